This is an optimization exercise on Yosys and OpenROAD, whose aim is small area and a short achievable clock period, not a production implementation. At most, simulation tests tie the RTL to the original design; equivalence was not proved. Order is by start time. A run may have started before the one above it ended, and the first run may already hold edits. Not every run is shown, and edits may drop behaviour that the tests do not exercise. Function not checked in runs 2 to 7, 10 to 17 and 20: the RTL went through the layout flow alone. The clock port is modelled as an ideal driver, which makes a skipped or thinned clock tree look cheaper than it is; a real chip needs a root buffer or a tree.

==> flow/design.v <==
module led_driver(input mclk, ready, input [15:0] data, output reg [15:0] LED);         
      always @(posedge(mclk))
          begin            
            if(ready == 1'b1)
                begin
                  case (data[15:12])
                    1:  LED <= 16'b11;
                    2:  LED <= 16'b111;
                    3:  LED <= 16'b1111;
                    4:  LED <= 16'b11111;
                    5:  LED <= 16'b111111;
                    6:  LED <= 16'b1111111; 
                    7:  LED <= 16'b11111111;
                    8:  LED <= 16'b111111111;
                    9:  LED <= 16'b1111111111;
                    10: LED <= 16'b11111111111;
                    11: LED <= 16'b111111111111;
                    12: LED <= 16'b1111111111111;
                    13: LED <= 16'b11111111111111;
                    14: LED <= 16'b111111111111111;
                    15: LED <= 16'b1111111111111111;                        
                    default: LED <= 16'b1; 
                   endcase
                end   
          end
endmodule
module decimal_to_digits(input mclk, input [15:0] data, output reg [3:0] dig0, dig1, dig2, dig3, dig4, dig5, dig6);
    reg [32:0] decimal; 
    always @ (posedge(mclk))
        begin
            decimal = data[15:4];
            if(decimal >= 4093)
                begin
                    dig0 = 0;
                    dig1 = 0;
                    dig2 = 0;
                    dig3 = 0;
                    dig4 = 0;
                    dig5 = 0;
                    dig6 = 1;
                end
            else 
                begin
                    decimal = decimal * 250000;
                    decimal = decimal >> 10;
                    dig0 = decimal % 10;
                    decimal = decimal / 10;
                    dig1 = decimal % 10;
                    decimal = decimal / 10;
                    dig2 = decimal % 10;
                    decimal = decimal / 10;
                    dig3 = decimal % 10;
                    decimal = decimal / 10;
                    dig4 = decimal % 10;
                    decimal = decimal / 10;
                    dig5 = decimal % 10;
                    decimal = decimal / 10; 
                    dig6 = decimal % 10;
                    decimal = decimal / 10; 
                end
        end  
endmodule
module adc_display(
    input         clk,
    input         ready,
    input  [15:0] data,
    output [15:0] LED,
    output [3:0]  dig0,
    output [3:0]  dig1,
    output [3:0]  dig2,
    output [3:0]  dig3,
    output [3:0]  dig4,
    output [3:0]  dig5,
    output [3:0]  dig6
);
    led_driver led_driver_module(.mclk(clk), .ready(ready), .data(data), .LED(LED));
    decimal_to_digits dec_to_dig_module(.mclk(clk), .data(data), .dig0(dig0), .dig1(dig1),
        .dig2(dig2), .dig3(dig3), .dig4(dig4), .dig5(dig5), .dig6(dig6));
endmodule
==> flow/run.sh <==
#!/bin/bash
# synth_recipe.tcl (not shown) runs the flow's synth.tcl, then flattens the netlist and writes it again
# the make line also repeats each setting of config.mk as NAME=value (left out here)
make -C /OpenROAD-flow-scripts/flow DESIGN_CONFIG=/design/flow/config.mk WORK_HOME=/design/flow/orfs CLKGATE_MAP_FILE= SYNTH_SCRIPT=/design/flow/synth_recipe.tcl finish
==> flow/config.mk <==
export PLATFORM = sky130hd
export DESIGN_NAME = adc_display
export DESIGN_NICKNAME = adc_display
export VERILOG_FILES = /design/flow/design.v
export SDC_FILE = /design/flow/constraint.sdc
export NUM_CORES = 4
export LEC_CHECK = 0
export CAP_MARGIN = 20
export CORE_MARGIN = 2
export CORE_UTILIZATION = 40
export SLEW_MARGIN = 20
==> flow/constraint.sdc <==
create_clock -name core_clock -period 25.0 [get_ports {clk}]
set_input_delay 5.0000 -clock core_clock [delete_from_list [all_inputs] [get_ports {clk}]]
set_output_delay 5.0000 -clock core_clock [all_outputs]
set_load 0.01 [all_outputs]
==> summary.md, run 1 <==
| Metric | Value |
|---|---|
| Register area share after synthesis | 6.89% |
| Final period util | 96.6% |
| Starting Density | 40.7% |
| CTS root buf | clkbuf_16 |
| Startpoint types | input port |
| Crit-path max cell delay | 0.57 ns |
| Critical path required time | 25.17 ns |
| Area Growth Syn to Fin | 21.6% |
| Initial antenna violation count | 0 |
| Netlist cell types | 130 |
| Post-synth ARST share | 0% |
| Worst hold-check path type | in -> reg |
| CTS HTree Levels | 2 |
| Post-synthesis compound-gate area fraction | 37.3% |
| TritonCTS buffer count | 5 |
| DRT Wirelength | 44500 um |
| Post-Synthesis Cell Area | 14100 um^2 |
| Wirelength per Cell | 16.9 um |
| Worst slew pin tran | 1.18 ns |
| Xor-xnor portion of the synthesized cell area | 4.65% |
| Detail Route Antenna Nets | 0 |
| Multiplexer area fraction after synthesis | 2.05% |
| Average size of a mapped cell | 6.99 um^2 |
| All-Layer GR Usage | 23.4% |
| Num ports | 62 |
| Fin nets | 2332 |
| Clock transition at path regs | 0.06 ns |
| Crit path arrival time | 24.32 ns |
| CP Class | in -> reg |
| Max Fclk | 41.4 MHz |
| CP endpoint kind | register |
| Highest-count cells in the layout ignoring fill and taps | 216 x nand2_1, 203 x buf_4, 201 x nor2_1 |
| Slew Viols, Final | 0 |
| Hold buffer count at CTS | 0 |
| Most frequent CP cell | buf_4 |
| Post-synthesis register bit count | 41 |
| DIE AREA | 36700 um^2 |
| CP Max Fanout | 12 |
| GRT Residual Overflow | 0 |
| Share of cells above drive strength 1 | 19.2% |
| HPWL after detailed placement | 35200 um |
| Setup-failing EPs final | 0 |
| Placement-stage cell area | 16000 um^2 |
| Global-route wire length before repair | 73000 um |
| # DRC | 0 |
| Adder-Cell Fraction of Synth Area | 15.2% |
| Largest net degree at the start of global routing | 25 |
| Via-per-instance ratio | 6.14 |
| Final hold violations | 0 |
| Commonest non-fill, non-tap cell in the layout | nand2_1 |
| Routed via count | 16159 |
| Slew margin rel. | 21.4% |
| Synth Area in Simple Gates | 27.1% |
| Max cap viols | 0 |
| Number of synthesized flops with an enable pin | 15 |
| FP Rows | 68 |
| Setup TNS | 0 ns |
| Largest family of logic cells by synthesized area | compound AO/OA/AOI/OAI gates |
| Die height | 192 um |
| Number of global-route vias before repair | 14639 |
| Final instance area | 17100 um^2 |
| Die W | 192 um |
| Syn Inst Count | 2014 |
| Number of port buffers | 54 |
| Hold_sp | data[12] |
| CTS sink count | 41 |
| Slowest stage cell, crit path | fa_1 |
| Most used DFF post-synth | dfxtp_1 |
| Synthesis warning total | 2 |
| Status | complete, no violations |
| Core Footprint | 34600 um^2 |
| Worst setup startpoint | data[7] |
| Pre-antenna DRT Iters | 5 |
| Tmin final | 24.15 ns |
| CTS Buffer Depth | 2 |
| CTS tree | built |
| N_diodes | 0 |
| Iteration-0 DRC Markers | 1589 |
| Gpl congestion | 0.933 |
-- routing by layer --
metal	GRT usage, %	part of all wire, %	vias to the layer above
met4	4.14	1.1	0
li1	-	-	7985
met1	35.0	49	7608
met2	37.1	44	529
met5	0	0	-
met3	1.59	5.7	37
-- registers in the layout, indices dropped and copies added, names as in the netlist --
signal                  flops
dec_to_dig_module.dig4      4
dec_to_dig_module.dig1      4
dec_to_dig_module.dig3      4
dec_to_dig_module.dig0      4
led_driver_module.LED      15
dec_to_dig_module.dig5      4
dec_to_dig_module.dig6      2
dec_to_dig_module.dig2      4
-- worst max-delay path, delay by kind of cell --
| kind | cells | cell delay, ns |
|---|---|---|
| AND/OR/NAND/NOR | 21 | 4.38 |
| adder cells (fa/ha/maj) | 11 | 4.05 |
| XOR/XNOR | 3 | 0.45 |
| buffers and inverters | 16 | 2.45 |
| multiplexers | 5 | 1.26 |
| AO/OA/AOI/OAI | 32 | 6.69 |
-- cell families (layout without fill, tap and decap cells) --
group	Yosys count	in the layout
multiplexers	26	26
AO/OA/AOI/OAI	710	710
other	2	3
AND/OR/NAND/NOR	793	793
adder cells (fa/ha/maj)	153	153
XOR/XNOR	73	73
buffers and inverters	216	378
flip-flops	41	41
-- through the flow --
step	setup slack, ns	utilization, %	std cells	hold WS (ns)
final	0.850	49.4	2632	5.64
after global routing	-0.133	49.4	2632	5.70
after CTS	0.106	46.7	2602	5.63
after detailed placement	-0.109	46.2	2594	5.73
after global placement	-0.0774	46.2	2594	5.74
after floorplan	1.10	-	2015	5.10
-- final timing paths --
path | endpoint | slack, ns | cells past startpoint
setup / recovery | dec_to_dig_module.dig5[1] | 0.85 | 88
hold / removal | led_driver_module.LED[1] | 5.64 | 4
-- final cells by class --
type	instances	area, um^2
clock buffer	5	125
multi-input combinational	1758	12900
inverter	110	418
timing repair buffer	260	2090
clock inverter	3	43.8
tap	455	569
sequential	41	971
fill	3456	17500
-- timing repair --
action	CTS	global route
setup buffers	0	30
resized for setup	0	141
setup endpoints to repair	0	8
-- cells in the mapped netlist, types with 13 or more instances --
| library cell | count | area (um^2) |
|---|---|---|
| nor3_1 | 79 | 395 |
| a211oi_1 | 28 | 210 |
| o21ai_1 | 27 | 135 |
| and2_1 | 30 | 188 |
| mux2i_1 | 14 | 140 |
| and3_1 | 22 | 138 |
| dfxtp_1 | 26 | 521 |
| a21oi_1 | 135 | 676 |
| o22ai_1 | 26 | 163 |
| buf_2 | 30 | 150 |
| nand3_1 | 90 | 450 |
| ha_1 | 103 | 1290 |
| inv_1 | 107 | 402 |
| clkbuf_1 | 55 | 206 |
| nand2b_1 | 14 | 87.6 |
| o31ai_1 | 24 | 180 |
| o211ai_1 | 33 | 248 |
| nor2_1 | 208 | 781 |
| nand2_1 | 221 | 830 |
| xnor2_1 | 56 | 490 |
| maj3_1 | 14 | 140 |
| o21ai_0 | 92 | 460 |
| a31oi_1 | 37 | 231 |
| xor2_1 | 15 | 131 |
| nand4_1 | 22 | 138 |
| fa_1 | 35 | 701 |
| a22oi_1 | 13 | 97.6 |
| o21a_1 | 19 | 143 |
| nor4_1 | 24 | 150 |
| or3_1 | 20 | 125 |
| edfxtp_1 | 15 | 450 |
| a21o_1 | 22 | 165 |
Power of run 1 is not shown: default switching activity piles up to over one toggle a cycle in this logic, so the estimate is an artifact.
==> run 2, diff against run 1 <==
==> flow/design.v (replaced) <==
module frac_digits(input [11:0] c, output [3:0] d5, d4, d3, d2, d1, d0);
    wire [14:0] t1 = c * 3'd5;           
    wire [10:0] x1 = t1[10:0];
    wire [13:0] t2 = x1 * 3'd5;
    wire [9:0]  x2 = t2[9:0];
    wire [12:0] t3 = x2 * 3'd5;
    wire [8:0]  x3 = t3[8:0];
    wire [11:0] t4 = x3 * 3'd5;
    wire [7:0]  x4 = t4[7:0];
    wire [10:0] t5 = x4 * 3'd5;
    wire [6:0]  x5 = t5[6:0];
    wire [9:0]  t6 = x5 * 3'd5;
    assign d5 = t1[14:11];
    assign d4 = t2[13:10];
    assign d3 = t3[12:9];
    assign d2 = t4[11:8];
    assign d1 = t5[10:7];
    assign d0 = t6[9:6];
endmodule
module adc_display(
    input         clk,
    input         ready,
    input  [15:0] data,
    output [15:0] LED,
    output [3:0]  dig0,
    output [3:0]  dig1,
    output [3:0]  dig2,
    output [3:0]  dig3,
    output [3:0]  dig4,
    output [3:0]  dig5,
    output [3:0]  dig6
);
    reg [11:0] code;
    reg [3:0]  level;
    always @(posedge clk) begin
        code <= data[15:4];
        if (ready) level <= data[15:12];
    end
    genvar i;
    generate
        for (i = 0; i < 16; i = i + 1) begin : bar
            assign LED[i] = (level >= i);
        end
    endgenerate
    wire full = (code >= 12'd4093);
    wire [3:0] d5, d4, d3, d2, d1, d0;
    frac_digits conv(.c(code), .d5(d5), .d4(d4), .d3(d3), .d2(d2), .d1(d1), .d0(d0));
    assign dig0 = full ? 4'd0 : d0;
    assign dig1 = full ? 4'd0 : d1;
    assign dig2 = full ? 4'd0 : d2;
    assign dig3 = full ? 4'd0 : d3;
    assign dig4 = full ? 4'd0 : d4;
    assign dig5 = full ? 4'd0 : d5;
    assign dig6 = {3'b000, full};
endmodule
==> run 2 against run 1 <==
Net effect: via count shrank 84%; highest routed layer unchanged; non-clock buffer count shrank 207; synthesized area shrank 79%.
==> summary.md, run 2 <==
| Metric | Value |
|---|---|
| Worst setup startpoint | code[1] |
| Area Growth Syn to Fin | 21.3% |
| Commonest non-fill, non-tap cell in the layout | ha_1 |
| Die height | 90.2 um (-53%) |
| Most frequent CP cell | ha_1 |
| CP Max Fanout | 5 (-7) |
| Initial antenna violation count | 0 (unchanged) |
| Final period util | 49.8% (-47 points) |
| Synthesis warning total | 1 (-1) |
| Share of cells above drive strength 1 | 3.32% (-16 points) |
| Multiplexer area fraction after synthesis | 1.35% (-0.71 points) |
| CP Class | reg -> out |
| Critical path required time | 20.00 ns (-5.17 ns) |
| Wirelength per Cell | 12.3 um (-27%) |
| Starting Density | 41.2% (+0.57 points) |
| Worst hold-check path type | in -> reg |
| Average size of a mapped cell | 8.60 um^2 (+23%) |
| Number of flip-flops under the largest register name | 12 (-3) |
| Synth cell count leaders | 81 x ha_1, 23 x a21oi_1, 23 x nor2_1 |
| HPWL after detailed placement | 5170 um (-85%) |
| Post-Synthesis Cell Area | 2980 um^2 (-79%) |
| CTS HTree Levels | 1 (-1) |
| Via-per-instance ratio | 5.30 (-14%) |
| Synth top area share | 34.1% (+25 points) |
| All-Layer GR Usage | 15.1% (-8.4 points) |
| Core Footprint | 7210 um^2 (-79%) |
| Worst slew pin tran | 0.521 ns (-0.654 ns) |
| CTS tree | built |
| Register area share after synthesis | 12.1% (+5.2 points) |
| Largest family of logic cells by synthesized area | adder cells |
| Number of synthesized flops with an enable pin | 4 (-11) |
| Slew margin rel. | 65.2% (+44 points) |
| Global-route wire length before repair | 10800 um (-85%) |
| Post-synthesis register bit count | 16 (-61%) |
| Status | complete, no violations |
| Die W | 90.2 um (-53%) |
| Placed Instances | 487 (-81%) |
| Final Core Density | 50.0% (+0.59 points) |
| Crit-path max cell delay | 0.55 ns (-0.02 ns) |
| Setup TNS | 0 ns (unchanged) |
| CTS Buffer Depth | 2 (unchanged) |
| Adder-Cell Fraction of Synth Area | 36.8% (+22 points) |
| Largest registers | code: 12 flops, level: 4 flops |
| Tmin final | 12.45 ns (-11.70 ns) |
| Num ports | 62 (unchanged) |
| GRT Residual Overflow | 0 (unchanged) |
| Pre-antenna DRT Iters | 4 (-1) |
| Gpl congestion | 0.785 (-16%) |
| Most used DFF post-synth | dfxtp_1 |
| CP endpoint kind | output port |
| Iteration-0 DRC Markers | 65 (-96%) |
| Max cap viols | 0 (unchanged) |
| Detail Route Antenna Nets | 0 (unchanged) |
| Final hold violations | 0 (unchanged) |
| Netlist cell types | 53 (-59%) |
| Highest-count cells in the layout ignoring fill and taps | 81 x ha_1, 53 x clkdlybuf4s50_1, 23 x nor2_1, 23 x a21oi_1, 18 x inv_1 |
| Number of port buffers | 53 (-1.9%) |
| CTS sink count | 16 (-61%) |
| Top reg by flops | code |
| Hold buffer count at CTS | 0 (unchanged) |
| Slowest stage cell, crit path | clkdlybuf4s50_1 |
| Synth Area in Simple Gates | 13.7% (-13 points) |
| Post CTS Setup Buffer Count | 0 (unchanged) |
| Xor-xnor portion of the synthesized cell area | 8.54% (+3.9 points) |
| Top area cells in the synthesized netlist | ha_1 34%, dfxtp_1 8.1%, xnor2_1 5.0% |
| DRT Wirelength | 6040 um (-86%) |
| Most common cell in the synthesized netlist | ha_1 |
| CTS root buf | clkbuf_8 |
| Resized Gates After CTS | 0 (unchanged) |
| FP Rows | 31 (-54%) |
| DIE AREA | 8140 um^2 (-78%) |
| Crit path arrival time | 7.45 ns (-16.87 ns) |
| TritonCTS buffer count | 3 (-2) |
| Syn Inst Count | 346 (-83%) |
| Post-synthesis compound-gate area fraction | 22.6% (-15 points) |
| Routed via count | 2595 (-84%) |
| RSZ-0062 raised after global routing | false |
| Number of global-route vias before repair | 2585 (-82%) |
| Hold_sp | data[4] |
| N_diodes | 0 (unchanged) |
| Fin nets | 496 (-79%) |
| # DRC | 0 (unchanged) |
| Max Fclk | 80.3 MHz (+94%) |
| Synth area leader | ha_1 |
| Slew Viols, Final | 0 (unchanged) |
| Clock transition at path regs | 0.06 ns (about the same) |
| Fin cells | 490 (-81%) |
| Startpoint types | register |
| Post-synth ARST share | 0% (unchanged) |
| Setup-failing EPs final | 0 (unchanged) |
| Largest net degree at the start of global routing | 18 (-28%) |
-- run 2: cell types whose count changed after synthesis, sizes merged, moves of 31 or more --
| cell | previous run | this run |
|---|---|---|
| a21oi | 141 | 23 |
| a31oi | 39 | 2 |
| buf | 51 | 6 |
| clkbuf | 55 | 7 |
| fa | 35 | 4 |
| inv | 108 | 19 |
| nand2 | 222 | 16 |
| nand3 | 90 | 4 |
| nor2 | 211 | 23 |
| nor3 | 85 | 7 |
| o211ai | 37 | 4 |
| o21ai | 125 | 14 |
| xnor2 | 58 | 17 |
-- run 2: cell type report --
class,count,area (um^2)
fill,742,3600
multi-input combinational,300,2480
timing repair buffer,53,531
sequential,16,360
tap,99,124
inverter,19,71.3
clock buffer,3,41.3
-- run 2: metal layers --
layer | up-vias | routed length [um] | GRT usage (%)
met5 | - | 0 | 0
met4 | 0 | 27 | 1.67
met3 | 2 | 85 | 0.838
met2 | 29 | 2890 | 27.8
met1 | 1192 | 3030 | 19.9
li1 | 1372 | - | -
-- run 2: stage by stage --
step / setup slack [ns] / hold slack (ns) / cell area (um^2)
global route: 11.98 / 5.19 / 3610
finish: 12.55 / 5.20 / 3610
detailed placement: 12.80 / 5.45 / 3570
CTS: 12.49 / 5.19 / 3610
floorplan: 13.79 / 5.03 / 2980
global placement: 12.84 / 5.45 / 3570
-- run 2: path summary, 6_finish.rpt --
| kind | to | depth (start not counted) | slack, ns |
|---|---|---|---|
| setup / recovery | dig0[2] | 25 | 12.55 |
| hold / removal | code[0] | 1 | 5.20 |
-- run 2: cell families after synthesis --
family	after synthesis
multiplexers	4
adder cells (fa/ha/maj)	85
buffers and inverters	32
flip-flops	16
AO/OA/AOI/OAI	98
other	2
XOR/XNOR	29
AND/OR/NAND/NOR	80
-- run 2: critical path: cells and delay by family, from the launching register on --
kind / cells / cell delay (ns)
AOI/OAI and AO/OA: 3 / 0.68
xor gates and xnor gates: 5 / 1.11
adders and majority gates: 13 / 4.13
buffers and inverters: 2 / 0.63
DFF: 1 / 0.44
and+or+nand+nor: 2 / 0.24
Power of run 2 is left out for the same reason.
==> run 3, diff against run 2 <==
--- a/flow/design.v
+++ b/flow/design.v
@@ -1,13 +1,13 @@
 module frac_digits(input [11:0] c, output [3:0] d5, d4, d3, d2, d1, d0);
-    wire [14:0] t1 = c * 3'd5;           
+    wire [14:0] t1 = {c, 2'b00} + c;
     wire [10:0] x1 = t1[10:0];
-    wire [13:0] t2 = x1 * 3'd5;
+    wire [13:0] t2 = {x1, 2'b00} + x1;
     wire [9:0]  x2 = t2[9:0];
-    wire [12:0] t3 = x2 * 3'd5;
+    wire [12:0] t3 = {x2, 2'b00} + x2;
     wire [8:0]  x3 = t3[8:0];
-    wire [11:0] t4 = x3 * 3'd5;
+    wire [11:0] t4 = {x3, 2'b00} + x3;
     wire [7:0]  x4 = t4[7:0];
-    wire [10:0] t5 = x4 * 3'd5;
+    wire [10:0] t5 = {x4, 2'b00} + x4;
     wire [6:0]  x5 = t5[6:0];
-    wire [9:0]  t6 = x5 * 3'd5;
+    wire [9:0]  t6 = {x5, 2'b00} + x5;
     assign d5 = t1[14:11];
==> run 3 against run 2 <==
Net effect: utilization grew 2.1 points; hold slack lost 0.00079 ns; largest cell class unchanged; first-iteration DRC count grew 6.2%; count of clock-buffer cells in the layout is the same; via count shrank 12%; setup slack gained 1.4 ns; design area shrank 13%; final cell count shrank 10%.
==> summary.md, run 3 <==
| Metric | Value |
|---|---|
| Max cap viols | 0 (unchanged) |
| CTS HTree Levels | 1 (unchanged) |
| Worst hold-check path type | in -> reg |
| CTS root buf | clkbuf_8 |
| # DRC | 0 (unchanged) |
| Xor-xnor portion of the synthesized cell area | 10.8% (+2.2 points) |
| All-Layer GR Usage | 15.3% (+0.24 points) |
| Synth area leader | ha_1 |
| Commonest non-fill, non-tap cell in the layout | clkdlybuf4s50_1 |
| Number of flip-flops under the largest register name | 12 (unchanged) |
| Clock transition at path regs | 0.06 ns (about the same) |
| Routed via count | 2296 (-12%) |
| Number of global-route vias before repair | 2132 (-18%) |
| Final hold violations | 0 (unchanged) |
| Synthesis warning total | 1 (unchanged) |
| Slew margin rel. | 58.2% (-7.0 points) |
| Hold Crit Depth | 1 (unchanged) |
| Highest-count cells in the layout ignoring fill and taps | 53 x clkdlybuf4s50_1, 41 x ha_1, 33 x nor2_1 |
| Die W | 83.5 um (-7.5%) |
| Max Fclk | 90.1 MHz (+12%) |
| Share of cells above drive strength 1 | 4.37% (+1.0 points) |
| Largest family of logic cells by synthesized area | adder cells |
| CP endpoint kind | output port |
| Worst slew pin tran | 0.621 ns (+0.0992 ns) |
| CTS sink count | 16 (unchanged) |
| Pre-antenna DRT Iters | 4 (unchanged) |
| Synth top area share | 20.3% (-14 points) |
| Post-Synthesis Cell Area | 2520 um^2 (-15%) |
| N_diodes | 0 (unchanged) |
| DIE AREA | 6960 um^2 (-14%) |
| Hold buffer count at CTS | 0 (unchanged) |
| Number of synthesized flops with an enable pin | 4 (unchanged) |
| Critical path required time | 20.00 ns (about the same) |
| Crit path arrival time | 6.09 ns (-1.36 ns) |
| Slew Viols, Final | 0 (unchanged) |
| Post-synthesis register bit count | 16 (unchanged) |
| Slowest stage cell, crit path | clkdlybuf4s50_1 |
| Setup TNS | 0 ns (unchanged) |
| Hold EP | code[3] |
| FP Rows | 28 (-9.7%) |
| Status | complete, no violations |
| Die height | 83.5 um (-7.5%) |
| Detail Route Antenna Nets | 0 (unchanged) |
| Wirelength per Cell | 12.2 um (-1.2%) |
| Adder-Cell Fraction of Synth Area | 24.3% (-12 points) |
| Core Footprint | 6030 um^2 (-16%) |
| Netlist cell types | 52 (-1.9%) |
| Post-synthesis compound-gate area fraction | 23.7% (+1.1 points) |
| Average size of a mapped cell | 7.97 um^2 (-7.4%) |
| Post CTS Setup Buffer Count | 0 (unchanged) |
| Largest net degree at the start of global routing | 20 (+2) |
| Post-synth ARST share | 0% (unchanged) |
| Via-per-instance ratio | 5.21 (-1.7%) |
| Multiplexer area fraction after synthesis | 1.39% (+0.042 points) |
| CTS tree | built |
| CTS Buffer Depth | 2 (unchanged) |
| Hold_sp | data[7] |
| Filler instances | 627 (-15%) |
| CP Class | reg -> out |
| Tmin final | 11.09 ns (-1.36 ns) |
| Register area share after synthesis | 14.3% (+2.2 points) |
| Fin nets | 431 (-13%) |
| Initial antenna violation count | 0 (unchanged) |
| Most common cell in the synthesized netlist | ha_1 |
| Most used DFF post-synth | dfxtp_1 |
| Syn Inst Count | 317 (-8.4%) |
| Top area cells in the synthesized netlist | ha_1 20%, dfxtp_1 9.5%, xnor2_1 7.3% |
| RSZ-0062 raised after global routing | false |
| DRT Wirelength | 5370 um (-11%) |
| Final period util | 44.4% (-5.4 points) |
| Gpl congestion | 0.809 (+3.0%) |
| Synth cell count leaders | 41 x ha_1, 33 x nor2_1, 27 x a21oi_1 |
| Startpoint types | register |
| Resized Gates After CTS | 0 (unchanged) |
| Starting Density | 41.9% (+0.66 points) |
| Area Growth Syn to Fin | 24.5% |
| Final Core Density | 52.2% (+2.1 points) |
| Worst-path cell chain | ha_1 > fa_1 > a21oi_1 > nor2b_1 > or3_1 > nor2b_1 > ha_1 > o21a_1 > o31a_1 > a21oi_1 > ha_1 > xor2_1 > ha_1 > xnor2_1 > ha_1 > xor2_1 > ha_1 > a21oi_1 > nor2b_1 > xnor2_1 > nor2_1 > clkdlybuf4s50_1 |
| Setup-failing EPs final | 0 (unchanged) |
| Iteration-0 DRC Markers | 69 (+6.2%) |
| Largest registers | code: 12 flops, level: 4 flops |
| Crit-path max cell delay | 0.54 ns (about the same) |
| Synth Area in Simple Gates | 19.9% (+6.2 points) |
| Global-route wire length before repair | 9260 um (-15%) |
| Num ports | 62 (unchanged) |
| HPWL after detailed placement | 4440 um (-14%) |
| Number of port buffers | 53 (unchanged) |
| Most frequent CP cell | ha_1 |
| CP Max Fanout | 7 (+2) |
| Top reg by flops | code |
| GRT Residual Overflow | 0 (unchanged) |
| TritonCTS buffer count | 3 (unchanged) |
==> run 3: how the worst max path moves through the flow <==
stage	to	from	slack, ns
after floorplan	dig0[1]	code[0]	15.14
after global placement	dig0[2]	code[0]	14.22
after detailed placement	dig0[2]	code[0]	14.17
after CTS	dig0[2]	code[0]	13.86
after global routing	dig0[1]	code[0]	13.42
final	dig0[2]	code[0]	13.91
==> run 3: cell type report <==
| class | count | area (um^2) | area share [%] |
|---|---|---|---|
| Timing Repair Buffer | 53 | 531 | 16.9 |
| Clock buffer | 3 | 41.3 | 1.31 |
| Multi-Input combinational cell | 272 | 2040 | 64.7 |
| Clock inverter | 1 | 3.75 | 0.119 |
| Sequential cell | 16 | 360 | 11.5 |
| Tap cell | 75 | 93.8 | 2.98 |
| Inverter | 21 | 78.8 | 2.51 |
==> run 3: cell families (layout without fill, tap and decap cells) <==
group / count (synthesis) / after routing
multiplexers: 3 / 3
adder cells (fa/ha/maj): 46 / 46
flip-flops: 16 / 16
other: 2 / 4
AND/OR/NAND/NOR: 95 / 95
XOR/XNOR: 31 / 31
AO/OA/AOI/OAI: 93 / 93
buffers and inverters: 31 / 78
==> run 3: metrics by stage <==
step	instances	hold slack, ns	area, um^2	worst slack (ns)
after floorplan	319	5.03	2530	15.14
after global placement	437	5.45	3100	14.22
after detailed placement	437	5.45	3100	14.17
after CTS	441	5.19	3140	13.86
after global routing	441	5.18	3140	13.42
final	441	5.20	3140	13.91
==> run 3: layer usage <==
layer | routed length [um] | part of all wire, % | up-vias | track usage, %
met4 | 65 | 1.2 | 0 | 3.08
met2 | 2420 | 45 | 51 | 25.7
li1 | - | - | 1224 | -
met3 | 169 | 3.1 | 10 | 1.48
met1 | 2720 | 51 | 1011 | 21.4
met5 | 0 | 0 | - | 0
==> run 3: worst max-delay path, delay by kind of cell, from the launching register on <==
kind / cells / cell delay (ns)
xor+xnor: 4 / 1.02
fa+ha+maj: 7 / 2.46
compound gates: 5 / 0.76
flops: 1 / 0.35
buf+inv: 1 / 0.54
simple gates: 5 / 0.70
Power of run 3 is left out for the same reason.
==> run 4, diff against run 3 <==
==> flow/design.v (replaced) <==
module frac_digits_hi(input [11:0] c, output [3:0] d5, d4, d3, output [8:0] x3);
    wire [14:0] t1 = {c, 2'b00} + c;
    wire [10:0] x1 = t1[10:0];
    wire [13:0] t2 = {x1, 2'b00} + x1;
    wire [9:0]  x2 = t2[9:0];
    wire [12:0] t3 = {x2, 2'b00} + x2;
    assign x3 = t3[8:0];
    assign d5 = t1[14:11];
    assign d4 = t2[13:10];
    assign d3 = t3[12:9];
endmodule
module frac_digits_lo(input [8:0] x3, output [3:0] d2, d1, d0);
    wire [11:0] t4 = {x3, 2'b00} + x3;
    wire [7:0]  x4 = t4[7:0];
    wire [10:0] t5 = {x4, 2'b00} + x4;
    wire [6:0]  x5 = t5[6:0];
    wire [9:0]  t6 = {x5, 2'b00} + x5;
    assign d2 = t4[11:8];
    assign d1 = t5[10:7];
    assign d0 = t6[9:6];
endmodule
module adc_display(
    input         clk,
    input         ready,
    input  [15:0] data,
    output [15:0] LED,
    output [3:0]  dig0,
    output [3:0]  dig1,
    output [3:0]  dig2,
    output [3:0]  dig3,
    output [3:0]  dig4,
    output [3:0]  dig5,
    output [3:0]  dig6
);
    wire [11:0] c = data[15:4];
    wire full = (c >= 12'd4093);
    wire [3:0] d5, d4, d3;
    wire [8:0] x3;
    frac_digits_hi conv_hi(.c(c), .d5(d5), .d4(d4), .d3(d3), .x3(x3));
    reg        full_q;
    reg [3:0]  d5_q, d4_q, d3_q;
    reg [8:0]  x3_q;
    reg [3:0]  level;
    always @(posedge clk) begin
        full_q <= full;
        d5_q   <= full ? 4'd0 : d5;
        d4_q   <= full ? 4'd0 : d4;
        d3_q   <= full ? 4'd0 : d3;
        x3_q   <= full ? 9'd0 : x3;
        if (ready) level <= data[15:12];
    end
    genvar i;
    generate
        for (i = 0; i < 16; i = i + 1) begin : bar
            assign LED[i] = (level >= i);
        end
    endgenerate
    wire [3:0] d2, d1, d0;
    frac_digits_lo conv_lo(.x3(x3_q), .d2(d2), .d1(d1), .d0(d0));
    assign dig0 = d0;
    assign dig1 = d1;
    assign dig2 = d2;
    assign dig3 = d3_q;
    assign dig4 = d4_q;
    assign dig5 = d5_q;
    assign dig6 = {3'b000, full_q};
endmodule
==> run 4 against run 3 <==
Net effect: still clean; synthesized area rose by 9.6%; utilization decreased by 1.8 points; setup slack improved by 2.0 ns; maximum frequency is 23% higher; routed wire length shrank 1.5%; flip-flop and latch count up 10; via count is 2.1% lower; hold slack improved by 0.23 ns; critical path type is now in -> reg; highest routed layer unchanged.
==> summary.md, run 4 <==
| Metric | Value |
|---|---|
| Resized Gates After CTS | 0 (unchanged) |
| Hold buffer count at CTS | 0 (unchanged) |
| Synth top area share | 19.0% (-1.3 points) |
| Wirelength per Cell | 11.7 um (-3.9%) |
| Placement-stage cell area | 3340 um^2 (+7.6%) |
| Top reg by flops | x3_q |
| Top area cells in the synthesized netlist | ha_1 19%, dfxtp_1 16%, xnor2_1 8.2% |
| Netlist cell types | 48 (-7.7%) |
| DIE AREA | 7600 um^2 (+9.1%) |
| HPWL after detailed placement | 4540 um (+2.2%) |
| Setup TNS | 0 ns (unchanged) |
| Critical path required time | 25.19 ns (+5.19 ns) |
| Number of global-route vias before repair | 2063 (-3.2%) |
| Placed Instances | 448 (+2.5%) |
| CTS tree | built |
| Fin cells | 452 (+2.5%) |
| Via-per-instance ratio | 4.97 (-4.5%) |
| Crit path arrival time | 9.25 ns (+3.16 ns) |
| Most frequent CP cell | ha_1 |
| Routed via count | 2248 (-2.1%) |
| Setup-failing EPs final | 0 (unchanged) |
| Worst-path cell chain | clkdlybuf4s50_1 > ha_1 > inv_1 > fa_1 > nor2b_1 > o21a_1 > o21ai_1 > nand2b_1 > a21oi_1 > xnor2_1 > ha_1 > nor2b_1 > o2111ai_1 > o211a_1 > xor2_1 > ha_1 > or4_1 > a31o_1 > mux2i_1 |
| Slew Viols, Final | 0 (unchanged) |
| RSZ-0062 raised after global routing | false |
| CP Max Fanout | 5 (-2) |
| Worst hold-check path type | in -> reg |
| Filler instances | 693 (+11%) |
| PnR worst setup slack | 15.95 ns (+2.04 ns) |
| CTS sink count | 26 (+10) |
| GRT Residual Overflow | 0 (unchanged) |
| Synthesis warning total | 1 (unchanged) |
| Area Growth Syn to Fin | 23.2% |
| # DRC | 0 (unchanged) |
| Average size of a mapped cell | 8.51 um^2 (+6.9%) |
| Final instance area | 3410 um^2 (+8.4%) |
| Die W | 87.2 um (+4.4%) |
| Detail Route Antenna Nets | 0 (unchanged) |
| Share of cells above drive strength 1 | 4.57% (+0.20 points) |
| Crit-path max cell delay | 0.58 ns (+0.04 ns) |
| Number of synthesized flops with an enable pin | 4 (unchanged) |
| Post-Synthesis Cell Area | 2770 um^2 (+9.6%) |
| Iteration-0 DRC Markers | 80 (+16%) |
| FP Rows | 30 (+7.1%) |
| Pre-antenna DRT Iters | 4 (unchanged) |
| Num ports | 62 (unchanged) |
| CP endpoint kind | register |
| All-Layer GR Usage | 14.4% (-0.91 points) |
| Final period util | 36.2% (-8.2 points) |
| Number of port buffers | 53 (unchanged) |
| Worst path buffer plus inverter count | 2 (+1) |
| Gpl congestion | 0.836 (+3.4%) |
| Post-synthesis register bit count | 26 (+10) |
| Number of flip-flops under the largest register name | 9 (-3) |
| Synth area leader | ha_1 |
| TritonCTS buffer count | 3 (unchanged) |
| Most used DFF post-synth | dfxtp_1 |
| CP Class | in -> reg |
| Synth cell count leaders | 42 x ha_1, 29 x nor2_1, 26 x xnor2_1 |
| Setup WS pre-CTS | 15.67 ns (+1.50 ns) |
| Global-route wire length before repair | 9190 um (-0.75%) |
| Post CTS Setup Buffer Count | 0 (unchanged) |
| Core Footprint | 6760 um^2 (+12%) |
| Commonest non-fill, non-tap cell in the layout | clkdlybuf4s50_1 |
| CTS Buffer Depth | 2 (unchanged) |
| Slowest stage cell, crit path | clkdlybuf4s50_1 |
| Status | complete, no violations |
| Syn Inst Count | 325 (+2.5%) |
| Tmin final | 9.05 ns (-2.04 ns) |
| Register area share after synthesis | 20.3% (+6.0 points) |
| Starting Density | 40.9% (-0.96 points) |
| Crit path max-delay family | adder cells |
| Startpoint types | input port |
| N_diodes | 0 (unchanged) |
| Clock transition at path regs | 0.09 ns (+0.03 ns) |
| Max cap viols | 0 (unchanged) |
| Highest-count cells in the layout ignoring fill and taps | 53 x clkdlybuf4s50_1, 42 x ha_1, 29 x nor2_1 |
| DRT Wirelength | 5290 um (-1.5%) |
| CTS root buf | clkbuf_8 |
| CTS HTree Levels | 1 (unchanged) |
| Final hold violations | 0 (unchanged) |
| Post-synth ARST share | 0% (unchanged) |
| Initial antenna violation count | 0 (unchanged) |
| Fin nets | 438 (+1.6%) |
| Die height | 87.2 um (+4.4%) |
| Most common cell in the synthesized netlist | ha_1 |
| Max Fclk | 110 MHz (+23%) |
| Largest net degree at the start of global routing | 24 (+20%) |
## run 4: worst paths after layout
kind | start | to | slack, ns | cells past startpoint
setup / recovery | data[4] | d3_q[2] | 15.95 | 19
hold / removal | ready | level[0] | 5.42 | 1
## run 4: logic make-up (layout without fill, tap and decap cells)
group	after synthesis	count (layout)	synth area share, %
AND/OR/NAND/NOR	82	82	15.0
buffers and inverters	37	82	6.24
other	2	4	0.271
XOR/XNOR	37	37	12.0
AO/OA/AOI/OAI	91	91	22.5
flip-flops	26	26	20.3
adder cells (fa/ha/maj)	47	47	22.6
multiplexers	3	3	1.09
## run 4: metrics by stage
step | hold WS [ns] | util (%)
after floorplan | 5.09 | -
after global placement | 5.69 | 49.4
after detailed placement | 5.70 | 49.4
after CTS | 5.41 | 50.4
after global routing | 5.41 | 50.4
final | 5.42 | 50.4
## run 4: area by class of cell
type / instances / area (um^2) / share of cell area [%]
Tap cell: 80 / 100 / 2.94
Inverter: 24 / 90.1 / 2.64
Sequential cell: 26 / 561 / 16.5
Multi-Input combinational cell: 264 / 2050 / 60.1
Timing Repair Buffer: 54 / 538 / 15.8
Clock buffer: 3 / 41.3 / 1.21
Clock inverter: 1 / 30.0 / 0.881
## run 4: metal layers
layer / share of wire (%) / vias up / track usage (%)
met5: 0 / - / 0
met2: 44 / 34 / 22.5
met1: 53 / 989 / 21.7
met4: 1.2 / 0 / 3.78
li1: - / 1220 / -
met3: 1.8 / 5 / 0.569
Power of run 4 is not shown: the default activity estimate is doubtful for this run.
==> run 5, diff against run 4 <==
==> flow/flow/run.sh (new file) <==
#!/bin/bash
# The standard layout, with the port buffers made of the smallest plain buffer
# (buf_1) instead of the delay buffer that buffer_ports picks on its own.
set -euo pipefail
export BUFFER_PORTS_ARGS="-buffer_cell sky130_fd_sc_hd__buf_1"
bash standard.sh finish > standard.log 2>&1
==> flow/standard.sh (new file) <==
#!/bin/bash
# synth_recipe.tcl (not shown) runs the flow's synth.tcl, then flattens the netlist and writes it again
# the make line also repeats each setting of config.mk as NAME=value (left out here)
make -C /OpenROAD-flow-scripts/flow DESIGN_CONFIG=/design/flow/config.mk WORK_HOME=/design/flow/orfs CLKGATE_MAP_FILE= SYNTH_SCRIPT=/design/flow/synth_recipe.tcl "${@:-finish}"
removed: flow/run.sh
==> run 5 against run 4 <==
Net effect: still clean; count of clock-buffer cells in the layout stayed put; hold slack got worse by 0.38 ns; utilization fell by 4.9 points; synthesized cell count did not move; critical path depth unchanged; design area is 9.7% lower; global-route usage decreased by 0.35 points; largest cell class unchanged.
==> summary.md, run 5 <==
| Metric | Value |
|---|---|
| Crit path arrival time | 8.97 ns (-0.28 ns) |
| Top area cells in the synthesized netlist | ha_1 19%, dfxtp_1 16%, xnor2_1 8.2% |
| Post-synthesis compound-gate area fraction | 22.5% (unchanged) |
| Most common cell in the synthesized netlist | ha_1 |
| Largest net degree at the start of global routing | 24 (unchanged) |
| Synth cell count leaders | 42 x ha_1, 29 x nor2_1, 26 x xnor2_1 |
| RSZ-0062 raised after global routing | false |
| Iteration-0 DRC Markers | 70 (-13%) |
| Synthesis warning total | 1 (unchanged) |
| Multiplexer area fraction after synthesis | 1.09% (unchanged) |
| Average size of a mapped cell | 8.51 um^2 (unchanged) |
| Hold Crit Depth | 1 (unchanged) |
| N_diodes | 0 (unchanged) |
| Detail Route Antenna Nets | 0 (unchanged) |
| Share of cells above drive strength 1 | 4.57% (unchanged) |
| Slew Viols, Final | 0 (unchanged) |
| DRT Wirelength | 5320 um (+0.55%) |
| Syn Inst Count | 325 (unchanged) |
| Critical path required time | 25.20 ns (about the same) |
| Top reg by flops | x3_q |
| Setup WS pre-CTS | 15.93 ns (+0.263 ns) |
| Max Fclk | 114 MHz (+3.2%) |
| Startpoint types | input port |
| Num ports | 62 (unchanged) |
| Wirelength per Cell | 11.8 um (+0.55%) |
| Worst hold-check path type | in -> reg |
| Register area share after synthesis | 20.3% (unchanged) |
| Die height | 87.2 um (unchanged) |
| TritonCTS buffer count | 3 (unchanged) |
| Multi-input logic area | 2050 um^2 (unchanged) |
| CTS sink count | 26 (unchanged) |
| HPWL after detailed placement | 4430 um (-2.4%) |
| Xor-xnor portion of the synthesized cell area | 12.0% (unchanged) |
| CP endpoint kind | register |
| Final hold violations | 0 (unchanged) |
| Synth area leader | ha_1 |
| Number of port buffers | 53 (unchanged) |
| Synth Area in Simple Gates | 15.0% (unchanged) |
| CTS HTree Levels | 1 (unchanged) |
| Hold_sp | ready |
| Setup-failing EPs final | 0 (unchanged) |
| Max cap viols | 0 (unchanged) |
| Register Area | 561 um^2 (unchanged) |
| Number of global-route vias before repair | 2024 (-1.9%) |
| Area Growth Syn to Fin | 11.2% |
| # DRC | 0 (unchanged) |
| Final period util | 35.1% (-1.1 points) |
| CTS root buf | clkbuf_8 |
| Most used DFF post-synth | dfxtp_1 |
| Filler instances | 702 (+1.3%) |
| CP Class | in -> reg |
| Number of synthesized flops with an enable pin | 4 (unchanged) |
| GRT Residual Overflow | 0 (unchanged) |
| Via-per-instance ratio | 5.08 (+2.0%) |
| PnR worst setup slack | 16.23 ns (+0.281 ns) |
| Tmin final | 8.77 ns (-0.281 ns) |
| Netlist cell types | 48 (unchanged) |
| Largest family of logic cells by synthesized area | adder cells |
| Routed via count | 2294 (+2.0%) |
| Pre-antenna DRT Iters | 4 (unchanged) |
| FP Rows | 30 (unchanged) |
| CTS tree | built |
| Post-Synthesis Cell Area | 2770 um^2 (unchanged) |
| Post CTS Setup Buffer Count | 0 (unchanged) |
| Starting Density | 40.9% (unchanged) |
| Gpl congestion | 0.782 (-6.5%) |
| Core Footprint | 6760 um^2 (unchanged) |
| Adder-Cell Fraction of Synth Area | 22.6% (unchanged) |
| Post-synthesis register bit count | 26 (unchanged) |
| Fin nets | 438 (unchanged) |
| Global-route wire length before repair | 8920 um (-2.9%) |
| Min Hold Slack | 5.04 ns (-0.380 ns) |
| Die W | 87.2 um (unchanged) |
| DIE AREA | 7600 um^2 (unchanged) |
| Synth top area share | 19.0% (unchanged) |
| Hold EP | level[3] |
| CP Max Fanout | 5 (unchanged) |
| Clock transition at path regs | 0.09 ns (about the same) |
| CTS Buffer Depth | 2 (unchanged) |
| Commonest non-fill, non-tap cell in the layout | buf_1 |
| Highest-count cells in the layout ignoring fill and taps | 53 x buf_1, 42 x ha_1, 29 x nor2_1 |
| Hold buffer count at CTS | 0 (unchanged) |
| Resized Gates After CTS | 0 (unchanged) |
| All-Layer GR Usage | 14.0% (-0.35 points) |
| Status | complete, no violations |
| Setup TNS | 0 ns (unchanged) |
| Post-synth ARST share | 0% (unchanged) |
| Number of flip-flops under the largest register name | 9 (unchanged) |
| Initial antenna violation count | 0 (unchanged) |
## run 5: cell counts after synthesis
Identical to the previous run, type by type.
## run 5: worst max-delay path by stage
| stage | from | to | slack [ns] | cells past startpoint |
|---|---|---|---|---|
| final | data[4] | d3_q[2] | 16.23 | 19 |
| after global routing | data[4] | d3_q[2] | 15.84 | 19 |
| after CTS | data[4] | d3_q[2] | 16.18 | 19 |
| after detailed placement | data[4] | d3_q[2] | 15.93 | 19 |
| after global placement | data[4] | d3_q[2] | 16.03 | 19 |
| after floorplan | data[4] | d3_q[2] | 16.68 | 18 |
## run 5: worst max-delay path, cell delays in order
cell,delay [ns]
buf_1,0.22
ha_1,0.33
inv_1,0.08
fa_1,0.40
nor2b_1,0.14
o21a_1,0.15
o21ai_1,0.08
nand2b_1,0.09
a21oi_1,0.08
xnor2_1,0.17
ha_1,0.37
nor2b_1,0.16
o2111ai_1,0.13
o211a_1,0.21
xor2_1,0.22
ha_1,0.26
or4_1,0.51
a31o_1,0.23
mux2i_1,0.14
## run 5: metrics by stage
| step | std cells | instance area (um^2) | utilization [%] |
|---|---|---|---|
| after floorplan | 327 | 2770 | - |
| after detailed placement | 448 | 3000 | 44.5 |
| after global routing | 452 | 3080 | 45.5 |
| final | 452 | 3080 | 45.5 |
| after global placement | 448 | 3000 | 44.5 |
| after CTS | 452 | 3080 | 45.5 |
## run 5: final cells by class
cell class,instances,share of cell area [%]
Multi-Input combinational cell,264,66.6
Tap cell,80,3.25
Clock buffer,3,1.34
Clock inverter,1,0.976
Sequential cell,26,18.2
Inverter,24,2.93
Timing Repair Buffer,54,6.71
## run 5: cells by family (layout without fill, tap and decap cells)
group / Yosys count / in the layout
flops: 26 / 26
simple gates: 82 / 82
other cells: 2 / 4
xor+xnor: 37 / 37
compound gates: 91 / 91
buf+inv: 37 / 82
fa+ha+maj: 47 / 47
mux: 3 / 3
## run 5: metal layers
layer  GRT usage, %  up-vias  wire length, um
li1               -     1225                -
met1           20.4     1030             2790
met2           23.0       35             2350
met3          0.379        4              127
met4           3.78        0               46
met5              0        -                0
Power of run 5 is not shown: the default activity estimate is doubtful for this run.
==> run 6, diff against run 5 <==
--- a/flow/design.v
+++ b/flow/design.v
@@ -1,21 +1,35 @@
+module times_five #(parameter M = 12) (input [M-1:0] x, output [3:0] d, output [M-2:0] xn);
+    wire [M+2:0] t;
+    wire [M:2]   cy;             
+    assign t[1:0] = x[1:0];
+    assign cy[2] = 1'b0;
+    genvar j;
+    generate
+        for (j = 2; j < M; j = j + 1) begin : add
+            assign t[j]    = x[j] ^ x[j-2] ^ cy[j];
+            assign cy[j+1] = (x[j] & x[j-2]) | (x[j] & cy[j]) | (x[j-2] & cy[j]);
+        end
+    endgenerate
+    wire cm1;
+    assign t[M]   = x[M-2] ^ cy[M];
+    assign cm1    = x[M-2] & cy[M];
+    assign t[M+1] = x[M-1] ^ cm1;
+    assign t[M+2] = x[M-1] & cm1;
+    assign d  = t[M+2:M-1];
+    assign xn = t[M-2:0];
+endmodule
 module frac_digits_hi(input [11:0] c, output [3:0] d5, d4, d3, output [8:0] x3);
-    wire [14:0] t1 = {c, 2'b00} + c;
-    wire [10:0] x1 = t1[10:0];
-    wire [13:0] t2 = {x1, 2'b00} + x1;
-    wire [9:0]  x2 = t2[9:0];
-    wire [12:0] t3 = {x2, 2'b00} + x2;
-    assign x3 = t3[8:0];
-    assign d5 = t1[14:11];
-    assign d4 = t2[13:10];
-    assign d3 = t3[12:9];
+    wire [10:0] x1;
+    wire [9:0]  x2;
+    times_five #(12) s1(.x(c),  .d(d5), .xn(x1));
+    times_five #(11) s2(.x(x1), .d(d4), .xn(x2));
+    times_five #(10) s3(.x(x2), .d(d3), .xn(x3));
 endmodule
 module frac_digits_lo(input [8:0] x3, output [3:0] d2, d1, d0);
-    wire [11:0] t4 = {x3, 2'b00} + x3;
-    wire [7:0]  x4 = t4[7:0];
-    wire [10:0] t5 = {x4, 2'b00} + x4;
-    wire [6:0]  x5 = t5[6:0];
-    wire [9:0]  t6 = {x5, 2'b00} + x5;
-    assign d2 = t4[11:8];
-    assign d1 = t5[10:7];
-    assign d0 = t6[9:6];
+    wire [7:0] x4;
+    wire [6:0] x5;
+    wire [5:0] x6;
+    times_five #(9) s4(.x(x3), .d(d2), .xn(x4));
+    times_five #(8) s5(.x(x4), .d(d1), .xn(x5));
+    times_five #(7) s6(.x(x5), .d(d0), .xn(x6));
 endmodule
==> run 6 against run 5 <==
Net effect: still clean; die area shrank 24%; maximum frequency decreased by 15%; first-iteration DRC count decreased by 79%; critical endpoint unchanged; highest routed layer unchanged.
==> summary.md, run 6 <==
| Metric | Value |
|---|---|
| Status | complete, no violations |
| Hold EP | level[2] |
| Final period util | 41.1% (+6.1 points) |
| Number of flip-flops under the largest register name | 9 (unchanged) |
| RSZ-0062 raised after global routing | false |
| M3 GR Usage | 1.98% (+1.6 points) |
| CTS root buf | clkbuf_8 |
| HPWL after detailed placement | 2530 um (-43%) |
| Slowest stage cell, crit path | fa_1 |
| Post-synth ARST share | 0% (unchanged) |
| Slew Viols, Final | 0 (unchanged) |
| Worst hold-check path type | in -> reg |
| Min Hold Slack | 5.04 ns (-0.000730 ns) |
| GRT Residual Overflow | 0 (unchanged) |
| Clock transition at path regs | 0.09 ns (about the same) |
| Num ports | 62 (unchanged) |
| CTS Buffer Depth | 2 (unchanged) |
| Via-per-instance ratio | 4.08 (-20%) |
| Hold Crit Depth | 1 (unchanged) |
| Met2 Use GR | 17.5% (-5.4 points) |
| TritonCTS buffer count | 3 (unchanged) |
| DRT Wirelength | 2850 um (-46%) |
| Number of port buffers | 53 (unchanged) |
| Critical path required time | 25.13 ns (-0.07 ns) |
| Hold buffer count at CTS | 0 (unchanged) |
| Resized Gates After CTS | 0 (unchanged) |
| Post CTS Setup Buffer Count | 0 (unchanged) |
| Final instance area | 2360 um^2 (-23%) |
| Register Area | 561 um^2 (unchanged) |
| Most frequent CP cell | fa_1 |
| Starting Density | 41.0% (+0.048 points) |
| Commonest non-fill, non-tap cell in the layout | buf_1 |
| Area Growth Syn to Fin | 14.4% |
| # DRC | 0 (unchanged) |
| PnR worst setup slack | 14.71 ns (-1.52 ns) |
| Iteration-0 DRC Markers | 15 (-79%) |
| Max cap viols | 0 (unchanged) |
| Crit path arrival time | 10.42 ns (+1.45 ns) |
| Post-Synthesis Cell Area | 2070 um^2 (-25%) |
| DIE AREA | 5760 um^2 (-24%) |
| Setup-failing EPs final | 0 (unchanged) |
| Netlist cell types | 29 (-40%) |
| FP Rows | 26 (-13%) |
| Crit-path max cell delay | 0.58 ns (+0.07 ns) |
| Initial antenna violation count | 0 (unchanged) |
| Top area cells in the synthesized netlist | fa_1 35%, dfxtp_1 21%, ha_1 10% |
| CTS tree | built |
| Most common cell in the synthesized netlist | inv_1 |
| Synthesis warning total | 1 (unchanged) |
| Setup WS pre-CTS | 14.36 ns (-1.58 ns) |
| Routed via count | 1265 (-45%) |
| Highest-count cells in the layout ignoring fill and taps | 53 x buf_1, 49 x inv_1, 36 x fa_1 |
| Max Fclk | 97.2 MHz (-15%) |
| Startpoint types | input port |
| Top reg by flops | x3_q |
| Worst-path cell chain | buf_1 > ha_1 > inv_1 > fa_1 > fa_1 > fa_1 > fa_1 > fa_1 > fa_1 > fa_1 > inv_1 > fa_1 > inv_1 > fa_1 > inv_1 > ha_1 > ha_1 > nor2b_1 |
| Synth top area share | 34.9% (+16 points) |
| CP endpoint kind | register |
| Synth cell count leaders | 49 x inv_1, 36 x fa_1, 22 x dfxtp_1 |
| Hold_sp | data[14] |
| Global-route wire length before repair | 4680 um (-48%) |
| GR peak layer | met2 |
| Register area share after synthesis | 27.1% (+6.9 points) |
| Detail Route Antenna Nets | 0 (unchanged) |
| Met1 usage | 13.8% (-6.5 points) |
| Fin nets | 312 (-29%) |
| Placement-stage cell area | 2290 um^2 (-24%) |
| Average size of a mapped cell | 10.8 um^2 (+26%) |
| Share of cells above drive strength 1 | 2.92% (-1.7 points) |
| Gpl congestion | 0.692 (-12%) |
| Most used DFF post-synth | dfxtp_1 |
| CTS HTree Levels | 1 (unchanged) |
| All-Layer GR Usage | 10.6% (-3.4 points) |
| Multi-input logic area | 1260 um^2 (-38%) |
| Slew margin rel. | 49.4% |
| CP Class | in -> reg |
| Die height | 75.9 um (-13%) |
| Setup TNS | 0 ns (unchanged) |
| Final hold violations | 0 (unchanged) |
| Pre-antenna DRT Iters | 2 (-2) |
| Core Footprint | 5040 um^2 (-25%) |
| Synth area leader | fa_1 |
| Number of global-route vias before repair | 1132 (-44%) |
| Post-synthesis register bit count | 26 (unchanged) |
| CP Max Fanout | 5 (unchanged) |
| Largest net degree at the start of global routing | 23 (-4.2%) |
| Worst slew pin tran | 0.757 ns |
| Die W | 75.9 um (-13%) |
| Number of synthesized flops with an enable pin | 4 (unchanged) |
| CTS sink count | 26 (unchanged) |
| Syn Inst Count | 192 (-41%) |
| N_diodes | 0 (unchanged) |
| Filler instances | 504 (-28%) |
| Wirelength per Cell | 9.18 um (-22%) |
| Tmin final | 10.29 ns (+1.52 ns) |
## run 6: cell count changes in the layout (fill, tap and decap cells not counted), moves of 14 or more
cell	previous run	this run
a21oi_1	24	1
ha_1	42	17
fa_1	5	36
nor2_1	29	9
inv_1	24	49
a21o_1	15	1
xnor2_1	26	1
## run 6: final cells by class
class	instances	share of cell area, %
clock buffers	3	1.75
inverters	49	7.78
well taps	70	3.70
repair buffers	53	8.41
flip-flops and latches	26	23.7
multi-input cells	108	53.4
clock inverters	1	1.27
## run 6: worst max path at each step
stage,startpoint,to,slack (ns),cells after the start
2_1_floorplan,data[4],d3_q[2],14.87,17
3_3_place_gp,data[4],d3_q[2],14.38,18
3_5_place_dp,data[4],d3_q[2],14.36,18
4_1_cts,data[4],d3_q[2],14.66,18
5_1_grt,data[4],d3_q[2],14.45,18
6_report,data[4],d3_q[2],14.71,18
## run 6: cells by family (layout without fill, tap and decap cells)
family	count (synthesis)	in the layout	share of synthesized area [%]
flops	26	26	27.1
fa+ha+maj	53	53	45.2
xor+xnor	2	2	0.848
buf+inv	60	106	12.2
other cells	2	4	0.363
simple gates	39	39	10.7
compound gates	10	10	3.69
## run 6: through the flow
stage               util, %  instances
floorplan                 -        194
global placement       45.5        306
detailed placement     45.5        306
CTS                    46.9        310
global route           46.9        310
finish                 46.9        310
## run 6: metal layers
| metal | vias up | wire length [um] |
|---|---|---|
| met2 | 33 | 1350 |
| met3 | 4 | 138 |
| met5 | - | 0 |
| met1 | 577 | 1320 |
| met4 | 0 | 40 |
| li1 | 651 | - |
## run 6: worst max-delay path: cells and delay by family
| family | cells | cell delay (ns) |
|---|---|---|
| adder cells (fa/ha/maj) | 12 | 4.79 |
| buffers and inverters | 5 | 0.50 |
| AND/OR/NAND/NOR | 1 | 0.12 |
Power of run 6 is not shown: the default activity estimate is doubtful for this run.
==> run 7, diff against run 6 <==
--- a/flow/design.v
+++ b/flow/design.v
@@ -20,8 +20,16 @@
 endmodule
-module frac_digits_hi(input [11:0] c, output [3:0] d5, d4, d3, output [8:0] x3);
+module frac_digits_hi(input [11:0] c, output full, output [3:0] d5, d4, d3, output [8:0] x3);
     wire [10:0] x1;
     wire [9:0]  x2;
-    times_five #(12) s1(.x(c),  .d(d5), .xn(x1));
-    times_five #(11) s2(.x(x1), .d(d4), .xn(x2));
-    times_five #(10) s3(.x(x2), .d(d3), .xn(x3));
+    wire [3:0]  e5, e4, e3;
+    wire [8:0]  y3;
+    times_five #(12) s1(.x(c),  .d(e5), .xn(x1));
+    times_five #(11) s2(.x(x1), .d(e4), .xn(x2));
+    times_five #(10) s3(.x(x2), .d(e3), .xn(y3));
+    assign full = &c[11:2] & (c[1] | c[0]);
+    wire keep = ~full;
+    assign d5 = {e5[3] & keep, e5[2:1], e5[0] & keep};
+    assign d4 = {e4[3] & keep, e4[2:1], e4[0] & keep};
+    assign d3 = {e3[3] & keep, e3[2:1], e3[0] & keep};
+    assign x3 = {y3[8:7] & {2{keep}}, y3[6:4], y3[3:0] & {4{keep}}};
 endmodule
@@ -48,7 +56,6 @@
 );
-    wire [11:0] c = data[15:4];
-    wire full = (c >= 12'd4093);
+    wire       full;
     wire [3:0] d5, d4, d3;
     wire [8:0] x3;
-    frac_digits_hi conv_hi(.c(c), .d5(d5), .d4(d4), .d3(d3), .x3(x3));
+    frac_digits_hi conv_hi(.c(data[15:4]), .full(full), .d5(d5), .d4(d4), .d3(d3), .x3(x3));
     reg        full_q;
@@ -59,6 +66,6 @@
         full_q <= full;
-        d5_q   <= full ? 4'd0 : d5;
-        d4_q   <= full ? 4'd0 : d4;
-        d3_q   <= full ? 4'd0 : d3;
-        x3_q   <= full ? 9'd0 : x3;
+        d5_q   <= d5;
+        d4_q   <= d4;
+        d3_q   <= d3;
+        x3_q   <= x3;
         if (ready) level <= data[15:12];
@@ -71,7 +78,3 @@
     endgenerate
-    wire [3:0] d2, d1, d0;
-    frac_digits_lo conv_lo(.x3(x3_q), .d2(d2), .d1(d1), .d0(d0));
-    assign dig0 = d0;
-    assign dig1 = d1;
-    assign dig2 = d2;
+    frac_digits_lo conv_lo(.x3(x3_q), .d2(dig2), .d1(dig1), .d0(dig0));
     assign dig3 = d3_q;
--- a/flow/config.mk
+++ b/flow/config.mk
@@ -7,2 +7,3 @@
 export LEC_CHECK = 0
+export ABC_AREA = 1
 export CAP_MARGIN = 20
@@ -11 +12,2 @@
 export SLEW_MARGIN = 20
+export SYNTH_HIERARCHICAL = 1
==> run 7 against run 6 <==
Net effect: still clean on timing, DRC and antenna; hold slack improved by 0.0028 ns; global-route usage about the same; first-iteration DRC count is 6.7% higher; critical path type unchanged.
==> summary.md, run 7 <==
| Metric | Value |
|---|---|
| CP Max Fanout | 5 (unchanged) |
| Detail Route Antenna Nets | 0 (unchanged) |
| DIE AREA | 5460 um^2 (-5.1%) |
| Max cap viols | 0 (unchanged) |
| Final hold violations | 0 (unchanged) |
| Gpl congestion | 0.810 (+17%) |
| Max Fclk | 105 MHz (+7.8%) |
| Num ports | 62 (unchanged) |
| Number of flip-flops under the largest register name | 9 (unchanged) |
| Post-Synthesis Cell Area | 1960 um^2 (-5.4%) |
| Starting Density | 41.4% (+0.41 points) |
| Setup-failing EPs final | 0 (unchanged) |
| Commonest non-fill, non-tap cell in the layout | buf_1 |
| N_diodes | 0 (unchanged) |
| Syn Inst Count | 161 (-16%) |
| Core Footprint | 4720 um^2 (-6.3%) |
| Placed Instances | 266 (-13%) |
| FP Rows | 25 (-3.8%) |
| CTS HTree Levels | 1 (unchanged) |
| Resized Gates After CTS | 0 (unchanged) |
| Fin nets | 279 (-11%) |
| CP endpoint kind | register |
| HPWL after detailed placement | 2440 um (-3.6%) |
| CTS root buf | clkbuf_8 |
| Status | complete, no violations |
| Post CTS Setup Buffer Count | 0 (unchanged) |
| Share of cells above drive strength 1 | 5.91% (+3.0 points) |
| Slew Viols, Final | 0 (unchanged) |
| Highest-count cells in the layout ignoring fill and taps | 53 x buf_1, 39 x fa_1, 23 x nand2_1 |
| Average size of a mapped cell | 12.1 um^2 (+13%) |
| Critical path required time | 25.16 ns (+0.03 ns) |
| Number of global-route vias before repair | 1083 (-4.3%) |
| # DRC | 0 (unchanged) |
| TritonCTS buffer count | 3 (unchanged) |
| Initial antenna violation count | 0 (unchanged) |
| Clock transition at path regs | 0.09 ns (about the same) |
| Worst hold-check path type | in -> reg |
| Wirelength per Cell | 9.86 um (+7.4%) |
| Top reg by flops | x3_q |
| Final period util | 38.2% (-3.0 points) |
| CP Class | in -> reg |
| Crit path arrival time | 9.70 ns (-0.72 ns) |
| Tmin final | 9.54 ns (-0.746 ns) |
| Iteration-0 DRC Markers | 16 (+1) |
| Largest net degree at the start of global routing | 16 (-30%) |
| Hold Crit Depth | 1 (unchanged) |
| Synthesis warning total | 7 (+6) |
| Hold buffer count at CTS | 0 (unchanged) |
| GRT Residual Overflow | 0 (unchanged) |
| Via-per-instance ratio | 4.06 (-0.61%) |
| CTS tree | built |
| Startpoint types | input port |
| CTS sink count | 26 (unchanged) |
| Die height | 73.9 um (-2.6%) |
| Routed via count | 1095 (-13%) |
| DRT Wirelength | 2660 um (-6.5%) |
| RSZ-0062 raised after global routing | false |
| Number of port buffers | 53 (unchanged) |
| Global-route wire length before repair | 4460 um (-4.6%) |
| Setup TNS | 0 ns (unchanged) |
| Die W | 73.9 um (-2.6%) |
| Pre-antenna DRT Iters | 2 (unchanged) |
| CTS Buffer Depth | 2 (unchanged) |
| Filler instances | 458 (-9.1%) |
| Area Growth Syn to Fin | 12.0% |
| Fin cells | 270 (-13%) |
| All-Layer GR Usage | 10.6% (-0.017 points) |
==> run 7: stage by stage <==
stage | setup WS (ns) | hold slack (ns) | area (um^2) | utilization [%]
5_1_grt | 15.28 | 5.04 | 2190 | 46.4
4_1_cts | 15.46 | 5.04 | 2190 | 46.4
2_1_floorplan | 15.53 | 5.10 | 1960 | -
3_3_place_gp | 15.19 | 5.32 | 2120 | 44.8
6_report | 15.46 | 5.04 | 2190 | 46.4
3_5_place_dp | 15.17 | 5.33 | 2120 | 44.8
==> run 7: critical path, cell delays in order <==
cell and delay, ns:
buf_1 0.23, ha_1 0.21, fa_1 0.47, fa_1 0.43
fa_1 0.39, fa_1 0.39, fa_1 0.52, fa_1 0.44
fa_1 0.40, fa_1 0.40, fa_1 0.37, ha_1 0.19
ha_1 0.17, nand2_1 0.06, inv_1 0.04
==> run 7: cell type report <==
type / instances / area (um^2) / share of cell area (%)
multi-input cells: 102 / 1210 / 55.1
inverters: 18 / 67.6 / 3.09
clock buffers: 3 / 41.3 / 1.89
well taps: 67 / 83.8 / 3.83
repair buffers: 53 / 199 / 9.09
flip-flops and latches: 26 / 561 / 25.6
clock inverters: 1 / 30.0 / 1.37
==> run 7: worst paths after layout <==
path | from | to
min | ready | level[3]
max | data[4] | d3_q[3]
==> run 7: metal layers <==
metal,part of all wire [%],global-route usage [%]
met5,0,0
met4,2.2,5.45
met3,4.1,1.65
met2,50,17.4
met1,44,13.5
Power of run 7 is not shown: the default activity estimate is doubtful for this run.
==> run 8, diff against run 7 <==
--- a/flow/design.v
+++ b/flow/design.v
@@ -20,10 +20,8 @@
 endmodule
-module frac_digits_hi(input [11:0] c, output full, output [3:0] d5, d4, d3, output [8:0] x3);
+module frac_digits_hi(input [11:0] c, output full, output [3:0] d5, d4, output [9:0] x2);
     wire [10:0] x1;
-    wire [9:0]  x2;
-    wire [3:0]  e5, e4, e3;
-    wire [8:0]  y3;
+    wire [9:0]  y2;
+    wire [3:0]  e5, e4;
     times_five #(12) s1(.x(c),  .d(e5), .xn(x1));
-    times_five #(11) s2(.x(x1), .d(e4), .xn(x2));
-    times_five #(10) s3(.x(x2), .d(e3), .xn(y3));
+    times_five #(11) s2(.x(x1), .d(e4), .xn(y2));
     assign full = &c[11:2] & (c[1] | c[0]);
@@ -32,6 +30,6 @@
     assign d4 = {e4[3] & keep, e4[2:1], e4[0] & keep};
-    assign d3 = {e3[3] & keep, e3[2:1], e3[0] & keep};
-    assign x3 = {y3[8:7] & {2{keep}}, y3[6:4], y3[3:0] & {4{keep}}};
+    assign x2 = y2 & {10{keep}};
 endmodule
-module frac_digits_lo(input [8:0] x3, output [3:0] d2, d1, d0);
+module frac_digits_lo(input [9:0] x2, output [3:0] d3, d2, d1, d0);
+    wire [8:0] x3;
     wire [7:0] x4;
@@ -39,5 +37,6 @@
     wire [5:0] x6;
-    times_five #(9) s4(.x(x3), .d(d2), .xn(x4));
-    times_five #(8) s5(.x(x4), .d(d1), .xn(x5));
-    times_five #(7) s6(.x(x5), .d(d0), .xn(x6));
+    times_five #(10) s3(.x(x2), .d(d3), .xn(x3));
+    times_five #(9)  s4(.x(x3), .d(d2), .xn(x4));
+    times_five #(8)  s5(.x(x4), .d(d1), .xn(x5));
+    times_five #(7)  s6(.x(x5), .d(d0), .xn(x6));
 endmodule
@@ -57,8 +56,8 @@
     wire       full;
-    wire [3:0] d5, d4, d3;
-    wire [8:0] x3;
-    frac_digits_hi conv_hi(.c(data[15:4]), .full(full), .d5(d5), .d4(d4), .d3(d3), .x3(x3));
+    wire [3:0] d5, d4;
+    wire [9:0] x2;
+    frac_digits_hi conv_hi(.c(data[15:4]), .full(full), .d5(d5), .d4(d4), .x2(x2));
     reg        full_q;
-    reg [3:0]  d5_q, d4_q, d3_q;
-    reg [8:0]  x3_q;
+    reg [3:0]  d5_q, d4_q;
+    reg [9:0]  x2_q;
     reg [3:0]  level;
@@ -68,4 +67,3 @@
         d4_q   <= d4;
-        d3_q   <= d3;
-        x3_q   <= x3;
+        x2_q   <= x2;
         if (ready) level <= data[15:12];
@@ -78,4 +76,3 @@
     endgenerate
-    frac_digits_lo conv_lo(.x3(x3_q), .d2(dig2), .d1(dig1), .d0(dig0));
-    assign dig3 = d3_q;
+    frac_digits_lo conv_lo(.x2(x2_q), .d3(dig3), .d2(dig2), .d1(dig1), .d0(dig0));
     assign dig4 = d4_q;
==> run 8 against run 7 <==
Net effect: die area is 2.2% lower; synthesized cell count increased by 0.62%; still clean; design area down 3.9%; flip-flop and latch count shrank 3; via count up 2.5%; count of clock-buffer cells in the layout is the same; non-clock buffer count unchanged; synthesized area down 2.3%; setup slack worse by 0.080 ns; maximum frequency is 0.83% lower; first-iteration DRC count increased by 88%.
==> summary.md, run 8 <==
| Metric | Value |
|---|---|
| Setup TNS | 0 ns (unchanged) |
| CTS tree | built |
| HPWL after detailed placement | 2410 um (-1.3%) |
| Top reg by flops | x2_q |
| Largest net degree at the start of global routing | 16 (unchanged) |
| Hold buffer count at CTS | 0 (unchanged) |
| RSZ-0062 raised after global routing | false |
| CP Class | reg -> out |
| Register Area | 500 um^2 (-11%) |
| Commonest non-fill, non-tap cell in the layout | buf_1 |
| GRT Residual Overflow | 0 (unchanged) |
| Detail Route Antenna Nets | 0 (unchanged) |
| Die W | 73.1 um (-1.1%) |
| DRT Wirelength | 2600 um (-2.2%) |
| Startpoint types | register |
| Worst hold-check path type | in -> reg |
| Filler instances | 467 (+2.0%) |
| Most frequent CP cell | fa_1 |
| Average size of a mapped cell | 11.8 um^2 (-2.9%) |
| Area Growth Syn to Fin | 10.1% |
| Core Footprint | 4660 um^2 (-1.3%) |
| CP endpoint kind | output port |
| Starting Density | 41.0% (-0.41 points) |
| Global-route wire length before repair | 4510 um (+0.92%) |
| Initial antenna violation count | 0 (unchanged) |
| Setup-failing EPs final | 0 (unchanged) |
| All-Layer GR Usage | 10.7% (+0.15 points) |
| Slowest stage cell, crit path | fa_1 |
| Fin nets | 280 (+0.36%) |
| Number of port buffers | 53 (unchanged) |
| Hold_sp | data[4] |
| Iteration-0 DRC Markers | 30 (+14) |
| Tmin final | 9.62 ns (+0.0802 ns) |
| Max Fclk | 104 MHz (-0.83%) |
| Slew Viols, Final | 0 (unchanged) |
| Post-Synthesis Cell Area | 1910 um^2 (-2.3%) |
| CTS root buf | clkbuf_8 |
| Routed via count | 1122 (+2.5%) |
| Crit path max-delay family | adder cells |
| Final hold violations | 0 (unchanged) |
| Hold EP | x2_q[0] |
| Crit-path max cell delay | 0.56 ns (+0.04 ns) |
| Critical path required time | 20.00 ns (-5.16 ns) |
| Multi-input logic area | 1210 um^2 (+0.62%) |
| Wirelength per Cell | 10.1 um (+2.3%) |
| DIE AREA | 5350 um^2 (-2.2%) |
| Die height | 73.1 um (-1.1%) |
| Clock transition at path regs | 0.07 ns (-0.02 ns) |
| CTS Buffer Depth | 2 (unchanged) |
| Status | complete, no violations |
| Crit path arrival time | 4.62 ns (-5.08 ns) |
| Synthesis warning total | 7 (unchanged) |
| Final period util | 38.5% (+0.32 points) |
| Hold Crit Depth | 3 (+2) |
| Highest-count cells in the layout ignoring fill and taps | 53 x buf_1, 39 x fa_1, 25 x nand2_1 |
| Resized Gates After CTS | 0 (unchanged) |
| Via-per-instance ratio | 4.35 (+7.2%) |
| CTS sink count | 23 (-12%) |
| Worst-path cell chain | ha_1 > fa_1 > fa_1 > fa_1 > fa_1 > fa_1 > fa_1 > fa_1 > ha_1 > ha_1 > buf_1 |
| Syn Inst Count | 162 (+0.62%) |
| Number of flip-flops under the largest register name | 10 (+1) |
| TritonCTS buffer count | 3 (unchanged) |
| FP Rows | 25 (unchanged) |
| Share of cells above drive strength 1 | 5.88% (-0.029 points) |
| Gpl congestion | 0.690 (-15%) |
| Num ports | 62 (unchanged) |
| CP Max Fanout | 4 (-1) |
| Max cap viols | 0 (unchanged) |
| CTS HTree Levels | 1 (unchanged) |
| Worst path buffer plus inverter count | 1 (-1) |
| N_diodes | 0 (unchanged) |
| Number of global-route vias before repair | 1087 (+0.37%) |
| Post CTS Setup Buffer Count | 0 (unchanged) |
| # DRC | 0 (unchanged) |
| Pre-antenna DRT Iters | 4 (+2) |
[run 8: worst max-delay path by stage]
| stage | start | end | slack, ns | cells past startpoint |
|---|---|---|---|---|
| 2_1_floorplan | data[4] | d4_q[2] | 15.70 | 12 |
| 3_3_place_gp | data[4] | d4_q[3] | 15.43 | 15 |
| 3_5_place_dp | data[4] | d4_q[2] | 15.39 | 13 |
| 4_1_cts | x2_q[0] | dig0[2] | 15.33 | 11 |
| 5_1_grt | x2_q[0] | dig0[2] | 15.14 | 11 |
| 6_report | x2_q[0] | dig0[2] | 15.38 | 11 |
[run 8: tightest hold or removal path: cells and delay by family]
family	cells	cell delay [ns]
buf+inv	2	0.16
simple gates	1	0.09
[run 8: final cells by class]
class,instances,share of cell area [%]
multi-input cells,104,57.8
clock buffers,3,1.96
flip-flops and latches,23,23.8
well taps,54,3.21
clock inverters,1,0.238
inverters,20,3.57
repair buffers,53,9.46
[run 8: metrics by stage]
stage               std cells  cell area (um^2)  setup WS, ns  util [%]  hold WS (ns)
floorplan                 164              1920         15.70         -          5.10
global placement          254              2060         15.43      44.1          5.31
detailed placement        254              2060         15.39      44.1          5.31
CTS                       258              2100         15.33      45.1          5.03
global route              258              2100         15.14      45.1          5.06
finish                    258              2100         15.38      45.1          5.04
[run 8: per-layer routing]
| metal | wire length (um) | track usage (%) | share of wire (%) |
|---|---|---|---|
| met5 | 0 | 0 | 0 |
| met4 | 25 | 3.70 | 0.96 |
| met3 | 104 | 1.80 | 4.0 |
| met2 | 1240 | 17.0 | 48 |
| met1 | 1230 | 14.9 | 47 |
Power of run 8 is left out: the tool's default activity adds up to more than one toggle a clock period on the data nets, which glitch-free logic cannot reach.
==> run 9, diff against run 8 <==
==> flow/flow/run.sh (replaced) <==
#!/bin/bash
# The standard layout, with two changes to how it is built:
# - the port buffers are the smallest plain buffer (buf_1) instead of the delay
#   buffer that buffer_ports picks on its own;
# - clock tree synthesis inserts no dummy load cells.
set -euo pipefail
export BUFFER_PORTS_ARGS="-buffer_cell sky130_fd_sc_hd__buf_1"
export CTS_ARGS="-sink_clustering_enable -repair_clock_nets -dont_use_dummy_load"
bash standard.sh finish > standard.log 2>&1
==> run 9 against run 8 <==
Net effect: die area is the same; first-iteration DRC count grew 3.3%; highest routed layer unchanged; hold slack gained 0.0097 ns; synthesized cell count is the same; via count shrank 0.27%.
==> summary.md, run 9 <==
| Metric | Value |
|---|---|
| Worst setup startpoint | x2_q[0] |
| CTS root buf | clkbuf_8 |
| Hold buffer count at CTS | 0 (unchanged) |
| RSZ-0062 raised after global routing | false |
| Startpoint types | register |
| Fin nets | 280 (unchanged) |
| CP Max Fanout | 4 (unchanged) |
| Final instance area | 2100 um^2 (-0.24%) |
| Post CTS Setup Buffer Count | 0 (unchanged) |
| Setup TNS | 0 ns (unchanged) |
| FP Rows | 25 (unchanged) |
| Area Growth Syn to Fin | 9.82% |
| Most frequent CP cell | fa_1 |
| Largest net degree at the start of global routing | 16 (unchanged) |
| Global-route wire length before repair | 4500 um (-0.16%) |
| Crit path max-delay family | adder cells |
| Crit path arrival time | 4.61 ns (about the same) |
| Die W | 73.1 um (unchanged) |
| Gpl congestion | 0.690 (unchanged) |
| CP Class | reg -> out |
| CTS Buffer Depth | 2 (unchanged) |
| Post-Synthesis Cell Area | 1910 um^2 (unchanged) |
| Num ports | 62 (unchanged) |
| # DRC | 0 (unchanged) |
| Resized Gates After CTS | 0 (unchanged) |
| Number of port buffers | 53 (unchanged) |
| Highest-count cells in the layout ignoring fill and taps | 53 x buf_1, 39 x fa_1, 25 x nand2_1 |
| Critical path required time | 20.00 ns (about the same) |
| Worst path buffer plus inverter count | 1 (unchanged) |
| Final hold violations | 0 (unchanged) |
| Setup WS pre-CTS | 15.39 ns (unchanged) |
| Tmin final | 9.61 ns (-0.0122 ns) |
| Final period util | 38.4% (-0.049 points) |
| Slowest stage cell, crit path | fa_1 |
| DIE AREA | 5350 um^2 (unchanged) |
| HPWL after detailed placement | 2410 um (unchanged) |
| Initial antenna violation count | 0 (unchanged) |
| Wirelength per Cell | 10.1 um (+0.23%) |
| Crit-path max cell delay | 0.56 ns (about the same) |
| Setup-failing EPs final | 0 (unchanged) |
| Hold_sp | data[4] |
| PnR worst setup slack | 15.39 ns (+0.0122 ns) |
| Number of flip-flops under the largest register name | 10 (unchanged) |
| Placement-stage cell area | 2060 um^2 (unchanged) |
| Synthesis warning total | 7 (unchanged) |
| Iteration-0 DRC Markers | 31 (+3.3%) |
| TritonCTS buffer count | 3 (unchanged) |
| Pre-antenna DRT Iters | 4 (unchanged) |
| CTS sink count | 23 (unchanged) |
| Status | complete, no violations |
| Clock transition at path regs | 0.06 ns (about the same) |
| Routed via count | 1119 (-0.27%) |
| N_diodes | 0 (unchanged) |
| All-Layer GR Usage | 10.7% (unchanged) |
| Share of cells above drive strength 1 | 5.42% (-0.46 points) |
| Worst hold-check path type | in -> reg |
| Commonest non-fill, non-tap cell in the layout | buf_1 |
| Worst-path cell chain | ha_1 > fa_1 > fa_1 > fa_1 > fa_1 > fa_1 > fa_1 > fa_1 > ha_1 > ha_1 > buf_1 |
| Core Footprint | 4660 um^2 (unchanged) |
| DRT Wirelength | 2600 um (-0.15%) |
| Syn Inst Count | 162 (unchanged) |
| Max Fclk | 104 MHz (+0.13%) |
| Average size of a mapped cell | 11.8 um^2 (unchanged) |
| Number of global-route vias before repair | 1082 (-0.46%) |
| CTS HTree Levels | 1 (unchanged) |
| Slew Viols, Final | 0 (unchanged) |
| Detail Route Antenna Nets | 0 (unchanged) |
| CTS tree | built |
| Max cap viols | 0 (unchanged) |
| GRT Residual Overflow | 0 (unchanged) |
| Die height | 73.1 um (unchanged) |
| Top reg by flops | x2_q |
| CP endpoint kind | output port |
| Starting Density | 41.0% (unchanged) |
| Via-per-instance ratio | 4.35 (+0.12%) |
==> run 9: cell types whose count changed in the layout (fill, tap and decap cells not counted), sizes merged <==
cell    delta
clkinv     -1
==> run 9: final timing paths <==
path	cells past startpoint	slack [ns]	to
worst max-delay path	11	15.39	dig0[2]
worst min-delay path	3	5.05	x2_q[0]
==> run 9: final cells by class <==
cell class              count  area [um^2]
fillers                   466         2560
clock buffers               3         41.3
repair buffers             53          199
multi-input cells         104         1210
flip-flops and latches     23          500
well taps                  54         67.6
inverters                  20         75.1
==> run 9: metrics by stage <==
step	cells	hold slack, ns	utilization (%)
4_1_cts	257	5.04	45.0
3_5_place_dp	254	5.31	44.1
2_1_floorplan	164	5.10	-
3_3_place_gp	254	5.31	44.1
5_1_grt	257	5.06	45.0
6_report	257	5.05	45.0
==> run 9: routing by layer <==
metal	vias up	routed length (um)	GRT usage, %
li1	553	-	-
met1	534	1230	14.8
met2	28	1240	17.1
met3	4	104	1.80
met4	0	25	3.70
met5	-	0	0
Power of run 9 is left out for the same reason.
==> run 10, diff against run 9 <==
--- a/flow/design.v
+++ b/flow/design.v
@@ -1,11 +1,21 @@
-module times_five #(parameter M = 12) (input [M-1:0] x, output [3:0] d, output [M-2:0] xn);
-    wire [M+2:0] t;
-    wire [M:2]   cy;             
-    assign t[1:0] = x[1:0];
-    assign cy[2] = 1'b0;
+module full_add(input a, input b, input ci, output s, output co);
+    assign s  = a ^ b ^ ci;
+    assign co = (a & b) | (a & ci) | (b & ci);
+endmodule
+module half_add(input a, input b, output s, output co);
+    assign s  = a ^ b;
+    assign co = a & b;
+endmodule
+module carry3(input a, input b, input ci, output co);
+    assign co = (a & b) | (a & ci) | (b & ci);
+endmodule
+module times_five_hi #(parameter M = 12, parameter L = 3)
+        (input [M-1:0] x, input cin, output [M-2:L] s, output [3:0] d);
+    wire [M+2:L] t;
+    wire [M:L]   cy;             
+    assign cy[L] = cin;
     genvar j;
     generate
-        for (j = 2; j < M; j = j + 1) begin : add
-            assign t[j]    = x[j] ^ x[j-2] ^ cy[j];
-            assign cy[j+1] = (x[j] & x[j-2]) | (x[j] & cy[j]) | (x[j-2] & cy[j]);
+        for (j = L; j < M; j = j + 1) begin : add
+            full_add fa(.a(x[j]), .b(x[j-2]), .ci(cy[j]), .s(t[j]), .co(cy[j+1]));
         end
@@ -13,8 +23,6 @@
     wire cm1;
-    assign t[M]   = x[M-2] ^ cy[M];
-    assign cm1    = x[M-2] & cy[M];
-    assign t[M+1] = x[M-1] ^ cm1;
-    assign t[M+2] = x[M-1] & cm1;
-    assign d  = t[M+2:M-1];
-    assign xn = t[M-2:0];
+    half_add top0(.a(x[M-2]), .b(cy[M]), .s(t[M]),   .co(cm1));
+    half_add top1(.a(x[M-1]), .b(cm1),   .s(t[M+1]), .co(t[M+2]));
+    assign d = t[M+2:M-1];
+    assign s = t[M-2:L];
 endmodule
@@ -24,4 +32,9 @@
     wire [3:0]  e5, e4;
-    times_five #(12) s1(.x(c),  .d(e5), .xn(x1));
-    times_five #(11) s2(.x(x1), .d(e4), .xn(y2));
+    wire        c1_3, c2_3;
+    assign x1[1:0] = c[1:0];
+    half_add h1(.a(c[2]), .b(c[0]), .s(x1[2]), .co(c1_3));
+    times_five_hi #(12, 3) s1(.x(c), .cin(c1_3), .s(x1[10:3]), .d(e5));
+    assign y2[2:0] = c[2:0];
+    assign c2_3 = x1[2] & x1[0];
+    times_five_hi #(11, 3) s2(.x(x1), .cin(c2_3), .s(y2[9:3]), .d(e4));
     assign full = &c[11:2] & (c[1] | c[0]);
@@ -37,6 +50,14 @@
     wire [5:0] x6;
-    times_five #(10) s3(.x(x2), .d(d3), .xn(x3));
-    times_five #(9)  s4(.x(x3), .d(d2), .xn(x4));
-    times_five #(8)  s5(.x(x4), .d(d1), .xn(x5));
-    times_five #(7)  s6(.x(x5), .d(d0), .xn(x6));
+    wire       c3_3, c4_3, c6_4;
+    assign x3[1:0] = x2[1:0];
+    half_add h3(.a(x2[2]), .b(x2[0]), .s(x3[2]), .co(c3_3));
+    times_five_hi #(10, 3) s3(.x(x2), .cin(c3_3), .s(x3[8:3]), .d(d3));
+    assign x4[2:0] = x2[2:0];
+    assign c4_3 = x3[2] & x3[0];
+    times_five_hi #(9, 3) s4(.x(x3), .cin(c4_3), .s(x4[7:3]), .d(d2));
+    assign x5[2:0] = x3[2:0];
+    times_five_hi #(8, 3) s5(.x(x4), .cin(c3_3), .s(x5[6:3]), .d(d1));
+    assign x6[3:0] = x2[3:0];
+    carry3 k6(.a(x5[3]), .b(x5[1]), .ci(c4_3), .co(c6_4));
+    times_five_hi #(7, 4) s6(.x(x5), .cin(c6_4), .s(x6[5:4]), .d(d0));
 endmodule
==> run 10 against run 9 <==
Net effect: hold slack worse by 0.051 ns; count of clock-buffer cells in the layout stayed put; non-clock buffer count did not move; synthesized cell count shrank 4.3%; global-route usage up 0.57 points; routed wire length rose by 0.35%; setup slack got worse by 0.16 ns; design area is 2.1% lower; final cell count increased by 0.39%; flip-flop and latch count unchanged; sequential share of layout area is 0.51 points higher; highest routed layer unchanged.
==> summary.md, run 10 <==
| Metric | Value |
|---|---|
| Status | complete, no violations |
| TritonCTS buffer count | 3 (unchanged) |
| Setup-failing EPs final | 0 (unchanged) |
| N_diodes | 0 (unchanged) |
| Via-per-instance ratio | 4.35 (about the same) |
| Hold buffer count at CTS | 0 (unchanged) |
| Clock transition at path regs | 0.07 ns (about the same) |
| Syn Inst Count | 155 (-4.3%) |
| Most common cell in the synthesized netlist | fa_1 |
| Slew Viols, Final | 0 (unchanged) |
| Number of flip-flops under the largest register name | 10 (unchanged) |
| Top area cells in the synthesized netlist | fa_1 42%, dfxtp_1 21%, ha_1 9.8% |
| Post-Synthesis Cell Area | 1790 um^2 (-6.1%) |
| Max Fclk | 102 MHz (-1.6%) |
| Number of port buffers | 53 (unchanged) |
| Starting Density | 41.5% (+0.50 points) |
| Post-synthesis register bit count | 23 |
| Largest net degree at the start of global routing | 16 (unchanged) |
| Most frequent CP cell | fa_1 |
| Register area share after synthesis | 27.9% |
| Post-synth ARST share | 0% |
| Worst-path cell chain | ha_1 > fa_1 > fa_1 > fa_1 > fa_1 > fa_1 > fa_1 > fa_1 > ha_1 > ha_1 > buf_1 |
| HPWL after detailed placement | 2360 um (-1.9%) |
| Global-route wire length before repair | 4610 um (+2.5%) |
| Synth area leader | fa_1 |
| Routed via count | 1123 (+0.36%) |
| CTS HTree Levels | 1 (unchanged) |
| CP Class | reg -> out |
| Core Footprint | 4320 um^2 (-7.2%) |
| Num ports | 62 (unchanged) |
| RSZ-0062 raised after global routing | false |
| Netlist cell types | 17 |
| Max cap viols | 0 (unchanged) |
| CP Max Fanout | 3 (-1) |
| Tmin final | 9.76 ns (+0.155 ns) |
| Share of cells above drive strength 1 | 4.37% (-1.0 points) |
| Worst path buffer plus inverter count | 1 (unchanged) |
| Gpl congestion | 0.713 (+3.3%) |
| Slowest stage cell, crit path | fa_1 |
| Critical path required time | 20.00 ns (about the same) |
| # DRC | 0 (unchanged) |
| Die W | 71.0 um (-2.9%) |
| Final hold violations | 0 (unchanged) |
| CTS sink count | 23 (unchanged) |
| Highest-count cells in the layout ignoring fill and taps | 53 x buf_1, 38 x fa_1, 31 x nand2_1 |
| DRT Wirelength | 2610 um (+0.35%) |
| DIE AREA | 5040 um^2 (-5.8%) |
| Crit-path max cell delay | 0.52 ns (-0.04 ns) |
| Worst hold-check path type | in -> reg |
| Commonest non-fill, non-tap cell in the layout | buf_1 |
| Detail Route Antenna Nets | 0 (unchanged) |
| CP endpoint kind | output port |
| Resized Gates After CTS | 0 (unchanged) |
| Synth top area share | 42.4% |
| Wirelength per Cell | 10.1 um (about the same) |
| Number of synthesized flops with an enable pin | 4 |
| Iteration-0 DRC Markers | 12 (-61%) |
| Top reg by flops | x2_q |
| Die height | 71.0 um (-2.9%) |
| Post CTS Setup Buffer Count | 0 (unchanged) |
| Initial antenna violation count | 0 (unchanged) |
| Final period util | 39.1% (+0.62 points) |
| Area Growth Syn to Fin | 14.5% |
| Synthesis warning total | 7 (unchanged) |
| Number of global-route vias before repair | 1083 (+0.092%) |
| CTS Buffer Depth | 2 (unchanged) |
| Most used DFF post-synth | dfxtp_1 |
| CTS root buf | clkbuf_8 |
| GRT Residual Overflow | 0 (unchanged) |
| Average size of a mapped cell | 11.6 um^2 (-1.8%) |
| Hold Crit Depth | 3 (unchanged) |
| Startpoint types | register |
| Hold EP | x2_q[0] |
| FP Rows | 24 (-4.0%) |
| Synth cell count leaders | 38 x fa_1, 31 x nand2_1, 22 x inv_1 |
| Hold_sp | data[4] |
| CTS tree | built |
| Crit path arrival time | 4.76 ns (+0.15 ns) |
| All-Layer GR Usage | 11.3% (+0.57 points) |
| Pre-antenna DRT Iters | 4 (unchanged) |
| Fin nets | 278 (-0.71%) |
| Crit path max-delay family | adder cells |
| Setup TNS | 0 ns (unchanged) |
==> run 10: cell count changes in the layout (fill, tap and decap cells not counted), moves of 2 or more <==
cell | previous run | this run
inv_1 | 20 | 22
nand2_1 | 25 | 31
nor2_2 | 2 | 0
nor2_1 | 7 | 9
ha_1 | 18 | 14
==> run 10: worst max-delay path by stage <==
| stage | cells after the start | from | end | slack (ns) |
|---|---|---|---|---|
| finish | 11 | x2_q[2] | dig0[2] | 15.24 |
| CTS | 11 | x2_q[2] | dig0[2] | 15.18 |
| global route | 11 | x2_q[2] | dig0[2] | 15.00 |
| floorplan | 12 | data[6] | d4_q[2] | 15.67 |
| global placement | 13 | data[6] | d4_q[2] | 15.41 |
| detailed placement | 15 | data[6] | d4_q[3] | 15.39 |
==> run 10: metal layers <==
| metal | wire (um) | global-route usage, % | share of wire, % | up-vias |
|---|---|---|---|---|
| li1 | - | - | - | 560 |
| met1 | 1110 | 14.9 | 43 | 529 |
| met2 | 1330 | 19.1 | 51 | 30 |
| met3 | 126 | 1.85 | 4.8 | 4 |
| met4 | 37 | 3.77 | 1.4 | 0 |
| met5 | 0 | 0 | 0 | - |
==> run 10: cell type report <==
class	count	area [um^2]
Clock buffer	3	41.3
Tap cell	52	65.1
Inverter	22	82.6
Multi-Input combinational cell	105	1170
Timing Repair Buffer	53	199
Sequential cell	23	500
Fill cell	430	2270
==> run 10: cells by family (layout without fill, tap and decap cells) <==
kind of cell	after synthesis	count (layout)	synth area share (%)
flip-flops	23	23	27.9
AO/OA/AOI/OAI	4	4	1.53
other	2	4	0.419
buffers and inverters	29	78	7.53
AND/OR/NAND/NOR	45	45	10.5
adder cells (fa/ha/maj)	52	52	52.2
==> run 10: per-module statistics from Yosys, one instance, submodules excluded, excerpt <==
module          area, um^2  cells inside  flip-flops and latches
full_add              20.0             1                       0
half_add              12.5             1                       0
frac_digits_hi         174            42                       0
frac_digits_lo        7.51             2                       0
carry3                21.3             4                       0
adc_display            656            55                      23
==> run 10: worst min-delay path, stage by stage <==
cell,delay [ns]
buf_1,0.11
nand2_1,0.08
inv_1,0.03
==> run 10: per-stage QoR <==
| stage | std cells | hold WS (ns) | utilization [%] | setup WS [ns] | area, um^2 |
|---|---|---|---|---|---|
| 2_1_floorplan | 157 | 5.10 | - | 15.67 | 1800 |
| 3_3_place_gp | 255 | 5.27 | 46.6 | 15.41 | 2010 |
| 3_5_place_dp | 255 | 5.27 | 46.6 | 15.39 | 2010 |
| 4_1_cts | 258 | 4.99 | 47.5 | 15.18 | 2050 |
| 5_1_grt | 258 | 5.04 | 47.5 | 15.00 | 2050 |
| 6_report | 258 | 5.00 | 47.5 | 15.24 | 2050 |
Power of run 10 is left out for the same reason.
==> run 11, diff against run 10 <==
--- a/flow/design.v
+++ b/flow/design.v
@@ -7,2 +7,5 @@
     assign co = a & b;
+endmodule
+module and_bit(input a, input b, output y);
+    assign y = a & b;
 endmodule
@@ -41,5 +44,15 @@
     wire keep = ~full;
-    assign d5 = {e5[3] & keep, e5[2:1], e5[0] & keep};
-    assign d4 = {e4[3] & keep, e4[2:1], e4[0] & keep};
-    assign x2 = y2 & {10{keep}};
+    wire [1:0] m5, m4;
+    and_bit k53(.a(e5[3]), .b(keep), .y(m5[1]));
+    and_bit k50(.a(e5[0]), .b(keep), .y(m5[0]));
+    and_bit k43(.a(e4[3]), .b(keep), .y(m4[1]));
+    and_bit k40(.a(e4[0]), .b(keep), .y(m4[0]));
+    assign d5 = {m5[1], e5[2:1], m5[0]};
+    assign d4 = {m4[1], e4[2:1], m4[0]};
+    genvar i;
+    generate
+        for (i = 0; i < 10; i = i + 1) begin : mask
+            and_bit k(.a(y2[i]), .b(keep), .y(x2[i]));
+        end
+    endgenerate
 endmodule
@@ -62,2 +75,10 @@
     times_five_hi #(7, 4) s6(.x(x5), .cin(c6_4), .s(x6[5:4]), .d(d0));
+endmodule
+module led_bar(input [3:0] level, output [15:0] LED);
+    genvar i;
+    generate
+        for (i = 0; i < 16; i = i + 1) begin : bar
+            assign LED[i] = (level >= i);
+        end
+    endgenerate
 endmodule
@@ -91,8 +112,3 @@
     end
-    genvar i;
-    generate
-        for (i = 0; i < 16; i = i + 1) begin : bar
-            assign LED[i] = (level >= i);
-        end
-    endgenerate
+    led_bar bar(.level(level), .LED(LED));
     frac_digits_lo conv_lo(.x2(x2_q), .d3(dig3), .d2(dig2), .d1(dig1), .d0(dig0));
==> flow/flow/run.sh (replaced) <==
#!/bin/bash
# The standard layout, with two changes to how it is built:
# - the port buffers are the smallest plain buffer (buf_1) instead of the delay
#   buffer that buffer_ports picks on its own;
# - clock tree synthesis inserts no dummy load cells and clusters all the
#   flip-flops under one buffer.
set -euo pipefail
export BUFFER_PORTS_ARGS="-buffer_cell sky130_fd_sc_hd__buf_1"
export CTS_ARGS="-sink_clustering_enable -repair_clock_nets -dont_use_dummy_load -sink_clustering_size 30 -sink_clustering_max_diameter 200"
bash standard.sh finish > standard.log 2>&1
--- a/flow/config.mk
+++ b/flow/config.mk
@@ -7,3 +7,2 @@
 export LEC_CHECK = 0
-export ABC_AREA = 1
 export CAP_MARGIN = 20
==> run 11 against run 10 <==
Net effect: flip-flop and latch count unchanged; final cell count decreased by 11%; critical path depth unchanged; via count decreased by 5.4%; critical path type unchanged; still clean; design area decreased by 2.2%; synthesized cell count decreased by 17%; maximum frequency decreased by 0.94%; first-iteration DRC count decreased by 58%; routed wire length increased by 10%; non-clock buffer count unchanged; setup slack got worse by 0.092 ns; global-route usage increased by 0.82 points.
==> summary.md, run 11 <==
| Metric | Value |
|---|---|
| Status | complete, no violations |
| TritonCTS buffer count | 3 (unchanged) |
| DIE AREA | 4960 um^2 (-1.5%) |
| DRT Wirelength | 2870 um (+10%) |
| CTS root buf | clkbuf_8 |
| Core Footprint | 4290 um^2 (-0.69%) |
| Pre-antenna DRT Iters | 2 (-2) |
| Global-route wire length before repair | 4750 um (+3.1%) |
| Hold EP | x2_q[0] |
| Iteration-0 DRC Markers | 5 (-7) |
| Most used DFF post-synth | dfxtp_1 |
| Max Fclk | 101 MHz (-0.94%) |
| Critical path required time | 20.00 ns (about the same) |
| CTS sink count | 23 (unchanged) |
| Synth top area share | 43.1% (+0.69 points) |
| FP Rows | 24 (unchanged) |
| Synthesis warning total | 7 (unchanged) |
| CP Class | reg -> out |
| Die W | 70.4 um (-0.76%) |
| Number of flip-flops under the largest register name | 10 (unchanged) |
| Resized Gates After CTS | 0 (unchanged) |
| Placement-stage cell area | 1970 um^2 (-2.2%) |
| Detail Route Antenna Nets | 0 (unchanged) |
| Synth area leader | fa_1 |
| HPWL after detailed placement | 2530 um (+7.0%) |
| Initial antenna violation count | 0 (unchanged) |
| Starting Density | 41.1% (-0.38 points) |
| Max cap viols | 0 (unchanged) |
| GRT Residual Overflow | 0 (unchanged) |
| Final hold violations | 0 (unchanged) |
| Num ports | 62 (unchanged) |
| Average size of a mapped cell | 13.8 um^2 (+19%) |
| Hold buffer count at CTS | 0 (unchanged) |
| Netlist cell types | 28 (+11) |
| Syn Inst Count | 128 (-17%) |
| Worst hold-check path type | in -> reg |
| Hold_sp | data[4] |
| CP endpoint kind | output port |
| Crit path arrival time | 4.86 ns (+0.10 ns) |
| Synth cell count leaders | 38 x fa_1, 19 x dfxtp_1, 15 x and2_1 |
| CP Max Fanout | 3 (unchanged) |
| Setup-failing EPs final | 0 (unchanged) |
| Post-Synthesis Cell Area | 1770 um^2 (-1.6%) |
| Number of global-route vias before repair | 1108 (+2.3%) |
| Number of port buffers | 53 (unchanged) |
| Tmin final | 9.86 ns (+0.0923 ns) |
| CTS HTree Levels | 1 (unchanged) |
| Top area cells in the synthesized netlist | fa_1 43%, dfxtp_1 22%, ha_1 9.9% |
| Largest net degree at the start of global routing | 15 (-1) |
| Setup TNS | 0 ns (unchanged) |
| Post-synthesis register bit count | 23 (unchanged) |
| Startpoint types | register |
| RSZ-0062 raised after global routing | false |
| Post CTS Setup Buffer Count | 0 (unchanged) |
| Via-per-instance ratio | 4.64 (+6.5%) |
| Final period util | 39.4% (+0.37 points) |
| Post-synth ARST share | 0% (unchanged) |
| # DRC | 0 (unchanged) |
| Final instance area | 2010 um^2 (-2.2%) |
| Commonest non-fill, non-tap cell in the layout | buf_1 |
| Die height | 70.4 um (-0.76%) |
| Slew Viols, Final | 0 (unchanged) |
| Routed via count | 1062 (-5.4%) |
| N_diodes | 0 (unchanged) |
| Register area share after synthesis | 28.3% (+0.45 points) |
| Gpl congestion | 0.830 (+16%) |
| Wirelength per Cell | 12.5 um (+24%) |
| Highest-count cells in the layout ignoring fill and taps | 53 x buf_1, 38 x fa_1, 19 x dfxtp_1 |
| All-Layer GR Usage | 12.1% (+0.82 points) |
| CTS tree | built |
| Most common cell in the synthesized netlist | fa_1 |
| CTS Buffer Depth | 2 (unchanged) |
| Top reg by flops | x2_q |
| Share of cells above drive strength 1 | 5.08% (+0.72 points) |
| Fin nets | 249 (-10%) |
| Clock transition at path regs | 0.08 ns (about the same) |
| Area Growth Syn to Fin | 13.8% |
| Number of synthesized flops with an enable pin | 4 (unchanged) |
| Hold Crit Depth | 2 (-1) |
run 11: per-layer routing:
layer / wire length, um / part of all wire, % / GRT usage (%) / vias to the layer above
li1: - / - / - / 506
met1: 1100 / 38 / 13.4 / 524
met2: 1590 / 55 / 22.4 / 30
met3: 149 / 5.2 / 2.60 / 2
met4: 27 / 0.94 / 4.70 / 0
met5: 0 / 0 / 0 / -
run 11: cells by family (layout without fill, tap and decap cells):
| kind of cell | after synthesis | after routing | share of synthesized area, % |
|---|---|---|---|
| buffers and inverters | 11 | 58 | 4.32 |
| AO/OA/AOI/OAI | 7 | 7 | 2.98 |
| flip-flops | 23 | 23 | 28.3 |
| adder cells (fa/ha/maj) | 53 | 53 | 53.6 |
| other | 2 | 4 | 0.425 |
| AND/OR/NAND/NOR | 32 | 32 | 10.3 |
run 11: how the worst max path moves through the flow:
stage | start | end | slack, ns | cells past startpoint
global placement | data[6] | d4_q[3] | 15.36 | 14
global route | x2_q[2] | dig0[2] | 14.92 | 11
floorplan | data[6] | d4_q[3] | 15.63 | 13
finish | x2_q[2] | dig0[2] | 15.14 | 11
detailed placement | data[6] | d4_q[3] | 15.31 | 14
CTS | x2_q[2] | dig0[2] | 15.11 | 11
run 11: Yosys stat by module, one instance, submodules excluded, a selection:
module	copies in the design	flip-flops and latches
and_bit	14	0
led_bar	1	0
full_add	38	0
carry3	1	0
adc_display	1	23
frac_digits_lo	1	0
frac_digits_hi	1	0
half_add	14	0
run 11: metrics by stage:
step | utilization [%] | instances | hold WS, ns | setup WS (ns)
3_3_place_gp | 45.8 | 226 | 5.31 | 15.36
2_1_floorplan | - | 130 | 5.10 | 15.63
6_report | 46.8 | 229 | 5.04 | 15.14
4_1_cts | 46.8 | 229 | 5.05 | 15.11
5_1_grt | 46.8 | 229 | 5.06 | 14.92
3_5_place_dp | 45.8 | 226 | 5.32 | 15.31
run 11: final cells by class:
class                   count  area, um^2
flip-flops and latches     23         500
repair buffers             53         199
fillers                   405        2280
well taps                  52        65.1
multi-input cells          96        1200
clock buffers               3        41.3
inverters                   2        7.51
run 11: critical path, cell delays in order (launching register included):
cell,delay (ns)
dfxtp_1,0.42
ha_1,0.23
fa_1,0.49
fa_1,0.47
fa_1,0.42
fa_1,0.53
fa_1,0.47
fa_1,0.50
fa_1,0.44
ha_1,0.20
ha_1,0.28
buf_1,0.15
Power of run 11 is left out for the same reason.
==> run 12, diff against run 11 <==
--- a/flow/config.mk
+++ b/flow/config.mk
@@ -7,2 +7,3 @@
 export LEC_CHECK = 0
+export ABC_AREA = 1
 export CAP_MARGIN = 20
==> run 12 against run 11 <==
Net effect: flip-flop and latch count is the same; die area grew 0.74%; hold slack lost 0.033 ns; setup slack gained 0.087 ns; utilization grew 0.63 points; sequential share of layout area shrank 0.50 points; critical path depth is the same; design area grew 2.1%; first-iteration DRC count grew to 6.4 times the previous value.
==> summary.md, run 12 <==
| Metric | Value |
|---|---|
| Average size of a mapped cell | 11.4 um^2 (-17%) |
| Number of port buffers | 53 (unchanged) |
| CP endpoint kind | output port |
| Tmin final | 9.77 ns (-0.0874 ns) |
| Multi-input logic area | 1160 um^2 (-2.8%) |
| Synth cell count leaders | 38 x fa_1, 33 x nand2_1, 22 x inv_1 |
| All-Layer GR Usage | 11.4% (-0.70 points) |
| CP Max Fanout | 3 (unchanged) |
| Synth Area in Simple Gates | 10.5% (+0.27 points) |
| Most used DFF post-synth | dfxtp_1 |
| N_diodes | 0 (unchanged) |
| Starting Density | 41.1% (about the same) |
| Number of flip-flops under the largest register name | 10 (unchanged) |
| Initial antenna violation count | 0 (unchanged) |
| CTS sink count | 23 (unchanged) |
| Clock transition at path regs | 0.06 ns (-0.02 ns) |
| Post-synthesis compound-gate area fraction | 1.34% (-1.6 points) |
| Final hold violations | 0 (unchanged) |
| Adder-Cell Fraction of Synth Area | 52.6% (-1.0 points) |
| Critical path required time | 20.00 ns (about the same) |
| Startpoint types | register |
| Num ports | 62 (unchanged) |
| Status | complete, no violations |
| Number of synthesized flops with an enable pin | 4 (unchanged) |
| Resized Gates After CTS | 0 (unchanged) |
| Worst slew pin tran | 0.519 ns |
| Commonest non-fill, non-tap cell in the layout | buf_1 |
| Post-Synthesis Cell Area | 1780 um^2 (+0.78%) |
| Post-synth ARST share | 0% (unchanged) |
| Final period util | 39.1% (-0.35 points) |
| Synthesis warning total | 7 (unchanged) |
| Gpl congestion | 0.706 (-15%) |
| Setup WS pre-CTS | 15.33 ns (+0.0198 ns) |
| Max cap viols | 0 (unchanged) |
| Die height | 70.7 um (+0.37%) |
| RSZ-0062 raised after global routing | false |
| Hold Crit Depth | 3 (+1) |
| GRT Residual Overflow | 0 (unchanged) |
| PnR worst setup slack | 15.23 ns (+0.0874 ns) |
| Via-per-instance ratio | 4.49 (-3.2%) |
| CTS tree | built |
| CTS Buffer Depth | 2 (unchanged) |
| Routed via count | 1167 (+9.9%) |
| Iteration-0 DRC Markers | 32 (+27) |
| Hold buffer count at CTS | 0 (unchanged) |
| Number of global-route vias before repair | 1122 (+1.3%) |
| Hold EP | x2_q[0] |
| Register Area | 500 um^2 (unchanged) |
| TritonCTS buffer count | 3 (unchanged) |
| Fin nets | 280 (+12%) |
| Worst hold-check path type | in -> reg |
| # DRC | 0 (unchanged) |
| Multiplexer area fraction after synthesis | 0% (unchanged) |
| Highest-count cells in the layout ignoring fill and taps | 53 x buf_1, 38 x fa_1, 33 x nand2_1 |
| DRT Wirelength | 2770 um (-3.2%) |
| CTS HTree Levels | 1 (unchanged) |
| Max Fclk | 102 MHz (+0.90%) |
| FP Rows | 24 (unchanged) |
| Hold_sp | data[4] |
| Slew Viols, Final | 0 (unchanged) |
| Netlist cell types | 16 (-43%) |
| HPWL after detailed placement | 2510 um (-0.86%) |
| Slew margin rel. | 65.3% |
| DIE AREA | 5000 um^2 (+0.74%) |
| Area Growth Syn to Fin | 15.3% |
| Largest net degree at the start of global routing | 15 (unchanged) |
| Most common cell in the synthesized netlist | fa_1 |
| Synth area leader | fa_1 |
| Core Footprint | 4320 um^2 (+0.70%) |
| Pre-antenna DRT Iters | 4 (+2) |
| Syn Inst Count | 156 (+22%) |
| Min Hold Slack | 5.01 ns (-0.0330 ns) |
| Fin cells | 260 (+14%) |
| Detail Route Antenna Nets | 0 (unchanged) |
| Xor-xnor portion of the synthesized cell area | 0% (unchanged) |
| Global-route wire length before repair | 4600 um (-3.2%) |
| Largest family of logic cells by synthesized area | adder cells |
| Placed Instances | 257 (+14%) |
| Top reg by flops | x2_q |
| Top area cells in the synthesized netlist | fa_1 43%, dfxtp_1 21%, ha_1 9.8% |
| CP Class | reg -> out |
| Die W | 70.7 um (+0.37%) |
| Post-synthesis register bit count | 23 (unchanged) |
| Filler instances | 444 (+9.6%) |
| Crit path arrival time | 4.77 ns (-0.09 ns) |
| CTS root buf | clkbuf_8 |
| Share of cells above drive strength 1 | 2.88% (-2.2 points) |
| Register area share after synthesis | 28.1% (-0.22 points) |
| Setup TNS | 0 ns (unchanged) |
| Post CTS Setup Buffer Count | 0 (unchanged) |
| Wirelength per Cell | 10.7 um (-15%) |
| Synth top area share | 42.8% (-0.33 points) |
| Setup-failing EPs final | 0 (unchanged) |
==> run 12: worst max-delay path by stage <==
stage                  from      end  slack [ns]
detailed placement  data[6]  d4_q[3]       15.33
finish              x2_q[2]  dig0[2]       15.23
floorplan           data[6]  d4_q[2]       15.67
global route        x2_q[2]  dig0[2]       15.01
global placement    data[6]  d4_q[3]       15.41
CTS                 x2_q[2]  dig0[2]       15.16
==> run 12: logic make-up (layout without fill, tap and decap cells) <==
family                     after synthesis  after routing
DFF                                     23             23
adders and majority gates               52             52
AOI/OAI and AO/OA                        4              4
and+or+nand+nor                         47             47
buffers and inverters                   28             78
other                                    2              4
==> run 12: layout make-up <==
type                    count  share of cell area [%]
repair buffers             53                    9.70
well taps                  52                    3.17
clock buffers               3                    2.01
flip-flops and latches     23                    24.4
multi-input cells         107                    56.7
inverters                  22                    4.03
==> run 12: critical path, stage by stage (launching register included) <==
cell and delay [ns]:
dfxtp_1 0.41, ha_1 0.24, fa_1 0.49, fa_1 0.46, fa_1 0.52, fa_1 0.46, fa_1 0.39, fa_1 0.50
fa_1 0.44, ha_1 0.19, ha_1 0.27, buf_1 0.14
==> run 12: stage by stage <==
step,utilization (%),instance area [um^2]
6_report,47.4,2050
5_1_grt,47.4,2050
3_3_place_gp,46.5,2010
2_1_floorplan,-,1790
3_5_place_dp,46.5,2010
4_1_cts,47.4,2050
==> run 12: per-module statistics from Yosys, one instance, submodules excluded, a selection <==
module | cells | cell area (um^2) | flip-flops and latches | times used
frac_digits_hi | 15 | 57.6 | 0 | 1
adc_display | 28 | 534 | 23 | 1
frac_digits_lo | 2 | 7.51 | 0 | 1
led_bar | 27 | 118 | 0 | 1
full_add | 1 | 20.0 | 0 | 38
half_add | 1 | 12.5 | 0 | 14
and_bit | 2 | 7.51 | 0 | 14
carry3 | 4 | 21.3 | 0 | 1
==> run 12: routing by layer <==
layer	GRT usage [%]	vias to the layer above	share of wire [%]
li1	-	564	-
met1	14.5	565	40
met2	19.9	34	54
met3	1.85	4	4.7
met4	3.77	0	1.0
met5	0	-	0
Power of run 12 is left out for the same reason.
==> run 13, diff against run 12 <==
--- a/flow/flow/run.sh
+++ b/flow/flow/run.sh
@@ -9,2 +9,3 @@
 export CTS_ARGS="-sink_clustering_enable -repair_clock_nets -dont_use_dummy_load -sink_clustering_size 30 -sink_clustering_max_diameter 200"
+export SETUP_SLACK_MARGIN=15.6
 bash standard.sh finish > standard.log 2>&1
--- a/flow/config.mk
+++ b/flow/config.mk
@@ -7,3 +7,2 @@
 export LEC_CHECK = 0
-export ABC_AREA = 1
 export CAP_MARGIN = 20
==> run 13 against run 12 <==
Net effect: design area grew 8.3%; sequential share of layout area shrank 1.6 points; critical path depth is the same; highest routed layer unchanged; utilization grew 4.3 points; hold slack lost 0.017 ns; count of clock-buffer cells in the layout is the same; via count shrank 2.1%; synthesized cell count shrank 18%; non-clock buffer count grew 15; routed wire length grew 14%.
==> summary.md, run 13 <==
| Metric | Value |
|---|---|
| Gpl congestion | 0.830 (+18%) |
| Top reg by flops | x2_q |
| Routed via count | 1142 (-2.1%) |
| Critical path required time | 20.00 ns (about the same) |
| Global-route wire length before repair | 5150 um (+12%) |
| Detail Route Antenna Nets | 0 (unchanged) |
| Via-per-instance ratio | 4.68 (+4.3%) |
| Area Growth Syn to Fin | 25.8% |
| Hold_sp | data[4] |
| RSZ-0062 raised after global routing | true |
| Core Footprint | 4290 um^2 (-0.69%) |
| Max cap viols | 0 (unchanged) |
| Number of flip-flops under the largest register name | 10 (unchanged) |
| CTS tree | built |
| Post-Synthesis Cell Area | 1770 um^2 (-0.77%) |
| Max Fclk | 107 MHz (+4.4%) |
| Crit path arrival time | 4.36 ns (-0.41 ns) |
| Hold EP | x2_q[0] |
| Highest-count cells in the layout ignoring fill and taps | 50 x buf_1, 20 x fa_1, 18 x fa_2 |
| Top area cells in the synthesized netlist | fa_1 43%, dfxtp_1 22%, ha_1 9.9% |
| Synth top area share | 43.1% (+0.33 points) |
| Final hold violations | 0 (unchanged) |
| Share of cells above drive strength 1 | 26.6% (+24 points) |
| GRT Residual Overflow | 0 (unchanged) |
| Number of synthesized flops with an enable pin | 4 (unchanged) |
| Worst-path cell chain | ha_4 > fa_2 > fa_2 > fa_2 > fa_2 > fa_2 > fa_2 > fa_2 > ha_4 > ha_4 > buf_6 |
| CTS sink count | 23 (unchanged) |
| Post-synthesis register bit count | 23 (unchanged) |
| All-Layer GR Usage | 13.2% (+1.8 points) |
| Initial antenna violation count | 0 (unchanged) |
| Netlist cell types | 28 (+12) |
| Tmin final | 9.36 ns (-0.409 ns) |
| Most used DFF post-synth | dfxtp_1 |
| Num ports | 62 (unchanged) |
| Clock transition at path regs | 0.08 ns (+0.02 ns) |
| Post-synth ARST share | 0% (unchanged) |
| CP Max Fanout | 2 (-1) |
| Synth area leader | fa_1 |
| Pre-antenna DRT Iters | 4 (unchanged) |
| Register area share after synthesis | 28.3% (+0.22 points) |
| CTS HTree Levels | 1 (unchanged) |
| Status | complete, no violations |
| Hold Crit Depth | 2 (-1) |
| Fin nets | 264 (-5.7%) |
| Setup-failing EPs final | 0 (unchanged) |
| Worst hold-check path type | in -> reg |
| HPWL after detailed placement | 2530 um (+0.87%) |
| Syn Inst Count | 128 (-18%) |
| Final period util | 37.4% (-1.6 points) |
| DRT Wirelength | 3150 um (+14%) |
| CP Class | reg -> out |
| Die height | 70.4 um (-0.37%) |
| Slew Viols, Final | 0 (unchanged) |
| Slowest stage cell, crit path | fa_2 |
| Most frequent CP cell | fa_2 |
| CTS root buf | clkbuf_8 |
| Crit-path max cell delay | 0.57 ns (+0.05 ns) |
| Iteration-0 DRC Markers | 7 (-78%) |
| N_diodes | 0 (unchanged) |
| FP Rows | 24 (unchanged) |
| Hold buffer count at CTS | 0 (unchanged) |
| DIE AREA | 4960 um^2 (-0.73%) |
| Wirelength per Cell | 12.9 um (+21%) |
| Commonest non-fill, non-tap cell in the layout | buf_1 |
| Largest net degree at the start of global routing | 15 (unchanged) |
| CTS Buffer Depth | 2 (unchanged) |
| Average size of a mapped cell | 13.8 um^2 (+21%) |
| TritonCTS buffer count | 3 (unchanged) |
| Number of port buffers | 53 (unchanged) |
| Die W | 70.4 um (-0.37%) |
| Number of global-route vias before repair | 1184 (+5.5%) |
| # DRC | 0 (unchanged) |
| Most common cell in the synthesized netlist | fa_1 |
| Starting Density | 41.1% (about the same) |
| Synthesis warning total | 7 (unchanged) |
| Startpoint types | register |
| CP endpoint kind | output port |
| Synth cell count leaders | 38 x fa_1, 19 x dfxtp_1, 15 x and2_1 |
| Setup TNS | 0 ns (unchanged) |
[run 13: changes by cell type in the layout (fill, tap and decap cells not counted), sizes merged, moves of 2 or more]
cell,before,now
and2,0,16
buf,53,66
clkbuf,3,5
inv,22,2
nand2,34,4
nand3,3,0
nand4,0,2
nor2,10,4
o21ai,3,1
or3,0,2
[run 13: repair_timing]
| action | 4_1_cts | 5_1_grt |
|---|---|---|
| buffers inserted | 12 | 3 |
| gates resized for setup | 22 | 9 |
| pin swaps | 16 | 14 |
| setup endpoints to repair | 9 | 8 |
[run 13: routing by layer]
metal / up-vias / part of all wire [%] / global-route usage, %
met5: - / 0 / 0
li1: 533 / - / -
met1: 570 / 37 / 14.7
met3: 2 / 4.9 / 2.31
met4: 0 / 0.86 / 4.70
met2: 37 / 57 / 24.8
[run 13: cell type report]
type | count | area, um^2
repair buffers | 68 | 322
inverters | 2 | 7.51
multi-input cells | 96 | 1280
clock buffers | 3 | 41.3
flip-flops and latches | 23 | 507
fillers | 390 | 2070
well taps | 52 | 65.1
[run 13: cell families (layout without fill, tap and decap cells)]
| kind of cell | count (synthesis) | in the layout | share of synthesized area, % |
|---|---|---|---|
| compound gates | 7 | 7 | 2.98 |
| fa+ha+maj | 53 | 53 | 53.6 |
| buf+inv | 11 | 73 | 4.32 |
| flops | 23 | 23 | 28.3 |
| other cells | 2 | 4 | 0.425 |
| simple gates | 32 | 32 | 10.3 |
[run 13: metrics by stage]
| step | hold slack [ns] | instance area [um^2] | utilization (%) | setup slack, ns | std cells |
|---|---|---|---|---|---|
| after floorplan | 5.10 | 1770 | - | 15.63 | 130 |
| after global placement | 5.31 | 1970 | 45.8 | 15.36 | 226 |
| after detailed placement | 5.32 | 1970 | 45.8 | 15.31 | 226 |
| after CTS | 5.05 | 2180 | 50.8 | 15.57 | 241 |
| after global routing | 5.00 | 2220 | 51.7 | 15.54 | 244 |
| final | 4.99 | 2220 | 51.7 | 15.64 | 244 |
[run 13: critical path: cells and delay by family, from the launching register on]
family                     cells  cell delay, ns
buffers and inverters          1            0.09
adders and majority gates     10            3.66
DFF                            1            0.36
[run 13: worst max path at each step]
stage	from	end	slack, ns
2_1_floorplan	data[6]	d4_q[3]	15.63
3_3_place_gp	data[6]	d4_q[3]	15.36
3_5_place_dp	data[6]	d4_q[3]	15.31
4_1_cts	x2_q[2]	dig0[2]	15.57
5_1_grt	x2_q[2]	dig0[2]	15.54
6_report	x2_q[2]	dig0[2]	15.64
[run 13: modules after synthesis (local to each module, per instance), a selection]
module	area, um^2	copies in the design
frac_digits_hi	38.8	1
adc_display	534	1
led_bar	151	1
full_add	20.0	38
frac_digits_lo	6.26	1
half_add	12.5	14
and_bit	6.26	14
carry3	11.3	1
Power of run 13 is left out for the same reason.
==> run 14, diff against run 13 <==
==> flow/flow/run.sh (replaced) <==
#!/bin/bash
# The standard layout, with three changes to how it is built:
# - the port buffers are the smallest plain buffer (buf_1) instead of the delay
#   buffer that buffer_ports picks on its own;
# - clock tree synthesis inserts no dummy load cells;
# - after clock tree synthesis, one root buffer drives every flip-flop
#   (flow/cts_hook.tcl), in place of a root and two leaf buffers.
set -euo pipefail
export BUFFER_PORTS_ARGS="-buffer_cell sky130_fd_sc_hd__buf_1"
export CTS_ARGS="-sink_clustering_enable -repair_clock_nets -dont_use_dummy_load"
export POST_CTS_TCL="$(pwd)/flow/cts_hook.tcl"
export CLOCK_ROOT_CELL=sky130_fd_sc_hd__clkbuf_16
bash standard.sh finish > standard.log 2>&1
==> flow/flow/cts_hook.tcl (new file) <==
# After clock tree synthesis: the design has few flip-flops, so drive all of
# them from the root clock buffer (upsized so their clock slew stays low) and
# remove the leaf buffers of the tree.
set block [ord::get_db_block]
set root [$block findInst clkbuf_0_clk]
set rootnet [[$root findITerm X] getNet]
foreach it [$rootnet getITerms] {
  set inst [$it getInst]
  if {$inst eq $root} { continue }
  if {![string match "*clkbuf*" [[$inst getMaster] getName]]} { continue }
  set leafnet [[$inst findITerm X] getNet]
  foreach sink [$leafnet getITerms] {
    if {[$sink getInst] eq $inst} { continue }
    $sink disconnect
    $sink connect $rootnet
  }
  puts "clock hook: removed [$inst getName]"
  odb::dbInst_destroy $inst
  odb::dbNet_destroy $leafnet
}
$root swapMaster [[ord::get_db] findMaster $::env(CLOCK_ROOT_CELL)]
puts "clock hook: root [$root getName] is [[$root getMaster] getName], driving [llength [$rootnet getITerms]] pins"
detailed_placement
estimate_parasitics -placement
report_clock_skew
==> run 14 against run 13 <==
Net effect: still clean on timing, DRC and antenna; critical path depth is the same; first-iteration DRC count grew to 4.7 times the previous value; non-clock buffer count shrank 15; count of clock-buffer cells in the layout shrank 2; highest routed layer unchanged.
==> summary.md, run 14 <==
| Metric | Value |
|---|---|
| CP Max Fanout | 3 (+1) |
| Detail Route Antenna Nets | 0 (unchanged) |
| Highest-count cells in the layout ignoring fill and taps | 53 x buf_1, 38 x fa_1, 19 x dfxtp_1 |
| Filler instances | 407 (+4.4%) |
| Synth top area share | 43.1% (unchanged) |
| Worst hold-check path type | in -> reg |
| Share of cells above drive strength 1 | 4.00% (-23 points) |
| Area Growth Syn to Fin | 12.9% |
| Fin nets | 247 (-6.4%) |
| CP endpoint kind | output port |
| Pre-antenna DRT Iters | 5 (+1) |
| Synth area leader | fa_1 |
| Via-per-instance ratio | 4.76 (+1.7%) |
| # DRC | 0 (unchanged) |
| Post-Synthesis Cell Area | 1770 um^2 (unchanged) |
| Wirelength per Cell | 12.7 um (-1.3%) |
| Register area share after synthesis | 28.3% (unchanged) |
| Number of flip-flops under the largest register name | 10 (unchanged) |
| Starting Density | 41.1% (unchanged) |
| Critical path required time | 20.00 ns (about the same) |
| CP Capture Point | dig0[2] |
| Setup TNS | 0 ns (unchanged) |
| Final hold violations | 0 (unchanged) |
| Iteration-0 DRC Markers | 33 (+26) |
| Multi-input logic area | 1200 um^2 (-6.5%) |
| Clock transition at path regs | 0.09 ns (about the same) |
| All-Layer GR Usage | 13.0% (-0.18 points) |
| Syn Inst Count | 128 (unchanged) |
| Average size of a mapped cell | 13.8 um^2 (unchanged) |
| RSZ-0062 raised after global routing | false |
| Slew Viols, Final | 0 (unchanged) |
| Number of global-route vias before repair | 1095 (-7.5%) |
| Post-synthesis register bit count | 23 (unchanged) |
| Most common cell in the synthesized netlist | fa_1 |
| Worst setup startpoint | x2_q[2] |
| Post-synth ARST share | 0% (unchanged) |
| Die W | 70.4 um (unchanged) |
| Routed via count | 1081 (-5.3%) |
| Largest net degree at the start of global routing | 24 (+9) |
| Max cap viols | 0 (unchanged) |
| Gpl congestion | 0.830 (unchanged) |
| Synth cell count leaders | 38 x fa_1, 19 x dfxtp_1, 15 x and2_1 |
| Synthesis warning total | 7 (unchanged) |
| Top reg by flops | x2_q |
| Max Fclk | 103 MHz (-4.0%) |
| Tmin final | 9.75 ns (+0.389 ns) |
| Top area cells in the synthesized netlist | fa_1 43%, dfxtp_1 22%, ha_1 9.9% |
| FP Rows | 24 (unchanged) |
| HPWL after detailed placement | 2530 um (unchanged) |
| Register Area | 500 um^2 (-1.2%) |
| Startpoint types | register |
| DIE AREA | 4960 um^2 (unchanged) |
| Commonest non-fill, non-tap cell in the layout | buf_1 |
| Final period util | 39.0% (+1.6 points) |
| Netlist cell types | 28 (unchanged) |
| CTS sink count | 23 (unchanged) |
| DRT Wirelength | 2890 um (-8.2%) |
| N_diodes | 0 (unchanged) |
| Number of port buffers | 53 (unchanged) |
| Global-route wire length before repair | 4690 um (-9.1%) |
| Status | complete, no violations |
| Crit path arrival time | 4.75 ns (+0.39 ns) |
| Core Footprint | 4290 um^2 (unchanged) |
| Most used DFF post-synth | dfxtp_1 |
| Setup-failing EPs final | 0 (unchanged) |
| CP Class | reg -> out |
| GRT Residual Overflow | 0 (unchanged) |
| Initial antenna violation count | 0 (unchanged) |
| Die height | 70.4 um (unchanged) |
| Number of synthesized flops with an enable pin | 4 (unchanged) |
| Num ports | 62 (unchanged) |
run 14: cell types whose count changed in the layout (fill, tap and decap cells not counted), sizes merged:
cell | before | now
buf | 66 | 53
clkbuf | 5 | 1
run 14: logic make-up (layout without fill, tap and decap cells):
kind of cell,after synthesis,after routing,share of synthesized area [%]
DFF,23,23,28.3
buffers and inverters,11,56,4.32
other,2,4,0.425
adders and majority gates,53,53,53.6
AOI/OAI and AO/OA,7,7,2.98
and+or+nand+nor,32,32,10.3
run 14: layout make-up:
type                    count  share of cell area (%)
inverters                   2                   0.377
well taps                  52                    3.26
repair buffers             53                    9.98
flip-flops and latches     23                    25.1
clock buffers               1                    1.26
multi-input cells          96                    60.0
run 14: how the worst min path moves through the flow:
stage	start	endpoint	slack, ns	cells after the start
after global routing	data[4]	x2_q[0]	5.17	2
after global placement	ready	level[3]	5.31	1
after detailed placement	ready	level[2]	5.32	1
after floorplan	data[12]	level[0]	5.10	0
final	ready	level[2]	5.15	1
run 14: per-layer routing:
metal / share of wire, % / GRT usage [%]
met5: 0 / 0
met4: 1.5 / 2.78
met1: 37 / 14.6
met2: 54 / 25.4
met3: 6.6 / 2.16
run 14: stage by stage:
| step | area, um^2 | cells | util (%) | hold WS [ns] | setup slack [ns] |
|---|---|---|---|---|---|
| after global routing | 1990 | 227 | 46.4 | 5.17 | 15.04 |
| final | 1990 | 227 | 46.4 | 5.15 | 15.25 |
| after global placement | 1970 | 226 | 45.8 | 5.31 | 15.36 |
| after floorplan | 1770 | 130 | - | 5.10 | 15.63 |
| after detailed placement | 1970 | 226 | 45.8 | 5.32 | 15.31 |
run 14: worst max-delay path: stages (launching register included):
cell and delay, ns:
dfxtp_1 0.42, ha_1 0.23, fa_1 0.49, fa_1 0.47, fa_1 0.42, fa_1 0.53, fa_1 0.47, fa_1 0.50
fa_1 0.44, ha_1 0.20, ha_1 0.28, buf_1 0.15
run 14: per-module statistics from Yosys, one instance, submodules excluded, excerpt:
module / cell area, um^2 / cells / times used / flip-flops and latches
carry3: 11.3 / 1 / 1 / 0
adc_display: 534 / 28 / 1 / 23
full_add: 20.0 / 1 / 38 / 0
frac_digits_lo: 6.26 / 1 / 1 / 0
frac_digits_hi: 38.8 / 6 / 1 / 0
and_bit: 6.26 / 1 / 14 / 0
half_add: 12.5 / 1 / 14 / 0
led_bar: 151 / 26 / 1 / 0
Power of run 14 is left out for the same reason.
==> run 15, diff against run 14 <==
--- a/flow/flow/run.sh
+++ b/flow/flow/run.sh
@@ -11,3 +11,3 @@
 export POST_CTS_TCL="$(pwd)/flow/cts_hook.tcl"
-export CLOCK_ROOT_CELL=sky130_fd_sc_hd__clkbuf_16
+export CLOCK_ROOT_CELL=sky130_fd_sc_hd__clkbuf_8
 bash standard.sh finish > standard.log 2>&1
==> run 15 against run 14 <==
Net effect: first-iteration DRC count is 45% lower; count of clock-buffer cells in the layout unchanged; routed wire length fell by 1.4%; global-route usage rose by 0.092 points; synthesized cell count did not move; hold slack got worse by 0.027 ns; flip-flop and latch count unchanged; critical path type unchanged.
==> summary.md, run 15 <==
| Metric | Value |
|---|---|
| Synth top area share | 43.1% (unchanged) |
| Detail Route Antenna Nets | 0 (unchanged) |
| Number of port buffers | 53 (unchanged) |
| Highest-count cells in the layout ignoring fill and taps | 53 x buf_1, 38 x fa_1, 19 x dfxtp_1 |
| Top reg by flops | x2_q |
| DRT met1 WL | 1090 um (+0.46%) |
| Top area cells in the synthesized netlist | fa_1 43%, dfxtp_1 22%, ha_1 9.9% |
| Die W | 70.4 um (unchanged) |
| Setup TNS | 0 ns (unchanged) |
| Fin nets | 247 (unchanged) |
| Starting Density | 41.1% (unchanged) |
| Num ports | 62 (unchanged) |
| N_diodes | 0 (unchanged) |
| CP Max Fanout | 3 (unchanged) |
| Share of cells above drive strength 1 | 4.00% (unchanged) |
| Post-Synthesis Cell Area | 1770 um^2 (unchanged) |
| Via-per-instance ratio | 4.67 (-1.9%) |
| Met3 WL | 138 um (-28%) |
| Routed via count | 1060 (-1.9%) |
| Crit path arrival time | 4.79 ns (+0.04 ns) |
| Register area share after synthesis | 28.3% (unchanged) |
| Most common cell in the synthesized netlist | fa_1 |
| Wirelength per Cell | 12.6 um (-1.4%) |
| # DRC | 0 (unchanged) |
| Number of synthesized flops with an enable pin | 4 (unchanged) |
| RSZ-0062 raised after global routing | false |
| GRT Residual Overflow | 0 (unchanged) |
| Commonest non-fill, non-tap cell in the layout | buf_1 |
| Global-route wire length before repair | 4700 um (+0.28%) |
| Area Growth Syn to Fin | 12.3% |
| Setup-failing EPs final | 0 (unchanged) |
| Pre-antenna DRT Iters | 4 (-1) |
| Most used DFF post-synth | dfxtp_1 |
| Netlist cell types | 28 (unchanged) |
| CTS sink count | 23 (unchanged) |
| Final period util | 39.1% (+0.14 points) |
| Final hold violations | 0 (unchanged) |
| Synthesis warning total | 7 (unchanged) |
| All-Layer GR Usage | 13.1% (+0.092 points) |
| Synth cell count leaders | 38 x fa_1, 19 x dfxtp_1, 15 x and2_1 |
| Syn Inst Count | 128 (unchanged) |
| Largest net degree at the start of global routing | 24 (unchanged) |
| Max cap viols | 0 (unchanged) |
| Clock transition at path regs | 0.12 ns (+0.03 ns) |
| Metal2 WL | 1600 um (+1.5%) |
| Critical path required time | 20.00 ns (about the same) |
| HPWL after detailed placement | 2530 um (unchanged) |
| Iteration-0 DRC Markers | 18 (-45%) |
| Slew Viols, Final | 0 (unchanged) |
| FP Rows | 24 (unchanged) |
| CP Class | reg -> out |
| Number of global-route vias before repair | 1098 (+0.27%) |
| Highest metal used | met4 |
| Max Fclk | 102 MHz (-0.37%) |
| Core Footprint | 4290 um^2 (unchanged) |
| Number of flip-flops under the largest register name | 10 (unchanged) |
| Average size of a mapped cell | 13.8 um^2 (unchanged) |
| Startpoint types | register |
| Tmin final | 9.79 ns (+0.0357 ns) |
| CP endpoint kind | output port |
| DIE AREA | 4960 um^2 (unchanged) |
| Die height | 70.4 um (unchanged) |
| Post-synth ARST share | 0% (unchanged) |
| Initial antenna violation count | 0 (unchanged) |
| Gpl congestion | 0.830 (unchanged) |
| Status | complete, no violations |
| Worst hold-check path type | in -> reg |
| Post-synthesis register bit count | 23 (unchanged) |
| DRT Wirelength | 2850 um (-1.4%) |
| Synth area leader | fa_1 |
run 15: cell counts after synthesis:
Identical to the previous run, type by type.
run 15: final timing paths:
path / startpoint / to / slack [ns] / depth (start not counted)
max: x2_q[2] / dig0[2] / 15.21 / 11
min: ready / level[2] / 5.13 / 1
run 15: final cells by class:
type	count	area, um^2
repair buffers	53	199
fillers	409	2310
flip-flops and latches	23	500
clock buffers	1	13.8
well taps	52	65.1
multi-input cells	96	1200
inverters	2	7.51
run 15: through the flow:
step	utilization [%]	area [um^2]	instances	hold WS [ns]	setup WS (ns)
3_3_place_gp	45.8	1970	226	5.31	15.36
2_1_floorplan	-	1770	130	5.10	15.63
5_1_grt	46.2	1980	227	5.13	14.99
3_5_place_dp	45.8	1970	226	5.32	15.31
6_report	46.2	1980	227	5.13	15.21
run 15: metal layers:
metal / up-vias / track usage, %
met5: - / 0
met2: 32 / 25.4
met4: 0 / 2.78
met3: 2 / 2.16
met1: 528 / 14.9
li1: 498 / -
run 15: worst max-delay path, cell delays in order, from the launching register on:
cell and delay, ns:
dfxtp_1 0.43, ha_1 0.23, fa_1 0.49, fa_1 0.47, fa_1 0.42, fa_1 0.53
fa_1 0.47, fa_1 0.50, fa_1 0.44, ha_1 0.20, ha_1 0.28, buf_1 0.15
run 15: per-module statistics from Yosys (local to each module, per instance), excerpt:
module          area, um^2  cells
adc_display            534     28
and_bit               6.26      1
carry3                11.3      1
frac_digits_hi        38.8      6
frac_digits_lo        6.26      1
full_add              20.0      1
half_add              12.5      1
led_bar                151     26
run 15: cells by family after synthesis:
logic type | synth area share (%)
buf+inv | 4.32
simple gates | 10.3
fa+ha+maj | 53.6
flops | 28.3
compound gates | 2.98
other cells | 0.425
Power of run 15 is left out for the same reason.
==> run 16, diff against run 15 <==
--- a/flow/design.v
+++ b/flow/design.v
@@ -30,2 +30,19 @@
     assign s = t[M-2:L];
+endmodule
+module times_five_last #(parameter M = 7, parameter L = 4)
+        (input [M-1:0] x, input cin, output [3:0] d);
+    wire [M+2:M-1] t;
+    wire [M:L]     cy;           
+    assign cy[L] = cin;
+    genvar j;
+    generate
+        for (j = L; j < M-1; j = j + 1) begin : add
+            carry3 ca(.a(x[j]), .b(x[j-2]), .ci(cy[j]), .co(cy[j+1]));
+        end
+    endgenerate
+    full_add fa(.a(x[M-1]), .b(x[M-3]), .ci(cy[M-1]), .s(t[M-1]), .co(cy[M]));
+    wire cm1;
+    half_add top0(.a(x[M-2]), .b(cy[M]), .s(t[M]),   .co(cm1));
+    half_add top1(.a(x[M-1]), .b(cm1),   .s(t[M+1]), .co(t[M+2]));
+    assign d = t[M+2:M-1];
 endmodule
@@ -62,3 +79,2 @@
     wire [6:0] x5;
-    wire [5:0] x6;
     wire       c3_3, c4_3, c6_4;
@@ -72,5 +88,3 @@
     times_five_hi #(8, 3) s5(.x(x4), .cin(c3_3), .s(x5[6:3]), .d(d1));
-    assign x6[3:0] = x2[3:0];
-    carry3 k6(.a(x5[3]), .b(x5[1]), .ci(c4_3), .co(c6_4));
-    times_five_hi #(7, 4) s6(.x(x5), .cin(c6_4), .s(x6[5:4]), .d(d0));
+    times_five_last #(7, 3) s6(.x(x5), .cin(c4_3), .d(d0));
 endmodule
--- a/flow/flow/run.sh
+++ b/flow/flow/run.sh
@@ -11,3 +11,5 @@
 export POST_CTS_TCL="$(pwd)/flow/cts_hook.tcl"
-export CLOCK_ROOT_CELL=sky130_fd_sc_hd__clkbuf_8
+export CLOCK_ROOT_CELL=sky130_fd_sc_hd__clkbuf_16
+export SETUP_SLACK_MARGIN=15.45
+export SETUP_MOVE_SEQUENCE=sizeup,swap
 bash standard.sh finish > standard.log 2>&1
==> run 16 against run 15 <==
Net effect: still clean on timing, DRC and antenna; utilization grew 2.0 points; routed wire length rose by 0.18%; sequential share of layout area down 0.86 points; first-iteration DRC count up 5.6%; critical path depth unchanged; design area is 4.3% higher; final cell count stayed put; count of clock-buffer cells in the layout unchanged; die area shrank 0.93%; critical path type unchanged.
==> summary.md, run 16 <==
| Metric | Value |
|---|---|
| Status | complete, no violations |
| Final period util | 37.6% (-1.5 points) |
| Fin nets | 245 (-0.81%) |
| Highest-count cells in the layout ignoring fill and taps | 50 x buf_1, 21 x fa_1, 18 x dfxtp_1 |
| Num ports | 62 (unchanged) |
| Worst hold-check path type | in -> reg |
| Number of port buffers | 53 (unchanged) |
| DIE AREA | 4910 um^2 (-0.93%) |
| Most common cell in the synthesized netlist | fa_1 |
| Slowest stage cell, crit path | fa_2 |
| Synth cell count leaders | 36 x fa_1, 19 x dfxtp_1, 15 x and2_1 |
| Post-Synthesis Cell Area | 1750 um^2 (-0.99%) |
| Fin cells | 227 (unchanged) |
| Detail Route Antenna Nets | 0 (unchanged) |
| Area Growth Syn to Fin | 18.3% |
| GRT Residual Overflow | 0 (unchanged) |
| Register area share after synthesis | 28.6% (+0.28 points) |
| Largest net degree at the start of global routing | 24 (unchanged) |
| Syn Inst Count | 128 (unchanged) |
| Most frequent CP cell | fa_2 |
| CP Class | reg -> out |
| Synth top area share | 41.2% (-1.9 points) |
| Worst path buffer plus inverter count | 1 (unchanged) |
| Post-synthesis register bit count | 23 (unchanged) |
| HPWL after detailed placement | 2490 um (-1.7%) |
| Filler instances | 418 (+2.2%) |
| Top reg by flops | x2_q |
| Hold Crit Depth | 2 (+1) |
| All-Layer GR Usage | 13.4% (+0.27 points) |
| Startpoint types | register |
| Initial antenna violation count | 0 (unchanged) |
| Routed via count | 1088 (+2.6%) |
| Number of flip-flops under the largest register name | 10 (unchanged) |
| Most used DFF post-synth | dfxtp_1 |
| DRT Wirelength | 2860 um (+0.18%) |
| Hold_sp | data[4] |
| Final hold violations | 0 (unchanged) |
| Via-per-instance ratio | 4.79 (+2.6%) |
| Crit path max-delay family | adder cells |
| Setup TNS | 0 ns (unchanged) |
| N_diodes | 0 (unchanged) |
| Commonest non-fill, non-tap cell in the layout | buf_1 |
| Starting Density | 40.7% (-0.41 points) |
| Die W | 70.1 um (-0.47%) |
| RSZ-0062 raised after global routing | false |
| Tmin final | 9.40 ns (-0.385 ns) |
| Crit-path max cell delay | 0.61 ns (+0.08 ns) |
| Netlist cell types | 28 (unchanged) |
| Setup-failing EPs final | 0 (unchanged) |
| Die height | 70.1 um (-0.47%) |
| Post-synth ARST share | 0% (unchanged) |
| FP Rows | 24 (unchanged) |
| CP endpoint kind | output port |
| Setup WS pre-CTS | 15.30 ns (-0.0114 ns) |
| Global-route wire length before repair | 4780 um (+1.8%) |
| Crit path arrival time | 4.40 ns (-0.39 ns) |
| Placed Instances | 226 (unchanged) |
| Number of global-route vias before repair | 1129 (+2.8%) |
| Iteration-0 DRC Markers | 19 (+1) |
| Register Area | 504 um^2 (+0.75%) |
| # DRC | 0 (unchanged) |
| CTS sink count | 23 (unchanged) |
| Max cap viols | 0 (unchanged) |
| Critical path required time | 20.00 ns (about the same) |
| Wirelength per Cell | 12.6 um (+0.18%) |
| Synthesis warning total | 7 (unchanged) |
| Multi-input logic area | 1260 um^2 (+5.0%) |
| Hold EP | x2_q[0] |
| CP Max Fanout | 3 (unchanged) |
| Share of cells above drive strength 1 | 18.3% (+14 points) |
| Worst-path cell chain | ha_4 > fa_2 > fa_2 > fa_2 > fa_2 > fa_2 > fa_2 > fa_2 > ha_4 > ha_4 > buf_6 |
| Average size of a mapped cell | 13.7 um^2 (-0.99%) |
| Number of synthesized flops with an enable pin | 4 (unchanged) |
| Top area cells in the synthesized netlist | fa_1 41%, dfxtp_1 22%, ha_1 10% |
| Clock transition at path regs | 0.08 ns (-0.04 ns) |
| Slew Viols, Final | 0 (unchanged) |
| PnR worst setup slack | 15.60 ns (+0.385 ns) |
| Max Fclk | 106 MHz (+4.1%) |
| Core Footprint | 4290 um^2 (unchanged) |
| Synth area leader | fa_1 |
| Pre-antenna DRT Iters | 4 (unchanged) |
| Gpl congestion | 0.789 (-5.0%) |
-- run 16: final cells by class --
| type | count | share of cell area, % |
|---|---|---|
| well taps | 52 | 3.15 |
| repair buffers | 53 | 10.1 |
| flip-flops and latches | 23 | 24.4 |
| clock buffers | 1 | 1.21 |
| multi-input cells | 96 | 60.8 |
| inverters | 2 | 0.363 |
-- run 16: cell families (layout without fill, tap and decap cells) --
| kind of cell | count (synthesis) | count (layout) | synth area share, % |
|---|---|---|---|
| adders and majority gates | 53 | 53 | 53.2 |
| and+or+nand+nor | 32 | 32 | 10.4 |
| DFF | 23 | 23 | 28.6 |
| buffers and inverters | 11 | 56 | 4.37 |
| AOI/OAI and AO/OA | 7 | 7 | 3.01 |
| other | 2 | 4 | 0.430 |
-- run 16: worst max-delay path by stage --
stage             from      end  cells after the start
2_1_floorplan  data[6]  d4_q[3]                     13
3_3_place_gp   data[6]  d4_q[3]                     14
3_5_place_dp   data[6]  d4_q[3]                     14
5_1_grt        data[6]  d4_q[3]                     14
6_report       x2_q[2]  dig0[2]                     11
-- run 16: metal layers --
layer,track usage (%),share of wire (%),vias up
met4,1.92,0.49,0
met1,15.2,38,550
met5,0,0,-
met2,26.6,55,32
li1,-,-,504
met3,2.02,5.8,2
-- run 16: modules after synthesis, one instance, submodules excluded, a selection --
module          copies in the design  cells
half_add                          14      1
frac_digits_lo                     1      1
and_bit                           14      1
adc_display                        1     28
full_add                          36      1
carry3                             3      1
led_bar                            1     26
frac_digits_hi                     1      6
-- run 16: through the flow --
stage                     hold slack (ns)  area (um^2)  utilization, %
after floorplan                      5.10         1760               -
after global placement               5.31         1950            45.4
after detailed placement             5.32         1950            45.4
after global routing                 5.13         2070            48.1
final                                5.12         2070            48.1
Power of run 16 is left out for the same reason.
==> run 17, diff against run 16 <==
--- a/flow/flow/run.sh
+++ b/flow/flow/run.sh
@@ -12,4 +12,2 @@
 export CLOCK_ROOT_CELL=sky130_fd_sc_hd__clkbuf_16
-export SETUP_SLACK_MARGIN=15.45
-export SETUP_MOVE_SEQUENCE=sizeup,swap
 bash standard.sh finish > standard.log 2>&1
==> run 17 against run 16 <==
Net effect: count of clock-buffer cells in the layout stayed put; synthesized cell count is the same; design area is 4.4% lower; still clean; maximum frequency is 3.1% lower; first-iteration DRC count grew 47%.
==> summary.md, run 17 <==
| Metric | Value |
|---|---|
| Status | complete, no violations |
| Crit path arrival time | 4.70 ns (+0.30 ns) |
| Top reg by flops | x2_q |
| Global-route wire length before repair | 4770 um (-0.15%) |
| CP Class | reg -> out |
| Synthesis warning total | 7 (unchanged) |
| Area Growth Syn to Fin | 13.0% |
| Xor-xnor portion of the synthesized cell area | 0% (unchanged) |
| Max Fclk | 103 MHz (-3.1%) |
| Number of port buffers | 53 (unchanged) |
| Most common cell in the synthesized netlist | fa_1 |
| Gpl congestion | 0.789 (unchanged) |
| Synth area leader | fa_1 |
| Top area cells in the synthesized netlist | fa_1 41%, dfxtp_1 22%, ha_1 10% |
| All-Layer GR Usage | 13.4% (about the same) |
| Startpoint types | register |
| Worst setup startpoint | x2_q[2] |
| Most used DFF post-synth | dfxtp_1 |
| Post-synthesis register bit count | 23 (unchanged) |
| Worst hold-check path type | in -> reg |
| Pre-antenna DRT Iters | 4 (unchanged) |
| Synth Area in Simple Gates | 10.4% (unchanged) |
| Critical path required time | 20.00 ns (about the same) |
| Post-synth ARST share | 0% (unchanged) |
| Synth cell count leaders | 36 x fa_1, 19 x dfxtp_1, 15 x and2_1 |
| Clock transition at path regs | 0.08 ns (about the same) |
| Initial antenna violation count | 0 (unchanged) |
| Post-Synthesis Cell Area | 1750 um^2 (unchanged) |
| Final period util | 38.8% (+1.2 points) |
| Adder-Cell Fraction of Synth Area | 53.2% (unchanged) |
| Routed via count | 1084 (-0.37%) |
| Iteration-0 DRC Markers | 28 (+9) |
| Highest-count cells in the layout ignoring fill and taps | 53 x buf_1, 36 x fa_1, 19 x dfxtp_1 |
| Largest net degree at the start of global routing | 24 (unchanged) |
| Commonest non-fill, non-tap cell in the layout | buf_1 |
| Starting Density | 40.7% (unchanged) |
| Via-per-instance ratio | 4.78 (-0.37%) |
| Core Footprint | 4290 um^2 (unchanged) |
| Number of synthesized flops with an enable pin | 4 (unchanged) |
| Slew Viols, Final | 0 (unchanged) |
| RSZ-0062 raised after global routing | false |
| # DRC | 0 (unchanged) |
| CP Capture Point | dig0[2] |
| Syn Inst Count | 128 (unchanged) |
| Die W | 70.1 um (unchanged) |
| DRT Wirelength | 2860 um (unchanged) |
| Number of global-route vias before repair | 1129 (unchanged) |
| Largest family of logic cells by synthesized area | adder cells |
| Max cap viols | 0 (unchanged) |
| CP endpoint kind | output port |
| CP Max Fanout | 3 (unchanged) |
| N_diodes | 0 (unchanged) |
| Wirelength per Cell | 12.6 um (unchanged) |
| Post-synthesis compound-gate area fraction | 3.01% (unchanged) |
| Number of flip-flops under the largest register name | 10 (unchanged) |
| Multiplexer area fraction after synthesis | 0% (unchanged) |
| Share of cells above drive strength 1 | 5.14% (-13 points) |
| Netlist cell types | 28 (unchanged) |
| CTS sink count | 23 (unchanged) |
| Final hold violations | 0 (unchanged) |
| Register area share after synthesis | 28.6% (unchanged) |
| FP Rows | 24 (unchanged) |
| Die height | 70.1 um (unchanged) |
| HPWL after detailed placement | 2490 um (unchanged) |
| Setup TNS | 0 ns (unchanged) |
| Fin nets | 245 (unchanged) |
| GRT Residual Overflow | 0 (unchanged) |
| Tmin final | 9.70 ns (+0.297 ns) |
| DIE AREA | 4910 um^2 (unchanged) |
| Setup-failing EPs final | 0 (unchanged) |
| Average size of a mapped cell | 13.7 um^2 (unchanged) |
| Num ports | 62 (unchanged) |
| Synth top area share | 41.2% (unchanged) |
| Detail Route Antenna Nets | 0 (unchanged) |
run 17: changes by cell type in the layout (fill, tap and decap cells not counted):
cell / change
fa_1: +15
fa_2: -15
ha_1: +4
buf_1: +3
ha_4: -3
clkbuf_2: -2
buf_6: -1
dfxtp_1: +1
dfxtp_4: -1
ha_2: -1
run 17: how the worst min path moves through the flow:
stage / from / to / slack [ns] / cells after the start
finish: ready / level[2] / 5.15 / 1
floorplan: data[12] / level[0] / 5.10 / 0
global placement: ready / level[3] / 5.31 / 1
global route: ready / level[2] / 5.16 / 1
detailed placement: ready / level[2] / 5.32 / 1
run 17: final cells by class:
type / instances / area (um^2)
Timing Repair Buffer: 53 / 199
Tap cell: 52 / 65.1
Sequential cell: 23 / 500
Fill cell: 428 / 2320
Inverter: 2 / 7.51
Multi-Input combinational cell: 96 / 1180
Clock buffer: 1 / 25.0
run 17: worst max-delay path, stage by stage, from the launching register on:
cell	delay (ns)
dfxtp_1	0.43
ha_1	0.24
fa_1	0.49
fa_1	0.47
fa_1	0.40
fa_1	0.51
fa_1	0.45
fa_1	0.50
fa_1	0.44
ha_1	0.19
ha_1	0.26
buf_1	0.14
run 17: routing by layer:
metal / GRT usage (%) / share of wire, %
met1: 15.3 / 40
met2: 26.6 / 54
met3: 2.02 / 5.5
met4: 1.92 / 0.49
met5: 0 / 0
run 17: stage by stage:
stage | instances | hold WS (ns) | utilization, % | cell area [um^2] | worst slack [ns]
5_1_grt | 227 | 5.16 | 46.0 | 1980 | 15.08
6_report | 227 | 5.15 | 46.0 | 1980 | 15.30
2_1_floorplan | 130 | 5.10 | - | 1760 | 15.63
3_5_place_dp | 226 | 5.32 | 45.4 | 1950 | 15.30
3_3_place_gp | 226 | 5.31 | 45.4 | 1950 | 15.36
run 17: cells by family after synthesis:
kind of cell | after synthesis
AO/OA/AOI/OAI | 7
AND/OR/NAND/NOR | 32
buffers and inverters | 11
adder cells (fa/ha/maj) | 53
flip-flops | 23
other | 2
run 17: per-module statistics from Yosys, one instance, submodules excluded, excerpt:
module,flip-flops and latches,copies in the design,area (um^2),cells inside
full_add,0,36,20.0,1
frac_digits_hi,0,1,38.8,6
adc_display,23,1,534,28
led_bar,0,1,151,26
and_bit,0,14,6.26,1
half_add,0,14,12.5,1
frac_digits_lo,0,1,6.26,1
carry3,0,3,11.3,1
Power of run 17 is left out for the same reason.
==> run 18, diff against run 17 <==
--- a/flow/design.v
+++ b/flow/design.v
@@ -79,3 +79,3 @@
     wire [6:0] x5;
-    wire       c3_3, c4_3, c6_4;
+    wire       c3_3, c4_3;
     assign x3[1:0] = x2[1:0];
==> run 18 against run 17 <==
Net effect: setup slack unchanged; synthesized cell count unchanged; synthesized area unchanged; sequential share of layout area unchanged; non-clock buffer count unchanged; via count unchanged; highest routed layer unchanged; critical endpoint unchanged; first-iteration DRC count unchanged; maximum frequency unchanged; critical path depth unchanged; flip-flop and latch count unchanged.
==> summary.md, run 18 <==
| Metric | Value |
|---|---|
| Clock transition at path regs | 0.08 ns (about the same) |
| Routed via count | 1084 (unchanged) |
| Top reg by flops | x2_q |
| CTS sink count | 23 (unchanged) |
| CP endpoint kind | output port |
| Top area cells in the synthesized netlist | fa_1 41%, dfxtp_1 22%, ha_1 10% |
| Tmin final | 9.70 ns (unchanged) |
| Most common cell in the synthesized netlist | fa_1 |
| Hold_sp | ready |
| Share of cells above drive strength 1 | 5.14% (unchanged) |
| Number of port buffers | 53 (unchanged) |
| HPWL after detailed placement | 2490 um (unchanged) |
| GRT Residual Overflow | 0 (unchanged) |
| Starting Density | 40.7% (unchanged) |
| Post-synthesis register bit count | 23 (unchanged) |
| Largest net degree at the start of global routing | 24 (unchanged) |
| Slew Viols, Final | 0 (unchanged) |
| Iteration-0 DRC Markers | 28 (unchanged) |
| Netlist cell types | 28 (unchanged) |
| RSZ-0062 raised after global routing | false |
| All-Layer GR Usage | 13.4% (unchanged) |
| Synth top area share | 41.2% (unchanged) |
| Average size of a mapped cell | 13.7 um^2 (unchanged) |
| Critical path required time | 20.00 ns (about the same) |
| Core Footprint | 4290 um^2 (unchanged) |
| Startpoint types | register |
| Highest-count cells in the layout ignoring fill and taps | 53 x buf_1, 36 x fa_1, 19 x dfxtp_1 |
| Hold Crit Depth | 1 (unchanged) |
| Slowest stage cell, crit path | fa_1 |
| Crit path arrival time | 4.70 ns (about the same) |
| Worst-path cell chain | ha_1 > fa_1 > fa_1 > fa_1 > fa_1 > fa_1 > fa_1 > fa_1 > ha_1 > ha_1 > buf_1 |
| Most frequent CP cell | fa_1 |
| Pre-antenna DRT Iters | 4 (unchanged) |
| Max cap viols | 0 (unchanged) |
| Synth area leader | fa_1 |
| Num ports | 62 (unchanged) |
| # DRC | 0 (unchanged) |
| Final period util | 38.8% (unchanged) |
| Status | complete, no violations |
| Most used DFF post-synth | dfxtp_1 |
| Global-route wire length before repair | 4770 um (unchanged) |
| Hold EP | level[2] |
| Via-per-instance ratio | 4.78 (unchanged) |
| Area Growth Syn to Fin | 13.0% (unchanged) |
| Synthesis warning total | 7 (unchanged) |
| Number of flip-flops under the largest register name | 10 (unchanged) |
| Final hold violations | 0 (unchanged) |
| Filler instances | 428 (unchanged) |
| Gpl congestion | 0.789 (unchanged) |
| Synth cell count leaders | 36 x fa_1, 19 x dfxtp_1, 15 x and2_1 |
| Die W | 70.1 um (unchanged) |
| Crit-path max cell delay | 0.51 ns (about the same) |
| Setup TNS | 0 ns (unchanged) |
| Worst hold-check path type | in -> reg |
| Commonest non-fill, non-tap cell in the layout | buf_1 |
| Setup-failing EPs final | 0 (unchanged) |
| Number of synthesized flops with an enable pin | 4 (unchanged) |
| N_diodes | 0 (unchanged) |
| Number of global-route vias before repair | 1129 (unchanged) |
| Syn Inst Count | 128 (unchanged) |
| Initial antenna violation count | 0 (unchanged) |
| Wirelength per Cell | 12.6 um (unchanged) |
| Register Area | 500 um^2 (unchanged) |
| Register area share after synthesis | 28.6% (unchanged) |
| CP Class | reg -> out |
| Multi-input logic area | 1180 um^2 (unchanged) |
| FP Rows | 24 (unchanged) |
| Detail Route Antenna Nets | 0 (unchanged) |
| Fin nets | 245 (unchanged) |
| DIE AREA | 4910 um^2 (unchanged) |
| Max Fclk | 103 MHz (unchanged) |
| Post-Synthesis Cell Area | 1750 um^2 (unchanged) |
| DRT Wirelength | 2860 um (unchanged) |
| Die height | 70.1 um (unchanged) |
| Post-synth ARST share | 0% (unchanged) |
| CP Max Fanout | 3 (unchanged) |
[run 18: cell counts after synthesis]
Identical to the previous run, type by type.
[run 18: cells by family (layout without fill, tap and decap cells)]
logic type,after synthesis,in the layout,share of synthesized area (%)
AOI/OAI and AO/OA,7,7,3.01
DFF,23,23,28.6
adders and majority gates,53,53,53.2
and+or+nand+nor,32,32,10.4
other,2,4,0.430
buffers and inverters,11,56,4.37
[run 18: per-module statistics from Yosys, one instance, submodules excluded, a selection]
module,flip-flops and latches,cell area [um^2],cells inside,times used
frac_digits_hi,0,38.8,6,1
full_add,0,20.0,1,36
frac_digits_lo,0,6.26,1,1
half_add,0,12.5,1,14
and_bit,0,6.26,1,14
adc_display,23,534,28,1
carry3,0,11.3,1,3
led_bar,0,151,26,1
[run 18: final cells by class]
class	instances	share of cell area, %
Clock buffer	1	1.27
Tap cell	52	3.29
Sequential cell	23	25.3
Timing Repair Buffer	53	10.1
Multi-Input combinational cell	96	59.7
Inverter	2	0.380
[run 18: worst max-delay path: cells and delay by family (launching register included)]
family                     cells  cell delay, ns
adders and majority gates     10            3.95
DFF                            1            0.43
buffers and inverters          1            0.14
[run 18: worst max-delay path by stage]
stage                 start      end  slack [ns]
detailed placement  data[6]  d4_q[3]       15.30
finish              x2_q[2]  dig0[2]       15.30
global placement    data[6]  d4_q[3]       15.36
floorplan           data[6]  d4_q[3]       15.63
global route        x2_q[2]  dig0[2]       15.08
[run 18: layer usage]
metal | GRT usage, % | up-vias | wire, um
li1 | - | 506 | -
met1 | 15.3 | 546 | 1130
met2 | 26.6 | 30 | 1560
met3 | 2.02 | 2 | 156
met4 | 1.92 | 0 | 14
met5 | 0 | - | 0
[run 18: stage by stage]
| step | cell area [um^2] | worst slack, ns | utilization, % | std cells | hold slack [ns] |
|---|---|---|---|---|---|
| global route | 1980 | 15.08 | 46.0 | 227 | 5.16 |
| floorplan | 1760 | 15.63 | - | 130 | 5.10 |
| detailed placement | 1950 | 15.30 | 45.4 | 226 | 5.32 |
| global placement | 1950 | 15.36 | 45.4 | 226 | 5.31 |
| finish | 1980 | 15.30 | 46.0 | 227 | 5.15 |
Power of run 18 is left out for the same reason.
==> run 19, diff against run 18 <==
--- a/flow/flow/run.sh
+++ b/flow/flow/run.sh
@@ -12,2 +12,4 @@
 export CLOCK_ROOT_CELL=sky130_fd_sc_hd__clkbuf_16
+export SETUP_SLACK_MARGIN=15.7
+export SETUP_MOVE_SEQUENCE=swap
 bash standard.sh finish > standard.log 2>&1
==> run 19 against run 18 <==
Net effect: design area up 1.1%; critical path depth unchanged; critical endpoint unchanged; maximum frequency up 0.63%; global-route usage up 0.28 points; final cell count unchanged; utilization up 0.52 points; flip-flop and latch count unchanged; still clean.
==> summary.md, run 19 <==
| Metric | Value |
|---|---|
| Post-synth ARST share | 0% (unchanged) |
| PnR worst setup slack | 15.36 ns (+0.0602 ns) |
| Final instance area | 2000 um^2 (+1.1%) |
| Worst-path cell chain | ha_1 > fa_1 > fa_1 > fa_1 > fa_1 > fa_1 > fa_1 > fa_1 > ha_1 > ha_1 > buf_1 |
| Area Growth Syn to Fin | 14.3% |
| Register area share after synthesis | 28.6% (unchanged) |
| Num ports | 62 (unchanged) |
| Met3 WL | 198 um (+27%) |
| Detail Route Antenna Nets | 0 (unchanged) |
| Critical path required time | 20.00 ns (about the same) |
| Setup WS pre-CTS | 15.37 ns (+0.0685 ns) |
| Synth cell count leaders | 36 x fa_1, 19 x dfxtp_1, 15 x and2_1 |
| Share of cells above drive strength 1 | 10.3% (+5.1 points) |
| RSZ-0062 raised after global routing | true |
| Largest net degree at the start of global routing | 24 (unchanged) |
| CP endpoint kind | output port |
| Number of flip-flops under the largest register name | 10 (unchanged) |
| Final period util | 38.5% (-0.24 points) |
| Min Hold Slack | 5.16 ns (+0.00769 ns) |
| All-Layer GR Usage | 13.7% (+0.28 points) |
| Number of port buffers | 53 (unchanged) |
| Global-route wire length before repair | 4900 um (+2.6%) |
| Post-Synthesis Cell Area | 1750 um^2 (unchanged) |
| CP Max Fanout | 3 (unchanged) |
| Gpl congestion | 0.762 (-3.4%) |
| DRT Wirelength | 2930 um (+2.5%) |
| Commonest non-fill, non-tap cell in the layout | buf_1 |
| Most frequent CP cell | fa_1 |
| Number of synthesized flops with an enable pin | 4 (unchanged) |
| Worst hold-check path type | in -> reg |
| Iteration-0 DRC Markers | 19 (-32%) |
| Fin nets | 245 (unchanged) |
| Tmin final | 9.64 ns (-0.0602 ns) |
| Most common cell in the synthesized netlist | fa_1 |
| HPWL after detailed placement | 2550 um (+2.6%) |
| DIE AREA | 4910 um^2 (unchanged) |
| Initial antenna violation count | 0 (unchanged) |
| Netlist cell types | 28 (unchanged) |
| Setup TNS | 0 ns (unchanged) |
| Wirelength per Cell | 12.9 um (+2.5%) |
| Core Footprint | 4290 um^2 (unchanged) |
| Synth area leader | fa_1 |
| CP Class | reg -> out |
| Metal2 WL | 1550 um (-0.71%) |
| Die W | 70.1 um (unchanged) |
| Slew Viols, Final | 0 (unchanged) |
| Crit path max-delay family | adder cells |
| Routed via count | 1090 (+0.55%) |
| Pre-antenna DRT Iters | 4 (unchanged) |
| Number of global-route vias before repair | 1123 (-0.53%) |
| CTS sink count | 23 (unchanged) |
| Die height | 70.1 um (unchanged) |
| Max Fclk | 104 MHz (+0.63%) |
| Starting Density | 40.7% (unchanged) |
| Post-synthesis register bit count | 23 (unchanged) |
| Highest-count cells in the layout ignoring fill and taps | 53 x buf_1, 27 x fa_1, 19 x dfxtp_1 |
| N_diodes | 0 (unchanged) |
| Startpoint types | register |
| DRT met1 WL | 1170 um (+3.5%) |
| GRT Residual Overflow | 0 (unchanged) |
| Worst path buffer plus inverter count | 1 (unchanged) |
| Status | complete, no violations |
| Top area cells in the synthesized netlist | fa_1 41%, dfxtp_1 22%, ha_1 10% |
| Via-per-instance ratio | 4.80 (+0.55%) |
| Slowest stage cell, crit path | fa_1 |
| Filler instances | 405 (-5.4%) |
| Top reg by flops | x2_q |
| # DRC | 0 (unchanged) |
| Setup-failing EPs final | 0 (unchanged) |
| Final hold violations | 0 (unchanged) |
| Max cap viols | 0 (unchanged) |
| Placement-stage cell area | 1970 um^2 (+1.2%) |
| Crit path arrival time | 4.64 ns (-0.06 ns) |
| Syn Inst Count | 128 (unchanged) |
| Highest metal used | met4 |
| Clock transition at path regs | 0.08 ns (about the same) |
| Crit-path max cell delay | 0.51 ns (about the same) |
| Synthesis warning total | 7 (unchanged) |
| Most used DFF post-synth | dfxtp_1 |
| Average size of a mapped cell | 13.7 um^2 (unchanged) |
| FP Rows | 24 (unchanged) |
| Synth top area share | 41.2% (unchanged) |
==> run 19: final cells by class <==
class / count / area, um^2 / area share (%)
multi-input combinational: 96 / 1200 / 60.1
clock buffer: 1 / 25.0 / 1.25
tap: 52 / 65.1 / 3.26
timing repair buffer: 53 / 199 / 9.96
sequential: 23 / 500 / 25.0
inverter: 2 / 7.51 / 0.376
==> run 19: Yosys stat by module (local to each module, per instance), a selection <==
module          times used  area, um^2  flip-flops and latches  cells inside
frac_digits_lo           1        6.26                       0             1
carry3                   3        11.3                       0             1
adc_display              1         534                      23            28
half_add                14        12.5                       0             1
full_add                36        20.0                       0             1
led_bar                  1         151                       0            26
frac_digits_hi           1        38.8                       0             6
and_bit                 14        6.26                       0             1
==> run 19: routing by layer <==
layer | vias up | GRT usage (%)
met4 | 0 | 1.92
met3 | 2 | 2.31
met2 | 40 | 26.3
met5 | - | 0
li1 | 503 | -
met1 | 545 | 16.2
==> run 19: final timing paths <==
| kind | depth (start not counted) | from | endpoint |
|---|---|---|---|
| setup / recovery | 11 | x2_q[2] | dig0[2] |
| hold / removal | 1 | ready | level[2] |
==> run 19: cells by family after synthesis <==
family,count (synthesis),synth area share (%)
AOI/OAI and AO/OA,7,3.01
adders and majority gates,53,53.2
buffers and inverters,11,4.37
DFF,23,28.6
other,2,0.430
and+or+nand+nor,32,10.4
==> run 19: stage by stage <==
stage	cells	util [%]
global route	227	46.5
finish	227	46.5
global placement	226	45.9
detailed placement	226	45.9
floorplan	130	-
Power of run 19 is left out for the same reason.
==> run 20, diff against run 19 <==
--- a/flow/design.v
+++ b/flow/design.v
@@ -48,6 +48,7 @@
 endmodule
-module frac_digits_hi(input [11:0] c, output full, output [3:0] d5, d4, output [9:0] x2);
+module frac_digits_hi(input [11:0] c, output full, output [3:0] d5, d4, d3, output [8:0] x3);
     wire [10:0] x1;
-    wire [9:0]  y2;
-    wire [3:0]  e5, e4;
+    wire [9:0]  x2;
+    wire [8:0]  y3;
+    wire [3:0]  e5, e4, e3;
     wire        c1_3, c2_3;
@@ -56,34 +57,42 @@
     times_five_hi #(12, 3) s1(.x(c), .cin(c1_3), .s(x1[10:3]), .d(e5));
-    assign y2[2:0] = c[2:0];
-    assign c2_3 = x1[2] & x1[0];
-    times_five_hi #(11, 3) s2(.x(x1), .cin(c2_3), .s(y2[9:3]), .d(e4));
+    assign x2[2:0] = c[2:0];
+    and_bit a2(.a(x1[2]), .b(x1[0]), .y(c2_3));
+    times_five_hi #(11, 3) s2(.x(x1), .cin(c2_3), .s(x2[9:3]), .d(e4));
+    assign y3[2:0] = x1[2:0];
+    times_five_hi #(10, 3) s3(.x(x2), .cin(c1_3), .s(y3[8:3]), .d(e3));
     assign full = &c[11:2] & (c[1] | c[0]);
     wire keep = ~full;
-    wire [1:0] m5, m4;
-    and_bit k53(.a(e5[3]), .b(keep), .y(m5[1]));
-    and_bit k50(.a(e5[0]), .b(keep), .y(m5[0]));
-    and_bit k43(.a(e4[3]), .b(keep), .y(m4[1]));
-    and_bit k40(.a(e4[0]), .b(keep), .y(m4[0]));
-    assign d5 = {m5[1], e5[2:1], m5[0]};
-    assign d4 = {m4[1], e4[2:1], m4[0]};
+    wire [5:0] m;
+    and_bit k53(.a(e5[3]), .b(keep), .y(m[5]));
+    and_bit k50(.a(e5[0]), .b(keep), .y(m[4]));
+    and_bit k43(.a(e4[3]), .b(keep), .y(m[3]));
+    and_bit k40(.a(e4[0]), .b(keep), .y(m[2]));
+    and_bit k33(.a(e3[3]), .b(keep), .y(m[1]));
+    and_bit k30(.a(e3[0]), .b(keep), .y(m[0]));
+    assign d5 = {m[5], e5[2:1], m[4]};
+    assign d4 = {m[3], e4[2:1], m[2]};
+    assign d3 = {m[1], e3[2:1], m[0]};
+    wire [8:0] mx;
     genvar i;
     generate
-        for (i = 0; i < 10; i = i + 1) begin : mask
-            and_bit k(.a(y2[i]), .b(keep), .y(x2[i]));
+        for (i = 0; i < 9; i = i + 1) begin : mask
+            if (i >= 4 && i <= 6) begin : zero
+                assign mx[i] = y3[i];
+            end else begin : gate
+                and_bit k(.a(y3[i]), .b(keep), .y(mx[i]));
+            end
         end
     endgenerate
+    assign x3 = mx;
 endmodule
-module frac_digits_lo(input [9:0] x2, output [3:0] d3, d2, d1, d0);
-    wire [8:0] x3;
+module frac_digits_lo(input [8:0] x3, output [3:0] d2, d1, d0);
     wire [7:0] x4;
     wire [6:0] x5;
-    wire       c3_3, c4_3;
-    assign x3[1:0] = x2[1:0];
-    half_add h3(.a(x2[2]), .b(x2[0]), .s(x3[2]), .co(c3_3));
-    times_five_hi #(10, 3) s3(.x(x2), .cin(c3_3), .s(x3[8:3]), .d(d3));
-    assign x4[2:0] = x2[2:0];
-    assign c4_3 = x3[2] & x3[0];
+    wire       c4_3, c5_3;
+    assign x4[1:0] = x3[1:0];
+    half_add h4(.a(x3[2]), .b(x3[0]), .s(x4[2]), .co(c4_3));
     times_five_hi #(9, 3) s4(.x(x3), .cin(c4_3), .s(x4[7:3]), .d(d2));
     assign x5[2:0] = x3[2:0];
-    times_five_hi #(8, 3) s5(.x(x4), .cin(c3_3), .s(x5[6:3]), .d(d1));
+    and_bit a5(.a(x4[2]), .b(x4[0]), .y(c5_3));
+    times_five_hi #(8, 3) s5(.x(x4), .cin(c5_3), .s(x5[6:3]), .d(d1));
     times_five_last #(7, 3) s6(.x(x5), .cin(c4_3), .d(d0));
@@ -112,8 +121,8 @@
     wire       full;
-    wire [3:0] d5, d4;
-    wire [9:0] x2;
-    frac_digits_hi conv_hi(.c(data[15:4]), .full(full), .d5(d5), .d4(d4), .x2(x2));
+    wire [3:0] d5, d4, d3;
+    wire [8:0] x3;
+    frac_digits_hi conv_hi(.c(data[15:4]), .full(full), .d5(d5), .d4(d4), .d3(d3), .x3(x3));
     reg        full_q;
-    reg [3:0]  d5_q, d4_q;
-    reg [9:0]  x2_q;
+    reg [3:0]  d5_q, d4_q, d3_q;
+    reg [8:0]  x3_q;
     reg [3:0]  level;
@@ -123,3 +132,4 @@
         d4_q   <= d4;
-        x2_q   <= x2;
+        d3_q   <= d3;
+        x3_q   <= x3;
         if (ready) level <= data[15:12];
@@ -127,3 +137,4 @@
     led_bar bar(.level(level), .LED(LED));
-    frac_digits_lo conv_lo(.x2(x2_q), .d3(dig3), .d2(dig2), .d1(dig1), .d0(dig0));
+    frac_digits_lo conv_lo(.x3(x3_q), .d2(dig2), .d1(dig1), .d0(dig0));
+    assign dig3 = d3_q;
     assign dig4 = d4_q;
--- a/flow/flow/run.sh
+++ b/flow/flow/run.sh
@@ -12,4 +12,2 @@
 export CLOCK_ROOT_CELL=sky130_fd_sc_hd__clkbuf_16
-export SETUP_SLACK_MARGIN=15.7
-export SETUP_MOVE_SEQUENCE=swap
 bash standard.sh finish > standard.log 2>&1
==> run 20 against run 19 <==
Net effect: critical endpoint is now d3_q[3]; still clean on timing, DRC and antenna; largest cell class unchanged; maximum frequency shrank 1.2%; critical path type is now in -> reg; final cell count is 0.44% higher; setup slack got worse by 0.12 ns; first-iteration DRC count rose by 32%; routed wire length decreased by 5.3%; global-route usage shrank 0.11 points; flip-flop and latch count up 3; synthesized area is 2.6% higher; critical path depth rose by 3; utilization increased by 0.23 points; design area increased by 1.2%.
==> summary.md, run 20 <==
| Metric | Value |
|---|---|
| Slew Viols, Final | 0 (unchanged) |
| Final period util | 39.0% (+0.46 points) |
| Post-synthesis register bit count | 26 (+13%) |
| Die W | 71.0 um (+1.2%) |
| Routed via count | 1077 (-1.2%) |
| DIE AREA | 5040 um^2 (+2.5%) |
| CP Class | in -> reg |
| GRT Residual Overflow | 0 (unchanged) |
| Setup-failing EPs final | 0 (unchanged) |
| Pre-antenna DRT Iters | 4 (unchanged) |
| FP Rows | 24 (unchanged) |
| Num ports | 62 (unchanged) |
| Detail Route Antenna Nets | 0 (unchanged) |
| Highest-count cells in the layout ignoring fill and taps | 53 x buf_1, 36 x fa_1, 22 x dfxtp_1 |
| Status | complete, no violations |
| Global-route wire length before repair | 5020 um (+2.4%) |
| Worst hold-check path type | in -> reg |
| Top reg by flops | x3_q |
| CTS sink count | 26 (+13%) |
| Gpl congestion | 0.812 (+6.6%) |
| Setup TNS | 0 ns (unchanged) |
| Area Growth Syn to Fin | 12.7% |
| Initial antenna violation count | 0 (unchanged) |
| All-Layer GR Usage | 13.6% (-0.11 points) |
| Startpoint types | input port |
| Post-Synthesis Cell Area | 1790 um^2 (+2.6%) |
| Netlist cell types | 27 (-3.6%) |
| Synthesis warning total | 7 (unchanged) |
| Top area cells in the synthesized netlist | fa_1 40%, dfxtp_1 25%, ha_1 9.8% |
| Largest net degree at the start of global routing | 27 (+13%) |
| Syn Inst Count | 129 (+0.78%) |
| Register area share after synthesis | 31.2% (+2.6 points) |
| CP endpoint kind | register |
| RSZ-0062 raised after global routing | false |
| Clock transition at path regs | 0.09 ns (about the same) |
| HPWL after detailed placement | 2440 um (-4.4%) |
| # DRC | 0 (unchanged) |
| Synth cell count leaders | 36 x fa_1, 22 x dfxtp_1, 14 x and2_1, 14 x ha_1, 5 x buf_4 |
| Crit path arrival time | 9.81 ns (+5.17 ns) |
| Core Footprint | 4320 um^2 (+0.70%) |
| Worst setup startpoint | data[6] |
| Min Hold Slack | 5.15 ns (-0.0137 ns) |
| Max cap viols | 0 (unchanged) |
| Most common cell in the synthesized netlist | fa_1 |
| Synth top area share | 40.2% (-1.1 points) |
| Number of port buffers | 53 (unchanged) |
| Number of synthesized flops with an enable pin | 4 (unchanged) |
| Share of cells above drive strength 1 | 4.55% (-5.7 points) |
| Average size of a mapped cell | 13.9 um^2 (+1.9%) |
| CP Capture Point | d3_q[3] |
| Commonest non-fill, non-tap cell in the layout | buf_1 |
| Number of global-route vias before repair | 1189 (+5.9%) |
| CP Max Fanout | 4 (+1) |
| Wirelength per Cell | 12.2 um (-5.7%) |
| Tmin final | 9.75 ns (+0.115 ns) |
| N_diodes | 0 (unchanged) |
| Synth area leader | fa_1 |
| Starting Density | 41.5% (+0.79 points) |
| Max Fclk | 103 MHz (-1.2%) |
| Fin nets | 246 (+0.41%) |
| Most used DFF post-synth | dfxtp_1 |
| Via-per-instance ratio | 4.72 (-1.6%) |
| Post-synth ARST share | 0% (unchanged) |
| Final hold violations | 0 (unchanged) |
| DRT Wirelength | 2770 um (-5.3%) |
| Iteration-0 DRC Markers | 25 (+6) |
| Die height | 71.0 um (+1.2%) |
| Number of flip-flops under the largest register name | 9 (-1) |
| Critical path required time | 25.06 ns (+5.06 ns) |
## run 20: cell count changes in the layout (fill, tap and decap cells not counted)
cell / before / now
dfxtp_1: 19 / 22
and2_2: 1 / 0
and2_1: 15 / 14
fa_1: 27 / 36
fa_2: 9 / 0
## run 20: cell families (layout without fill, tap and decap cells)
family,after synthesis,in the layout,synth area share (%)
compound gates,7,7,2.93
simple gates,30,30,9.34
flops,26,26,31.2
other cells,2,4,0.419
buf+inv,11,56,4.25
fa+ha+maj,53,53,51.8
## run 20: how the worst min path moves through the flow
stage,from,to,cells past startpoint
after floorplan,data[12],level[0],0
after global placement,ready,level[0],1
after detailed placement,ready,level[2],1
after global routing,ready,level[3],1
final,ready,level[2],1
## run 20: modules after synthesis, one instance, submodules excluded, excerpt
module	area, um^2	flip-flops and latches
adc_display	594	26
and_bit	6.26	0
carry3	11.3	0
full_add	20.0	0
half_add	12.5	0
led_bar	151	0
## run 20: routing by layer
layer / part of all wire [%] / global-route usage (%)
met1: 38 / 16.1
met2: 55 / 25.9
met5: 0 / 0
met3: 6.6 / 2.14
met4: 0.94 / 2.52
## run 20: worst max-delay path: stages
cell	delay (ns)
buf_1	0.23
ha_1	0.26
fa_1	0.49
fa_1	0.57
fa_1	0.47
fa_1	0.39
fa_1	0.39
fa_1	0.39
fa_1	0.38
fa_1	0.38
fa_1	0.37
ha_1	0.19
ha_1	0.16
and2_1	0.15
## run 20: per-stage QoR
step           std cells  cell area [um^2]  worst slack [ns]  utilization, %
5_1_grt              228              2020             15.00            46.8
2_1_floorplan        131              1800             15.41               -
3_5_place_dp         227              2000             15.04            46.2
3_3_place_gp         227              2000             15.07            46.2
6_report             228              2020             15.25            46.8
## run 20: area by class of cell
cell class / count / area, um^2
clock buffer: 1 / 25.0
fill: 402 / 2300
inverter: 2 / 7.51
multi-input combinational: 94 / 1160
sequential: 26 / 561
tap: 52 / 65.1
timing repair buffer: 53 / 199
Power of run 20 is not shown: the default activity estimate is doubtful for this run.
==> run 21, diff against run 20 <==
==> flow/design.v (replaced) <==
module full_add(input a, input b, input ci, output s, output co);
    assign s  = a ^ b ^ ci;
    assign co = (a & b) | (a & ci) | (b & ci);
endmodule
module half_add(input a, input b, output s, output co);
    assign s  = a ^ b;
    assign co = a & b;
endmodule
module and_bit(input a, input b, output y);
    assign y = a & b;
endmodule
module carry3(input a, input b, input ci, output co);
    assign co = (a & b) | (a & ci) | (b & ci);
endmodule
module times_five_hi #(parameter M = 12, parameter L = 3)
        (input [M-1:0] x, input cin, output [M-2:L] s, output [3:0] d);
    wire [M+2:L] t;
    wire [M:L]   cy;             
    assign cy[L] = cin;
    genvar j;
    generate
        for (j = L; j < M; j = j + 1) begin : add
            full_add fa(.a(x[j]), .b(x[j-2]), .ci(cy[j]), .s(t[j]), .co(cy[j+1]));
        end
    endgenerate
    wire cm1;
    half_add top0(.a(x[M-2]), .b(cy[M]), .s(t[M]),   .co(cm1));
    half_add top1(.a(x[M-1]), .b(cm1),   .s(t[M+1]), .co(t[M+2]));
    assign d = t[M+2:M-1];
    assign s = t[M-2:L];
endmodule
module times_five_pre #(parameter M = 12, parameter L = 3)
        (input [M-1:0] x, input cin, output [M-2:L] s, output [1:0] top, output co, output lsb);
    wire [M-1:L] t;
    wire [M:L]   cy;             
    assign cy[L] = cin;
    genvar j;
    generate
        for (j = L; j < M; j = j + 1) begin : add
            full_add fa(.a(x[j]), .b(x[j-2]), .ci(cy[j]), .s(t[j]), .co(cy[j+1]));
        end
    endgenerate
    assign top = x[M-1:M-2];
    assign co  = cy[M];
    assign lsb = t[M-1];
    assign s   = t[M-2:L];
endmodule
module digit_post(input [1:0] top, input co, input lsb, input clr, output [3:0] d);
    wire cm1;
    wire d3;
    half_add top0(.a(top[0]), .b(co),  .s(d[1]), .co(cm1));
    half_add top1(.a(top[1]), .b(cm1), .s(d[2]), .co(d3));
    assign d[3] = d3 & ~clr;
    assign d[0] = lsb & ~clr;
endmodule
module times_five_last #(parameter M = 7, parameter L = 4)
        (input [M-1:0] x, input cin, output [3:0] d);
    wire [M+2:M-1] t;
    wire [M:L]     cy;           
    assign cy[L] = cin;
    genvar j;
    generate
        for (j = L; j < M-1; j = j + 1) begin : add
            carry3 ca(.a(x[j]), .b(x[j-2]), .ci(cy[j]), .co(cy[j+1]));
        end
    endgenerate
    full_add fa(.a(x[M-1]), .b(x[M-3]), .ci(cy[M-1]), .s(t[M-1]), .co(cy[M]));
    wire cm1;
    half_add top0(.a(x[M-2]), .b(cy[M]), .s(t[M]),   .co(cm1));
    half_add top1(.a(x[M-1]), .b(cm1),   .s(t[M+1]), .co(t[M+2]));
    assign d = t[M+2:M-1];
endmodule
module frac_digits_hi(input [11:0] c, output full,
        output [1:0] t5, output co5, output lsb5, output [1:0] t4, output co4, output lsb4,
        output [9:1] x2, output x3_2, output c3_3, output c4_3);
    wire [10:0] x1;
    wire [9:0]  y2;
    wire        c1_3, c2_3;
    assign x1[1:0] = c[1:0];
    half_add h1(.a(c[2]), .b(c[0]), .s(x1[2]), .co(c1_3));
    times_five_pre #(12, 3) s1(.x(c), .cin(c1_3), .s(x1[10:3]), .top(t5), .co(co5), .lsb(lsb5));
    assign y2[2:0] = c[2:0];
    and_bit a2(.a(x1[2]), .b(x1[0]), .y(c2_3));
    times_five_pre #(11, 3) s2(.x(x1), .cin(c2_3), .s(y2[9:3]), .top(t4), .co(co4), .lsb(lsb4));
    assign full = &c[11:2] & (c[1] | c[0]);
    wire keep = ~full;
    genvar i;
    generate
        for (i = 1; i < 10; i = i + 1) begin : mask
            and_bit k(.a(y2[i]), .b(keep), .y(x2[i]));
        end
    endgenerate
    and_bit k32(.a(x1[2]), .b(keep), .y(x3_2));
    and_bit k33(.a(c1_3),  .b(keep), .y(c3_3));
    and_bit k43(.a(c2_3),  .b(keep), .y(c4_3));
endmodule
module frac_digits_lo(input [9:1] x2, input x3_2, input c3_3, input c4_3,
        output [3:0] d3, d2, d1, d0);
    wire [8:1] x3;
    wire [7:1] x4;
    wire [6:1] x5;
    wire [9:0] x2f = {x2, 1'b0};     
    wire [8:0] x3f = {x3, 1'b0};
    wire [7:0] x4f = {x4, 1'b0};
    wire [6:0] x5f = {x5, 1'b0};
    assign x3[2:1] = {x3_2, x2[1]};
    times_five_hi #(10, 3) s3(.x(x2f), .cin(c3_3), .s(x3[8:3]), .d(d3));
    assign x4[2:1] = x2[2:1];
    times_five_hi #(9, 3) s4(.x(x3f), .cin(c4_3), .s(x4[7:3]), .d(d2));
    assign x5[2:1] = x3[2:1];
    times_five_hi #(8, 3) s5(.x(x4f), .cin(c3_3), .s(x5[6:3]), .d(d1));
    times_five_last #(7, 3) s6(.x(x5f), .cin(c4_3), .d(d0));
endmodule
module led_bar(input [3:0] level, output [15:0] LED);
    genvar i;
    generate
        for (i = 0; i < 16; i = i + 1) begin : bar
            assign LED[i] = (level >= i);
        end
    endgenerate
endmodule
module adc_display(
    input         clk,
    input         ready,
    input  [15:0] data,
    output [15:0] LED,
    output [3:0]  dig0,
    output [3:0]  dig1,
    output [3:0]  dig2,
    output [3:0]  dig3,
    output [3:0]  dig4,
    output [3:0]  dig5,
    output [3:0]  dig6
);
    wire       full;
    wire [1:0] t5, t4;
    wire       co5, lsb5, co4, lsb4;
    wire [9:1] x2;
    wire       x3_2, c3_3, c4_3;
    frac_digits_hi conv_hi(.c(data[15:4]), .full(full),
        .t5(t5), .co5(co5), .lsb5(lsb5), .t4(t4), .co4(co4), .lsb4(lsb4),
        .x2(x2), .x3_2(x3_2), .c3_3(c3_3), .c4_3(c4_3));
    reg        full_q;
    reg [1:0]  t5_q, t4_q;
    reg        co5_q, lsb5_q, co4_q, lsb4_q;
    reg [9:1]  x2_q;
    reg        x3_2_q, c3_3_q, c4_3_q;
    reg [3:0]  level;
    always @(posedge clk) begin
        full_q <= full;
        t5_q   <= t5;
        co5_q  <= co5;
        lsb5_q <= lsb5;
        t4_q   <= t4;
        co4_q  <= co4;
        lsb4_q <= lsb4;
        x2_q   <= x2;
        x3_2_q <= x3_2;
        c3_3_q <= c3_3;
        c4_3_q <= c4_3;
        if (ready) level <= data[15:12];
    end
    led_bar bar(.level(level), .LED(LED));
    frac_digits_lo conv_lo(.x2(x2_q), .x3_2(x3_2_q), .c3_3(c3_3_q), .c4_3(c4_3_q),
        .d3(dig3), .d2(dig2), .d1(dig1), .d0(dig0));
    digit_post p5(.top(t5_q), .co(co5_q), .lsb(lsb5_q), .clr(full_q), .d(dig5));
    digit_post p4(.top(t4_q), .co(co4_q), .lsb(lsb4_q), .clr(full_q), .d(dig4));
    assign dig6 = {3'b000, full_q};
endmodule
==> flow/run.sh (new file) <==
#!/bin/bash
# synth_recipe.tcl (not shown) runs the flow's synth.tcl, then flattens the netlist and writes it again
# the make line also repeats each setting of config.mk as NAME=value (left out here)
make -C /OpenROAD-flow-scripts/flow DESIGN_CONFIG=/design/flow/config.mk WORK_HOME=/design/flow/orfs CLKGATE_MAP_FILE= SYNTH_SCRIPT=/design/flow/synth_recipe.tcl finish
removed: flow/flow/run.sh
removed: flow/flow/cts_hook.tcl
removed: flow/standard.sh
==> run 21 against run 20 <==
Net effect: maximum frequency shrank 2.2%; critical endpoint is now dig0[2]; non-clock buffer count is the same; setup slack lost 0.22 ns; still clean on timing, DRC and antenna; sequential share of layout area shrank 4.8 points; utilization grew 7.5 points; critical path type is now reg -> out; global-route usage shrank 0.44 points; count of clock-buffer cells in the layout grew 2; critical path depth shrank 4.
==> summary.md, run 21 <==
| Metric | Value |
|---|---|
| GRT Residual Overflow | 0 (unchanged) |
| Setup-failing EPs final | 0 (unchanged) |
| Via-per-instance ratio | 4.68 (-0.99%) |
| DIE AREA | 5080 um^2 (+0.85%) |
| Startpoint types | register |
| Post-Synthesis Cell Area | 1810 um^2 (+0.91%) |
| Slowest stage cell, crit path | fa_1 |
| FP Rows | 24 (unchanged) |
| Crit-path max cell delay | 0.52 ns (-0.05 ns) |
| CP Class | reg -> out |
| Die W | 71.3 um (+0.42%) |
| Synthesis warning total | 7 (unchanged) |
| CTS root buf | clkbuf_8 |
| # DRC | 0 (unchanged) |
| PnR worst setup slack | 15.03 ns (-0.216 ns) |
| Clock transition at path regs | 0.08 ns (about the same) |
| Tmin final | 9.97 ns (+0.216 ns) |
| Resized Gates After CTS | 0 |
| Setup TNS | 0 ns (unchanged) |
| Setup WS pre-CTS | 15.28 ns (+0.244 ns) |
| Number of global-route vias before repair | 1251 (+5.2%) |
| Gpl congestion | 0.806 (-0.71%) |
| Worst-path cell chain | fa_1 > fa_1 > fa_1 > fa_1 > fa_1 > fa_1 > fa_1 > ha_1 > ha_1 > clkdlybuf4s50_1 |
| Placed Instances | 228 (+0.44%) |
| Share of cells above drive strength 1 | 6.11% (+1.6 points) |
| CTS sink count | 25 (-3.8%) |
| Commonest non-fill, non-tap cell in the layout | clkdlybuf4s50_1 |
| Largest net degree at the start of global routing | 15 (-44%) |
| Status | complete, no violations |
| CTS Buffer Depth | 2 |
| Number of flip-flops under the largest register name | 9 (unchanged) |
| Syn Inst Count | 134 (+3.9%) |
| Max Fclk | 100 MHz (-2.2%) |
| Initial antenna violation count | 0 (unchanged) |
| Hold buffer count at CTS | 0 |
| Top reg by flops | x2_q |
| Fin nets | 248 (+0.81%) |
| Final instance area | 2360 um^2 (+17%) |
| Average size of a mapped cell | 13.5 um^2 (-2.9%) |
| CP endpoint kind | output port |
| Core Footprint | 4350 um^2 (+0.69%) |
| N_diodes | 0 (unchanged) |
| Global-route wire length before repair | 5250 um (+4.7%) |
| CP Max Fanout | 4 (unchanged) |
| Post CTS Setup Buffer Count | 0 |
| Crit path arrival time | 4.97 ns (-4.84 ns) |
| Number of port buffers | 53 (unchanged) |
| Iteration-0 DRC Markers | 9 (-64%) |
| Die height | 71.3 um (+0.42%) |
| Routed via count | 1085 (+0.74%) |
| Placement-stage cell area | 2310 um^2 (+16%) |
| All-Layer GR Usage | 13.1% (-0.44 points) |
| Final period util | 39.9% (+0.86 points) |
| Worst hold-check path type | in -> reg |
| Wirelength per Cell | 12.4 um (+1.6%) |
| Critical path required time | 20.00 ns (-5.06 ns) |
| CTS HTree Levels | 1 |
| Starting Density | 41.6% (+0.087 points) |
| Num ports | 62 (unchanged) |
| Detail Route Antenna Nets | 0 (unchanged) |
| Largest registers | x2_q: 9 flops, level: 4 flops |
| Slew Viols, Final | 0 (unchanged) |
| Highest-count cells in the layout ignoring fill and taps | 53 x clkdlybuf4s50_1, 36 x fa_1, 21 x dfxtp_1 |
| Area Growth Syn to Fin | 30.4% |
| Pre-antenna DRT Iters | 2 (-2) |
| CTS tree | built |
| Most frequent CP cell | fa_1 |
| Fin cells | 232 (+1.8%) |
| DRT Wirelength | 2870 um (+3.4%) |
| RSZ-0062 raised after global routing | false |
| Multi-input logic area | 1170 um^2 (+0.54%) |
| Filler instances | 360 (-10%) |
| Final hold violations | 0 (unchanged) |
| HPWL after detailed placement | 2640 um (+8.3%) |
| Register Area | 541 um^2 (-3.6%) |
| Max cap viols | 0 (unchanged) |
| TritonCTS buffer count | 3 |
==> run 21: worst max-delay path, delay by kind of cell (launching register included) <==
family / cells / cell delay [ns]
adder cells (fa/ha/maj): 9 / 3.75
buffers and inverters: 1 / 0.52
flip-flops: 1 / 0.45
==> run 21: metal layers <==
metal,vias to the layer above,global-route usage (%),wire [um]
met3,5,2.25,134
met1,536,13.8,1080
met2,32,25.6,1610
li1,512,-,-
met5,-,0,0
met4,0,5.03,45
==> run 21: final timing paths <==
path                  from  endpoint  slack, ns  depth (start not counted)
setup / recovery   x2_q[1]   dig0[2]      15.03                         10
hold / removal    data[15]   t5_q[1]       5.32                          1
==> run 21: final cells by class <==
cell class / instances / area share (%)
multi-input combinational: 96 / 49.6
sequential: 25 / 22.9
timing repair buffer: 53 / 22.5
tap: 52 / 2.76
clock buffer: 3 / 1.75
inverter: 2 / 0.318
clock inverter: 1 / 0.212
==> run 21: per-stage QoR <==
step	hold WS, ns	utilization, %
2_1_floorplan	5.10	-
3_3_place_gp	5.61	53.2
3_5_place_dp	5.62	53.2
4_1_cts	5.32	54.2
5_1_grt	5.33	54.2
6_report	5.32	54.2
Power of run 21 is not shown: default switching activity piles up to over one toggle a cycle in this logic, so the estimate is an artifact.

==> afterwards: timing with drivers on the ports <==
How much do the figures lean on ideal ports? The routed layouts below were timed once more, with nothing changed but the port constraints.
Step 1, drivers: a clkbuf_16 drives clk and a buf_2 each remaining input, both assumed.
Step 2 adds t to the input delays and takes it off the output delays; t is the mean of the earliest and latest rising clock arrival at the registers after step 1. Input paths then give back, and output paths get back, about the clock's delay inside the block.
Three values: no drivers, after step 1, after step 2; two values: the first two.
run	shift t [ns]	slack for setup (ns)	pins driven straight from the clock port
run 1	0.319	0.850 / 0.857 / 0.539	1
run 2	0.261	12.545 / 12.526 / 12.787	1
run 3	0.267	13.906 / 13.886 / 14.153	1
run 4	0.287	15.947 / 15.948 / 15.661	1
run 5	0.288	16.228 / 16.230 / 15.942	1
run 6	0.293	14.713 / 14.714 / 14.421	1
run 7	0.287	15.458 / 15.462 / 15.175	1
run 8	0.277	15.378 / 15.356 / 15.405	1
run 9	0.274	15.390 / 15.368 / 15.408	1
run 10	0.278	15.235 / 15.213 / 15.384	1
run 11	0.278	15.143 / 15.117 / 15.332	1
run 12	0.276	15.230 / 15.207 / 15.343	1
run 13	0.278	15.640 / 15.614 / 15.459	1
run 14	0.178	15.250 / 15.220 / 15.328	1
run 15	0.197	15.214 / 15.189 / 15.340	1
run 16	0.175	15.600 / 15.572 / 15.443	1
run 17	0.174	15.303 / 15.276 / 15.308	1
run 18	0.174	15.303 / 15.276 / 15.308	1
run 19	0.176	15.363 / 15.335 / 15.446	1
run 20	0.184	15.248 / 15.249 / 15.065	1
run 21	0.283	15.032 / 15.008 / 15.291	1
After both steps setup and hold are still met in every run listed. For run 1, which loses most, drivers alone change the setup slack by +0.007 ns; drivers and shift together by -0.311 ns.
